This design comes from an exercise in tuning for small area, a short achievable clock period and few clock cycles on the open sky130 flow, not from production work.
At most, simulation tests tie the RTL to the original design; equivalence was not proved.
Order is by start time. A run may have started before the one above it ended, and the first run may already hold edits.
The series may have gaps, and a smaller design here may also do less where the tests do not look.
For runs 1 and 2, only the layout was checked, not whether the RTL still works.

[flow/run.sh]
#!/bin/bash
# synth_recipe.tcl (not shown) runs the flow's synth.tcl, then flattens the netlist and writes it again
# the make line also repeats each setting of config.mk as NAME=value (left out here)
make -C /OpenROAD-flow-scripts/flow DESIGN_CONFIG=/design/flow/config.mk WORK_HOME=/design/flow/orfs CLKGATE_MAP_FILE= SYNTH_SCRIPT=/design/flow/synth_recipe.tcl finish
[flow/config.mk]
export PLATFORM = sky130hd
export DESIGN_NAME = postfix
export DESIGN_NICKNAME = postfix
export VERILOG_FILES = /design/flow/design.v
export SDC_FILE = /design/flow/constraint.sdc
export NUM_CORES = 4
export LEC_CHECK = 0
export CAP_MARGIN = 20
export CORE_MARGIN = 2
export CORE_UTILIZATION = 45
export PLACE_DENSITY = 0.6
export SLEW_MARGIN = 20
[flow/constraint.sdc]
create_clock -name core_clock -period 17.0 [get_ports {clk}]
set_input_delay 3.4000 -clock core_clock [delete_from_list [all_inputs] [get_ports {clk}]]
set_output_delay 3.4000 -clock core_clock [all_outputs]
set_load 0.01 [all_outputs]
[flow/design.v]
`timescale 1ns / 1ps
module postfix(input clk,
               input rst,
               input [7:0] infix,
               input infix_valid,
               output infix_ready,
               output reg [7:0] result,
               output reg done);
reg [7:0] in_val[0:50];
reg [7:0] out_val[0:50];
reg [7:0] stack[0:50];
reg [7:0] ch;
reg [5:0] top;
reg [1:0] ch_pr;
reg [1:0] stacktop_pr;
reg [1:0] k;
reg [5:0] i;
reg [5:0] j;
reg [5:0] l;
localparam RECEIVE = 0,
           INIT = 1,
           GET_INPUT = 2,
           POP_VAL = 3,
           CHECK_PRECEDENCE = 4,
           COMPARE_PRECEDENCE = 5,
           EMPTY_STACK = 6,
           EVALUATE = 7;
reg [2:0] p_s;
assign infix_ready = (p_s == RECEIVE);
function [1:0] ret_val(input [7:0] temp);
  case (temp)
    "#": ret_val = 2'b00;
    "(": ret_val = 2'b01;
    "+": ret_val = 2'b10;
    "-": ret_val = 2'b10;
    "*": ret_val = 2'b11;
    "%": ret_val = 2'b11;
    default: ret_val = 2'b00;
  endcase
endfunction
wire [7:0] in_ch = in_val[i];
wire [7:0] st_top = stack[top];
wire [7:0] st_next = stack[top - 6'd1];
wire [7:0] out_ch = out_val[i];
wire [7:0] op1 = st_top - 8'd48;
wire [7:0] op2 = st_next - 8'd48;
reg  [7:0] res;
always @(*) begin
  case (out_ch)
    "+": res = op1 + op2;
    "-": res = op2 - op1;
    "*": res = op1 * op2;
    default: res = (op1 == 8'd0) ? op2 : op2 % op1;
  endcase
end
always @(posedge clk)
begin
  done <= 1'b0;
  if (rst) begin
    p_s <= RECEIVE;
    l <= 6'd0;
    result <= 8'd0;
  end else begin
    case (p_s)
    RECEIVE:
    begin
      if (infix_valid) begin
        in_val[l] <= infix;
        l <= l + 6'd1;
        if (infix == "=")
          p_s <= INIT;
      end
    end
    INIT:
    begin
      stack[0] <= "#";
      top <= 6'd0;
      i <= 6'd0;
      j <= 6'd0;
      k <= 2'd0;
      p_s <= GET_INPUT;
    end
    GET_INPUT:
    begin
      ch <= in_ch;
      if (in_ch != "=") begin
        if (in_ch == "(") begin
          top <= top + 6'd1;
          stack[top + 6'd1] <= in_ch;
          i <= i + 6'd1;
        end else if (in_ch >= "0" && in_ch <= "9") begin
          out_val[j] <= in_ch;
          j <= j + 6'd1;
          i <= i + 6'd1;
        end else if (in_ch == ")") begin
          p_s <= POP_VAL;
        end else begin
          p_s <= CHECK_PRECEDENCE;
        end
      end else begin
        p_s <= EMPTY_STACK;  
      end
    end
    POP_VAL:
    begin
      if (st_top != "(") begin
        out_val[j] <= st_top;
        top <= top - 6'd1;
        j <= j + 6'd1;
      end else begin
        top <= top - 6'd1;  
        i <= i + 6'd1;
        p_s <= GET_INPUT;
      end
    end
    CHECK_PRECEDENCE:
    begin
      if (k == 2'd0) begin
        stacktop_pr <= ret_val(st_top);
        k <= 2'd1;
      end else if (k == 2'd1) begin
        ch_pr <= ret_val(ch);
        k <= 2'd2;
      end else begin
        k <= 2'd0;
        p_s <= COMPARE_PRECEDENCE;
      end
    end
    COMPARE_PRECEDENCE:
    begin
      if (stacktop_pr >= ch_pr) begin
        out_val[j] <= st_top;
        top <= top - 6'd1;
        j <= j + 6'd1;
        p_s <= CHECK_PRECEDENCE;
      end else begin
        top <= top + 6'd1;
        stack[top + 6'd1] <= ch;
        i <= i + 6'd1;
        p_s <= GET_INPUT;
      end
    end
    EMPTY_STACK:
    begin
      if (st_top != "#") begin  
        out_val[j] <= st_top;
        top <= top - 6'd1;
        j <= j + 6'd1;
      end else begin
        i <= 6'd0;
        top <= 6'd0;
        p_s <= EVALUATE;
      end
    end
    EVALUATE:
    begin
      if (i < j) begin
        if (out_ch >= "0" && out_ch <= "9") begin
          top <= top + 6'd1;
          stack[top + 6'd1] <= out_ch;
        end else begin
          top <= top - 6'd1;
          stack[top - 6'd1] <= res + 8'd48;
        end
        i <= i + 6'd1;
      end else begin
        result <= st_top;
        done <= 1'b1;
        l <= 6'd0;
        p_s <= RECEIVE;
      end
    end
    endcase
  end
end
endmodule
==> results of run 1 <==
[worst min-delay path: stages (launching register included)]
cell and delay (ps):
sky130_fd_sc_hd__dfxtp_1 300, sky130_fd_sc_hd__nand2_1 50, sky130_fd_sc_hd__a21oi_1 50
[layout make-up]
type,count,area share [%]
clock buffer,169,5.33
sequential,1286,56.9
clock inverter,77,1.30
timing repair buffer,270,3.70
inverter,74,0.416
tap,1742,3.23
multi-input combinational,1925,29.2
[placed cells by master (no fill, tap or decap), types with 30 or more instances in the layout]
master	count
sky130_fd_sc_hd__a21oi_1	79
sky130_fd_sc_hd__buf_4	214
sky130_fd_sc_hd__clkbuf_1	30
sky130_fd_sc_hd__clkbuf_16	143
sky130_fd_sc_hd__clkinv_1	32
sky130_fd_sc_hd__edfxtp_1	1256
sky130_fd_sc_hd__ha_1	80
sky130_fd_sc_hd__inv_1	69
sky130_fd_sc_hd__mux2_2	38
sky130_fd_sc_hd__mux2i_1	99
sky130_fd_sc_hd__mux4_2	394
sky130_fd_sc_hd__nand2_1	196
sky130_fd_sc_hd__nand3_1	49
sky130_fd_sc_hd__nor2_1	299
sky130_fd_sc_hd__nor2b_1	31
sky130_fd_sc_hd__nor3_1	62
sky130_fd_sc_hd__o21ai_0	63
sky130_fd_sc_hd__xnor2_1	36
[state kept, by name, indices dropped and copies added, names as in the netlist, named ones only]
name         flops
ch               8
ch_pr            2
done             1
i                6
in_val         408
j                6
k                2
l                6
out_val        408
p_s              3
result           8
stack          408
stacktop_pr      2
top              6
[how the worst max path moves through the flow]
stage | to | cells past startpoint | slack [ps] | startpoint
3_3_place_gp | stack[20][6] | 79 | -30 | top[1]
2_1_floorplan | stack[0][7] | 88 | 10 | top[0]
4_1_cts | stack[9][6] | 78 | 60 | top[0]
6_report | stack[28][7] | 81 | 480 | top[2]
3_5_place_dp | stack[38][1] | 79 | -40 | top[1]
5_1_grt | stack[50][7] | 83 | -140 | top[0]
[logic make-up (layout without fill, tap and decap cells)]
| kind of cell | count (synthesis) | in the layout |
|---|---|---|
| fa+ha+maj | 100 | 100 |
| xor+xnor | 65 | 65 |
| simple gates | 816 | 816 |
| compound gates | 393 | 395 |
| flops | 1286 | 1286 |
| mux | 549 | 549 |
| buf+inv | 259 | 590 |
[metrics by stage]
| stage | hold slack [ps] | std cells |
|---|---|---|
| after floorplan | 481 | 3468 |
| after global placement | 446 | 5250 |
| after detailed placement | 449 | 5253 |
| after CTS | 457 | 5502 |
| after global routing | 476 | 5543 |
| final | 454 | 5543 |
[per-layer routing]
layer	routed length, um	track usage (%)
met1	65900	32.8
met2	74400	37.0
met3	10500	3.78
met4	4790	7.83
met5	12	0
[timing repair]
action                                  CTS  global route
buffers inserted                          2            33
cloned                                    1             6
gates resized for setup                   1            66
endpoints found under the setup margin   78           408
pin swaps                                 3            37
==> impl_results.html, run 1 <==
<table>
<tr><th>Metric</th><th>Value</th></tr>
<tr><th colspan="2">Setup path</th></tr>
<tr><td>Reg-to-reg slack, setup</td><td>480 ps</td></tr>
<tr><td>Worst reg2reg path endpoint</td><td>stack[28][7]</td></tr>
<tr><td>Largest incremental delay on the critical path</td><td>490 ps</td></tr>
<tr><td>Most used cell along the critical path</td><td>sky130_fd_sc_hd__o21a_1</td></tr>
<tr><td>Critical path data required time</td><td>17500 ps</td></tr>
<tr><td>Path depth of the worst reg2reg path</td><td>81</td></tr>
<tr><td>Number of buffer and inverter stages on the critical path</td><td>10</td></tr>
<tr><td>Maximum fanout count along the critical path</td><td>13</td></tr>
<tr><td>Worst Setup Path Type</td><td>reg -&gt; reg</td></tr>
<tr><td>Critical R2R Launch</td><td>top[2]</td></tr>
<tr><td>CP Launch Type</td><td>flop</td></tr>
<tr><td>Sort of element at the end of the critical path</td><td>flop</td></tr>
<tr><td>Top delay family on crit path</td><td>compound AO/OA/AOI/OAI gates</td></tr>
<tr><td>Worst endpoint data arrival time</td><td>17020 ps</td></tr>
<tr><td>Slowest cell on the critical path</td><td>sky130_fd_sc_hd__nor4_1</td></tr>
<tr><th colspan="2">Synthesis</th></tr>
<tr><td>Avg Synthesized Cell Area</td><td>16.9 um^2</td></tr>
<tr><td>Proportion of synthesized area in mux cells</td><td>18.1%</td></tr>
<tr><td>Most instantiated flip-flop cell in the synthesis netlist</td><td>sky130_fd_sc_hd__edfxtp_1</td></tr>
<tr><td>Part of the Yosys area used for sequential elements</td><td>65.4%</td></tr>
<tr><td>Count of mapped cells out of synthesis</td><td>3468</td></tr>
<tr><td>Count leader, synth</td><td>sky130_fd_sc_hd__edfxtp_1</td></tr>
<tr><td>Share of the synthesized area in the top cell type</td><td>64.4%</td></tr>
<tr><td>Post-synthesis share of cell area spent on xor and xnor gates</td><td>1.01%</td></tr>
<tr><td>Cell Area, Synth</td><td>58600 um^2</td></tr>
<tr><td>Cell types with the highest counts after synthesis</td><td>sky130_fd_sc_hd__edfxtp_1 (1256), sky130_fd_sc_hd__mux4_2 (394), sky130_fd_sc_hd__nor2_1 (308)</td></tr>
<tr><td>Post-synthesis compound-gate area fraction</td><td>4.55%</td></tr>
<tr><td>Fraction of the mapped netlist area in adder cells</td><td>2.32%</td></tr>
<tr><td>Combinational family with the most area after synthesis</td><td>multiplexers</td></tr>
<tr><td>Fraction of registers with async set or reset after synthesis</td><td>0%</td></tr>
<tr><td>Library cell with the largest summed area after synthesis</td><td>sky130_fd_sc_hd__edfxtp_1</td></tr>
<tr><td>Number of enable-type register cells in the synthesized netlist</td><td>1256</td></tr>
<tr><td>#FFs+latches synth</td><td>1286</td></tr>
<tr><td>Count of cell types in the netlist</td><td>89</td></tr>
<tr><td>Leading post-synthesis cells by cell area</td><td>sky130_fd_sc_hd__edfxtp_1 (64%), sky130_fd_sc_hd__mux4_2 (15%), sky130_fd_sc_hd__nor2_1 (2.0%)</td></tr>
<tr><td>Synth warn</td><td>1</td></tr>
<tr><td>Simple-gate portion of the synthesized area</td><td>6.46%</td></tr>
<tr><th colspan="2">Min path</th></tr>
<tr><td>Worst hold path type</td><td>reg -&gt; reg</td></tr>
<tr><td>HP Start</td><td>result[2]</td></tr>
<tr><td>Destination of the worst hold path</td><td>result[2]</td></tr>
<tr><td>Hold depth</td><td>2</td></tr>
<tr><th colspan="2">Cells and area</th></tr>
<tr><td># nets final</td><td>3806</td></tr>
<tr><td>Area of the multi-input gates</td><td>19700 um^2</td></tr>
<tr><td>Fraction of final layout cells with drive strength greater than 1</td><td>26.6%</td></tr>
<tr><td>Synth-to-layout area growth</td><td>15.1%</td></tr>
<tr><td>Antenna Diode Count</td><td>0</td></tr>
<tr><td>Final design area excluding fillers</td><td>67400 um^2</td></tr>
<tr><td>Sequential cell area</td><td>38300 um^2</td></tr>
<tr><td>Fillers</td><td>10418</td></tr>
<tr><td>Core utilization of the finished layout</td><td>52.1%</td></tr>
<tr><th colspan="2">Routing</th></tr>
<tr><td>DR vias/cell</td><td>6.05</td></tr>
<tr><td>Number of routed nets with antenna violations</td><td>0</td></tr>
<tr><td>Routed wire per std cell</td><td>28.1 um</td></tr>
<tr><td>Detailed-route via count</td><td>33532</td></tr>
<tr><td>Iteration-0 DRC Markers</td><td>3608</td></tr>
<tr><td>Drc violations</td><td>0</td></tr>
<tr><td>Number of detailed-route iterations in the first pass</td><td>6</td></tr>
<tr><td>Detailed-route wire length</td><td>156 mm</td></tr>
<tr><th colspan="2">Placement</th></tr>
<tr><td>Port Buffer Count</td><td>20</td></tr>
<tr><td>Detailed placer's ending HPWL</td><td>100 mm</td></tr>
<tr><td>Post-Place Worst Slack</td><td>-39.9 ps</td></tr>
<tr><td>GP Congestion</td><td>0.916</td></tr>
<tr><td>Cell Area, Placed</td><td>62100 um^2</td></tr>
<tr><th colspan="2">Outcome</th></tr>
<tr><td>Status</td><td>timing/DRC/antenna clean</td></tr>
<tr><th colspan="2">Clocking</th></tr>
<tr><td>Number of clock buffers inserted by TritonCTS</td><td>138</td></tr>
<tr><td>H-tree levels</td><td>4</td></tr>
<tr><td>Clock transition at the registers of the reported paths</td><td>60 ps</td></tr>
<tr><td>Number of buffers added to fix hold violations after cts</td><td>0</td></tr>
<tr><td>Sinks on the clock net</td><td>1286</td></tr>
<tr><td>Clock Root Buffer</td><td>sky130_fd_sc_hd__clkbuf_16</td></tr>
<tr><td>Maximum count of clock buffers along a single path</td><td>3</td></tr>
<tr><td>Clock tree from TritonCTS</td><td>done</td></tr>
<tr><td>Clock insertion delay at the later pin of the skew report</td><td>780 ps</td></tr>
<tr><th colspan="2">GRT</th></tr>
<tr><td>Wire length of the first global-routing pass</td><td>226 mm</td></tr>
<tr><td>Global route total overflow</td><td>0</td></tr>
<tr><td>Largest net degree at the start of global routing</td><td>82</td></tr>
<tr><td>Number of global-route vias before repair</td><td>33357</td></tr>
<tr><td>Antenna violations before repair</td><td>1</td></tr>
<tr><td>Overall routing resource usage</td><td>23.3%</td></tr>
<tr><th colspan="2">Timing</th></tr>
<tr><td>Setup TNS</td><td>0 ps</td></tr>
<tr><td>Final worst path period share</td><td>97.2%</td></tr>
<tr><td>Final critical path time including I/O delays and setup</td><td>16520 ps</td></tr>
<tr><td>Worst slew slack as a fraction of its limit</td><td>23.5%</td></tr>
<tr><td>Worst slew pin tran</td><td>1140 ps</td></tr>
<tr><td>Count of final hold-check violations</td><td>0</td></tr>
<tr><td>Slack of the critical path</td><td>477 ps</td></tr>
<tr><td>Max Clock Freq</td><td>60.5 MHz</td></tr>
<tr><td>Count of final max-slew check failures</td><td>0</td></tr>
<tr><td>Final setup vio count</td><td>0</td></tr>
<tr><td>Maximum clock skew at final layout</td><td>46.0 ps</td></tr>
<tr><th colspan="2">Job</th></tr>
<tr><td>Max-capacitance violation count</td><td>0</td></tr>
<tr><th colspan="2">Floorplanning</th></tr>
<tr><td>Die Span Y</td><td>365 um</td></tr>
<tr><td>Die width</td><td>365 um</td></tr>
<tr><td>Initial Utilization</td><td>45.3%</td></tr>
<tr><td>Die ar.</td><td>133000 um^2</td></tr>
<tr><td>Floorplan row count</td><td>132</td></tr>
<tr><td>I/O Pins</td><td>21</td></tr>
<tr><td>CORE AREA</td><td>129000 um^2</td></tr>
</table>
Power of run 1 is not shown: default switching activity piles up to over one toggle a cycle in this logic, so the estimate is an artifact.
==> run 2, diff against run 1 <==
==> flow/design.v (replaced) <==
module postfix(input clk,
               input rst,
               input [7:0] infix,
               input infix_valid,
               output infix_ready,
               output reg [7:0] result,
               output reg done);
localparam NE = 12;    
localparam NB = 24;    
reg [11:0] q0, q1;
reg [1:0]  cnt;
assign infix_ready = ~cnt[1];
wire b4 = infix[4];
wire [11:0] dec = { b4 & ~(infix[3] & infix[2]),
                    ~b4 & (infix[3:0] == 4'hB),
                    ~b4 & (infix[3:0] == 4'hD),
                    ~b4 & (infix[3:0] == 4'hA),
                    ~b4 & (infix[3:0] == 4'h5),
                    ~b4 & (infix[3:0] == 4'h8),
                    ~b4 & (infix[3:0] == 4'h9),
                    b4 & infix[3] & infix[2],
                    infix[3:0] };
wire c_v   = cnt != 2'd0;
wire c_dig = q0[11], c_add = q0[10], c_sub = q0[9], c_mul = q0[8],
     c_mod = q0[7],  c_lp  = q0[6],  c_rp  = q0[5], c_eq  = q0[4];
wire [3:0] c_d = q0[3:0];
wire take;    
wire push_q = infix_valid & ~cnt[1];
always @(posedge clk) begin
  if (rst) cnt <= 2'd0;
  else     cnt <= cnt + {1'b0, push_q} - {1'b0, take};
  if (take) begin
    q0 <= (cnt == 2'd2) ? q1 : dec;
  end else if (cnt == 2'd0) begin
    q0 <= dec;
  end
  if (cnt == 2'd1 && !take) q1 <= dec;
  if (cnt == 2'd2 && take) q1 <= dec;
end
reg [7:0] S, T;
reg [1:0] aop;    
reg [1:0] mop;    
reg [19:0] stk [0:NE-1];
reg [NB-1:0] bst;
wire [7:0] Sp = stk[0][19:12];
wire [7:0] Tp = stk[0][11:4];
wire [1:0] ap = stk[0][3:2];
wire [1:0] mp = stk[0][1:0];
wire [7:0] inner = (aop == 2'd1) ? S + T : (aop == 2'd2) ? S - T : T;
wire       triv  = bst[0];
wire [7:0] dprod = T * c_d;
reg  [7:0] drem;
always @(*) begin
  case (c_d)
    4'd0: drem = T;
    4'd1: drem = 8'd0;
    4'd2: drem = {7'd0, T[0]};
    4'd3: drem = T % 8'd3;
    4'd4: drem = {6'd0, T[1:0]};
    4'd5: drem = T % 8'd5;
    4'd6: drem = T % 8'd6;
    4'd7: drem = T % 8'd7;
    4'd8: drem = {5'd0, T[2:0]};
    default: drem = T % 8'd9;
  endcase
end
wire [7:0] tdig = (mop == 2'd1) ? dprod : (mop == 2'd2) ? drem : {4'd0, c_d};
reg  [1:0] ph;         
reg  [2:0] dcnt;
reg  [7:0] R;          
wire slow = c_rp & ~triv & (mp != 2'd0);
function [8:0] dstep(input [8:0] r, input b, input [7:0] v);
  reg [9:0] t;
  begin
    t = {r[8:0], b} - {2'd0, v};
    dstep = t[9] ? {r[7:0], b} : t[8:0];
  end
endfunction
reg [7:0] rnext;
always @(*) begin : divblk
  reg [8:0] r;
  r = {1'b0, R};
  case (dcnt)
    3'd0: begin r = 9'd0; r = dstep(r, Tp[7], T); r = dstep(r, Tp[6], T); r = dstep(r, Tp[5], T); end
    3'd1: begin r = dstep(r, Tp[4], T); r = dstep(r, Tp[3], T); r = dstep(r, Tp[2], T); end
    default: begin r = dstep(r, Tp[1], T); r = dstep(r, Tp[0], T); end
  endcase
  rnext = r[7:0];
end
wire finish_slow = (ph == 2'd1) | (ph == 2'd2 && dcnt == 3'd2);
assign take = c_v & ((ph == 2'd0) ? ~slow : finish_slow);
wire empty = (aop == 2'd0) && (mop == 2'd0);
wire do_push = c_v & (ph == 2'd0) & c_lp & ~empty;
wire do_pop  = c_v & c_rp & ~triv & take;
integer n;
always @(posedge clk) begin
  if (do_push) begin
    stk[0] <= {S, T, aop, mop};
    for (n = 1; n < NE; n = n + 1) stk[n] <= stk[n-1];
  end else if (do_pop) begin
    for (n = 0; n < NE-1; n = n + 1) stk[n] <= stk[n+1];
  end
  if (c_v & c_lp) bst <= {bst[NB-2:0], empty};
  else if (c_v & c_rp & take) bst <= {1'b0, bst[NB-1:1]};
end
always @(posedge clk) begin
  done <= 1'b0;
  if (rst) begin
    aop <= 2'd0;
    mop <= 2'd0;
    ph <= 2'd0;
  end else if (c_v) begin
    if (ph == 2'd1) begin
      T <= Tp * T;
      ph <= 2'd0;
    end else if (ph == 2'd2) begin
      R <= rnext;
      dcnt <= dcnt + 3'd1;
      if (dcnt == 3'd2) begin
        T <= (T == 8'd0) ? Tp : rnext;
        ph <= 2'd0;
      end
    end else begin
      if (c_dig) begin
        T <= tdig;
        mop <= 2'd0;
      end
      if (c_mul) mop <= 2'd1;
      if (c_mod) mop <= 2'd2;
      if (c_add | c_sub) begin
        S <= inner;
        aop <= c_add ? 2'd1 : 2'd2;
      end
      if (c_lp) begin
        aop <= 2'd0;
        mop <= 2'd0;
      end
      if (c_rp) begin
        T <= inner;
        mop <= 2'd0;
        if (slow) begin
          ph <= mp;
          dcnt <= 3'd0;
        end
      end
      if (c_eq) begin
        result <= inner + 8'd48;
        done <= 1'b1;
        aop <= 2'd0;
        mop <= 2'd0;
      end
    end
    if (do_pop) begin
      aop <= ap;
      S <= Sp;
    end else if (c_rp & take & triv) begin
      aop <= 2'd0;
    end
  end
end
endmodule
==> run 2 against run 1 <==
  * Register-to-register slack improved by 3200 ps
  * Area after synthesis decreased by 64%
  * Core utilization decreased by 1.9 points
  * First-iteration DRC count decreased by 74%
  * Global-route usage decreased by 5.5 points
  * Maximum frequency increased by 24%
  * Cell count decreased by 56%
  * Final area decreased by 65%
  * Largest cell class is now multi-input combinational cells
  * Highest routed layer is now met4
==> impl_results.html, run 2 <==
<table>
<tr><th>Metric</th><th>Value</th></tr>
<tr><th colspan="2">Clocking</th></tr>
<tr><td>Maximum count of clock buffers along a single path</td><td>3 (unchanged)</td></tr>
<tr><td>Number of clock buffers inserted by TritonCTS</td><td>37 (was 138)</td></tr>
<tr><td>H-tree levels</td><td>2 (was 4)</td></tr>
<tr><td>Clock insertion delay at the later pin of the skew report</td><td>550 ps (was 780 ps)</td></tr>
<tr><td>Number of buffers added to fix hold violations after cts</td><td>0 (unchanged)</td></tr>
<tr><td>Clock Root Buffer</td><td>sky130_fd_sc_hd__clkbuf_16 (unchanged)</td></tr>
<tr><td>Clock transition at the registers of the reported paths</td><td>60 ps (about the same)</td></tr>
<tr><td>Sinks on the clock net</td><td>332 (was 1286)</td></tr>
<tr><td>Post-CTS setup buffers</td><td>0 (was 2)</td></tr>
<tr><td>Post-cts sizing count</td><td>0 (was 1)</td></tr>
<tr><td>Clock tree from TritonCTS</td><td>done (unchanged)</td></tr>
<tr><th colspan="2">Synthesis</th></tr>
<tr><td>Number of enable-type register cells in the synthesized netlist</td><td>323 (was 1256)</td></tr>
<tr><td>Cell types with the highest counts after synthesis</td><td>sky130_fd_sc_hd__edfxtp_1 (323), sky130_fd_sc_hd__mux2_2 (269), sky130_fd_sc_hd__ha_1 (134) (was sky130_fd_sc_hd__edfxtp_1 (1256), sky130_fd_sc_hd__mux4_2 (394), sky130_fd_sc_hd__nor2_1 (308))</td></tr>
<tr><td>Fraction of registers with async set or reset after synthesis</td><td>0% (unchanged)</td></tr>
<tr><td>#FFs+latches synth</td><td>332 (was 1286)</td></tr>
<tr><td>Part of the Yosys area used for sequential elements</td><td>46.7% (was 65.4%)</td></tr>
<tr><td>Count of cell types in the netlist</td><td>101 (was 89)</td></tr>
<tr><td>Cell Area, Synth</td><td>21200 um^2 (was 58600 um^2)</td></tr>
<tr><td>Count leader, synth</td><td>sky130_fd_sc_hd__edfxtp_1 (unchanged)</td></tr>
<tr><td>Share of the synthesized area in the top cell type</td><td>45.8% (was 64.4%)</td></tr>
<tr><td>Leading post-synthesis cells by cell area</td><td>sky130_fd_sc_hd__edfxtp_1 (46%), sky130_fd_sc_hd__mux2_2 (14%), sky130_fd_sc_hd__ha_1 (7.9%) (was sky130_fd_sc_hd__edfxtp_1 (64%), sky130_fd_sc_hd__mux4_2 (15%), sky130_fd_sc_hd__nor2_1 (2.0%))</td></tr>
<tr><td>Library cell with the largest summed area after synthesis</td><td>sky130_fd_sc_hd__edfxtp_1 (unchanged)</td></tr>
<tr><td>Count of mapped cells out of synthesis</td><td>1806 (was 3468)</td></tr>
<tr><td>Synth warn</td><td>2 (was 1)</td></tr>
<tr><td>Most instantiated flip-flop cell in the synthesis netlist</td><td>sky130_fd_sc_hd__edfxtp_1 (unchanged)</td></tr>
<tr><td>Avg Synthesized Cell Area</td><td>11.7 um^2 (was 16.9 um^2)</td></tr>
<tr><th colspan="2">Cells and area</th></tr>
<tr><td>Largest register by flop count</td><td>stk</td></tr>
<tr><td>Number of flip-flops under the largest register name</td><td>240</td></tr>
<tr><td>Synth-to-layout area growth</td><td>10.1% (was 15.1%)</td></tr>
<tr><td>Leading cell types in the layout, fill and taps excluded</td><td>sky130_fd_sc_hd__edfxtp_1 (323), sky130_fd_sc_hd__mux2_2 (269), sky130_fd_sc_hd__ha_1 (134) (was sky130_fd_sc_hd__edfxtp_1 (1256), sky130_fd_sc_hd__mux4_2 (394), sky130_fd_sc_hd__nor2_1 (299))</td></tr>
<tr><td>Most common library cell in the layout ignoring fill and taps</td><td>sky130_fd_sc_hd__edfxtp_1 (unchanged)</td></tr>
<tr><td>Biggest registers after layout</td><td>stk: 240 flops, bst: 24 flops (was in_val: 408 flops, out_val: 408 flops, stack: 408 flops)</td></tr>
<tr><td>Antenna Diode Count</td><td>0 (unchanged)</td></tr>
<tr><td>Fraction of final layout cells with drive strength greater than 1</td><td>21.5% (was 26.6%)</td></tr>
<tr><td># nets final</td><td>1989 (was 3806)</td></tr>
<tr><th colspan="2">Routing</th></tr>
<tr><td>Detailed-route via count</td><td>13723 (was 33532)</td></tr>
<tr><td>Highest metal layer with signal wires</td><td>met4 (was met5)</td></tr>
<tr><td>Detailed-route wire length</td><td>43.6 mm (was 156 mm)</td></tr>
<tr><td>DR vias/cell</td><td>5.61 (was 6.05)</td></tr>
<tr><td>Number of routed nets with antenna violations</td><td>0 (unchanged)</td></tr>
<tr><td>Drc violations</td><td>0 (unchanged)</td></tr>
<tr><td>Number of detailed-route iterations in the first pass</td><td>5 (was 6)</td></tr>
<tr><td>Iteration-0 DRC Markers</td><td>926 (was 3608)</td></tr>
<tr><td>Routed length on met2</td><td>20.5 mm (was 74.4 mm)</td></tr>
<tr><td>Post-route met1 wirelength</td><td>20.5 mm (was 65.9 mm)</td></tr>
<tr><td>Routed wire per std cell</td><td>17.8 um (was 28.1 um)</td></tr>
<tr><td>Amount of wire on met3 after detailed routing</td><td>1.71 mm (was 10.5 mm)</td></tr>
<tr><th colspan="2">Job</th></tr>
<tr><td>Max-capacitance violation count</td><td>0 (unchanged)</td></tr>
<tr><th colspan="2">Floorplanning</th></tr>
<tr><td>Die width</td><td>221 um (was 365 um)</td></tr>
<tr><td>CORE AREA</td><td>46500 um^2 (was 129000 um^2)</td></tr>
<tr><td>Initial Utilization</td><td>45.6% (was 45.3%)</td></tr>
<tr><td>I/O Pins</td><td>21 (unchanged)</td></tr>
<tr><td>Die Span Y</td><td>221 um (was 365 um)</td></tr>
<tr><td>Die ar.</td><td>48800 um^2 (was 133000 um^2)</td></tr>
<tr><td>Floorplan row count</td><td>79 (was 132)</td></tr>
<tr><th colspan="2">Timing</th></tr>
<tr><td>Final critical path time including I/O delays and setup</td><td>13330 ps (was 16520 ps)</td></tr>
<tr><td>Setup TNS</td><td>0 ps (unchanged)</td></tr>
<tr><td>Maximum clock skew at final layout</td><td>15.7 ps (was 46.0 ps)</td></tr>
<tr><td>Count of final max-slew check failures</td><td>0 (unchanged)</td></tr>
<tr><td>Max Clock Freq</td><td>75.0 MHz (was 60.5 MHz)</td></tr>
<tr><td>Worst slew pin tran</td><td>1080 ps (was 1140 ps)</td></tr>
<tr><td>Final worst path period share</td><td>78.4% (was 97.2%)</td></tr>
<tr><td>Worst slew slack as a fraction of its limit</td><td>27.7% (was 23.5%)</td></tr>
<tr><td>Count of final hold-check violations</td><td>0 (unchanged)</td></tr>
<tr><td>RSZ-0062 raised after global routing</td><td>false</td></tr>
<tr><td>Final setup vio count</td><td>0 (unchanged)</td></tr>
<tr><th colspan="2">GRT</th></tr>
<tr><td>Number of global-route vias before repair</td><td>13640 (was 33357)</td></tr>
<tr><td>Overall routing resource usage</td><td>17.8% (was 23.3%)</td></tr>
<tr><td>Global route total overflow</td><td>0 (unchanged)</td></tr>
<tr><td>Largest net degree at the start of global routing</td><td>210 (was 82)</td></tr>
<tr><td>Antenna violations before repair</td><td>0 (was 1)</td></tr>
<tr><td>Wire length of the first global-routing pass</td><td>71.3 mm (was 226 mm)</td></tr>
<tr><th colspan="2">Setup path</th></tr>
<tr><td>Worst reg2reg path endpoint</td><td>T[4] (was stack[28][7])</td></tr>
<tr><td>Slowest cell on the critical path</td><td>sky130_fd_sc_hd__edfxtp_1 (was sky130_fd_sc_hd__nor4_1)</td></tr>
<tr><td>CP Capture Point</td><td>T[4] (was stack[28][7])</td></tr>
<tr><td>Maximum fanout count along the critical path</td><td>17 (was 13)</td></tr>
<tr><td>Path depth of the worst reg2reg path</td><td>54 (was 81)</td></tr>
<tr><td>Most used cell along the critical path</td><td>sky130_fd_sc_hd__o21a_1 (unchanged)</td></tr>
<tr><td>Sort of element at the end of the critical path</td><td>flop (unchanged)</td></tr>
<tr><td>Worst Setup Path Type</td><td>reg -&gt; reg (unchanged)</td></tr>
<tr><td>Critical R2R Launch</td><td>q0[2] (was top[2])</td></tr>
<tr><td>Worst endpoint data arrival time</td><td>13610 ps (was 17020 ps)</td></tr>
<tr><td>Critical path data required time</td><td>17290 ps (was 17500 ps)</td></tr>
<tr><td>Largest incremental delay on the critical path</td><td>700 ps (was 490 ps)</td></tr>
<tr><td>Critical path launch point</td><td>q0[2] (was top[2])</td></tr>
<tr><td>Reg-to-reg slack, setup</td><td>3670 ps (was 480 ps)</td></tr>
<tr><td>CP Launch Type</td><td>flop (unchanged)</td></tr>
<tr><th colspan="2">Outcome</th></tr>
<tr><td>Status</td><td>timing/DRC/antenna clean (unchanged)</td></tr>
<tr><th colspan="2">Placement</th></tr>
<tr><td>GP Congestion</td><td>0.876 (was 0.916)</td></tr>
<tr><td>Detailed placer's ending HPWL</td><td>30.5 mm (was 100 mm)</td></tr>
<tr><td>Port Buffer Count</td><td>17 (was 20)</td></tr>
<tr><th colspan="2">Min path</th></tr>
<tr><td>Worst hold path type</td><td>reg -&gt; reg (unchanged)</td></tr>
</table>
[run 2: cell types whose count changed after synthesis, sizes merged, moves of 18 or more]
cell / change
mux4: -401
xnor2: +18
inv: +32
dfxtp: -21
nand3: -35
nor2: -181
nor3: -26
buf: -108
edfxtp: -933
mux2: +225
mux2i: -86
nand2: -96
ha: +48
[run 2: through the flow]
stage          hold WS (ps)  util [%]  std cells  instance area (um^2)  worst slack, ps
6_report                445      50.2       2446                 23300             3670
5_1_grt                 461      50.2       2446                 23300             2490
4_1_cts                 447      50.1       2445                 23300             3670
3_5_place_dp            432      47.4       2380                 22000             3720
3_3_place_gp            427      47.4       2380                 22000             4010
2_1_floorplan           422         -       1808                 21200             5390
[run 2: area by class of cell]
cell class / instances / area [um^2]
fill: 4150 / 23100
sequential: 332 / 9880
clock buffer: 45 / 987
multi-input combinational: 1297 / 10700
clock inverter: 20 / 265
inverter: 105 / 394
tap: 607 / 759
timing repair buffer: 40 / 388
[run 2: layer usage]
layer	up-vias	global-route usage [%]
li1	6710	-
met2	211	29.0
met4	0	5.02
met5	-	0
met3	63	2.88
met1	6739	24.5
[run 2: how the worst min path moves through the flow]
stage                           start          end  slack (ps)  cells after the start
after floorplan            stk[10][0]   stk[11][0]         420                      0
after global placement    stk[10][12]  stk[11][12]         430                      0
after detailed placement   stk[10][9]   stk[11][9]         430                      0
after CTS                  stk[10][9]   stk[11][9]         450                      0
after global routing      stk[10][12]  stk[11][12]         460                      0
final                      stk[10][6]   stk[11][6]         440                      0
[run 2: cells by family (layout without fill, tap and decap cells)]
family	Yosys count	count (layout)	share of synthesized area, %
flip-flops	332	332	46.7
adder cells (fa/ha/maj)	170	170	11.1
AND/OR/NAND/NOR	428	428	10.0
XOR/XNOR	73	73	3.05
AO/OA/AOI/OAI	336	336	10.7
multiplexers	287	287	15.2
buffers and inverters	179	210	3.27
other	1	3	0.0177
[run 2: worst max-delay path: cells and delay by family, from the launching register on]
family / cells / cell delay, ps
compound gates: 24 / 5330
flops: 1 / 700
mux: 3 / 1080
simple gates: 16 / 3370
fa+ha+maj: 7 / 2150
buf+inv: 4 / 440
Power of run 2 is not shown: the default activity estimate is doubtful for this run.
==> run 3, diff against run 2 <==
==> flow/design.v (replaced) <==
module postfix(input clk,
               input rst,
               input [7:0] infix,
               input infix_valid,
               output infix_ready,
               output reg [7:0] result,
               output reg done);
localparam NV = 16;    
localparam NO = 12;    
localparam NB = 24;    
function [10:0] fadd(input [9:0] a, input [9:0] b, input cin);
  reg [9:0] g, p, G, P;
  reg [10:0] c;
  integer i, d;
  begin
    g = a & b;
    p = a ^ b;
    G = g;
    P = p;
    G[0] = g[0] | (p[0] & cin);
    for (d = 1; d < 10; d = d * 2)
      for (i = 9; i >= d; i = i - 1) begin
        G[i] = G[i] | (P[i] & G[i-d]);
        P[i] = P[i] & P[i-d];
      end
    c = {G, cin};
    fadd = {c[10], p ^ c[9:0]};
  end
endfunction
reg [4:0] q0, q1;
reg [1:0] cnt;
assign infix_ready = ~cnt[1];
wire [4:0] inc = {infix[4], infix[3:0]};
wire take;
wire push_q = infix_valid & ~cnt[1];
always @(posedge clk) begin
  if (rst) cnt <= 2'd0;
  else     cnt <= cnt + {1'b0, push_q} - {1'b0, take};
  if (take ? (cnt != 2'd2) : (cnt == 2'd0)) q0 <= inc;
  else if (take) q0 <= q1;
  if (take ? (cnt == 2'd2) : (cnt == 2'd1)) q1 <= inc;
end
wire c_v   = cnt != 2'd0;
wire [3:0] c_d = q0[3:0];
wire c_eq  = q0[4] & q0[3] & q0[2];
wire c_dig = q0[4] & ~(q0[3] & q0[2]);
wire c_mod = ~q0[4] & (q0[3:0] == 4'h5);
wire c_lp  = ~q0[4] & (q0[3:0] == 4'h8);
wire c_rp  = ~q0[4] & (q0[3:0] == 4'h9);
wire c_mul = ~q0[4] & (q0[3:0] == 4'hA);
wire c_add = ~q0[4] & (q0[3:0] == 4'hB);
wire c_sub = ~q0[4] & (q0[3:0] == 4'hD);
reg [7:0] S, T;
reg [1:0] aop;    
reg [1:0] mop;    
reg [7:0]    vst [0:NV-1];
reg [3:0]    ost [0:NO-1];
reg [NB-1:0] bst;
reg          pend_s;    
wire [7:0] V0 = vst[0];
wire [1:0] ap = ost[0][3:2];
wire [1:0] mp = ost[0][1:0];
wire       triv = bst[0];
wire [10:0] sum  = fadd({2'b0, S}, {2'b0, (aop == 2'd2) ? ~T : T}, aop == 2'd2);
wire [7:0] inner = (aop == 2'd0) ? T : sum[7:0];
reg  [1:0] ph;         
reg  [1:0] dcnt;
reg  [7:0] R;          
wire [3:0] mb   = (ph == 2'd1) ? V0[3:0] : c_d;
wire [7:0] prod = T * mb;
wire [3:0] phi  = T[3:0] * V0[7:4];
wire [3:0] s3 = T[1:0] + T[3:2] + T[5:4] + T[7:6];
wire [4:0] s5 = T[3:0] + T[7:4];
wire [4:0] s7 = T[2:0] + T[5:3] + T[7:6];
wire [6:0] s9 = T[5:0] + T[7:6];
reg [1:0] r3; reg [2:0] r5, r6, r7; reg [3:0] r9;
always @(*) begin
  case (s3)
    4'd0, 4'd3, 4'd6, 4'd9, 4'd12: r3 = 2'd0;
    4'd1, 4'd4, 4'd7, 4'd10, 4'd13: r3 = 2'd1;
    default: r3 = 2'd2;
  endcase
  r5 = (s5 >= 5'd25) ? s5 - 5'd25 : (s5 >= 5'd20) ? s5 - 5'd20 : (s5 >= 5'd15) ? s5 - 5'd15 :
       (s5 >= 5'd10) ? s5 - 5'd10 : (s5 >= 5'd5) ? s5 - 5'd5 : s5;
  r7 = (s7 >= 5'd14) ? s7 - 5'd14 : (s7 >= 5'd7) ? s7 - 5'd7 : s7;
  case ({r3, T[0]})
    3'b000: r6 = 3'd0; 3'b011: r6 = 3'd1; 3'b100: r6 = 3'd2;
    3'b001: r6 = 3'd3; 3'b010: r6 = 3'd4; default: r6 = 3'd5;
  endcase
  r9 = (s9 >= 7'd63) ? s9 - 7'd63 : (s9 >= 7'd54) ? s9 - 7'd54 : (s9 >= 7'd45) ? s9 - 7'd45 :
       (s9 >= 7'd36) ? s9 - 7'd36 : (s9 >= 7'd27) ? s9 - 7'd27 : (s9 >= 7'd18) ? s9 - 7'd18 :
       (s9 >= 7'd9) ? s9 - 7'd9 : s9;
end
reg [3:0] drem;
always @(*) begin
  case (c_d)
    4'd2: drem = {3'd0, T[0]};
    4'd3: drem = {2'd0, r3};
    4'd4: drem = {2'd0, T[1:0]};
    4'd5: drem = {1'd0, r5};
    4'd6: drem = {1'd0, r6};
    4'd7: drem = {1'd0, r7};
    4'd8: drem = {1'd0, T[2:0]};
    4'd9: drem = r9;
    default: drem = 4'd0;
  endcase
end
function [7:0] dstep(input [7:0] r, input b, input [7:0] v);
  reg [10:0] t;
  begin
    t = fadd({1'b0, r, b}, {2'b11, ~v}, 1'b1);
    dstep = t[9] ? {r[6:0], b} : t[7:0];
  end
endfunction
function [3:0] mod4(input [3:0] x, input [3:0] v);
  case ({x, v})
    8'h11: mod4 = 4'd0;
    8'h21: mod4 = 4'd0;
    8'h22: mod4 = 4'd0;
    8'h31: mod4 = 4'd0;
    8'h32: mod4 = 4'd1;
    8'h33: mod4 = 4'd0;
    8'h41: mod4 = 4'd0;
    8'h42: mod4 = 4'd0;
    8'h43: mod4 = 4'd1;
    8'h44: mod4 = 4'd0;
    8'h51: mod4 = 4'd0;
    8'h52: mod4 = 4'd1;
    8'h53: mod4 = 4'd2;
    8'h54: mod4 = 4'd1;
    8'h55: mod4 = 4'd0;
    8'h61: mod4 = 4'd0;
    8'h62: mod4 = 4'd0;
    8'h63: mod4 = 4'd0;
    8'h64: mod4 = 4'd2;
    8'h65: mod4 = 4'd1;
    8'h66: mod4 = 4'd0;
    8'h71: mod4 = 4'd0;
    8'h72: mod4 = 4'd1;
    8'h73: mod4 = 4'd1;
    8'h74: mod4 = 4'd3;
    8'h75: mod4 = 4'd2;
    8'h76: mod4 = 4'd1;
    8'h77: mod4 = 4'd0;
    8'h81: mod4 = 4'd0;
    8'h82: mod4 = 4'd0;
    8'h83: mod4 = 4'd2;
    8'h84: mod4 = 4'd0;
    8'h85: mod4 = 4'd3;
    8'h86: mod4 = 4'd2;
    8'h87: mod4 = 4'd1;
    8'h88: mod4 = 4'd0;
    8'h91: mod4 = 4'd0;
    8'h92: mod4 = 4'd1;
    8'h93: mod4 = 4'd0;
    8'h94: mod4 = 4'd1;
    8'h95: mod4 = 4'd4;
    8'h96: mod4 = 4'd3;
    8'h97: mod4 = 4'd2;
    8'h98: mod4 = 4'd1;
    8'h99: mod4 = 4'd0;
    8'ha1: mod4 = 4'd0;
    8'ha2: mod4 = 4'd0;
    8'ha3: mod4 = 4'd1;
    8'ha4: mod4 = 4'd2;
    8'ha5: mod4 = 4'd0;
    8'ha6: mod4 = 4'd4;
    8'ha7: mod4 = 4'd3;
    8'ha8: mod4 = 4'd2;
    8'ha9: mod4 = 4'd1;
    8'haa: mod4 = 4'd0;
    8'hb1: mod4 = 4'd0;
    8'hb2: mod4 = 4'd1;
    8'hb3: mod4 = 4'd2;
    8'hb4: mod4 = 4'd3;
    8'hb5: mod4 = 4'd1;
    8'hb6: mod4 = 4'd5;
    8'hb7: mod4 = 4'd4;
    8'hb8: mod4 = 4'd3;
    8'hb9: mod4 = 4'd2;
    8'hba: mod4 = 4'd1;
    8'hbb: mod4 = 4'd0;
    8'hc1: mod4 = 4'd0;
    8'hc2: mod4 = 4'd0;
    8'hc3: mod4 = 4'd0;
    8'hc4: mod4 = 4'd0;
    8'hc5: mod4 = 4'd2;
    8'hc6: mod4 = 4'd0;
    8'hc7: mod4 = 4'd5;
    8'hc8: mod4 = 4'd4;
    8'hc9: mod4 = 4'd3;
    8'hca: mod4 = 4'd2;
    8'hcb: mod4 = 4'd1;
    8'hcc: mod4 = 4'd0;
    8'hd1: mod4 = 4'd0;
    8'hd2: mod4 = 4'd1;
    8'hd3: mod4 = 4'd1;
    8'hd4: mod4 = 4'd1;
    8'hd5: mod4 = 4'd3;
    8'hd6: mod4 = 4'd1;
    8'hd7: mod4 = 4'd6;
    8'hd8: mod4 = 4'd5;
    8'hd9: mod4 = 4'd4;
    8'hda: mod4 = 4'd3;
    8'hdb: mod4 = 4'd2;
    8'hdc: mod4 = 4'd1;
    8'hdd: mod4 = 4'd0;
    8'he1: mod4 = 4'd0;
    8'he2: mod4 = 4'd0;
    8'he3: mod4 = 4'd2;
    8'he4: mod4 = 4'd2;
    8'he5: mod4 = 4'd4;
    8'he6: mod4 = 4'd2;
    8'he7: mod4 = 4'd0;
    8'he8: mod4 = 4'd6;
    8'he9: mod4 = 4'd5;
    8'hea: mod4 = 4'd4;
    8'heb: mod4 = 4'd3;
    8'hec: mod4 = 4'd2;
    8'hed: mod4 = 4'd1;
    8'hee: mod4 = 4'd0;
    8'hf1: mod4 = 4'd0;
    8'hf2: mod4 = 4'd1;
    8'hf3: mod4 = 4'd0;
    8'hf4: mod4 = 4'd3;
    8'hf5: mod4 = 4'd0;
    8'hf6: mod4 = 4'd3;
    8'hf7: mod4 = 4'd1;
    8'hf8: mod4 = 4'd7;
    8'hf9: mod4 = 4'd6;
    8'hfa: mod4 = 4'd5;
    8'hfb: mod4 = 4'd4;
    8'hfc: mod4 = 4'd3;
    8'hfd: mod4 = 4'd2;
    8'hfe: mod4 = 4'd1;
    8'hff: mod4 = 4'd0;
    default: mod4 = x;
  endcase
endfunction
wire [7:0] dvd = (ap != 2'd0) ? vst[1] : vst[0];    
wire [3:0] r4  = (inner[7:4] != 4'd0) ? dvd[7:4] : mod4(dvd[7:4], inner[3:0]);
reg [7:0] rnext;
always @(*) begin
  if (dcnt == 2'd0) rnext = dstep(dstep(R, V0[3], T), V0[2], T);
  else              rnext = dstep(dstep(R, V0[1], T), V0[0], T);
end
wire slow   = c_rp & ~triv & (mp != 2'd0);
wire finish = (ph != 2'd0) && dcnt == 2'd1;
assign take = c_v & ((ph == 2'd0) ? ~slow : finish);
wire empty   = (aop == 2'd0) && (mop == 2'd0);
wire lp_go   = c_v & (ph == 2'd0) & c_lp;
wire o_push  = lp_go & ~empty;
wire o_pop   = take & c_rp & ~triv;
wire v_push  = o_push | pend_s;
wire [7:0] v_in = (pend_s || mop == 2'd0) ? S : T;
wire v_pop   = c_v & c_rp & ~triv & (ph == 2'd0) & (ap != 2'd0) |
               take & c_rp & ~triv & (mp != 2'd0);
integer n;
always @(posedge clk) begin
  if (v_push) begin
    vst[0] <= v_in;
    for (n = 1; n < NV; n = n + 1) vst[n] <= vst[n-1];
  end else if (v_pop) begin
    for (n = 0; n < NV-1; n = n + 1) vst[n] <= vst[n+1];
  end
  if (o_push) begin
    ost[0] <= {aop, mop};
    for (n = 1; n < NO; n = n + 1) ost[n] <= ost[n-1];
  end else if (o_pop) begin
    for (n = 0; n < NO-1; n = n + 1) ost[n] <= ost[n+1];
  end
  if (lp_go) bst <= {bst[NB-2:0], empty};
  else if (take & c_rp) bst <= {1'b0, bst[NB-1:1]};
end
always @(posedge clk) begin
  done <= 1'b0;
  if (rst) begin
    aop <= 2'd0;
    mop <= 2'd0;
    ph <= 2'd0;
    pend_s <= 1'b0;
  end else begin
    pend_s <= o_push & (aop != 2'd0) & (mop != 2'd0);
    if (c_v) begin
      if (ph == 2'd1) begin
        dcnt <= dcnt + 2'd1;
        if (dcnt == 2'd0) R <= prod;
        else begin
          T <= {R[7:4] + phi, R[3:0]};
          ph <= 2'd0;
        end
      end else if (ph == 2'd2) begin
        R <= rnext;
        dcnt <= dcnt + 2'd1;
        if (dcnt == 2'd1) begin
          T <= (T == 8'd0) ? V0 : rnext;
          ph <= 2'd0;
        end
      end else begin
        if (c_dig) begin
          if (mop == 2'd1) T <= prod;
          else if (mop == 2'd0) T <= {4'd0, c_d};
          else if (c_d != 4'd0) T <= {4'd0, drem};
          mop <= 2'd0;
        end
        if (c_mul) mop <= 2'd1;
        if (c_mod) mop <= 2'd2;
        if (c_add | c_sub) begin
          S <= inner;
          aop <= c_add ? 2'd1 : 2'd2;
        end
        if (c_lp) begin
          aop <= 2'd0;
          mop <= 2'd0;
        end
        if (c_rp) begin
          T <= inner;
          mop <= 2'd0;
          if (triv) aop <= 2'd0;
          else begin
            aop <= ap;
            if (ap != 2'd0) S <= V0;
          end
          if (slow) begin
            ph <= mp;
            dcnt <= 2'd0;
            R <= {4'd0, r4};
          end
        end
        if (c_eq) begin
          result <= inner + 8'd48;
          done <= 1'b1;
          aop <= 2'd0;
          mop <= 2'd0;
        end
      end
    end
  end
end
endmodule
--- a/flow/config.mk
+++ b/flow/config.mk
@@ -5,6 +5,7 @@
 export SDC_FILE = /design/flow/constraint.sdc
 export NUM_CORES = 4
 export LEC_CHECK = 0
+export ABC_AREA = 1
 export CAP_MARGIN = 20
 export CORE_MARGIN = 2
 export CORE_UTILIZATION = 45
==> run 3 against run 2 <==
  * Sequential cell count shrank 78
  * Clock-buffer cell count is 6 lower
  * Critical path depth decreased by 31
  * Synthesized cell count up 17%
==> impl_results.html, run 3 <==
<table>
<tr><th>Metric</th><th>Value</th></tr>
<tr><th colspan="2">Placement</th></tr>
<tr><td>GP Congestion</td><td>0.918 (was 0.876)</td></tr>
<tr><td>Detailed placer's ending HPWL</td><td>29.6 mm (was 30.5 mm)</td></tr>
<tr><td>Port Buffer Count</td><td>17 (unchanged)</td></tr>
<tr><th colspan="2">Cells and area</th></tr>
<tr><td>Number of flip-flops under the largest register name</td><td>128 (was 240)</td></tr>
<tr><td>Fillers</td><td>3652 (was 4150)</td></tr>
<tr><td>Core utilization of the finished layout</td><td>49.8% (was 50.2%)</td></tr>
<tr><td>Synth-to-layout area growth</td><td>8.81% (was 10.1%)</td></tr>
<tr><td>Sequential cell area</td><td>7530 um^2 (was 9880 um^2)</td></tr>
<tr><td>Leading cell types in the layout, fill and taps excluded</td><td>sky130_fd_sc_hd__nand2_1 (684), sky130_fd_sc_hd__edfxtp_1 (244), sky130_fd_sc_hd__inv_1 (232) (was sky130_fd_sc_hd__edfxtp_1 (323), sky130_fd_sc_hd__mux2_2 (269), sky130_fd_sc_hd__ha_1 (134))</td></tr>
<tr><td>Most common library cell in the layout ignoring fill and taps</td><td>sky130_fd_sc_hd__nand2_1 (was sky130_fd_sc_hd__edfxtp_1)</td></tr>
<tr><td>Area of the multi-input gates</td><td>8510 um^2 (was 10700 um^2)</td></tr>
<tr><td># nets final</td><td>2236 (was 1989)</td></tr>
<tr><td>Largest register by flop count</td><td>vst (was stk)</td></tr>
<tr><td>Biggest registers after layout</td><td>vst: 128 flops, ost: 48 flops, bst: 24 flops (was stk: 240 flops, bst: 24 flops)</td></tr>
<tr><td>Fraction of final layout cells with drive strength greater than 1</td><td>6.72% (was 21.5%)</td></tr>
<tr><th colspan="2">Routing</th></tr>
<tr><td>Iteration-0 DRC Markers</td><td>1266 (was 926)</td></tr>
<tr><td>Number of detailed-route iterations in the first pass</td><td>5 (unchanged)</td></tr>
<tr><td>Detailed-route via count</td><td>14025 (was 13723)</td></tr>
<tr><td>DR vias/cell</td><td>5.31 (was 5.61)</td></tr>
<tr><td>Drc violations</td><td>0 (unchanged)</td></tr>
<tr><td>Detailed-route wire length</td><td>41.4 mm (was 43.6 mm)</td></tr>
<tr><td>Routed wire per std cell</td><td>15.7 um (was 17.8 um)</td></tr>
<tr><td>Number of routed nets with antenna violations</td><td>0 (unchanged)</td></tr>
<tr><th colspan="2">Synthesis</th></tr>
<tr><td>Share of the synthesized area in the top cell type</td><td>42.4% (was 45.8%)</td></tr>
<tr><td>Synth warn</td><td>3 (was 2)</td></tr>
<tr><td>Part of the Yosys area used for sequential elements</td><td>43.5% (was 46.7%)</td></tr>
<tr><td>Number of enable-type register cells in the synthesized netlist</td><td>244 (was 323)</td></tr>
<tr><td>Count leader, synth</td><td>sky130_fd_sc_hd__nand2_1 (was sky130_fd_sc_hd__edfxtp_1)</td></tr>
<tr><td>Count of cell types in the netlist</td><td>61 (was 101)</td></tr>
<tr><td>Avg Synthesized Cell Area</td><td>8.18 um^2 (was 11.7 um^2)</td></tr>
<tr><td>#FFs+latches synth</td><td>254 (was 332)</td></tr>
<tr><td>Most instantiated flip-flop cell in the synthesis netlist</td><td>sky130_fd_sc_hd__edfxtp_1 (unchanged)</td></tr>
<tr><td>Fraction of registers with async set or reset after synthesis</td><td>0% (unchanged)</td></tr>
<tr><td>Cell types with the highest counts after synthesis</td><td>sky130_fd_sc_hd__nand2_1 (686), sky130_fd_sc_hd__edfxtp_1 (244), sky130_fd_sc_hd__inv_1 (232) (was sky130_fd_sc_hd__edfxtp_1 (323), sky130_fd_sc_hd__mux2_2 (269), sky130_fd_sc_hd__ha_1 (134))</td></tr>
<tr><td>Cell Area, Synth</td><td>17300 um^2 (was 21200 um^2)</td></tr>
<tr><td>Count of mapped cells out of synthesis</td><td>2115 (was 1806)</td></tr>
<tr><td>Leading post-synthesis cells by cell area</td><td>sky130_fd_sc_hd__edfxtp_1 (42%), sky130_fd_sc_hd__nand2_1 (15%), sky130_fd_sc_hd__ha_1 (6.5%) (was sky130_fd_sc_hd__edfxtp_1 (46%), sky130_fd_sc_hd__mux2_2 (14%), sky130_fd_sc_hd__ha_1 (7.9%))</td></tr>
<tr><td>Library cell with the largest summed area after synthesis</td><td>sky130_fd_sc_hd__edfxtp_1 (unchanged)</td></tr>
<tr><th colspan="2">Setup path</th></tr>
<tr><td>Critical path data required time</td><td>17270 ps (was 17290 ps)</td></tr>
<tr><td>Maximum fanout count along the critical path</td><td>12 (was 17)</td></tr>
<tr><td>Most used cell along the critical path</td><td>sky130_fd_sc_hd__nand2_1 (was sky130_fd_sc_hd__o21a_1)</td></tr>
<tr><td>Number of buffer and inverter stages on the critical path</td><td>3 (was 4)</td></tr>
<tr><td>Top delay family on crit path</td><td>simple AND/OR/NAND/NOR gates (was compound AO/OA/AOI/OAI gates)</td></tr>
<tr><td>Slowest cell on the critical path</td><td>sky130_fd_sc_hd__edfxtp_1 (unchanged)</td></tr>
<tr><td>Largest incremental delay on the critical path</td><td>690 ps (was 700 ps)</td></tr>
<tr><td>Worst Setup Path Type</td><td>reg -&gt; reg (unchanged)</td></tr>
<tr><td>List of cells traversed by the critical path</td><td>clkinv_1, ha_1, nand2_1, nor3_1, nand2_1, nand3_1, nand2_1, o21ai_0, inv_1, ha_1, nand2_1, o21ai_0, nand4_1, nand3_1, nand2_1, nand2_1, inv_1, nand2_1, o21ai_0, o21ai_1, nand2_1, o211ai_1, o21ai_1</td></tr>
<tr><td>CP Launch Type</td><td>flop (unchanged)</td></tr>
<tr><td>Worst endpoint data arrival time</td><td>6050 ps (was 13610 ps)</td></tr>
<tr><td>Sort of element at the end of the critical path</td><td>flop (unchanged)</td></tr>
<tr><th colspan="2">Clocking</th></tr>
<tr><td>Post-cts sizing count</td><td>0 (unchanged)</td></tr>
<tr><td>Post-CTS setup buffers</td><td>0 (unchanged)</td></tr>
<tr><td>Maximum count of clock buffers along a single path</td><td>3 (unchanged)</td></tr>
<tr><td>Number of buffers added to fix hold violations after cts</td><td>0 (unchanged)</td></tr>
<tr><td>Clock insertion delay at the later pin of the skew report</td><td>550 ps (about the same)</td></tr>
<tr><td>Clock tree from TritonCTS</td><td>done (unchanged)</td></tr>
<tr><td>Clock Root Buffer</td><td>sky130_fd_sc_hd__clkbuf_16 (unchanged)</td></tr>
<tr><td>H-tree levels</td><td>1 (was 2)</td></tr>
<tr><td>Clock transition at the registers of the reported paths</td><td>60 ps (about the same)</td></tr>
<tr><td>Number of clock buffers inserted by TritonCTS</td><td>29 (was 37)</td></tr>
<tr><td>Sinks on the clock net</td><td>254 (was 332)</td></tr>
<tr><th colspan="2">Timing</th></tr>
<tr><td>Count of final max-slew check failures</td><td>0 (unchanged)</td></tr>
<tr><td>Setup TNS</td><td>0 ps (unchanged)</td></tr>
<tr><td>Final setup vio count</td><td>0 (unchanged)</td></tr>
<tr><td>Final worst path period share</td><td>34.0% (was 78.4%)</td></tr>
<tr><td>Count of final hold-check violations</td><td>0 (unchanged)</td></tr>
<tr><td>Maximum clock skew at final layout</td><td>17.0 ps (was 15.7 ps)</td></tr>
<tr><td>RSZ-0062 raised after global routing</td><td>false (unchanged)</td></tr>
<tr><td>Worst slew pin tran</td><td>1080 ps (about the same)</td></tr>
<tr><td>Max Clock Freq</td><td>173 MHz (was 75.0 MHz)</td></tr>
<tr><td>Final critical path time including I/O delays and setup</td><td>5790 ps (was 13330 ps)</td></tr>
<tr><td>Worst hold margin</td><td>446 ps (was 445 ps)</td></tr>
<tr><td>Worst slew slack as a fraction of its limit</td><td>27.4% (was 27.7%)</td></tr>
<tr><th colspan="2">GRT</th></tr>
<tr><td>Number of global-route vias before repair</td><td>13280 (was 13640)</td></tr>
<tr><td>Largest net degree at the start of global routing</td><td>101 (was 210)</td></tr>
<tr><td>Global route total overflow</td><td>0 (unchanged)</td></tr>
<tr><td>Overall routing resource usage</td><td>20.9% (was 17.8%)</td></tr>
<tr><td>Wire length of the first global-routing pass</td><td>67.5 mm (was 71.3 mm)</td></tr>
<tr><td>Antenna violations before repair</td><td>0 (unchanged)</td></tr>
<tr><th colspan="2">Floorplanning</th></tr>
<tr><td>Initial Utilization</td><td>45.8% (was 45.6%)</td></tr>
<tr><td>I/O Pins</td><td>21 (unchanged)</td></tr>
<tr><td>Die width</td><td>200 um (was 221 um)</td></tr>
<tr><td>CORE AREA</td><td>37800 um^2 (was 46500 um^2)</td></tr>
<tr><td>Die Span Y</td><td>200 um (was 221 um)</td></tr>
<tr><td>Die ar.</td><td>40000 um^2 (was 48800 um^2)</td></tr>
<tr><td>Floorplan row count</td><td>71 (was 79)</td></tr>
<tr><th colspan="2">Job</th></tr>
<tr><td>Max-capacitance violation count</td><td>0 (unchanged)</td></tr>
<tr><th colspan="2">Min path</th></tr>
<tr><td>Worst hold path type</td><td>reg -&gt; reg (unchanged)</td></tr>
<tr><th colspan="2">Outcome</th></tr>
<tr><td>Status</td><td>timing/DRC/antenna clean (unchanged)</td></tr>
</table>
[run 3: changes by cell type in the layout (fill, tap and decap cells not counted), sizes merged, moves of 21 or more]
| cell | before | now |
|---|---|---|
| o21ai | 75 | 194 |
| a21oi | 83 | 105 |
| inv | 106 | 256 |
| xor2 | 16 | 41 |
| xnor2 | 57 | 22 |
| nand2b | 21 | 0 |
| nor2 | 127 | 163 |
| nand3 | 14 | 80 |
| ha | 134 | 90 |
| mux2 | 270 | 10 |
| nor3 | 43 | 11 |
| nor2b | 26 | 0 |
| nand2 | 104 | 696 |
| edfxtp | 323 | 244 |
[run 3: layout make-up]
cell class                      instances  share of cell area (%)
Antenna cell                            1                  0.0133
Clock buffer                           39                    4.06
Clock inverter                         12                   0.658
Inverter                              255                    5.12
Multi-Input combinational cell       1539                    45.2
Sequential cell                       254                    40.0
Tap cell                              511                    3.40
Timing Repair Buffer                   30                    1.51
[run 3: kinds of logic (layout without fill, tap and decap cells)]
family	after synthesis	after routing	synth area share, %
AOI/OAI and AO/OA	358	358	11.4
other	0	1	0
buffers and inverters	322	336	7.47
muxes	10	10	0.651
DFF	254	254	43.5
adders and majority gates	116	116	9.52
xor gates and xnor gates	63	63	3.34
and+or+nand+nor	992	992	24.1
[run 3: path summary, 6_finish.rpt]
check | end | from | slack [ps] | cells after the start
max reg2reg | T[6] | T[5] | 11210 | 23
min | vst[15][3] | vst[14][3] | 450 | 0
max | T[6] | T[5] | 11210 | 23
min reg2reg | vst[15][3] | vst[14][3] | 450 | 0
[run 3: per-layer routing]
metal / track usage, % / vias up / wire length (um)
met2: 33.8 / 350 / 18700
met3: 3.07 / 61 / 2110
met4: 6.26 / 0 / 1030
met5: 0 / - / 0
met1: 29.2 / 6631 / 19600
li1: - / 6983 / -
[run 3: metrics by stage]
| stage | area [um^2] | instances | worst slack, ps |
|---|---|---|---|
| 6_report | 18800 | 2641 | 11210 |
| 5_1_grt | 18800 | 2640 | 10700 |
| 4_1_cts | 18800 | 2639 | 11230 |
| 3_5_place_dp | 17900 | 2588 | 11000 |
| 3_3_place_gp | 17900 | 2587 | 10980 |
| 2_1_floorplan | 17300 | 2115 | 6410 |
Testbench counts for the RTL of run 3, summed over its fixed seeds: cycles 9,282.
Power of run 3 is not shown: the default activity estimate is doubtful for this run.
==> run 4, diff against run 3 <==
==> flow/flow/run.sh (new file) <==
#!/bin/bash
# Standard layout, with timing repair aimed well below the clock period:
# the SDC and its period stay as given, only repair_timing's setup margin
# is raised so that it keeps improving paths that already meet 17 ns.
set -euo pipefail
MARGIN=${MARGIN:-12.5}
bash standard.sh synth > synth.log 2>&1
bash standard.sh SETUP_SLACK_MARGIN=$MARGIN finish > layout.log 2>&1
==> flow/standard.sh (new file) <==
#!/bin/bash
# synth_recipe.tcl (not shown) runs the flow's synth.tcl, then flattens the netlist and writes it again
# the make line also repeats each setting of config.mk as NAME=value (left out here)
make -C /OpenROAD-flow-scripts/flow DESIGN_CONFIG=/design/flow/config.mk WORK_HOME=/design/flow/orfs CLKGATE_MAP_FILE= SYNTH_SCRIPT=/design/flow/synth_recipe.tcl "${@:-finish}"
removed: flow/run.sh
==> run 4 against run 3 <==
  * Die area unchanged
  * Worst setup slack improved by 1300 ps
  * Final area grew 1.5%
  * First-iteration DRC count fell by 0.39%
  * Hold slack gained 1.1 ps
==> impl_results.html, run 4 <==
<table>
<tr><th>Metric</th><th>Value</th></tr>
<tr><th colspan="2">Clocking</th></tr>
<tr><td>Maximum count of clock buffers along a single path</td><td>3 (unchanged)</td></tr>
<tr><td>Clock tree from TritonCTS</td><td>done (unchanged)</td></tr>
<tr><td>Sinks on the clock net</td><td>254 (unchanged)</td></tr>
<tr><td>Clock transition at the registers of the reported paths</td><td>60 ps (about the same)</td></tr>
<tr><td>Number of buffers added to fix hold violations after cts</td><td>0 (unchanged)</td></tr>
<tr><td>Clock Root Buffer</td><td>sky130_fd_sc_hd__clkbuf_16 (unchanged)</td></tr>
<tr><td>H-tree levels</td><td>1 (unchanged)</td></tr>
<tr><td>Clock insertion delay at the later pin of the skew report</td><td>550 ps (about the same)</td></tr>
<tr><td>Number of clock buffers inserted by TritonCTS</td><td>28 (was 29)</td></tr>
<tr><th colspan="2">Cells and area</th></tr>
<tr><td>Fraction of final layout cells with drive strength greater than 1</td><td>9.41% (was 6.72%)</td></tr>
<tr><td>Leading cell types in the layout, fill and taps excluded</td><td>sky130_fd_sc_hd__nand2_1 (683), sky130_fd_sc_hd__edfxtp_1 (244), sky130_fd_sc_hd__inv_1 (226) (was sky130_fd_sc_hd__nand2_1 (684), sky130_fd_sc_hd__edfxtp_1 (244), sky130_fd_sc_hd__inv_1 (232))</td></tr>
<tr><td>Area of the multi-input gates</td><td>8630 um^2 (was 8510 um^2)</td></tr>
<tr><td>Biggest registers after layout</td><td>vst: 128 flops, ost: 48 flops, bst: 24 flops (unchanged)</td></tr>
<tr><td>Most common library cell in the layout ignoring fill and taps</td><td>sky130_fd_sc_hd__nand2_1 (unchanged)</td></tr>
<tr><td>Antenna Diode Count</td><td>0 (was 1)</td></tr>
<tr><td>Fillers</td><td>3628 (was 3652)</td></tr>
<tr><td>Number of flip-flops under the largest register name</td><td>128 (unchanged)</td></tr>
<tr><td>Largest register by flop count</td><td>vst (unchanged)</td></tr>
<tr><td># nets final</td><td>2253 (was 2236)</td></tr>
<tr><td>Sequential cell area</td><td>7530 um^2 (about the same)</td></tr>
<tr><td>Synth-to-layout area growth</td><td>10.4% (was 8.81%)</td></tr>
<tr><th colspan="2">Routing</th></tr>
<tr><td>Routed wire per std cell</td><td>15.9 um (was 15.7 um)</td></tr>
<tr><td>Iteration-0 DRC Markers</td><td>1261 (was 1266)</td></tr>
<tr><td>Detailed-route wire length</td><td>42.4 mm (was 41.4 mm)</td></tr>
<tr><td>Number of detailed-route iterations in the first pass</td><td>6 (was 5)</td></tr>
<tr><td>Drc violations</td><td>0 (unchanged)</td></tr>
<tr><td>Routed length on met2</td><td>19.1 mm (was 18.7 mm)</td></tr>
<tr><td>Highest metal layer with signal wires</td><td>met4 (unchanged)</td></tr>
<tr><td>DR vias/cell</td><td>5.37 (was 5.31)</td></tr>
<tr><td>Number of routed nets with antenna violations</td><td>0 (unchanged)</td></tr>
<tr><td>Post-route met1 wirelength</td><td>19.4 mm (was 19.6 mm)</td></tr>
<tr><td>Amount of wire on met3 after detailed routing</td><td>2.24 mm (was 2.11 mm)</td></tr>
<tr><td>Detailed-route via count</td><td>14268 (was 14025)</td></tr>
<tr><th colspan="2">Floorplanning</th></tr>
<tr><td>Die ar.</td><td>40000 um^2 (unchanged)</td></tr>
<tr><td>Initial Utilization</td><td>45.8% (unchanged)</td></tr>
<tr><td>Die width</td><td>200 um (unchanged)</td></tr>
<tr><td>Floorplan row count</td><td>71 (unchanged)</td></tr>
<tr><td>I/O Pins</td><td>21 (unchanged)</td></tr>
<tr><td>CORE AREA</td><td>37800 um^2 (unchanged)</td></tr>
<tr><td>Die Span Y</td><td>200 um (unchanged)</td></tr>
<tr><th colspan="2">Timing</th></tr>
<tr><td>Final setup vio count</td><td>0 (unchanged)</td></tr>
<tr><td>Setup TNS</td><td>0 ps (unchanged)</td></tr>
<tr><td>Count of final hold-check violations</td><td>0 (unchanged)</td></tr>
<tr><td>Maximum clock skew at final layout</td><td>13.8 ps (was 17.0 ps)</td></tr>
<tr><td>Worst slew slack as a fraction of its limit</td><td>28.9% (was 27.4%)</td></tr>
<tr><td>Worst slew pin tran</td><td>1060 ps (was 1080 ps)</td></tr>
<tr><td>Max Clock Freq</td><td>224 MHz (was 173 MHz)</td></tr>
<tr><td>RSZ-0062 raised after global routing</td><td>true (was false)</td></tr>
<tr><td>Count of final max-slew check failures</td><td>0 (unchanged)</td></tr>
<tr><td>Final worst path period share</td><td>26.3% (was 34.0%)</td></tr>
<tr><td>Final critical path time including I/O delays and setup</td><td>4470 ps (was 5790 ps)</td></tr>
<tr><th colspan="2">Setup path</th></tr>
<tr><td>Reg-to-reg slack, setup</td><td>12720 ps (was 11210 ps)</td></tr>
<tr><td>Critical R2R Launch</td><td>T[7] (was T[5])</td></tr>
<tr><td>List of cells traversed by the critical path</td><td>buf_2 (was clkinv_1, ha_1, nand2_1, nor3_1, nand2_1, nand3_1, nand2_1, o21ai_0, inv_1, ha_1, nand2_1, o21ai_0, nand4_1, nand3_1, nand2_1, nand2_1, inv_1, nand2_1, o21ai_0, o21ai_1, nand2_1, o211ai_1, o21ai_1)</td></tr>
<tr><td>Sort of element at the end of the critical path</td><td>output port (was flop)</td></tr>
<tr><td>Worst Setup Path Type</td><td>reg -&gt; out (was reg -&gt; reg)</td></tr>
<tr><td>CP Launch Type</td><td>flop (unchanged)</td></tr>
<tr><td>Path depth of the worst reg2reg path</td><td>21 (was 23)</td></tr>
<tr><td>Critical path data required time</td><td>13600 ps (was 17270 ps)</td></tr>
<tr><td>Worst reg2reg path endpoint</td><td>T[6] (unchanged)</td></tr>
<tr><td>Number of stages on the worst setup path</td><td>1 (was 23)</td></tr>
<tr><td>Slowest cell on the critical path</td><td>sky130_fd_sc_hd__edfxtp_1 (unchanged)</td></tr>
<tr><td>Top delay family on crit path</td><td>flip-flops (was simple AND/OR/NAND/NOR gates)</td></tr>
<tr><td>Critical path launch point</td><td>result[6] (was T[5])</td></tr>
<tr><td>Number of buffer and inverter stages on the critical path</td><td>1 (was 3)</td></tr>
<tr><td>Largest incremental delay on the critical path</td><td>370 ps (was 690 ps)</td></tr>
<tr><td>Worst endpoint data arrival time</td><td>1070 ps (was 6050 ps)</td></tr>
<tr><td>Maximum fanout count along the critical path</td><td>1 (was 12)</td></tr>
<tr><th colspan="2">Min path</th></tr>
<tr><td>Destination of the worst hold path</td><td>ost[11][2] (was vst[15][3])</td></tr>
<tr><td>HP Start</td><td>ost[10][2] (was vst[14][3])</td></tr>
<tr><td>Hold depth</td><td>0 (unchanged)</td></tr>
<tr><td>Worst hold path type</td><td>reg -&gt; reg (unchanged)</td></tr>
<tr><th colspan="2">Synthesis</th></tr>
<tr><td>Library cell with the largest summed area after synthesis</td><td>sky130_fd_sc_hd__edfxtp_1 (unchanged)</td></tr>
<tr><td>Fraction of registers with async set or reset after synthesis</td><td>0% (unchanged)</td></tr>
<tr><td>Most instantiated flip-flop cell in the synthesis netlist</td><td>sky130_fd_sc_hd__edfxtp_1 (unchanged)</td></tr>
<tr><td>Leading post-synthesis cells by cell area</td><td>sky130_fd_sc_hd__edfxtp_1 (42%), sky130_fd_sc_hd__nand2_1 (15%), sky130_fd_sc_hd__ha_1 (6.5%) (unchanged)</td></tr>
<tr><td>Count of mapped cells out of synthesis</td><td>2115 (unchanged)</td></tr>
<tr><td>Cell Area, Synth</td><td>17300 um^2 (unchanged)</td></tr>
<tr><td>Avg Synthesized Cell Area</td><td>8.18 um^2 (unchanged)</td></tr>
<tr><td>Number of enable-type register cells in the synthesized netlist</td><td>244 (unchanged)</td></tr>
<tr><td>#FFs+latches synth</td><td>254 (unchanged)</td></tr>
<tr><td>Cell types with the highest counts after synthesis</td><td>sky130_fd_sc_hd__nand2_1 (686), sky130_fd_sc_hd__edfxtp_1 (244), sky130_fd_sc_hd__inv_1 (232) (unchanged)</td></tr>
<tr><td>Count of cell types in the netlist</td><td>61 (unchanged)</td></tr>
<tr><td>Part of the Yosys area used for sequential elements</td><td>43.5% (unchanged)</td></tr>
<tr><td>Synth warn</td><td>3 (unchanged)</td></tr>
<tr><td>Share of the synthesized area in the top cell type</td><td>42.4% (unchanged)</td></tr>
<tr><td>Count leader, synth</td><td>sky130_fd_sc_hd__nand2_1 (unchanged)</td></tr>
<tr><th colspan="2">Job</th></tr>
<tr><td>Max-capacitance violation count</td><td>0 (unchanged)</td></tr>
<tr><th colspan="2">Outcome</th></tr>
<tr><td>Status</td><td>timing/DRC/antenna clean (unchanged)</td></tr>
<tr><th colspan="2">Placement</th></tr>
<tr><td>Detailed placer's ending HPWL</td><td>29.6 mm (about the same)</td></tr>
<tr><td>GP Congestion</td><td>0.920 (was 0.918)</td></tr>
<tr><td>Port Buffer Count</td><td>17 (unchanged)</td></tr>
<tr><th colspan="2">GRT</th></tr>
<tr><td>Overall routing resource usage</td><td>21.3% (was 20.9%)</td></tr>
<tr><td>Largest net degree at the start of global routing</td><td>119 (was 101)</td></tr>
<tr><td>Wire length of the first global-routing pass</td><td>68.5 mm (was 67.5 mm)</td></tr>
<tr><td>Antenna violations before repair</td><td>0 (unchanged)</td></tr>
<tr><td>Number of global-route vias before repair</td><td>13498 (was 13280)</td></tr>
<tr><td>Global route total overflow</td><td>0 (unchanged)</td></tr>
</table>
run 4: metrics by stage:
step           instances  cell area, um^2  hold slack (ps)  setup WS (ps)  utilization (%)
2_1_floorplan       2115            17300              427          12160                -
3_3_place_gp        2585            17900              429          11210             47.4
3_5_place_dp        2586            17900              434          11060             47.4
4_1_cts             2648            18900              449          12490             50.2
5_1_grt             2658            19100              453          12500             50.6
6_report            2658            19100              447          12530             50.6
run 4: cell families (layout without fill, tap and decap cells):
kind of cell / count (synthesis) / count (layout) / share of synthesized area (%)
AOI/OAI and AO/OA: 358 / 360 / 11.4
xor gates and xnor gates: 63 / 63 / 3.34
adders and majority gates: 116 / 116 / 9.52
buffers and inverters: 322 / 352 / 7.47
DFF: 254 / 254 / 43.5
muxes: 10 / 10 / 0.651
and+or+nand+nor: 992 / 992 / 24.1
run 4: repair_timing:
item | 4_1_cts | 5_1_grt
setup buffers | 10 | 9
pin swaps | 1 | 1
hold endpoints to repair | 0 | 0
resized for setup | 65 | 23
cloned | 1 | 1
setup endpoints to repair | 209 | 151
run 4: how the worst max path moves through the flow:
stage,endpoint,slack (ps)
6_report,result[6],12530
5_1_grt,T[3],12500
4_1_cts,T[6],12490
3_5_place_dp,T[6],11060
3_3_place_gp,T[6],11210
2_1_floorplan,T[0],12160
run 4: metal layers:
metal / vias up / GRT usage (%)
met4: 0 / 8.53
li1: 7018 / -
met1: 6717 / 29.4
met2: 427 / 34.1
met5: - / 0
met3: 106 / 2.70
run 4: area by class of cell:
type	count	share of cell area [%]
Sequential cell	254	39.4
Clock buffer	38	4.08
Multi-Input combinational cell	1541	45.2
Inverter	255	5.22
Clock inverter	13	0.865
Timing Repair Buffer	46	1.84
Tap cell	511	3.35
Power of run 4 is not shown: the default activity estimate is doubtful for this run.
==> run 5, diff against run 4 <==
==> flow/design.v (replaced) <==
module postfix(input clk,
               input rst,
               input [7:0] infix,
               input infix_valid,
               output infix_ready,
               output reg [7:0] result,
               output reg done);
localparam NV = 16;    
localparam NO = 12;    
localparam NB = 24;    
function [10:0] fadd(input [9:0] a, input [9:0] b, input cin);
  reg [9:0] g, p, G, P;
  reg [10:0] c;
  integer i, d;
  begin
    g = a & b;
    p = a ^ b;
    G = g;
    P = p;
    G[0] = g[0] | (p[0] & cin);
    for (d = 1; d < 10; d = d * 2)
      for (i = 9; i >= d; i = i - 1) begin
        G[i] = G[i] | (P[i] & G[i-d]);
        P[i] = P[i] & P[i-d];
      end
    c = {G, cin};
    fadd = {c[10], p ^ c[9:0]};
  end
endfunction
reg [4:0] q0, q1;
reg [1:0] cnt;
assign infix_ready = ~cnt[1];
wire [4:0] inc = {infix[4], infix[3:0]};
wire take;
wire push_q = infix_valid & ~cnt[1];
always @(posedge clk) begin
  if (rst) cnt <= 2'd0;
  else     cnt <= cnt + {1'b0, push_q} - {1'b0, take};
  if (take ? (cnt != 2'd2) : (cnt == 2'd0)) q0 <= inc;
  else if (take) q0 <= q1;
  if (take ? (cnt == 2'd2) : (cnt == 2'd1)) q1 <= inc;
end
wire c_v   = cnt != 2'd0;
wire [3:0] c_d = q0[3:0];
wire c_eq  = q0[4] & q0[3] & q0[2];
wire c_dig = q0[4] & ~(q0[3] & q0[2]);
wire c_mod = ~q0[4] & (q0[3:0] == 4'h5);
wire c_lp  = ~q0[4] & (q0[3:0] == 4'h8);
wire c_rp  = ~q0[4] & (q0[3:0] == 4'h9);
wire c_mul = ~q0[4] & (q0[3:0] == 4'hA);
wire c_add = ~q0[4] & (q0[3:0] == 4'hB);
wire c_sub = ~q0[4] & (q0[3:0] == 4'hD);
reg [7:0] S, T;
reg [1:0] aop;    
reg [1:0] mop;    
reg [7:0]    vst [0:NV-1];
reg [2:0]    ost [0:NO-1];
reg [NB-1:0] bst;
reg          pend_s;    
wire [7:0] V0 = vst[0];
wire [7:0] dvd = (ap != 2'd0) ? vst[1] : vst[0];    
function [2:0] openc(input [1:0] a, input [1:0] m);
  openc = (a == 2'd0) ? {m[1], 2'b11} : {a[1], m};
endfunction
wire [2:0] o0 = ost[0];
wire [1:0] ap = (o0[1:0] == 2'b11) ? 2'd0 : {o0[2], ~o0[2]};
wire [1:0] mp = (o0[1:0] == 2'b11) ? {o0[2], ~o0[2]} : o0[1:0];
wire       triv = bst[0];
wire [10:0] sum  = fadd({2'b0, S}, {2'b0, (aop == 2'd2) ? ~T : T}, aop == 2'd2);
wire [7:0] inner = (aop == 2'd0) ? T : sum[7:0];
reg  [1:0] ph;         
reg  [1:0] dcnt;
reg  [7:0] R;          
wire [3:0] mb   = (ph == 2'd1) ? V0[3:0] : c_d;
wire [7:0] prod = T * mb;
wire [3:0] phi  = T[3:0] * V0[7:4];
function [3:0] nstep(input [3:0] r, input b, input [3:0] v);
  reg [4:0] x;
  reg [5:0] t;
  begin
    x = {r, b};
    t = {1'b0, x} - {2'b0, v};
    nstep = t[5] ? x[3:0] : t[3:0];
  end
endfunction
wire       nhi  = (ph == 2'd0) & (T[7:4] != 4'd0) | (ph == 2'd2) & (dcnt == 2'd0);
wire [3:0] nv   = (ph == 2'd0 || ph == 2'd3) ? c_d : T[3:0];
wire [3:0] nx   = (ph == 2'd0) ? (nhi ? T[7:4] : T[3:0]) :
                  (ph == 2'd3) ? T[3:0] : (nhi ? V0[7:4] : V0[3:0]);
wire [3:0] nr0  = (nhi || ph == 2'd0) ? 4'd0 : R[3:0];
wire [3:0] nout = nstep(nstep(nstep(nstep(nr0, nx[3], nv), nx[2], nv), nx[1], nv), nx[0], nv);
function [7:0] dstep(input [7:0] r, input b, input [7:0] v);
  reg [10:0] t;
  begin
    t = fadd({1'b0, r, b}, {2'b11, ~v}, 1'b1);
    dstep = t[9] ? {r[6:0], b} : t[7:0];
  end
endfunction
wire       vsmall = (T[7:4] == 4'd0);    
reg [7:0] rnext;
always @(*) begin
  if (vsmall)            rnext = {4'd0, nout};
  else if (dcnt == 2'd0) rnext = dstep(dstep(R, V0[3], T), V0[2], T);
  else                  rnext = dstep(dstep(R, V0[1], T), V0[0], T);
end
wire dslow  = c_dig & (mop == 2'd2) & (c_d != 4'd0) & nhi;
wire slow   = c_rp & ~triv & (mp != 2'd0) | dslow;
wire finish = (ph == 2'd3) || (ph != 2'd0) && dcnt == 2'd1;
assign take = c_v & ((ph == 2'd0) ? ~slow : finish);
wire empty   = (aop == 2'd0) && (mop == 2'd0);
wire lp_go   = c_v & (ph == 2'd0) & c_lp;
wire o_push  = lp_go & ~empty;
wire o_pop   = take & c_rp & ~triv;
wire v_push  = o_push | pend_s;
wire [7:0] v_in = (pend_s || mop == 2'd0) ? S : T;
wire v_pop   = c_v & c_rp & ~triv & (ph == 2'd0) & (ap != 2'd0) |
               take & c_rp & ~triv & (mp != 2'd0);
integer n;
always @(posedge clk) begin
  if (v_push) begin
    vst[0] <= v_in;
    for (n = 1; n < NV; n = n + 1) vst[n] <= vst[n-1];
  end else if (v_pop) begin
    for (n = 0; n < NV-1; n = n + 1) vst[n] <= vst[n+1];
  end
  if (o_push) begin
    ost[0] <= openc(aop, mop);
    for (n = 1; n < NO; n = n + 1) ost[n] <= ost[n-1];
  end else if (o_pop) begin
    for (n = 0; n < NO-1; n = n + 1) ost[n] <= ost[n+1];
  end
  if (lp_go) bst <= {bst[NB-2:0], empty};
  else if (take & c_rp) bst <= {1'b0, bst[NB-1:1]};
end
always @(posedge clk) begin
  done <= 1'b0;
  if (rst) begin
    aop <= 2'd0;
    mop <= 2'd0;
    ph <= 2'd0;
    pend_s <= 1'b0;
  end else begin
    pend_s <= o_push & (aop != 2'd0) & (mop != 2'd0);
    if (c_v) begin
      if (ph == 2'd1) begin
        dcnt <= dcnt + 2'd1;
        if (dcnt == 2'd0) R <= prod;
        else begin
          T <= {R[7:4] + phi, R[3:0]};
          ph <= 2'd0;
        end
      end else if (ph == 2'd3) begin
        T <= {4'd0, nout};
        mop <= 2'd0;
        ph <= 2'd0;
      end else if (ph == 2'd2) begin
        R <= rnext;
        dcnt <= dcnt + 2'd1;
        if (dcnt == 2'd1) begin
          T <= (T == 8'd0) ? V0 : rnext;
          ph <= 2'd0;
        end
      end else begin
        if (c_dig) begin
          if (mop == 2'd1) T <= prod;
          else if (mop == 2'd0) T <= {4'd0, c_d};
          else if (dslow) R <= {4'd0, nout};
          else if (c_d != 4'd0) T <= {4'd0, nout};
          if (dslow) ph <= 2'd3;
          else mop <= 2'd0;
        end
        if (c_mul) mop <= 2'd1;
        if (c_mod) mop <= 2'd2;
        if (c_add | c_sub) begin
          S <= inner;
          aop <= c_add ? 2'd1 : 2'd2;
        end
        if (c_lp) begin
          aop <= 2'd0;
          mop <= 2'd0;
        end
        if (c_rp) begin
          T <= inner;
          mop <= 2'd0;
          if (triv) aop <= 2'd0;
          else begin
            aop <= ap;
            if (ap != 2'd0) S <= V0;
          end
          if (slow) begin
            ph <= mp;
            dcnt <= 2'd0;
            R <= {4'd0, dvd[7:4]};
          end
        end
        if (c_eq) begin
          result <= inner + 8'd48;
          done <= 1'b1;
          aop <= 2'd0;
          mop <= 2'd0;
        end
      end
    end
  end
end
endmodule
==> run 5 against run 4 <==
  * Still clean
  * Sequential cell count shrank 12
  * Global-route usage rose by 0.54 points
  * Routed wire length fell by 6.9%
  * Clock skew decreased by 1.7 ps
  * Largest cell class unchanged
==> impl_results.html, run 5 <==
<table>
<tr><th>Metric</th><th>Value</th></tr>
<tr><th colspan="2">Synthesis</th></tr>
<tr><td>Cell Area, Synth</td><td>15300 um^2 (was 17300 um^2)</td></tr>
<tr><td>Library cell with the largest summed area after synthesis</td><td>sky130_fd_sc_hd__edfxtp_1 (unchanged)</td></tr>
<tr><td>Part of the Yosys area used for sequential elements</td><td>46.8% (was 43.5%)</td></tr>
<tr><td>Number of enable-type register cells in the synthesized netlist</td><td>232 (was 244)</td></tr>
<tr><td>Cell types with the highest counts after synthesis</td><td>sky130_fd_sc_hd__nand2_1 (689), sky130_fd_sc_hd__edfxtp_1 (232), sky130_fd_sc_hd__inv_1 (169) (was sky130_fd_sc_hd__nand2_1 (686), sky130_fd_sc_hd__edfxtp_1 (244), sky130_fd_sc_hd__inv_1 (232))</td></tr>
<tr><td>#FFs+latches synth</td><td>242 (was 254)</td></tr>
<tr><td>Leading post-synthesis cells by cell area</td><td>sky130_fd_sc_hd__edfxtp_1 (45%), sky130_fd_sc_hd__nand2_1 (17%), sky130_fd_sc_hd__ha_1 (5.8%) (was sky130_fd_sc_hd__edfxtp_1 (42%), sky130_fd_sc_hd__nand2_1 (15%), sky130_fd_sc_hd__ha_1 (6.5%))</td></tr>
<tr><td>Avg Synthesized Cell Area</td><td>8.39 um^2 (was 8.18 um^2)</td></tr>
<tr><td>Count of cell types in the netlist</td><td>54 (was 61)</td></tr>
<tr><td>Count of mapped cells out of synthesis</td><td>1826 (was 2115)</td></tr>
<tr><td>Most instantiated flip-flop cell in the synthesis netlist</td><td>sky130_fd_sc_hd__edfxtp_1 (unchanged)</td></tr>
<tr><td>Share of the synthesized area in the top cell type</td><td>45.5% (was 42.4%)</td></tr>
<tr><td>Synth warn</td><td>3 (unchanged)</td></tr>
<tr><td>Count leader, synth</td><td>sky130_fd_sc_hd__nand2_1 (unchanged)</td></tr>
<tr><td>Fraction of registers with async set or reset after synthesis</td><td>0% (unchanged)</td></tr>
<tr><th colspan="2">Floorplanning</th></tr>
<tr><td>CORE AREA</td><td>33500 um^2 (was 37800 um^2)</td></tr>
<tr><td>Die Span Y</td><td>189 um (was 200 um)</td></tr>
<tr><td>I/O Pins</td><td>21 (unchanged)</td></tr>
<tr><td>Die ar.</td><td>35500 um^2 (was 40000 um^2)</td></tr>
<tr><td>Die width</td><td>189 um (was 200 um)</td></tr>
<tr><td>Initial Utilization</td><td>45.7% (was 45.8%)</td></tr>
<tr><td>Floorplan row count</td><td>67 (was 71)</td></tr>
<tr><th colspan="2">Setup path</th></tr>
<tr><td>Sort of element at the end of the critical path</td><td>flop (was output port)</td></tr>
<tr><td>CP Launch Type</td><td>flop (unchanged)</td></tr>
<tr><td>Critical path data required time</td><td>17290 ps (was 13600 ps)</td></tr>
<tr><td>Maximum fanout count along the critical path</td><td>5 (was 1)</td></tr>
<tr><td>Worst endpoint data arrival time</td><td>6190 ps (was 1070 ps)</td></tr>
<tr><td>Slowest cell on the critical path</td><td>sky130_fd_sc_hd__fa_1 (was sky130_fd_sc_hd__edfxtp_1)</td></tr>
<tr><td>Most used cell along the critical path</td><td>sky130_fd_sc_hd__nand2_2</td></tr>
<tr><td>Largest incremental delay on the critical path</td><td>470 ps (was 370 ps)</td></tr>
<tr><td>Worst Setup Path Type</td><td>reg -&gt; reg (was reg -&gt; out)</td></tr>
<tr><th colspan="2">Placement</th></tr>
<tr><td>Detailed placer's ending HPWL</td><td>26.5 mm (was 29.6 mm)</td></tr>
<tr><td>Port Buffer Count</td><td>17 (unchanged)</td></tr>
<tr><td>GP Congestion</td><td>0.931 (was 0.920)</td></tr>
<tr><th colspan="2">Timing</th></tr>
<tr><td>Count of final hold-check violations</td><td>0 (unchanged)</td></tr>
<tr><td>Final setup vio count</td><td>0 (unchanged)</td></tr>
<tr><td>Count of final max-slew check failures</td><td>0 (unchanged)</td></tr>
<tr><td>Max Clock Freq</td><td>169 MHz (was 224 MHz)</td></tr>
<tr><td>RSZ-0062 raised after global routing</td><td>true (unchanged)</td></tr>
<tr><td>Worst slew slack as a fraction of its limit</td><td>28.8% (was 28.9%)</td></tr>
<tr><td>Setup TNS</td><td>0 ps (unchanged)</td></tr>
<tr><td>Final critical path time including I/O delays and setup</td><td>5910 ps (was 4470 ps)</td></tr>
<tr><td>Final worst path period share</td><td>34.7% (was 26.3%)</td></tr>
<tr><td>Worst slew pin tran</td><td>1070 ps (was 1060 ps)</td></tr>
<tr><td>Maximum clock skew at final layout</td><td>12.1 ps (was 13.8 ps)</td></tr>
<tr><th colspan="2">Cells and area</th></tr>
<tr><td>Antenna Diode Count</td><td>0 (unchanged)</td></tr>
<tr><td>Most common library cell in the layout ignoring fill and taps</td><td>sky130_fd_sc_hd__nand2_1 (unchanged)</td></tr>
<tr><td>Largest register by flop count</td><td>vst (unchanged)</td></tr>
<tr><td># nets final</td><td>1995 (was 2253)</td></tr>
<tr><td>Biggest registers after layout</td><td>vst: 128 flops, ost: 36 flops, bst: 24 flops (was vst: 128 flops, ost: 48 flops, bst: 24 flops)</td></tr>
<tr><td>Fillers</td><td>3170 (was 3628)</td></tr>
<tr><td>Number of flip-flops under the largest register name</td><td>128 (unchanged)</td></tr>
<tr><td>Fraction of final layout cells with drive strength greater than 1</td><td>16.4% (was 9.41%)</td></tr>
<tr><td>Leading cell types in the layout, fill and taps excluded</td><td>sky130_fd_sc_hd__nand2_1 (663), sky130_fd_sc_hd__edfxtp_1 (232), sky130_fd_sc_hd__inv_1 (152) (was sky130_fd_sc_hd__nand2_1 (683), sky130_fd_sc_hd__edfxtp_1 (244), sky130_fd_sc_hd__inv_1 (226))</td></tr>
<tr><td>Synth-to-layout area growth</td><td>17.2% (was 10.4%)</td></tr>
<tr><th colspan="2">Routing</th></tr>
<tr><td>Routed wire per std cell</td><td>16.7 um (was 15.9 um)</td></tr>
<tr><td>Drc violations</td><td>0 (unchanged)</td></tr>
<tr><td>Number of detailed-route iterations in the first pass</td><td>7 (was 6)</td></tr>
<tr><td>Number of routed nets with antenna violations</td><td>0 (unchanged)</td></tr>
<tr><td>Iteration-0 DRC Markers</td><td>1110 (was 1261)</td></tr>
<tr><td>Detailed-route wire length</td><td>39.4 mm (was 42.4 mm)</td></tr>
<tr><td>Detailed-route via count</td><td>12661 (was 14268)</td></tr>
<tr><td>DR vias/cell</td><td>5.36 (was 5.37)</td></tr>
<tr><th colspan="2">GRT</th></tr>
<tr><td>Largest net degree at the start of global routing</td><td>111 (was 119)</td></tr>
<tr><td>Global route total overflow</td><td>0 (unchanged)</td></tr>
<tr><td>Number of global-route vias before repair</td><td>11823 (was 13498)</td></tr>
<tr><td>Overall routing resource usage</td><td>21.8% (was 21.3%)</td></tr>
<tr><td>Antenna violations before repair</td><td>0 (unchanged)</td></tr>
<tr><td>Wire length of the first global-routing pass</td><td>62.6 mm (was 68.5 mm)</td></tr>
<tr><th colspan="2">Clocking</th></tr>
<tr><td>Clock insertion delay at the later pin of the skew report</td><td>540 ps (was 550 ps)</td></tr>
<tr><td>Maximum count of clock buffers along a single path</td><td>3 (unchanged)</td></tr>
<tr><td>Number of clock buffers inserted by TritonCTS</td><td>27 (was 28)</td></tr>
<tr><td>Sinks on the clock net</td><td>242 (was 254)</td></tr>
<tr><td>Clock tree from TritonCTS</td><td>done (unchanged)</td></tr>
<tr><td>Number of buffers added to fix hold violations after cts</td><td>0 (unchanged)</td></tr>
<tr><td>Clock transition at the registers of the reported paths</td><td>60 ps (about the same)</td></tr>
<tr><td>Clock Root Buffer</td><td>sky130_fd_sc_hd__clkbuf_16 (unchanged)</td></tr>
<tr><td>H-tree levels</td><td>1 (unchanged)</td></tr>
<tr><th colspan="2">Outcome</th></tr>
<tr><td>Status</td><td>timing/DRC/antenna clean (unchanged)</td></tr>
<tr><th colspan="2">Min path</th></tr>
<tr><td>Worst hold path type</td><td>reg -&gt; reg (unchanged)</td></tr>
<tr><th colspan="2">Job</th></tr>
<tr><td>Max-capacitance violation count</td><td>0 (unchanged)</td></tr>
</table>
## run 5: cell count changes after synthesis, moves of 11 or more
cell / change
sky130_fd_sc_hd__inv_1: -63
sky130_fd_sc_hd__nor2_1: -60
sky130_fd_sc_hd__o21ai_0: -58
sky130_fd_sc_hd__a21oi_1: -34
sky130_fd_sc_hd__ha_1: -19
sky130_fd_sc_hd__edfxtp_1: -12
sky130_fd_sc_hd__nand4_1: -11
## run 5: metal layers
layer  up-vias  GRT usage [%]  share of wire, %
li1       6177              -                 -
met1      5994           31.1                44
met2       409           34.8                46
met3        81           2.55               6.8
met4         0           7.09               3.2
met5         -              0                 0
## run 5: through the flow
step / setup slack [ps] / instances / util [%] / cell area (um^2) / hold WS (ps)
6_report: 11090 / 2362 / 53.5 / 18000 / 449
5_1_grt: 10720 / 2362 / 53.5 / 18000 / 464
4_1_cts: 11260 / 2339 / 52.4 / 17600 / 451
3_5_place_dp: 10450 / 2240 / 48.0 / 16100 / 435
3_3_place_gp: 10550 / 2239 / 48.0 / 16100 / 431
2_1_floorplan: 11540 / 1826 / - / 15600 / 427
## run 5: final timing paths
kind              cells after the start  slack [ps]         end       start
setup / recovery                     47       11090        R[0]     dcnt[0]
hold / removal                        0         450  vst[15][4]  vst[14][4]
setup reg to reg                     47       11090        R[0]     dcnt[0]
hold reg to reg                       0         450  vst[15][4]  vst[14][4]
## run 5: final cells by class
class	count	area (um^2)	area share, %
multi-input cells	1335	7770	43.3
flip-flops and latches	242	7180	40.0
well taps	448	561	3.12
repair buffers	100	769	4.29
inverters	187	739	4.12
clock buffers	36	719	4.01
clock inverters	14	220	1.23
## run 5: kinds of logic (layout without fill, tap and decap cells)
| kind of cell | count (synthesis) | in the layout | share of synthesized area, % |
|---|---|---|---|
| simple gates | 918 | 919 | 25.0 |
| compound gates | 269 | 269 | 10.2 |
| buf+inv | 250 | 337 | 6.48 |
| flops | 242 | 242 | 46.8 |
| fa+ha+maj | 91 | 91 | 8.41 |
| xor+xnor | 56 | 56 | 3.20 |
## run 5: repair_timing
item / 4_1_cts / 5_1_grt
gates resized for setup: 86 / 51
cloned: 0 / 1
pin swaps: 36 / 28
setup buffers: 49 / 22
endpoints found under the setup margin: 61 / 93
## run 5: worst max-delay path, delay by kind of cell (launching register included)
family	cells	cell delay, ps
adder cells (fa/ha/maj)	6	1520
flip-flops	1	400
buffers and inverters	6	400
AO/OA/AOI/OAI	8	1080
AND/OR/NAND/NOR	27	2290
Testbench counts for the RTL of run 5, summed over its fixed seeds: cycles 9,339.
Power of run 5 is not shown: default switching activity piles up to over one toggle a cycle in this logic, so the estimate is an artifact.
==> run 6, diff against run 5 <==
==> flow/design.v (replaced) <==
module postfix(input clk,
               input rst,
               input [7:0] infix,
               input infix_valid,
               output infix_ready,
               output reg [7:0] result,
               output reg done);
localparam NV = 16;    
localparam NO = 12;    
localparam NB = 24;    
function [10:0] fadd(input [9:0] a, input [9:0] b, input cin);
  reg [9:0] g, p, G, P;
  reg [10:0] c;
  integer i, d;
  begin
    g = a & b;
    p = a ^ b;
    G = g;
    P = p;
    G[0] = g[0] | (p[0] & cin);
    for (d = 1; d < 10; d = d * 2)
      for (i = 9; i >= d; i = i - 1) begin
        G[i] = G[i] | (P[i] & G[i-d]);
        P[i] = P[i] & P[i-d];
      end
    c = {G, cin};
    fadd = {c[10], p ^ c[9:0]};
  end
endfunction
reg [4:0] q0, q1;
reg       has0, has1;    
reg       rdy;           
assign infix_ready = rdy;
wire [4:0] inc = {infix[4], infix[3:0]};
wire take;
wire push_q = infix_valid & rdy;
wire has1_n = has1 ? ~take : has0 & ~take & push_q;
always @(posedge clk) begin
  if (rst) begin
    has0 <= 1'b0;
    has1 <= 1'b0;
    rdy  <= 1'b1;
  end else begin
    has0 <= has1 | push_q | has0 & ~take;
    has1 <= has1_n;
    rdy  <= ~has1_n;
  end
  if (has1 ? take : (push_q & (take | ~has0))) q0 <= has1 ? q1 : inc;
  if (~has1 & has0 & ~take) q1 <= inc;
end
wire c_v   = has0;
wire [3:0] c_d = q0[3:0];
wire c_eq  = q0[4] & q0[3] & q0[2];
wire c_dig = q0[4] & ~(q0[3] & q0[2]);
wire c_mod = ~q0[4] & (q0[3:0] == 4'h5);
wire c_lp  = ~q0[4] & (q0[3:0] == 4'h8);
wire c_rp  = ~q0[4] & (q0[3:0] == 4'h9);
wire c_mul = ~q0[4] & (q0[3:0] == 4'hA);
wire c_add = ~q0[4] & (q0[3:0] == 4'hB);
wire c_sub = ~q0[4] & (q0[3:0] == 4'hD);
reg [7:0] S, T;
reg [1:0] aop;    
reg [1:0] mop;    
reg [7:0]    vst [0:NV-1];
reg [2:0]    ost [0:NO-1];
reg [NB-1:0] bst;
reg          pend_s;    
wire [7:0] V0 = vst[0];
function [2:0] openc(input [1:0] a, input [1:0] m);
  openc = (a == 2'd0) ? {m[1], 2'b11} : {a[1], m};
endfunction
wire [2:0] o0 = ost[0];
wire [1:0] ap = (o0[1:0] == 2'b11) ? 2'd0 : {o0[2], ~o0[2]};
wire [1:0] mp = (o0[1:0] == 2'b11) ? {o0[2], ~o0[2]} : o0[1:0];
wire       triv = bst[0];
wire [10:0] sum  = fadd({2'b0, S}, {2'b0, (aop == 2'd2) ? ~T : T}, aop == 2'd2);
wire [7:0] inner = (aop == 2'd0) ? T : sum[7:0];
reg  [1:0] ph;         
reg  [1:0] dcnt;
reg  [7:0] R;          
wire [3:0] mb   = (ph == 2'd1) ? V0[3:0] : c_d;
wire [7:0] prod = T * mb;
wire [3:0] phi  = T[3:0] * V0[7:4];
wire [3:0] s3 = T[1:0] + T[3:2] + T[5:4] + T[7:6];
wire [4:0] s5 = T[3:0] + T[7:4];
wire [4:0] s7 = T[2:0] + T[5:3] + T[7:6];
wire [6:0] s9 = T[5:0] + T[7:6];
reg [1:0] r3; reg [2:0] r5, r6, r7; reg [3:0] r9;
always @(*) begin
  case (s3)
    4'd0, 4'd3, 4'd6, 4'd9, 4'd12: r3 = 2'd0;
    4'd1, 4'd4, 4'd7, 4'd10, 4'd13: r3 = 2'd1;
    default: r3 = 2'd2;
  endcase
  r5 = (s5 >= 5'd30) ? 3'd0 : (s5 >= 5'd25) ? s5 - 5'd25 : (s5 >= 5'd20) ? s5 - 5'd20 : (s5 >= 5'd15) ? s5 - 5'd15 :
       (s5 >= 5'd10) ? s5 - 5'd10 : (s5 >= 5'd5) ? s5 - 5'd5 : s5;
  r7 = (s7 >= 5'd14) ? s7 - 5'd14 : (s7 >= 5'd7) ? s7 - 5'd7 : s7;
  case ({r3, T[0]})
    3'b000: r6 = 3'd0; 3'b011: r6 = 3'd1; 3'b100: r6 = 3'd2;
    3'b001: r6 = 3'd3; 3'b010: r6 = 3'd4; default: r6 = 3'd5;
  endcase
  r9 = (s9 >= 7'd63) ? s9 - 7'd63 : (s9 >= 7'd54) ? s9 - 7'd54 : (s9 >= 7'd45) ? s9 - 7'd45 :
       (s9 >= 7'd36) ? s9 - 7'd36 : (s9 >= 7'd27) ? s9 - 7'd27 : (s9 >= 7'd18) ? s9 - 7'd18 :
       (s9 >= 7'd9) ? s9 - 7'd9 : s9;
end
reg [3:0] drem;
always @(*) begin
  case (c_d)
    4'd2: drem = {3'd0, T[0]};
    4'd3: drem = {2'd0, r3};
    4'd4: drem = {2'd0, T[1:0]};
    4'd5: drem = {1'd0, r5};
    4'd6: drem = {1'd0, r6};
    4'd7: drem = {1'd0, r7};
    4'd8: drem = {1'd0, T[2:0]};
    4'd9: drem = r9;
    default: drem = 4'd0;
  endcase
end
function [7:0] dstep(input [7:0] r, input b, input [7:0] v);
  reg [10:0] t;
  begin
    t = fadd({1'b0, r, b}, {2'b11, ~v}, 1'b1);
    dstep = t[9] ? {r[6:0], b} : t[7:0];
  end
endfunction
function [3:0] mod4(input [3:0] x, input [3:0] v);
  case ({x, v})
    8'h11: mod4 = 4'd0;
    8'h21: mod4 = 4'd0;
    8'h22: mod4 = 4'd0;
    8'h31: mod4 = 4'd0;
    8'h32: mod4 = 4'd1;
    8'h33: mod4 = 4'd0;
    8'h41: mod4 = 4'd0;
    8'h42: mod4 = 4'd0;
    8'h43: mod4 = 4'd1;
    8'h44: mod4 = 4'd0;
    8'h51: mod4 = 4'd0;
    8'h52: mod4 = 4'd1;
    8'h53: mod4 = 4'd2;
    8'h54: mod4 = 4'd1;
    8'h55: mod4 = 4'd0;
    8'h61: mod4 = 4'd0;
    8'h62: mod4 = 4'd0;
    8'h63: mod4 = 4'd0;
    8'h64: mod4 = 4'd2;
    8'h65: mod4 = 4'd1;
    8'h66: mod4 = 4'd0;
    8'h71: mod4 = 4'd0;
    8'h72: mod4 = 4'd1;
    8'h73: mod4 = 4'd1;
    8'h74: mod4 = 4'd3;
    8'h75: mod4 = 4'd2;
    8'h76: mod4 = 4'd1;
    8'h77: mod4 = 4'd0;
    8'h81: mod4 = 4'd0;
    8'h82: mod4 = 4'd0;
    8'h83: mod4 = 4'd2;
    8'h84: mod4 = 4'd0;
    8'h85: mod4 = 4'd3;
    8'h86: mod4 = 4'd2;
    8'h87: mod4 = 4'd1;
    8'h88: mod4 = 4'd0;
    8'h91: mod4 = 4'd0;
    8'h92: mod4 = 4'd1;
    8'h93: mod4 = 4'd0;
    8'h94: mod4 = 4'd1;
    8'h95: mod4 = 4'd4;
    8'h96: mod4 = 4'd3;
    8'h97: mod4 = 4'd2;
    8'h98: mod4 = 4'd1;
    8'h99: mod4 = 4'd0;
    8'ha1: mod4 = 4'd0;
    8'ha2: mod4 = 4'd0;
    8'ha3: mod4 = 4'd1;
    8'ha4: mod4 = 4'd2;
    8'ha5: mod4 = 4'd0;
    8'ha6: mod4 = 4'd4;
    8'ha7: mod4 = 4'd3;
    8'ha8: mod4 = 4'd2;
    8'ha9: mod4 = 4'd1;
    8'haa: mod4 = 4'd0;
    8'hb1: mod4 = 4'd0;
    8'hb2: mod4 = 4'd1;
    8'hb3: mod4 = 4'd2;
    8'hb4: mod4 = 4'd3;
    8'hb5: mod4 = 4'd1;
    8'hb6: mod4 = 4'd5;
    8'hb7: mod4 = 4'd4;
    8'hb8: mod4 = 4'd3;
    8'hb9: mod4 = 4'd2;
    8'hba: mod4 = 4'd1;
    8'hbb: mod4 = 4'd0;
    8'hc1: mod4 = 4'd0;
    8'hc2: mod4 = 4'd0;
    8'hc3: mod4 = 4'd0;
    8'hc4: mod4 = 4'd0;
    8'hc5: mod4 = 4'd2;
    8'hc6: mod4 = 4'd0;
    8'hc7: mod4 = 4'd5;
    8'hc8: mod4 = 4'd4;
    8'hc9: mod4 = 4'd3;
    8'hca: mod4 = 4'd2;
    8'hcb: mod4 = 4'd1;
    8'hcc: mod4 = 4'd0;
    8'hd1: mod4 = 4'd0;
    8'hd2: mod4 = 4'd1;
    8'hd3: mod4 = 4'd1;
    8'hd4: mod4 = 4'd1;
    8'hd5: mod4 = 4'd3;
    8'hd6: mod4 = 4'd1;
    8'hd7: mod4 = 4'd6;
    8'hd8: mod4 = 4'd5;
    8'hd9: mod4 = 4'd4;
    8'hda: mod4 = 4'd3;
    8'hdb: mod4 = 4'd2;
    8'hdc: mod4 = 4'd1;
    8'hdd: mod4 = 4'd0;
    8'he1: mod4 = 4'd0;
    8'he2: mod4 = 4'd0;
    8'he3: mod4 = 4'd2;
    8'he4: mod4 = 4'd2;
    8'he5: mod4 = 4'd4;
    8'he6: mod4 = 4'd2;
    8'he7: mod4 = 4'd0;
    8'he8: mod4 = 4'd6;
    8'he9: mod4 = 4'd5;
    8'hea: mod4 = 4'd4;
    8'heb: mod4 = 4'd3;
    8'hec: mod4 = 4'd2;
    8'hed: mod4 = 4'd1;
    8'hee: mod4 = 4'd0;
    8'hf1: mod4 = 4'd0;
    8'hf2: mod4 = 4'd1;
    8'hf3: mod4 = 4'd0;
    8'hf4: mod4 = 4'd3;
    8'hf5: mod4 = 4'd0;
    8'hf6: mod4 = 4'd3;
    8'hf7: mod4 = 4'd1;
    8'hf8: mod4 = 4'd7;
    8'hf9: mod4 = 4'd6;
    8'hfa: mod4 = 4'd5;
    8'hfb: mod4 = 4'd4;
    8'hfc: mod4 = 4'd3;
    8'hfd: mod4 = 4'd2;
    8'hfe: mod4 = 4'd1;
    8'hff: mod4 = 4'd0;
    default: mod4 = x;
  endcase
endfunction
wire [7:0] dvd = (ap != 2'd0) ? vst[1] : vst[0];    
wire [3:0] r4  = (inner[7:4] != 4'd0) ? dvd[7:4] : mod4(dvd[7:4], inner[3:0]);
reg [7:0] rnext;
always @(*) begin
  if (dcnt == 2'd0) rnext = dstep(dstep(R, V0[3], T), V0[2], T);
  else              rnext = dstep(dstep(R, V0[1], T), V0[0], T);
end
wire slow   = c_rp & ~triv & (mp != 2'd0);
wire finish = (ph != 2'd0) && dcnt == 2'd1;
assign take = c_v & ((ph == 2'd0) ? ~slow : finish);
wire empty   = (aop == 2'd0) && (mop == 2'd0);
wire lp_go   = c_v & (ph == 2'd0) & c_lp;
wire o_push  = lp_go & ~empty;
wire o_pop   = take & c_rp & ~triv;
wire v_push  = o_push | pend_s;
wire [7:0] v_in = (pend_s || mop == 2'd0) ? S : T;
wire v_pop   = c_v & c_rp & ~triv & (ph == 2'd0) & (ap != 2'd0) |
               take & c_rp & ~triv & (mp != 2'd0);
integer n;
always @(posedge clk) begin
  if (v_push) begin
    vst[0] <= v_in;
    for (n = 1; n < NV; n = n + 1) vst[n] <= vst[n-1];
  end else if (v_pop) begin
    for (n = 0; n < NV-1; n = n + 1) vst[n] <= vst[n+1];
  end
  if (o_push) begin
    ost[0] <= openc(aop, mop);
    for (n = 1; n < NO; n = n + 1) ost[n] <= ost[n-1];
  end else if (o_pop) begin
    for (n = 0; n < NO-1; n = n + 1) ost[n] <= ost[n+1];
  end
  if (lp_go) bst <= {bst[NB-2:0], empty};
  else if (take & c_rp) bst <= {1'b0, bst[NB-1:1]};
end
always @(posedge clk) begin
  if (rst) begin
    aop <= 2'd0;
    mop <= 2'd0;
    ph <= 2'd0;
    pend_s <= 1'b0;
    done <= 1'b0;
  end else begin
    pend_s <= o_push & (aop != 2'd0) & (mop != 2'd0);
    done <= c_v & (ph == 2'd0) & c_eq;
    if (c_v) begin
      if (ph != 2'd0) begin
        if (dcnt == 2'd1) ph <= 2'd0;
      end else begin
        if (c_dig) mop <= 2'd0;
        if (c_mul) mop <= 2'd1;
        if (c_mod) mop <= 2'd2;
        if (c_add | c_sub) aop <= c_add ? 2'd1 : 2'd2;
        if (c_lp | c_eq) begin
          aop <= 2'd0;
          mop <= 2'd0;
        end
        if (c_rp) begin
          mop <= 2'd0;
          aop <= triv ? 2'd0 : ap;
          if (slow) ph <= mp;
        end
      end
    end
  end
end
always @(posedge clk) begin
  result <= inner + 8'd48;    
  if (c_v) begin
    if (ph == 2'd1) begin
      dcnt <= dcnt + 2'd1;
      if (dcnt == 2'd0) R <= prod;
      else T <= {R[7:4] + phi, R[3:0]};
    end else if (ph == 2'd2) begin
      R <= rnext;
      dcnt <= dcnt + 2'd1;
      if (dcnt == 2'd1) T <= (T == 8'd0) ? V0 : rnext;
    end else begin
      if (c_dig) begin
        if (mop == 2'd1) T <= prod;
        else if (mop == 2'd0) T <= {4'd0, c_d};
        else if (c_d != 4'd0) T <= {4'd0, drem};
      end
      if (c_add | c_sub) S <= inner;
      if (c_rp) begin
        T <= inner;
        if (~triv && ap != 2'd0) S <= V0;
        if (slow) begin
          dcnt <= 2'd0;
          R <= {4'd0, r4};
        end
      end
    end
  end
end
endmodule
==> flow/flow/run.sh (replaced) <==
#!/bin/bash
# Standard layout, with timing repair aimed well below the clock period:
# the SDC and its period stay as given, only repair_timing's setup margin
# is raised so that it keeps improving paths that already meet 17 ns.
set -euo pipefail
MARGIN=${MARGIN:-13.0}
bash standard.sh synth > synth.log 2>&1
bash standard.sh SETUP_SLACK_MARGIN=$MARGIN finish > layout.log 2>&1
==> run 6 against run 5 <==
  * Still clean on timing, DRC and antenna
  * Routed wire length grew 9.1%
  * Register-to-register slack gained 1800 ps
  * Critical path depth shrank 46
  * Non-clock buffer count shrank 18
  * Hold slack lost 2.4 ps
  * Area after synthesis grew 8.9%
  * Via count grew 13%
  * Worst setup slack gained 1500 ps
  * Critical endpoint is now result[3]
==> impl_results.html, run 6 <==
<table>
<tr><th>Metric</th><th>Value</th></tr>
<tr><th colspan="2">Synthesis</th></tr>
<tr><td>Number of enable-type register cells in the synthesized netlist</td><td>224 (was 232)</td></tr>
<tr><td>Leading post-synthesis cells by cell area</td><td>sky130_fd_sc_hd__edfxtp_1 (40%), sky130_fd_sc_hd__nand2_1 (15%), sky130_fd_sc_hd__ha_1 (6.7%) (was sky130_fd_sc_hd__edfxtp_1 (45%), sky130_fd_sc_hd__nand2_1 (17%), sky130_fd_sc_hd__ha_1 (5.8%))</td></tr>
<tr><td>Avg Synthesized Cell Area</td><td>7.99 um^2 (was 8.39 um^2)</td></tr>
<tr><td>Cell Area, Synth</td><td>16700 um^2 (was 15300 um^2)</td></tr>
<tr><td>Count of mapped cells out of synthesis</td><td>2088 (was 1826)</td></tr>
<tr><td>Count leader, synth</td><td>sky130_fd_sc_hd__nand2_1 (unchanged)</td></tr>
<tr><td>Fraction of registers with async set or reset after synthesis</td><td>0% (unchanged)</td></tr>
<tr><td>Most instantiated flip-flop cell in the synthesis netlist</td><td>sky130_fd_sc_hd__edfxtp_1 (unchanged)</td></tr>
<tr><td>Synth warn</td><td>3 (unchanged)</td></tr>
<tr><td>#FFs+latches synth</td><td>243 (was 242)</td></tr>
<tr><td>Count of cell types in the netlist</td><td>57 (was 54)</td></tr>
<tr><td>Library cell with the largest summed area after synthesis</td><td>sky130_fd_sc_hd__edfxtp_1 (unchanged)</td></tr>
<tr><td>Part of the Yosys area used for sequential elements</td><td>42.6% (was 46.8%)</td></tr>
<tr><td>Cell types with the highest counts after synthesis</td><td>sky130_fd_sc_hd__nand2_1 (663), sky130_fd_sc_hd__inv_1 (228), sky130_fd_sc_hd__edfxtp_1 (224) (was sky130_fd_sc_hd__nand2_1 (689), sky130_fd_sc_hd__edfxtp_1 (232), sky130_fd_sc_hd__inv_1 (169))</td></tr>
<tr><td>Share of the synthesized area in the top cell type</td><td>40.3% (was 45.5%)</td></tr>
<tr><th colspan="2">Clocking</th></tr>
<tr><td>H-tree levels</td><td>1 (unchanged)</td></tr>
<tr><td>Clock insertion delay at the later pin of the skew report</td><td>550 ps (was 540 ps)</td></tr>
<tr><td>Clock Root Buffer</td><td>sky130_fd_sc_hd__clkbuf_16 (unchanged)</td></tr>
<tr><td>Number of clock buffers inserted by TritonCTS</td><td>27 (unchanged)</td></tr>
<tr><td>Clock tree from TritonCTS</td><td>done (unchanged)</td></tr>
<tr><td>Clock transition at the registers of the reported paths</td><td>80 ps (was 60 ps)</td></tr>
<tr><td>Maximum count of clock buffers along a single path</td><td>3 (unchanged)</td></tr>
<tr><td>Sinks on the clock net</td><td>243 (was 242)</td></tr>
<tr><th colspan="2">Setup path</th></tr>
<tr><td>Slowest cell on the critical path</td><td>sky130_fd_sc_hd__dfxtp_1 (was sky130_fd_sc_hd__fa_1)</td></tr>
<tr><td>Worst reg2reg path endpoint</td><td>T[3] (was R[0])</td></tr>
<tr><td>Number of buffer and inverter stages on the critical path</td><td>1 (was 6)</td></tr>
<tr><td>Maximum fanout count along the critical path</td><td>1 (was 5)</td></tr>
<tr><td>Worst Setup Path Type</td><td>reg -&gt; out (was reg -&gt; reg)</td></tr>
<tr><td>Critical R2R Launch</td><td>T[7] (was dcnt[0])</td></tr>
<tr><td>Top delay family on crit path</td><td>flip-flops (was simple AND/OR/NAND/NOR gates)</td></tr>
<tr><td>List of cells traversed by the critical path</td><td>buf_2</td></tr>
<tr><td>CP Launch Type</td><td>flop (unchanged)</td></tr>
<tr><td>Worst endpoint data arrival time</td><td>980 ps (was 6190 ps)</td></tr>
<tr><td>Path depth of the worst reg2reg path</td><td>26 (was 47)</td></tr>
<tr><td>Critical path data required time</td><td>13600 ps (was 17290 ps)</td></tr>
<tr><td>Sort of element at the end of the critical path</td><td>output port (was flop)</td></tr>
<tr><td>Reg-to-reg slack, setup</td><td>12880 ps (was 11090 ps)</td></tr>
<tr><td>Largest incremental delay on the critical path</td><td>310 ps (was 470 ps)</td></tr>
<tr><th colspan="2">Timing</th></tr>
<tr><td>Maximum clock skew at final layout</td><td>20.1 ps (was 12.1 ps)</td></tr>
<tr><td>Setup TNS</td><td>0 ps (unchanged)</td></tr>
<tr><td>Final worst path period share</td><td>25.8% (was 34.7%)</td></tr>
<tr><td>Worst hold margin</td><td>447 ps (was 449 ps)</td></tr>
<tr><td>Final critical path time including I/O delays and setup</td><td>4380 ps (was 5910 ps)</td></tr>
<tr><td>Max Clock Freq</td><td>228 MHz (was 169 MHz)</td></tr>
<tr><td>Slack of the critical path</td><td>12620 ps (was 11090 ps)</td></tr>
<tr><td>RSZ-0062 raised after global routing</td><td>true (unchanged)</td></tr>
<tr><td>Worst slew slack as a fraction of its limit</td><td>34.6% (was 28.8%)</td></tr>
<tr><td>Count of final max-slew check failures</td><td>0 (unchanged)</td></tr>
<tr><td>Count of final hold-check violations</td><td>0 (unchanged)</td></tr>
<tr><td>Worst slew pin tran</td><td>973 ps (was 1070 ps)</td></tr>
<tr><td>Final setup vio count</td><td>0 (unchanged)</td></tr>
<tr><th colspan="2">Cells and area</th></tr>
<tr><td># nets final</td><td>2262 (was 1995)</td></tr>
<tr><td>Most common library cell in the layout ignoring fill and taps</td><td>sky130_fd_sc_hd__nand2_1 (unchanged)</td></tr>
<tr><td>Core utilization of the finished layout</td><td>52.8% (was 53.5%)</td></tr>
<tr><td>Sequential cell area</td><td>7110 um^2 (was 7180 um^2)</td></tr>
<tr><td>Antenna Diode Count</td><td>0 (unchanged)</td></tr>
<tr><td>Fillers</td><td>3485 (was 3170)</td></tr>
<tr><td>Area of the multi-input gates</td><td>9070 um^2 (was 7770 um^2)</td></tr>
<tr><td>Biggest registers after layout</td><td>vst: 128 flops, ost: 36 flops, bst: 24 flops (unchanged)</td></tr>
<tr><td>Synth-to-layout area growth</td><td>15.9% (was 17.2%)</td></tr>
<tr><td>Number of flip-flops under the largest register name</td><td>128 (unchanged)</td></tr>
<tr><td>Leading cell types in the layout, fill and taps excluded</td><td>sky130_fd_sc_hd__nand2_1 (644), sky130_fd_sc_hd__edfxtp_1 (224), sky130_fd_sc_hd__inv_1 (214) (was sky130_fd_sc_hd__nand2_1 (663), sky130_fd_sc_hd__edfxtp_1 (232), sky130_fd_sc_hd__inv_1 (152))</td></tr>
<tr><td>Fraction of final layout cells with drive strength greater than 1</td><td>14.2% (was 16.4%)</td></tr>
<tr><td>Largest register by flop count</td><td>vst (unchanged)</td></tr>
<tr><th colspan="2">Routing</th></tr>
<tr><td>Iteration-0 DRC Markers</td><td>1222 (was 1110)</td></tr>
<tr><td>DR vias/cell</td><td>5.46 (was 5.36)</td></tr>
<tr><td>Detailed-route wire length</td><td>43.0 mm (was 39.4 mm)</td></tr>
<tr><td>Detailed-route via count</td><td>14325 (was 12661)</td></tr>
<tr><td>Drc violations</td><td>0 (unchanged)</td></tr>
<tr><td>Number of detailed-route iterations in the first pass</td><td>6 (was 7)</td></tr>
<tr><td>Number of routed nets with antenna violations</td><td>0 (unchanged)</td></tr>
<tr><td>Routed wire per std cell</td><td>16.4 um (was 16.7 um)</td></tr>
<tr><th colspan="2">Floorplanning</th></tr>
<tr><td>Die Span Y</td><td>197 um (was 189 um)</td></tr>
<tr><td>I/O Pins</td><td>21 (unchanged)</td></tr>
<tr><td>CORE AREA</td><td>36600 um^2 (was 33500 um^2)</td></tr>
<tr><td>Initial Utilization</td><td>45.6% (was 45.7%)</td></tr>
<tr><td>Floorplan row count</td><td>70 (was 67)</td></tr>
<tr><td>Die ar.</td><td>38600 um^2 (was 35500 um^2)</td></tr>
<tr><td>Die width</td><td>197 um (was 189 um)</td></tr>
<tr><th colspan="2">Min path</th></tr>
<tr><td>HP Start</td><td>vst[14][7] (was vst[14][4])</td></tr>
<tr><td>Destination of the worst hold path</td><td>vst[15][7] (was vst[15][4])</td></tr>
<tr><td>Hold depth</td><td>0 (unchanged)</td></tr>
<tr><td>Worst hold path type</td><td>reg -&gt; reg (unchanged)</td></tr>
<tr><th colspan="2">Placement</th></tr>
<tr><td>Port Buffer Count</td><td>17 (unchanged)</td></tr>
<tr><td>Post-Place Worst Slack</td><td>11650 ps (was 10450 ps)</td></tr>
<tr><td>Detailed placer's ending HPWL</td><td>28.8 mm (was 26.5 mm)</td></tr>
<tr><td>GP Congestion</td><td>0.906 (was 0.931)</td></tr>
<tr><th colspan="2">GRT</th></tr>
<tr><td>Largest net degree at the start of global routing</td><td>126 (was 111)</td></tr>
<tr><td>Overall routing resource usage</td><td>22.2% (was 21.8%)</td></tr>
<tr><td>Number of global-route vias before repair</td><td>13664 (was 11823)</td></tr>
<tr><td>Antenna violations before repair</td><td>0 (unchanged)</td></tr>
<tr><td>Global route total overflow</td><td>0 (unchanged)</td></tr>
<tr><td>Wire length of the first global-routing pass</td><td>69.6 mm (was 62.6 mm)</td></tr>
<tr><th colspan="2">Job</th></tr>
<tr><td>Max-capacitance violation count</td><td>0 (unchanged)</td></tr>
<tr><th colspan="2">Outcome</th></tr>
<tr><td>Status</td><td>timing/DRC/antenna clean (unchanged)</td></tr>
</table>
==> run 6: what timing repair did <==
item,CTS,global route
endpoints found under the setup margin,264,228
resized for setup,130,123
endpoints found under the hold margin,0,0
cloned,5,1
pin swaps,27,55
buffers inserted,36,17
hold buffers,0,0
==> run 6: worst max path at each step <==
stage	to	slack (ps)	from	cells after the start
after global placement	vst[12][1]	11720	q0[2]	13
after detailed placement	vst[7][1]	11650	q0[3]	14
after floorplan	vst[0][0]	13010	q0[3]	13
final	result[3]	12620	result[3]	1
after global routing	result[1]	12580	result[1]	1
after CTS	result[3]	12600	result[3]	1
==> run 6: layout make-up <==
cell class              instances  share of cell area (%)
inverters                     250                    5.04
multi-input cells            1533                    46.9
repair buffers                 82                    3.86
clock inverters                18                   0.899
flip-flops and latches        243                    36.8
well taps                     468                    3.03
clock buffers                  30                    3.55
==> run 6: per-stage QoR <==
stage	std cells	area, um^2
CTS	2606	18700
detailed placement	2517	17300
finish	2624	19300
global placement	2515	17200
floorplan	2088	16800
global route	2624	19300
==> run 6: layer usage <==
layer	wire, um	track usage (%)	up-vias
li1	-	-	7005
met1	19700	30.9	6854
met2	19800	35.8	371
met3	2180	2.81	95
met4	1360	7.52	0
met5	0	0	-
==> run 6: cells by family after synthesis <==
logic type / share of synthesized area, %
AOI/OAI and AO/OA: 11.9
DFF: 42.6
xor gates and xnor gates: 3.62
buffers and inverters: 7.60
adders and majority gates: 9.67
muxes: 0.405
and+or+nand+nor: 24.2
Testbench counts for the RTL of run 6, summed over its fixed seeds: cycles 9,282.
Power of run 6 is not shown: the default activity estimate is doubtful for this run.
==> run 7, diff against run 6 <==
--- a/flow/design.v
+++ b/flow/design.v
@@ -81,42 +81,6 @@
 wire [3:0] mb   = (ph == 2'd1) ? V0[3:0] : c_d;
 wire [7:0] prod = T * mb;
 wire [3:0] phi  = T[3:0] * V0[7:4];
-wire [3:0] s3 = T[1:0] + T[3:2] + T[5:4] + T[7:6];
-wire [4:0] s5 = T[3:0] + T[7:4];
-wire [4:0] s7 = T[2:0] + T[5:3] + T[7:6];
-wire [6:0] s9 = T[5:0] + T[7:6];
-reg [1:0] r3; reg [2:0] r5, r6, r7; reg [3:0] r9;
-always @(*) begin
-  case (s3)
-    4'd0, 4'd3, 4'd6, 4'd9, 4'd12: r3 = 2'd0;
-    4'd1, 4'd4, 4'd7, 4'd10, 4'd13: r3 = 2'd1;
-    default: r3 = 2'd2;
-  endcase
-  r5 = (s5 >= 5'd30) ? 3'd0 : (s5 >= 5'd25) ? s5 - 5'd25 : (s5 >= 5'd20) ? s5 - 5'd20 : (s5 >= 5'd15) ? s5 - 5'd15 :
-       (s5 >= 5'd10) ? s5 - 5'd10 : (s5 >= 5'd5) ? s5 - 5'd5 : s5;
-  r7 = (s7 >= 5'd14) ? s7 - 5'd14 : (s7 >= 5'd7) ? s7 - 5'd7 : s7;
-  case ({r3, T[0]})
-    3'b000: r6 = 3'd0; 3'b011: r6 = 3'd1; 3'b100: r6 = 3'd2;
-    3'b001: r6 = 3'd3; 3'b010: r6 = 3'd4; default: r6 = 3'd5;
-  endcase
-  r9 = (s9 >= 7'd63) ? s9 - 7'd63 : (s9 >= 7'd54) ? s9 - 7'd54 : (s9 >= 7'd45) ? s9 - 7'd45 :
-       (s9 >= 7'd36) ? s9 - 7'd36 : (s9 >= 7'd27) ? s9 - 7'd27 : (s9 >= 7'd18) ? s9 - 7'd18 :
-       (s9 >= 7'd9) ? s9 - 7'd9 : s9;
-end
-reg [3:0] drem;
-always @(*) begin
-  case (c_d)
-    4'd2: drem = {3'd0, T[0]};
-    4'd3: drem = {2'd0, r3};
-    4'd4: drem = {2'd0, T[1:0]};
-    4'd5: drem = {1'd0, r5};
-    4'd6: drem = {1'd0, r6};
-    4'd7: drem = {1'd0, r7};
-    4'd8: drem = {1'd0, T[2:0]};
-    4'd9: drem = r9;
-    default: drem = 4'd0;
-  endcase
-end
 function [7:0] dstep(input [7:0] r, input b, input [7:0] v);
   reg [10:0] t;
   begin
@@ -250,13 +214,18 @@
   endcase
 endfunction
 wire [7:0] dvd = (ap != 2'd0) ? vst[1] : vst[0];    
-wire [3:0] r4  = (inner[7:4] != 4'd0) ? dvd[7:4] : mod4(dvd[7:4], inner[3:0]);
+wire       thi = (T[7:4] != 4'd0);
+wire [3:0] m4  = c_dig ? mod4(thi ? T[7:4] : T[3:0], c_d) : mod4(dvd[7:4], inner[3:0]);
+wire [3:0] r4  = (inner[7:4] != 4'd0) ? dvd[7:4] : m4;
+wire [3:0] dd = (ph == 2'd3) ? T[3:0] : V0[3:0];
+wire [7:0] dv = (ph == 2'd3) ? {4'd0, c_d} : T;
 reg [7:0] rnext;
 always @(*) begin
-  if (dcnt == 2'd0) rnext = dstep(dstep(R, V0[3], T), V0[2], T);
-  else              rnext = dstep(dstep(R, V0[1], T), V0[0], T);
+  if (dcnt == 2'd0) rnext = dstep(dstep(R, dd[3], dv), dd[2], dv);
+  else              rnext = dstep(dstep(R, dd[1], dv), dd[0], dv);
 end
-wire slow   = c_rp & ~triv & (mp != 2'd0);
+wire dslow  = c_dig & (mop == 2'd2) & (c_d != 4'd0) & thi;
+wire slow   = c_rp & ~triv & (mp != 2'd0) | dslow;
 wire finish = (ph != 2'd0) && dcnt == 2'd1;
 assign take = c_v & ((ph == 2'd0) ? ~slow : finish);
 wire empty   = (aop == 2'd0) && (mop == 2'd0);
@@ -298,7 +267,10 @@
       if (ph != 2'd0) begin
         if (dcnt == 2'd1) ph <= 2'd0;
       end else begin
-        if (c_dig) mop <= 2'd0;
+        if (c_dig) begin
+          if (dslow) ph <= 2'd3;
+          mop <= 2'd0;
+        end
         if (c_mul) mop <= 2'd1;
         if (c_mod) mop <= 2'd2;
         if (c_add | c_sub) aop <= c_add ? 2'd1 : 2'd2;
@@ -322,15 +294,18 @@
       dcnt <= dcnt + 2'd1;
       if (dcnt == 2'd0) R <= prod;
       else T <= {R[7:4] + phi, R[3:0]};
-    end else if (ph == 2'd2) begin
+    end else if (ph[1]) begin
       R <= rnext;
       dcnt <= dcnt + 2'd1;
-      if (dcnt == 2'd1) T <= (T == 8'd0) ? V0 : rnext;
+      if (dcnt == 2'd1) T <= (ph == 2'd2 && T == 8'd0) ? V0 : rnext;
     end else begin
       if (c_dig) begin
         if (mop == 2'd1) T <= prod;
         else if (mop == 2'd0) T <= {4'd0, c_d};
-        else if (c_d != 4'd0) T <= {4'd0, drem};
+        else if (dslow) begin
+          R <= {4'd0, m4};
+          dcnt <= 2'd0;
+        end else if (c_d != 4'd0) T <= {4'd0, m4};
       end
       if (c_add | c_sub) S <= inner;
       if (c_rp) begin
--- a/flow/config.mk
+++ b/flow/config.mk
@@ -8,6 +8,6 @@
 export ABC_AREA = 1
 export CAP_MARGIN = 20
 export CORE_MARGIN = 2
-export CORE_UTILIZATION = 45
-export PLACE_DENSITY = 0.6
+export CORE_UTILIZATION = 60
+export PLACE_DENSITY = 0.75
 export SLEW_MARGIN = 20
==> run 7 against run 6 <==
  * Still clean on timing, DRC and antenna
  * Core utilization grew 20 points
  * Hold slack gained 6.0 ps
  * Maximum frequency shrank 0.56%
  * First-iteration DRC count grew 27%
  * Cell count shrank 8.2%
  * Sequential share of layout area grew 1.2 points
  * Sequential cell count is the same
  * Critical path depth is the same
  * Worst setup slack lost 25 ps
  * Clock-buffer cell count grew 6
  * Non-clock buffer count grew 34
  * Critical endpoint is now result[2]
  * Largest cell class unchanged
==> impl_results.html, run 7 <==
<table>
<tr><th>Metric</th><th>Value</th></tr>
<tr><th colspan="2">Outcome</th></tr>
<tr><td>Status</td><td>timing/DRC/antenna clean (unchanged)</td></tr>
<tr><th colspan="2">Synthesis</th></tr>
<tr><td>Part of the Yosys area used for sequential elements</td><td>45.1% (was 42.6%)</td></tr>
<tr><td>Synth warn</td><td>3 (unchanged)</td></tr>
<tr><td>Share of the synthesized area in the top cell type</td><td>42.7% (was 40.3%)</td></tr>
<tr><td>Count of cell types in the netlist</td><td>54 (was 57)</td></tr>
<tr><td>Count leader, synth</td><td>sky130_fd_sc_hd__nand2_1 (unchanged)</td></tr>
<tr><td>#FFs+latches synth</td><td>243 (unchanged)</td></tr>
<tr><td>Library cell with the largest summed area after synthesis</td><td>sky130_fd_sc_hd__edfxtp_1 (unchanged)</td></tr>
<tr><td>Proportion of synthesized area in mux cells</td><td>0.0635% (was 0.405%)</td></tr>
<tr><td>Post-synthesis compound-gate area fraction</td><td>13.4% (was 11.9%)</td></tr>
<tr><td>Count of mapped cells out of synthesis</td><td>1978 (was 2088)</td></tr>
<tr><td>Fraction of registers with async set or reset after synthesis</td><td>0% (unchanged)</td></tr>
<tr><td>Avg Synthesized Cell Area</td><td>7.97 um^2 (was 7.99 um^2)</td></tr>
<tr><td>Leading post-synthesis cells by cell area</td><td>sky130_fd_sc_hd__edfxtp_1 (43%), sky130_fd_sc_hd__nand2_1 (14%), sky130_fd_sc_hd__o21ai_0 (7.6%) (was sky130_fd_sc_hd__edfxtp_1 (40%), sky130_fd_sc_hd__nand2_1 (15%), sky130_fd_sc_hd__ha_1 (6.7%))</td></tr>
<tr><td>Simple-gate portion of the synthesized area</td><td>24.7% (was 24.2%)</td></tr>
<tr><td>Most instantiated flip-flop cell in the synthesis netlist</td><td>sky130_fd_sc_hd__edfxtp_1 (unchanged)</td></tr>
<tr><td>Fraction of the mapped netlist area in adder cells</td><td>6.00% (was 9.67%)</td></tr>
<tr><td>Post-synthesis share of cell area spent on xor and xnor gates</td><td>2.61% (was 3.62%)</td></tr>
<tr><td>Combinational family with the most area after synthesis</td><td>simple AND/OR/NAND/NOR gates (unchanged)</td></tr>
<tr><td>Cell Area, Synth</td><td>15800 um^2 (was 16700 um^2)</td></tr>
<tr><td>Number of enable-type register cells in the synthesized netlist</td><td>224 (unchanged)</td></tr>
<tr><td>Cell types with the highest counts after synthesis</td><td>sky130_fd_sc_hd__nand2_1 (589), sky130_fd_sc_hd__o21ai_0 (240), sky130_fd_sc_hd__inv_1 (226) (was sky130_fd_sc_hd__nand2_1 (663), sky130_fd_sc_hd__inv_1 (228), sky130_fd_sc_hd__edfxtp_1 (224))</td></tr>
<tr><th colspan="2">Setup path</th></tr>
<tr><td>Critical path data required time</td><td>13600 ps (about the same)</td></tr>
<tr><td>Worst endpoint data arrival time</td><td>1000 ps (was 980 ps)</td></tr>
<tr><td>Sort of element at the end of the critical path</td><td>output port (unchanged)</td></tr>
<tr><td>Worst Setup Path Type</td><td>reg -&gt; out (unchanged)</td></tr>
<tr><td>Top delay family on crit path</td><td>flip-flops (unchanged)</td></tr>
<tr><td>Number of buffer and inverter stages on the critical path</td><td>1 (unchanged)</td></tr>
<tr><td>List of cells traversed by the critical path</td><td>buf_6 (was buf_2)</td></tr>
<tr><td>Largest incremental delay on the critical path</td><td>360 ps (was 310 ps)</td></tr>
<tr><td>Maximum fanout count along the critical path</td><td>1 (unchanged)</td></tr>
<tr><td>CP Launch Type</td><td>flop (unchanged)</td></tr>
<tr><td>Slowest cell on the critical path</td><td>sky130_fd_sc_hd__dfxtp_2 (was sky130_fd_sc_hd__dfxtp_1)</td></tr>
<tr><th colspan="2">Routing</th></tr>
<tr><td>Number of routed nets with antenna violations</td><td>0 (unchanged)</td></tr>
<tr><td>Iteration-0 DRC Markers</td><td>1555 (was 1222)</td></tr>
<tr><td>Detailed-route via count</td><td>14188 (was 14325)</td></tr>
<tr><td>DR vias/cell</td><td>5.89 (was 5.46)</td></tr>
<tr><td>Detailed-route wire length</td><td>43.8 mm (was 43.0 mm)</td></tr>
<tr><td>Number of detailed-route iterations in the first pass</td><td>6 (unchanged)</td></tr>
<tr><td>Drc violations</td><td>0 (unchanged)</td></tr>
<tr><td>Routed wire per std cell</td><td>18.2 um (was 16.4 um)</td></tr>
<tr><th colspan="2">Clocking</th></tr>
<tr><td>Sinks on the clock net</td><td>243 (unchanged)</td></tr>
<tr><td>Number of buffers added to fix hold violations after cts</td><td>0 (unchanged)</td></tr>
<tr><td>Clock Root Buffer</td><td>sky130_fd_sc_hd__clkbuf_16 (unchanged)</td></tr>
<tr><td>Clock insertion delay at the later pin of the skew report</td><td>550 ps (about the same)</td></tr>
<tr><td>Clock tree from TritonCTS</td><td>done (unchanged)</td></tr>
<tr><td>Number of clock buffers inserted by TritonCTS</td><td>27 (unchanged)</td></tr>
<tr><td>H-tree levels</td><td>1 (unchanged)</td></tr>
<tr><td>Clock transition at the registers of the reported paths</td><td>60 ps (was 80 ps)</td></tr>
<tr><td>Maximum count of clock buffers along a single path</td><td>3 (unchanged)</td></tr>
<tr><th colspan="2">Cells and area</th></tr>
<tr><td>Antenna Diode Count</td><td>0 (unchanged)</td></tr>
<tr><td>Most common library cell in the layout ignoring fill and taps</td><td>sky130_fd_sc_hd__nand2_1 (unchanged)</td></tr>
<tr><td>Fraction of final layout cells with drive strength greater than 1</td><td>16.9% (was 14.2%)</td></tr>
<tr><td>Final design area excluding fillers</td><td>18800 um^2 (was 19300 um^2)</td></tr>
<tr><td>Synth-to-layout area growth</td><td>19.1% (was 15.9%)</td></tr>
<tr><td>Largest register by flop count</td><td>vst (unchanged)</td></tr>
<tr><td>Biggest registers after layout</td><td>vst: 128 flops, ost: 36 flops, bst: 24 flops (unchanged)</td></tr>
<tr><td>Number of flip-flops under the largest register name</td><td>128 (unchanged)</td></tr>
<tr><td>Fillers</td><td>2014 (was 3485)</td></tr>
<tr><td># nets final</td><td>2134 (was 2262)</td></tr>
<tr><td>Leading cell types in the layout, fill and taps excluded</td><td>sky130_fd_sc_hd__nand2_1 (563), sky130_fd_sc_hd__edfxtp_1 (224), sky130_fd_sc_hd__inv_1 (208) (was sky130_fd_sc_hd__nand2_1 (644), sky130_fd_sc_hd__edfxtp_1 (224), sky130_fd_sc_hd__inv_1 (214))</td></tr>
<tr><th colspan="2">Placement</th></tr>
<tr><td>Cell Area, Placed</td><td>16300 um^2 (was 17300 um^2)</td></tr>
<tr><td>Port Buffer Count</td><td>17 (unchanged)</td></tr>
<tr><td>GP Congestion</td><td>0.985 (was 0.906)</td></tr>
<tr><td>Detailed placer's ending HPWL</td><td>28.3 mm (was 28.8 mm)</td></tr>
<tr><th colspan="2">Timing</th></tr>
<tr><td>Worst slew slack as a fraction of its limit</td><td>33.9% (was 34.6%)</td></tr>
<tr><td>Count of final max-slew check failures</td><td>0 (unchanged)</td></tr>
<tr><td>Maximum clock skew at final layout</td><td>26.4 ps (was 20.1 ps)</td></tr>
<tr><td>Final worst path period share</td><td>25.9% (was 25.8%)</td></tr>
<tr><td>RSZ-0062 raised after global routing</td><td>true (unchanged)</td></tr>
<tr><td>Max Clock Freq</td><td>227 MHz (was 228 MHz)</td></tr>
<tr><td>Final critical path time including I/O delays and setup</td><td>4400 ps (was 4380 ps)</td></tr>
<tr><td>Setup TNS</td><td>0 ps (unchanged)</td></tr>
<tr><td>Final setup vio count</td><td>0 (unchanged)</td></tr>
<tr><td>Count of final hold-check violations</td><td>0 (unchanged)</td></tr>
<tr><td>Worst slew pin tran</td><td>985 ps (was 973 ps)</td></tr>
<tr><th colspan="2">Floorplanning</th></tr>
<tr><td>I/O Pins</td><td>21 (unchanged)</td></tr>
<tr><td>CORE AREA</td><td>25900 um^2 (was 36600 um^2)</td></tr>
<tr><td>Die ar.</td><td>27600 um^2 (was 38600 um^2)</td></tr>
<tr><td>Die width</td><td>166 um (was 197 um)</td></tr>
<tr><td>Floorplan row count</td><td>59 (was 70)</td></tr>
<tr><td>Initial Utilization</td><td>60.8% (was 45.6%)</td></tr>
<tr><td>Die Span Y</td><td>166 um (was 197 um)</td></tr>
<tr><th colspan="2">GRT</th></tr>
<tr><td>Antenna violations before repair</td><td>0 (unchanged)</td></tr>
<tr><td>Largest net degree at the start of global routing</td><td>115 (was 126)</td></tr>
<tr><td>Overall routing resource usage</td><td>30.5% (was 22.2%)</td></tr>
<tr><td>Global route total overflow</td><td>0 (unchanged)</td></tr>
<tr><td>Number of global-route vias before repair</td><td>13427 (was 13664)</td></tr>
<tr><td>Wire length of the first global-routing pass</td><td>69.2 mm (was 69.6 mm)</td></tr>
<tr><th colspan="2">Job</th></tr>
<tr><td>Max-capacitance violation count</td><td>0 (unchanged)</td></tr>
<tr><th colspan="2">Min path</th></tr>
<tr><td>Worst hold path type</td><td>reg -&gt; reg (unchanged)</td></tr>
</table>
run 7: changes by cell type in the layout (fill, tap and decap cells not counted), sizes merged, moves of 14 or more:
cell / before / now
nand2: 679 / 600
nor2: 169 / 155
ha: 89 / 50
a21oi: 105 / 48
o21ai: 177 / 268
nand4: 21 / 35
buf: 74 / 107
run 7: cell families after synthesis:
kind of cell               count (synthesis)
and+or+nand+nor                          920
AOI/OAI and AO/OA                        384
buffers and inverters                    317
DFF                                      243
adders and majority gates                 66
xor gates and xnor gates                  47
muxes                                      1
run 7: path summary, 6_finish.rpt:
check	from	endpoint	slack, ps	depth (start not counted)
max	result[2]	result[2]	12600	1
min	vst[14][7]	vst[15][7]	450	0
max reg2reg	ph[1]	T[3]	12670	27
min reg2reg	vst[14][7]	vst[15][7]	450	0
run 7: layout make-up:
class / instances / area [um^2] / area share (%)
clock buffers: 36 / 719 / 3.84
clock inverters: 11 / 113 / 0.600
inverters: 246 / 973 / 5.19
multi-input cells: 1422 / 8310 / 44.3
flip-flops and latches: 243 / 7120 / 38.0
well taps: 335 / 419 / 2.23
repair buffers: 116 / 1100 / 5.84
repair inverters: 1 / 5.00 / 0.0267
run 7: metrics by stage:
stage / setup WS, ps / instances / util, % / hold slack [ps]
after global routing: 12590 / 2410 / 72.4 / 467
after global placement: 10870 / 2266 / 63.0 / 432
final: 12600 / 2410 / 72.4 / 453
after CTS: 12590 / 2370 / 69.4 / 455
after detailed placement: 10850 / 2267 / 63.0 / 436
after floorplan: 12870 / 1978 / - / 427
run 7: timing repair:
item / 4_1_cts / 5_1_grt
pin swaps: 40 / 54
gates cloned: 6 / 1
setup buffers: 50 / 39
gates resized for setup: 139 / 100
setup endpoints to repair: 355 / 235
run 7: metal layers:
metal / up-vias / track usage (%) / wire, um
li1: 6773 / - / -
met1: 6669 / 42.7 / 18300
met2: 606 / 49.1 / 20300
met3: 140 / 3.86 / 3240
met4: 0 / 11.6 / 1840
met5: - / 0 / 0
Testbench counts for the RTL of run 7, summed over its fixed seeds: cycles 9,396.
Power of run 7 is not shown: the default activity estimate is doubtful for this run.
==> run 8, diff against run 7 <==
--- a/flow/design.v
+++ b/flow/design.v
@@ -215,8 +215,10 @@
 endfunction
 wire [7:0] dvd = (ap != 2'd0) ? vst[1] : vst[0];    
 wire       thi = (T[7:4] != 4'd0);
-wire [3:0] m4  = c_dig ? mod4(thi ? T[7:4] : T[3:0], c_d) : mod4(dvd[7:4], inner[3:0]);
-wire [3:0] r4  = (inner[7:4] != 4'd0) ? dvd[7:4] : m4;
+wire       tps = (dvd[7:4] == 4'd0);
+wire [3:0] mx  = tps ? dvd[3:0] : dvd[7:4];
+wire [3:0] m4  = c_dig ? mod4(thi ? T[7:4] : T[3:0], c_d) : mod4(mx, inner[3:0]);
+wire [3:0] r4  = (inner[7:4] != 4'd0) ? mx : m4;
 wire [3:0] dd = (ph == 2'd3) ? T[3:0] : V0[3:0];
 wire [7:0] dv = (ph == 2'd3) ? {4'd0, c_d} : T;
 reg [7:0] rnext;
@@ -225,17 +227,23 @@
   else              rnext = dstep(dstep(R, dd[1], dv), dd[0], dv);
 end
 wire dslow  = c_dig & (mop == 2'd2) & (c_d != 4'd0) & thi;
-wire slow   = c_rp & ~triv & (mp != 2'd0) | dslow;
-wire finish = (ph != 2'd0) && dcnt == 2'd1;
-assign take = c_v & ((ph == 2'd0) ? ~slow : finish);
+wire pfast  = (ph == 2'd0) & c_rp & ~triv & (mp == 2'd2) & tps;
+wire slow   = c_rp & ~triv & (mp != 2'd0) & ~pfast | dslow;
+wire mfast  = (V0[7:4] == 4'd0);
+wire finish = (ph != 2'd0) && dcnt == 2'd1 || (ph == 2'd1) && mfast;
+reg  pend_p;
+wire hold   = pend_p & c_rp & ~triv;
+wire go     = c_v & ~hold;
+assign take = (ph == 2'd0) ? go & ~slow : c_v & finish;
 wire empty   = (aop == 2'd0) && (mop == 2'd0);
-wire lp_go   = c_v & (ph == 2'd0) & c_lp;
+wire lp_go   = go & (ph == 2'd0) & c_lp;
 wire o_push  = lp_go & ~empty;
 wire o_pop   = take & c_rp & ~triv;
 wire v_push  = o_push | pend_s;
 wire [7:0] v_in = (pend_s || mop == 2'd0) ? S : T;
-wire v_pop   = c_v & c_rp & ~triv & (ph == 2'd0) & (ap != 2'd0) |
-               take & c_rp & ~triv & (mp != 2'd0);
+wire v_pop   = go & c_rp & ~triv & (ph == 2'd0) & (ap != 2'd0) |
+               take & c_rp & ~triv & (mp != 2'd0) & ~(pfast & (ap != 2'd0)) |
+               pend_p;
 integer n;
 always @(posedge clk) begin
   if (v_push) begin
@@ -259,62 +267,65 @@
     mop <= 2'd0;
     ph <= 2'd0;
     pend_s <= 1'b0;
+    pend_p <= 1'b0;
     done <= 1'b0;
   end else begin
     pend_s <= o_push & (aop != 2'd0) & (mop != 2'd0);
-    done <= c_v & (ph == 2'd0) & c_eq;
-    if (c_v) begin
-      if (ph != 2'd0) begin
-        if (dcnt == 2'd1) ph <= 2'd0;
-      end else begin
-        if (c_dig) begin
-          if (dslow) ph <= 2'd3;
-          mop <= 2'd0;
-        end
-        if (c_mul) mop <= 2'd1;
-        if (c_mod) mop <= 2'd2;
-        if (c_add | c_sub) aop <= c_add ? 2'd1 : 2'd2;
-        if (c_lp | c_eq) begin
-          aop <= 2'd0;
-          mop <= 2'd0;
-        end
-        if (c_rp) begin
-          mop <= 2'd0;
-          aop <= triv ? 2'd0 : ap;
-          if (slow) ph <= mp;
-        end
+    pend_p <= go & (ph == 2'd0) & pfast & (ap != 2'd0);
+    done <= go & (ph == 2'd0) & c_eq;
+    if (ph != 2'd0) begin
+      if (c_v & finish) ph <= 2'd0;
+    end else if (go) begin
+      if (c_dig) begin
+        if (dslow) ph <= 2'd3;
+        mop <= 2'd0;
+      end
+      if (c_mul) mop <= 2'd1;
+      if (c_mod) mop <= 2'd2;
+      if (c_add | c_sub) aop <= c_add ? 2'd1 : 2'd2;
+      if (c_lp | c_eq) begin
+        aop <= 2'd0;
+        mop <= 2'd0;
+      end
+      if (c_rp) begin
+        mop <= 2'd0;
+        aop <= triv ? 2'd0 : ap;
+        if (slow) ph <= mp;
       end
     end
   end
 end
 always @(posedge clk) begin
   result <= inner + 8'd48;    
-  if (c_v) begin
-    if (ph == 2'd1) begin
+  if (ph == 2'd1) begin
+    if (c_v) begin
       dcnt <= dcnt + 2'd1;
-      if (dcnt == 2'd0) R <= prod;
+      if (dcnt == 2'd0 && !mfast) R <= prod;
+      else if (dcnt == 2'd0) T <= prod;
       else T <= {R[7:4] + phi, R[3:0]};
-    end else if (ph[1]) begin
+    end
+  end else if (ph[1]) begin
+    if (c_v) begin
       R <= rnext;
       dcnt <= dcnt + 2'd1;
       if (dcnt == 2'd1) T <= (ph == 2'd2 && T == 8'd0) ? V0 : rnext;
-    end else begin
-      if (c_dig) begin
-        if (mop == 2'd1) T <= prod;
-        else if (mop == 2'd0) T <= {4'd0, c_d};
-        else if (dslow) begin
-          R <= {4'd0, m4};
-          dcnt <= 2'd0;
-        end else if (c_d != 4'd0) T <= {4'd0, m4};
-      end
-      if (c_add | c_sub) S <= inner;
-      if (c_rp) begin
-        T <= inner;
-        if (~triv && ap != 2'd0) S <= V0;
-        if (slow) begin
-          dcnt <= 2'd0;
-          R <= {4'd0, r4};
-        end
+    end
+  end else if (go) begin
+    if (c_dig) begin
+      if (mop == 2'd1) T <= prod;
+      else if (mop == 2'd0) T <= {4'd0, c_d};
+      else if (dslow) begin
+        R <= {4'd0, m4};
+        dcnt <= 2'd0;
+      end else if (c_d != 4'd0) T <= {4'd0, m4};
+    end
+    if (c_add | c_sub) S <= inner;
+    if (c_rp) begin
+      T <= pfast ? {4'd0, r4} : inner;
+      if (~triv && ap != 2'd0) S <= V0;
+      if (slow) begin
+        dcnt <= 2'd0;
+        R <= {4'd0, r4};
       end
     end
   end
==> run 8 against run 7 <==
  * Global-route usage grew 3.0 points
  * Clock skew decreased by 5.1 ps
  * Via count up 7.4%
  * Cell count rose by 3.2%
  * Sequential cell count rose by 1
  * Core utilization increased by 0.66 points
  * Routed wire length grew 11%
  * Maximum frequency decreased by 7.2%
  * Synthesized cell count grew 3.0%
  * Hold slack improved by 4.9 ps
  * First-iteration DRC count grew 28%
  * Highest routed layer unchanged
==> impl_results.html, run 8 <==
<table>
<tr><th>Metric</th><th>Value</th></tr>
<tr><th colspan="2">Cells and area</th></tr>
<tr><td>Core utilization of the finished layout</td><td>73.1% (was 72.4%)</td></tr>
<tr><td>Biggest registers after layout</td><td>vst: 128 flops, ost: 36 flops, bst: 24 flops (unchanged)</td></tr>
<tr><td>Fraction of final layout cells with drive strength greater than 1</td><td>18.5% (was 16.9%)</td></tr>
<tr><td>Number of flip-flops under the largest register name</td><td>128 (unchanged)</td></tr>
<tr><td>Antenna Diode Count</td><td>0 (unchanged)</td></tr>
<tr><td># nets final</td><td>2209 (was 2134)</td></tr>
<tr><td>Most common library cell in the layout ignoring fill and taps</td><td>sky130_fd_sc_hd__nand2_1 (unchanged)</td></tr>
<tr><td>Leading cell types in the layout, fill and taps excluded</td><td>sky130_fd_sc_hd__nand2_1 (607), sky130_fd_sc_hd__edfxtp_1 (224), sky130_fd_sc_hd__inv_1 (194) (was sky130_fd_sc_hd__nand2_1 (563), sky130_fd_sc_hd__edfxtp_1 (224), sky130_fd_sc_hd__inv_1 (208))</td></tr>
<tr><td>Synth-to-layout area growth</td><td>19.1% (about the same)</td></tr>
<tr><td>Largest register by flop count</td><td>vst (unchanged)</td></tr>
<tr><th colspan="2">Routing</th></tr>
<tr><td>Routed wire per std cell</td><td>19.6 um (was 18.2 um)</td></tr>
<tr><td>Amount of wire on met3 after detailed routing</td><td>4.80 mm (was 3.24 mm)</td></tr>
<tr><td>Drc violations</td><td>0 (unchanged)</td></tr>
<tr><td>Detailed-route via count</td><td>15245 (was 14188)</td></tr>
<tr><td>Iteration-0 DRC Markers</td><td>1997 (was 1555)</td></tr>
<tr><td>DR vias/cell</td><td>6.13 (was 5.89)</td></tr>
<tr><td>Highest metal layer with signal wires</td><td>met4 (unchanged)</td></tr>
<tr><td>Number of routed nets with antenna violations</td><td>0 (unchanged)</td></tr>
<tr><td>Post-route met1 wirelength</td><td>19.5 mm (was 18.3 mm)</td></tr>
<tr><td>Number of detailed-route iterations in the first pass</td><td>6 (unchanged)</td></tr>
<tr><td>Routed length on met2</td><td>22.2 mm (was 20.3 mm)</td></tr>
<tr><td>Detailed-route wire length</td><td>48.8 mm (was 43.8 mm)</td></tr>
<tr><th colspan="2">GRT</th></tr>
<tr><td>Largest net degree at the start of global routing</td><td>115 (unchanged)</td></tr>
<tr><td>Overall routing resource usage</td><td>33.6% (was 30.5%)</td></tr>
<tr><td>Global route total overflow</td><td>0 (unchanged)</td></tr>
<tr><td>Number of global-route vias before repair</td><td>14403 (was 13427)</td></tr>
<tr><td>Antenna violations before repair</td><td>1 (was 0)</td></tr>
<tr><td>Wire length of the first global-routing pass</td><td>75.8 mm (was 69.2 mm)</td></tr>
<tr><th colspan="2">Floorplanning</th></tr>
<tr><td>Floorplan row count</td><td>59 (unchanged)</td></tr>
<tr><td>Initial Utilization</td><td>61.4% (was 60.8%)</td></tr>
<tr><td>I/O Pins</td><td>21 (unchanged)</td></tr>
<tr><td>Die ar.</td><td>28100 um^2 (was 27600 um^2)</td></tr>
<tr><td>Die Span Y</td><td>168 um (was 166 um)</td></tr>
<tr><td>CORE AREA</td><td>26200 um^2 (was 25900 um^2)</td></tr>
<tr><td>Die width</td><td>168 um (was 166 um)</td></tr>
<tr><th colspan="2">Setup path</th></tr>
<tr><td>Number of buffer and inverter stages on the critical path</td><td>10 (was 1)</td></tr>
<tr><td>Worst endpoint data arrival time</td><td>5140 ps (was 1000 ps)</td></tr>
<tr><td>Sort of element at the end of the critical path</td><td>flop (was output port)</td></tr>
<tr><td>Worst Setup Path Type</td><td>reg -&gt; reg (was reg -&gt; out)</td></tr>
<tr><td>Critical path data required time</td><td>17400 ps (was 13600 ps)</td></tr>
<tr><td>Maximum fanout count along the critical path</td><td>5 (was 1)</td></tr>
<tr><td>Slowest cell on the critical path</td><td>sky130_fd_sc_hd__dfxtp_4 (was sky130_fd_sc_hd__dfxtp_2)</td></tr>
<tr><td>CP Launch Type</td><td>flop (unchanged)</td></tr>
<tr><td>Top delay family on crit path</td><td>compound AO/OA/AOI/OAI gates (was flip-flops)</td></tr>
<tr><td>Largest incremental delay on the critical path</td><td>450 ps (was 360 ps)</td></tr>
<tr><th colspan="2">Synthesis</th></tr>
<tr><td>Part of the Yosys area used for sequential elements</td><td>44.3% (was 45.1%)</td></tr>
<tr><td>Library cell with the largest summed area after synthesis</td><td>sky130_fd_sc_hd__edfxtp_1 (unchanged)</td></tr>
<tr><td>Post-synthesis share of cell area spent on xor and xnor gates</td><td>2.93% (was 2.61%)</td></tr>
<tr><td>Most instantiated flip-flop cell in the synthesis netlist</td><td>sky130_fd_sc_hd__edfxtp_1 (unchanged)</td></tr>
<tr><td>Number of enable-type register cells in the synthesized netlist</td><td>224 (unchanged)</td></tr>
<tr><td>Count leader, synth</td><td>sky130_fd_sc_hd__nand2_1 (unchanged)</td></tr>
<tr><td>Proportion of synthesized area in mux cells</td><td>0.0622% (was 0.0635%)</td></tr>
<tr><td>Count of cell types in the netlist</td><td>58 (was 54)</td></tr>
<tr><td>Leading post-synthesis cells by cell area</td><td>sky130_fd_sc_hd__edfxtp_1 (42%), sky130_fd_sc_hd__nand2_1 (15%), sky130_fd_sc_hd__o21ai_0 (6.9%) (was sky130_fd_sc_hd__edfxtp_1 (43%), sky130_fd_sc_hd__nand2_1 (14%), sky130_fd_sc_hd__o21ai_0 (7.6%))</td></tr>
<tr><td>#FFs+latches synth</td><td>244 (was 243)</td></tr>
<tr><td>Synth warn</td><td>3 (unchanged)</td></tr>
<tr><td>Fraction of registers with async set or reset after synthesis</td><td>0% (unchanged)</td></tr>
<tr><td>Post-synthesis compound-gate area fraction</td><td>13.5% (was 13.4%)</td></tr>
<tr><td>Cell types with the highest counts after synthesis</td><td>sky130_fd_sc_hd__nand2_1 (631), sky130_fd_sc_hd__edfxtp_1 (224), sky130_fd_sc_hd__o21ai_0 (221) (was sky130_fd_sc_hd__nand2_1 (589), sky130_fd_sc_hd__o21ai_0 (240), sky130_fd_sc_hd__inv_1 (226))</td></tr>
<tr><td>Count of mapped cells out of synthesis</td><td>2038 (was 1978)</td></tr>
<tr><td>Avg Synthesized Cell Area</td><td>7.89 um^2 (was 7.97 um^2)</td></tr>
<tr><td>Cell Area, Synth</td><td>16100 um^2 (was 15800 um^2)</td></tr>
<tr><td>Share of the synthesized area in the top cell type</td><td>41.8% (was 42.7%)</td></tr>
<tr><td>Combinational family with the most area after synthesis</td><td>simple AND/OR/NAND/NOR gates (unchanged)</td></tr>
<tr><td>Simple-gate portion of the synthesized area</td><td>25.5% (was 24.7%)</td></tr>
<tr><td>Fraction of the mapped netlist area in adder cells</td><td>5.80% (was 6.00%)</td></tr>
<tr><th colspan="2">Timing</th></tr>
<tr><td>RSZ-0062 raised after global routing</td><td>true (unchanged)</td></tr>
<tr><td>Slack of the critical path</td><td>12260 ps (was 12600 ps)</td></tr>
<tr><td>Final critical path time including I/O delays and setup</td><td>4740 ps (was 4400 ps)</td></tr>
<tr><td>Count of final max-slew check failures</td><td>0 (unchanged)</td></tr>
<tr><td>Setup TNS</td><td>0 ps (unchanged)</td></tr>
<tr><td>Worst slew pin tran</td><td>865 ps (was 985 ps)</td></tr>
<tr><td>Maximum clock skew at final layout</td><td>21.3 ps (was 26.4 ps)</td></tr>
<tr><td>Worst hold margin</td><td>458 ps (was 453 ps)</td></tr>
<tr><td>Max Clock Freq</td><td>211 MHz (was 227 MHz)</td></tr>
<tr><td>Final worst path period share</td><td>27.9% (was 25.9%)</td></tr>
<tr><td>Final setup vio count</td><td>0 (unchanged)</td></tr>
<tr><td>Worst slew slack as a fraction of its limit</td><td>42.1% (was 33.9%)</td></tr>
<tr><td>Count of final hold-check violations</td><td>0 (unchanged)</td></tr>
<tr><th colspan="2">Clocking</th></tr>
<tr><td>Clock Root Buffer</td><td>sky130_fd_sc_hd__clkbuf_16 (unchanged)</td></tr>
<tr><td>Clock transition at the registers of the reported paths</td><td>60 ps (about the same)</td></tr>
<tr><td>Sinks on the clock net</td><td>244 (was 243)</td></tr>
<tr><td>Maximum count of clock buffers along a single path</td><td>3 (unchanged)</td></tr>
<tr><td>H-tree levels</td><td>1 (unchanged)</td></tr>
<tr><td>Number of clock buffers inserted by TritonCTS</td><td>26 (was 27)</td></tr>
<tr><td>Clock insertion delay at the later pin of the skew report</td><td>540 ps (was 550 ps)</td></tr>
<tr><td>Clock tree from TritonCTS</td><td>done (unchanged)</td></tr>
<tr><th colspan="2">Min path</th></tr>
<tr><td>Worst hold path type</td><td>reg -&gt; reg (unchanged)</td></tr>
<tr><th colspan="2">Placement</th></tr>
<tr><td>Post-Place Worst Slack</td><td>11190 ps (was 10850 ps)</td></tr>
<tr><td>Detailed placer's ending HPWL</td><td>31.0 mm (was 28.3 mm)</td></tr>
<tr><td>Port Buffer Count</td><td>17 (unchanged)</td></tr>
<tr><td>GP Congestion</td><td>0.972 (was 0.985)</td></tr>
<tr><th colspan="2">Outcome</th></tr>
<tr><td>Status</td><td>timing/DRC/antenna clean (unchanged)</td></tr>
<tr><th colspan="2">Job</th></tr>
<tr><td>Max-capacitance violation count</td><td>0 (unchanged)</td></tr>
</table>
## run 8: repair_timing
item / in CTS / in global routing
setup endpoints to repair: 366 / 272
pin swaps: 59 / 43
buffers inserted: 71 / 24
gates resized for setup: 193 / 51
hold buffers: 0 / 0
cloned: 6 / 3
## run 8: worst reg2reg max path, delay by kind of cell, from the launching register on
kind	cells	cell delay (ps)
flip-flops	1	450
XOR/XNOR	1	250
buffers and inverters	10	1110
AND/OR/NAND/NOR	6	570
adder cells (fa/ha/maj)	2	630
AO/OA/AOI/OAI	9	1610
## run 8: cell families (layout without fill, tap and decap cells)
kind of cell	after synthesis	in the layout
fa+ha+maj	65	65
compound gates	383	383
xor+xnor	53	53
simple gates	974	980
mux	1	1
flops	244	244
buf+inv	318	426
## run 8: final timing paths
check,from,end,slack (ps),cells after the start
setup / recovery,ph[1],R[0],12260,28
hold / removal,vst[14][1],vst[15][1],460,0
setup reg to reg,ph[1],R[0],12260,28
hold reg to reg,vst[14][1],vst[15][1],460,0
## run 8: through the flow
| stage | std cells | cell area [um^2] |
|---|---|---|
| floorplan | 2038 | 16400 |
| global placement | 2336 | 16700 |
| detailed placement | 2336 | 16700 |
| CTS | 2460 | 18700 |
| global route | 2487 | 19100 |
| finish | 2487 | 19100 |
## run 8: metal layers
layer | track usage, % | vias up
li1 | - | 6957
met1 | 46.1 | 7162
met2 | 53.7 | 916
met3 | 6.00 | 210
met4 | 12.3 | 0
met5 | 0 | -
## run 8: layout make-up
class	instances	area, um^2
clock buffer	34	681
multi-input combinational	1482	8620
tap	335	419
fill	1875	7060
timing repair buffer	123	1140
clock inverter	13	128
inverter	256	1020
sequential	244	7140
Testbench counts for the RTL of run 8, summed over its fixed seeds: cycles 8,939.
Power of run 8 is not shown: the default activity estimate is doubtful for this run.
==> run 9, diff against run 8 <==
--- a/flow/design.v
+++ b/flow/design.v
@@ -61,15 +61,15 @@
 reg [7:0] S, T;
 reg [1:0] aop;    
 reg [1:0] mop;    
-reg [7:0]    vst [0:NV-1];
-reg [2:0]    ost [0:NO-1];
-reg [NB-1:0] bst;
+reg [8*NV-1:0] vst;
+reg [3*NO-1:0] ost;
+reg [NB-1:0]   bst;
 reg          pend_s;    
-wire [7:0] V0 = vst[0];
+wire [7:0] V0 = vst[7:0];
 function [2:0] openc(input [1:0] a, input [1:0] m);
   openc = (a == 2'd0) ? {m[1], 2'b11} : {a[1], m};
 endfunction
-wire [2:0] o0 = ost[0];
+wire [2:0] o0 = ost[2:0];
 wire [1:0] ap = (o0[1:0] == 2'b11) ? 2'd0 : {o0[2], ~o0[2]};
 wire [1:0] mp = (o0[1:0] == 2'b11) ? {o0[2], ~o0[2]} : o0[1:0];
 wire       triv = bst[0];
@@ -213,14 +213,15 @@
     default: mod4 = x;
   endcase
 endfunction
-wire [7:0] dvd = (ap != 2'd0) ? vst[1] : vst[0];    
+wire [7:0] dvd = (ap != 2'd0) ? vst[15:8] : vst[7:0];    
 wire       thi = (T[7:4] != 4'd0);
 wire       tps = (dvd[7:4] == 4'd0);
 wire [3:0] mx  = tps ? dvd[3:0] : dvd[7:4];
 wire [3:0] m4  = c_dig ? mod4(thi ? T[7:4] : T[3:0], c_d) : mod4(mx, inner[3:0]);
 wire [3:0] r4  = (inner[7:4] != 4'd0) ? mx : m4;
-wire [3:0] dd = (ph == 2'd3) ? T[3:0] : V0[3:0];
-wire [7:0] dv = (ph == 2'd3) ? {4'd0, c_d} : T;
+reg  [3:0] DN;
+wire [3:0] dd = DN;
+wire [7:0] dv = T;
 reg [7:0] rnext;
 always @(*) begin
   if (dcnt == 2'd0) rnext = dstep(dstep(R, dd[3], dv), dd[2], dv);
@@ -244,22 +245,23 @@
 wire v_pop   = go & c_rp & ~triv & (ph == 2'd0) & (ap != 2'd0) |
                take & c_rp & ~triv & (mp != 2'd0) & ~(pfast & (ap != 2'd0)) |
                pend_p;
-integer n;
+wire v_pop1 = v_pop & ~v_push;
+wire v_hold = ~v_push & ~v_pop;
+wire o_pop1 = o_pop & ~o_push;
+wire o_hold = ~o_push & ~o_pop;
+wire b_push = lp_go;
+wire b_pop  = take & c_rp & ~b_push;
+wire b_hold = ~b_push & ~(take & c_rp);
 always @(posedge clk) begin
-  if (v_push) begin
-    vst[0] <= v_in;
-    for (n = 1; n < NV; n = n + 1) vst[n] <= vst[n-1];
-  end else if (v_pop) begin
-    for (n = 0; n < NV-1; n = n + 1) vst[n] <= vst[n+1];
-  end
-  if (o_push) begin
-    ost[0] <= openc(aop, mop);
-    for (n = 1; n < NO; n = n + 1) ost[n] <= ost[n-1];
-  end else if (o_pop) begin
-    for (n = 0; n < NO-1; n = n + 1) ost[n] <= ost[n+1];
-  end
-  if (lp_go) bst <= {bst[NB-2:0], empty};
-  else if (take & c_rp) bst <= {1'b0, bst[NB-1:1]};
+  vst <= {8*NV{v_push}} & {vst[8*NV-9:0], v_in} |
+         {8*NV{v_pop1}} & {8'd0, vst[8*NV-1:8]} |
+         {8*NV{v_hold}} & vst;
+  ost <= {3*NO{o_push}} & {ost[3*NO-4:0], openc(aop, mop)} |
+         {3*NO{o_pop1}} & {3'd0, ost[3*NO-1:3]} |
+         {3*NO{o_hold}} & ost;
+  bst <= {NB{b_push}} & {bst[NB-2:0], empty} |
+         {NB{b_pop}} & {1'b0, bst[NB-1:1]} |
+         {NB{b_hold}} & bst;
 end
 always @(posedge clk) begin
   if (rst) begin
@@ -277,7 +279,7 @@
       if (c_v & finish) ph <= 2'd0;
     end else if (go) begin
       if (c_dig) begin
-        if (dslow) ph <= 2'd3;
+        if (dslow) ph <= 2'd2;
         mop <= 2'd0;
       end
       if (c_mul) mop <= 2'd1;
@@ -308,7 +310,7 @@
     if (c_v) begin
       R <= rnext;
       dcnt <= dcnt + 2'd1;
-      if (dcnt == 2'd1) T <= (ph == 2'd2 && T == 8'd0) ? V0 : rnext;
+      if (dcnt == 2'd1) T <= (T == 8'd0) ? V0 : rnext;
     end
   end else if (go) begin
     if (c_dig) begin
@@ -316,6 +318,8 @@
       else if (mop == 2'd0) T <= {4'd0, c_d};
       else if (dslow) begin
         R <= {4'd0, m4};
+        DN <= T[3:0];
+        T <= {4'd0, c_d};
         dcnt <= 2'd0;
       end else if (c_d != 4'd0) T <= {4'd0, m4};
     end
@@ -326,6 +330,7 @@
       if (slow) begin
         dcnt <= 2'd0;
         R <= {4'd0, r4};
+        DN <= dvd[3:0];
       end
     end
   end
==> run 9 against run 8 <==
  * Worst setup slack improved by 360 ps
  * Clock-buffer cell count is 2 lower
  * Sequential cell count increased by 4
  * Global-route usage down 0.82 points
  * First-iteration DRC count is 6.5% lower
  * Non-clock buffer count down 19
  * Hold slack got worse by 5.8 ps
  * Register-to-register slack better by 360 ps
  * Clock skew decreased by 2.4 ps
  * Critical path depth fell by 27
  * Sequential share of layout area shrank 7.3 points
==> impl_results.html, run 9 <==
<table>
<tr><th>Metric</th><th>Value</th></tr>
<tr><th colspan="2">Cells and area</th></tr>
<tr><td>Post-layout instance count excluding filler cells</td><td>2635 (was 2487)</td></tr>
<tr><td>Number of flip-flops under the largest register name</td><td>128 (unchanged)</td></tr>
<tr><td>Leading cell types in the layout, fill and taps excluded</td><td>sky130_fd_sc_hd__nand2_1 (732), sky130_fd_sc_hd__inv_1 (214), sky130_fd_sc_hd__dfxtp_1 (199) (was sky130_fd_sc_hd__nand2_1 (607), sky130_fd_sc_hd__edfxtp_1 (224), sky130_fd_sc_hd__inv_1 (194))</td></tr>
<tr><td>Core utilization of the finished layout</td><td>71.1% (was 73.1%)</td></tr>
<tr><td>Fillers</td><td>2032 (was 1875)</td></tr>
<tr><td>Final design area excluding fillers</td><td>17900 um^2 (was 19100 um^2)</td></tr>
<tr><td>Most common library cell in the layout ignoring fill and taps</td><td>sky130_fd_sc_hd__nand2_1 (unchanged)</td></tr>
<tr><td>Fraction of final layout cells with drive strength greater than 1</td><td>14.5% (was 18.5%)</td></tr>
<tr><td># nets final</td><td>2361 (was 2209)</td></tr>
<tr><td>Synth-to-layout area growth</td><td>16.4% (was 19.1%)</td></tr>
<tr><td>Biggest registers after layout</td><td>vst: 128 flops, ost: 36 flops, bst: 24 flops (unchanged)</td></tr>
<tr><td>Largest register by flop count</td><td>vst (unchanged)</td></tr>
<tr><td>Antenna Diode Count</td><td>0 (unchanged)</td></tr>
<tr><th colspan="2">Timing</th></tr>
<tr><td>Final worst path period share</td><td>25.8% (was 27.9%)</td></tr>
<tr><td>Setup TNS</td><td>0 ps (unchanged)</td></tr>
<tr><td>Worst slew slack as a fraction of its limit</td><td>30.2% (was 42.1%)</td></tr>
<tr><td>Count of final max-slew check failures</td><td>0 (unchanged)</td></tr>
<tr><td>Maximum clock skew at final layout</td><td>18.9 ps (was 21.3 ps)</td></tr>
<tr><td>Final critical path time including I/O delays and setup</td><td>4390 ps (was 4740 ps)</td></tr>
<tr><td>Count of final hold-check violations</td><td>0 (unchanged)</td></tr>
<tr><td>Max Clock Freq</td><td>228 MHz (was 211 MHz)</td></tr>
<tr><td>Worst slew pin tran</td><td>1040 ps (was 865 ps)</td></tr>
<tr><td>RSZ-0062 raised after global routing</td><td>true (unchanged)</td></tr>
<tr><td>Final setup vio count</td><td>0 (unchanged)</td></tr>
<tr><th colspan="2">Placement</th></tr>
<tr><td>GP Congestion</td><td>0.995 (was 0.972)</td></tr>
<tr><td>Detailed placer's ending HPWL</td><td>29.8 mm (was 31.0 mm)</td></tr>
<tr><td>Cell Area, Placed</td><td>15700 um^2 (was 16700 um^2)</td></tr>
<tr><td>Port Buffer Count</td><td>17 (unchanged)</td></tr>
<tr><td>Total placed cells including tap cells</td><td>2505 (was 2336)</td></tr>
<tr><th colspan="2">Routing</th></tr>
<tr><td>Iteration-0 DRC Markers</td><td>1867 (was 1997)</td></tr>
<tr><td>Detailed-route via count</td><td>15875 (was 15245)</td></tr>
<tr><td>Number of detailed-route iterations in the first pass</td><td>6 (unchanged)</td></tr>
<tr><td>Number of routed nets with antenna violations</td><td>0 (unchanged)</td></tr>
<tr><td>DR vias/cell</td><td>6.02 (was 6.13)</td></tr>
<tr><td>Drc violations</td><td>0 (unchanged)</td></tr>
<tr><td>Routed wire per std cell</td><td>17.7 um (was 19.6 um)</td></tr>
<tr><td>Detailed-route wire length</td><td>46.7 mm (was 48.8 mm)</td></tr>
<tr><th colspan="2">Synthesis</th></tr>
<tr><td>Avg Synthesized Cell Area</td><td>6.90 um^2 (was 7.89 um^2)</td></tr>
<tr><td>Count of mapped cells out of synthesis</td><td>2231 (was 2038)</td></tr>
<tr><td>Part of the Yosys area used for sequential elements</td><td>34.9% (was 44.3%)</td></tr>
<tr><td>Leading post-synthesis cells by cell area</td><td>sky130_fd_sc_hd__dfxtp_1 (27%), sky130_fd_sc_hd__nand2_1 (18%), sky130_fd_sc_hd__edfxtp_1 (7.8%) (was sky130_fd_sc_hd__edfxtp_1 (42%), sky130_fd_sc_hd__nand2_1 (15%), sky130_fd_sc_hd__o21ai_0 (6.9%))</td></tr>
<tr><td>Number of enable-type register cells in the synthesized netlist</td><td>40 (was 224)</td></tr>
<tr><td>Cell Area, Synth</td><td>15400 um^2 (was 16100 um^2)</td></tr>
<tr><td>Synth warn</td><td>1 (was 3)</td></tr>
<tr><td>#FFs+latches synth</td><td>248 (was 244)</td></tr>
<tr><td>Cell types with the highest counts after synthesis</td><td>sky130_fd_sc_hd__nand2_1 (743), sky130_fd_sc_hd__inv_1 (224), sky130_fd_sc_hd__dfxtp_1 (208) (was sky130_fd_sc_hd__nand2_1 (631), sky130_fd_sc_hd__edfxtp_1 (224), sky130_fd_sc_hd__o21ai_0 (221))</td></tr>
<tr><td>Count leader, synth</td><td>sky130_fd_sc_hd__nand2_1 (unchanged)</td></tr>
<tr><td>Count of cell types in the netlist</td><td>59 (was 58)</td></tr>
<tr><td>Most instantiated flip-flop cell in the synthesis netlist</td><td>sky130_fd_sc_hd__dfxtp_1 (was sky130_fd_sc_hd__edfxtp_1)</td></tr>
<tr><td>Fraction of registers with async set or reset after synthesis</td><td>0% (unchanged)</td></tr>
<tr><td>Share of the synthesized area in the top cell type</td><td>27.1% (was 41.8%)</td></tr>
<tr><td>Library cell with the largest summed area after synthesis</td><td>sky130_fd_sc_hd__dfxtp_1 (was sky130_fd_sc_hd__edfxtp_1)</td></tr>
<tr><th colspan="2">Setup path</th></tr>
<tr><td>Sort of element at the end of the critical path</td><td>output port (was flop)</td></tr>
<tr><td>Number of buffer and inverter stages on the critical path</td><td>1 (was 10)</td></tr>
<tr><td>Largest incremental delay on the critical path</td><td>320 ps (was 450 ps)</td></tr>
<tr><td>Maximum fanout count along the critical path</td><td>2 (was 5)</td></tr>
<tr><td>Worst Setup Path Type</td><td>reg -&gt; out (was reg -&gt; reg)</td></tr>
<tr><td>Worst endpoint data arrival time</td><td>990 ps (was 5140 ps)</td></tr>
<tr><td>CP Launch Type</td><td>flop (unchanged)</td></tr>
<tr><td>List of cells traversed by the critical path</td><td>buf_6</td></tr>
<tr><td>Critical path data required time</td><td>13600 ps (was 17400 ps)</td></tr>
<tr><td>Slowest cell on the critical path</td><td>sky130_fd_sc_hd__dfxtp_2 (was sky130_fd_sc_hd__dfxtp_4)</td></tr>
<tr><td>Top delay family on crit path</td><td>flip-flops (was compound AO/OA/AOI/OAI gates)</td></tr>
<tr><th colspan="2">Floorplanning</th></tr>
<tr><td>Die ar.</td><td>26900 um^2 (was 28100 um^2)</td></tr>
<tr><td>Die width</td><td>164 um (was 168 um)</td></tr>
<tr><td>Die Span Y</td><td>164 um (was 168 um)</td></tr>
<tr><td>Initial Utilization</td><td>61.1% (was 61.4%)</td></tr>
<tr><td>Floorplan row count</td><td>58 (was 59)</td></tr>
<tr><td>I/O Pins</td><td>21 (unchanged)</td></tr>
<tr><td>CORE AREA</td><td>25200 um^2 (was 26200 um^2)</td></tr>
<tr><th colspan="2">Clocking</th></tr>
<tr><td>Clock tree from TritonCTS</td><td>done (unchanged)</td></tr>
<tr><td>Maximum count of clock buffers along a single path</td><td>3 (unchanged)</td></tr>
<tr><td>Sinks on the clock net</td><td>248 (was 244)</td></tr>
<tr><td>Clock insertion delay at the later pin of the skew report</td><td>550 ps (was 540 ps)</td></tr>
<tr><td>H-tree levels</td><td>1 (unchanged)</td></tr>
<tr><td>Number of clock buffers inserted by TritonCTS</td><td>26 (unchanged)</td></tr>
<tr><td>Clock Root Buffer</td><td>sky130_fd_sc_hd__clkbuf_16 (unchanged)</td></tr>
<tr><td>Clock transition at the registers of the reported paths</td><td>70 ps (was 60 ps)</td></tr>
<tr><th colspan="2">Min path</th></tr>
<tr><td>Worst hold path type</td><td>reg -&gt; reg (unchanged)</td></tr>
<tr><th colspan="2">GRT</th></tr>
<tr><td>GR met2 Demand/Resource</td><td>53.5% (was 53.7%)</td></tr>
<tr><td>Most used routing layer in global routing</td><td>met2 (unchanged)</td></tr>
<tr><td>Number of global-route vias before repair</td><td>14461 (was 14403)</td></tr>
<tr><td>Largest net degree at the start of global routing</td><td>99 (was 115)</td></tr>
<tr><td>Antenna violations before repair</td><td>0 (was 1)</td></tr>
<tr><td>Grt met1 use</td><td>43.0% (was 46.1%)</td></tr>
<tr><td>Overall routing resource usage</td><td>32.7% (was 33.6%)</td></tr>
<tr><td>Global route total overflow</td><td>0 (unchanged)</td></tr>
<tr><td>Wire length of the first global-routing pass</td><td>72.1 mm (was 75.8 mm)</td></tr>
<tr><td>GR met3 Demand/Resource</td><td>4.87% (was 6.00%)</td></tr>
<tr><th colspan="2">Job</th></tr>
<tr><td>Max-capacitance violation count</td><td>0 (unchanged)</td></tr>
<tr><th colspan="2">Outcome</th></tr>
<tr><td>Status</td><td>timing/DRC/antenna clean (unchanged)</td></tr>
</table>
-- run 9: cell types whose count changed in the layout (fill, tap and decap cells not counted), sizes merged, moves of 16 or more --
cell / before / now
a21oi: 61 / 77
buf: 113 / 96
o221ai: 4 / 45
nor2: 200 / 181
dfxtp: 20 / 208
o211ai: 12 / 63
edfxtp: 224 / 40
nand3: 76 / 163
o21ai: 240 / 135
nand2: 655 / 754
-- run 9: worst paths after layout --
path,startpoint,endpoint,cells past startpoint,slack (ps)
setup / recovery,rdy,infix_ready,1,12610
setup reg to reg,T[6],T[1],21,12620
hold reg to reg,vst[126],vst[118],2,450
hold / removal,vst[126],vst[118],2,450
-- run 9: cell families (layout without fill, tap and decap cells) --
group	count (synthesis)	count (layout)	share of synthesized area, %
AO/OA/AOI/OAI	391	391	16.3
XOR/XNOR	49	49	2.79
adder cells (fa/ha/maj)	65	65	6.07
buffers and inverters	337	409	8.99
flip-flops	248	248	34.9
AND/OR/NAND/NOR	1141	1143	31.0
-- run 9: layout make-up --
| class | count | area [um^2] | area share, % |
|---|---|---|---|
| clock buffers | 32 | 736 | 4.11 |
| clock inverters | 16 | 188 | 1.05 |
| inverters | 256 | 1010 | 5.66 |
| multi-input cells | 1648 | 9260 | 51.7 |
| flip-flops and latches | 248 | 5380 | 30.0 |
| well taps | 330 | 413 | 2.31 |
| repair buffers | 104 | 911 | 5.09 |
| repair inverters | 1 | 5.00 | 0.0279 |
-- run 9: per-layer routing --
metal / vias to the layer above / routed length [um]
met3: 228 / 4040
met4: 0 / 2510
met2: 835 / 21300
met5: - / 0
li1: 7469 / -
met1: 7343 / 18900
-- run 9: timing repair --
item,4_1_cts,5_1_grt
resized for setup,145,69
endpoints found under the hold margin,0,0
endpoints found under the setup margin,196,164
setup buffers,63,15
gates cloned,2,2
pin swaps,59,41
hold buffers,0,0
-- run 9: metrics by stage --
step                hold WS, ps  worst slack (ps)
global placement            435             11790
detailed placement          449             11750
CTS                         463             12590
finish                      452             12610
floorplan                   429             12960
global route                485             12440
Testbench counts for the RTL of run 9, summed over its fixed seeds: cycles 8,939.
Power of run 9 is not shown: the default activity estimate is doubtful for this run.

## re-timing with driven ports
No port has a modelled driver above. Below, the same layouts with a new extraction and two added sets of constraints. Step 1 (the two cells are an assumption about what drives the block):
set clk [get_ports {clk}]
set_driving_cell -lib_cell sky130_fd_sc_hd__clkbuf_16 $clk
set_driving_cell -lib_cell sky130_fd_sc_hd__buf_2 [delete_from_list [all_inputs] $clk]
Step 2 adds t to the input delays and takes it off the output delays; t is the mean of the earliest and latest rising clock arrival at the registers after step 1. Input paths then give back, and output paths get back, about the clock's delay inside the block. Slacks: no drivers / after step 1 / after step 2; pairs: no drivers / after step 1.
run | t, ns | slack for setup (ns) | slew at the worst register clock pin (ns)
run 1 | 0.839 | 0.477 / 0.477 / 0.477 | 0.07 / 0.07
run 2 | 0.593 | 3.675 / 3.675 / 3.675 | 0.06 / 0.06
run 3 | 0.593 | 11.212 / 11.212 / 10.978 | 0.06 / 0.06
run 4 | 0.593 | 12.534 / 12.484 / 12.089 | 0.07 / 0.07
run 5 | 0.581 | 11.093 / 11.093 / 11.093 | 0.06 / 0.06
run 6 | 0.589 | 12.622 / 12.573 / 12.759 | 0.08 / 0.08
run 7 | 0.587 | 12.597 / 12.547 / 12.464 | 0.07 / 0.07
run 8 | 0.584 | 12.255 / 12.255 / 12.255 | 0.07 / 0.07
run 9 | 0.593 | 12.615 / 12.564 / 12.617 | 0.07 / 0.07
After both steps setup and hold are still met in every run listed. For run 4, which loses most, drivers alone change the setup slack by -0.050 ns; drivers and shift together by -0.445 ns.
